Source: an optimization exercise on an open RTL-to-GDS flow (aim: small area and a short achievable clock period). Production flows keep margins and buffers that such runs may drop.
At most, simulation tests tie the RTL to the original design; equivalence was not proved.
Order is by start time. A run may have started before the one above it ended, and the first run may already hold edits.
Some runs may be left out. An edit can pass the tests and still lose a function that they never use.
Only the layout flow was run in runs 8, 9, 12 and 28; the RTL was not checked for function there.
No activity file was given, so power comes from the tool's default toggle rates.

==> design.v <==
module rat_round #(parameter WIDTH=32) (
        input clk,
        input rst,
        input [WIDTH-1:0] in_num,
        input [WIDTH-1:0] in_den,
        output reg [WIDTH-1:0] out_num,
        output wire [WIDTH-1:0] out_den,
        output wire rdy
    );
    reg [WIDTH-1:0] tmp_num;
    reg [WIDTH-1:0] tmp_den;
    reg [WIDTH-1:0] quo;
    reg [WIDTH-1:0] rem;
    reg [WIDTH-1:0] den_b;
    reg reg_rdy_a;
    reg reg_rdy_b;
    reg reg_rdy_c;
    wire den_is_neg;
    wire [WIDTH-1:0] round_up;
    assign den_is_neg = in_den[WIDTH-1];
    assign round_up = rem >= (den_b >> 1);
    assign rdy = reg_rdy_c;
    assign out_den = 1;
    always @(posedge clk) begin
        if (rst) begin
            out_num <= 0;
            tmp_num <= 0;
            tmp_den <= 0;
            quo <= 0;
            rem <= 0;
            den_b <= 0;
            reg_rdy_a <= 0;
            reg_rdy_b <= 0;
            reg_rdy_c <= 0;
        end else begin
            tmp_num <= (den_is_neg) ? -in_num : in_num;
            tmp_den <= (den_is_neg) ? -in_den : in_den;
            reg_rdy_a <= 1;
            quo <= tmp_num / tmp_den;
            rem <= tmp_num % tmp_den;
            den_b <= tmp_den;
            reg_rdy_b <= reg_rdy_a;
            out_num <= quo + round_up;
            reg_rdy_c <= reg_rdy_b;
        end
    end
endmodule
==> run.sh <==
#!/bin/bash
# synth_recipe.tcl (not shown) runs the flow's synth.tcl, then flattens the netlist and writes it again
# the make line also repeats each setting of config.mk as NAME=value (left out here)
make -C /OpenROAD-flow-scripts/flow DESIGN_CONFIG=/design/flow/config.mk WORK_HOME=/design/flow/orfs CLKGATE_MAP_FILE= SYNTH_SCRIPT=/design/flow/synth_recipe.tcl finish
==> config.mk <==
export PLATFORM = sky130hd
export DESIGN_NAME = rat_round
export DESIGN_NICKNAME = rat_round
export VERILOG_FILES = /design/flow/design.v
export SDC_FILE = /design/flow/constraint.sdc
export NUM_CORES = 4
export LEC_CHECK = 0
export CAP_MARGIN = 20
export CORE_MARGIN = 2
export CORE_UTILIZATION = 40
export SLEW_MARGIN = 20
==> constraint.sdc <==
create_clock -name core_clock -period 72.0 [get_ports {clk}]
set_input_delay 14.4000 -clock core_clock [delete_from_list [all_inputs] [get_ports {clk}]]
set_output_delay 14.4000 -clock core_clock [all_outputs]
set_load 0.01 [all_outputs]
==> impl_results.md, run 1 <==
* HPWL Detailed at 140 mm
* Clk slew on worst S/H paths at 80 ps
* Max Cap Violations at 0
* Peak fanout along the critical path at 30
* CP Class: reg -> reg
* Register area at 3880 µm²
* Tcrit/Tclk final at 95.1%
* CTS HTree Levels at 4
* Kind of end point of the critical path: flop
* Yosys cell types at 106
* Die H at ~320 µm
* Root buffer cell: clkbuf_16
* Buf+Inv Stages, Crit Path at 36
* GRT Residual Overflow at 0
* Fmax at 14.6 MHz
* CP arrival at roughly 69000 ps
* Area grow syn2layout at 25.6%
* Post-synth top area share at 18.0%
* HP Class: reg -> reg
* Finished Layout Cells at 7681
* Total CTS buffers at 17
* Final min period at slightly below 70000 ps
* Final hold vios at 0
* Initial antenna violation count at 4
* Most frequent CP cell: ha_1
* Die Wd at 317 µm
* #FFs+latches synth at 194
* Fin nets at 7020
* Total Routed Length at 173 mm
* CTS tree: built
* Worst Path Required at between 70000 and 80000 ps
* WHS at 432 ps
* 1st-iter DRT viols at 4602
* Vias in the first global route at 42.8k
* Fillers at between 9k and 10k
* DR vias at 46.5k
* Inst Count DP at 7613
* Slowest CP cell: o311ai_1
* Synthesized area at 39200 µm²
* First-pass DRT Iterations at 6
* Syn_area_per_cell at roughly 7 µm²
* Yosys warnings at 1
* Worst-Skew Late Latency at 500 ps
* Setup crit start kind: flop
* Post-synth EDFFs at 0
* Die area at 100000 µm²
* Final setup fails at 0
* Syn Inst Count at 5536
* Dominant synthesized flop cell: dfxtp_1
* First-pass GRT wire length at between 200 and 300 mm
* Peak per-stage delay on the critical path at ~600 ps
* Status: complete, no violations
* Area of the multi-input gates at 34300 µm²
* Post-synth ARST share at 0%
* Share of cells above drive strength 1 at between 15 and 20%
* Critical path's top delay family: compound AO/OA/AOI/OAI gates
* Rows at 114
* Drt drc at 0
* Initial core utilization at 40.5%
* Post-DR wirelength/cell at roughly 23 µm
* I/O pin cnt at about 130
* Slew @ Worst Pin at ~1200 ps
* Antenna Nets Post-Route at 0
* Largest area contributor in the netlist: ha_1
* Setup Skew at 22.7 ps
* Routability cong. at 1.06
* PortBufs at 98
* # clock sinks at about 190
* Total Routing Usage GR at about 33%
* Largest net degree at the start of global routing at roughly 70
* Top post-synthesis cells by area: ha_1 18%, dfxtp_1 9.9%, nor2_1 6.3%, a21oi_1 5.5%, xor2_1 5.1%
* Clock Tree Buf Depth at 2
* Vias/cell at 6.05
* Seq/Total Area, Yosys at 9.91%
* Fin. max-slew vios at 0
* Total core area at slightly below 100000 µm²
* Slew margin rel. at 23.2%
[worst paths after layout]
kind / startpoint / to / slack, ps / cells past startpoint
setup / recovery: tmp_den[14] / rem[15] / 3530 / 287
hold / removal: reg_rdy_b / reg_rdy_c / 430 / 1
setup reg to reg: tmp_den[14] / rem[15] / 3530 / 287
hold reg to reg: reg_rdy_b / reg_rdy_c / 430 / 1
[cell type report]
| class | count | area share, % |
|---|---|---|
| diodes | 4 | 0.0203 |
| clock buffers | 18 | 0.892 |
| clock inverters | 14 | 0.328 |
| inverters | 228 | 1.74 |
| multi-input cells | 4929 | 69.6 |
| flip-flops and latches | 194 | 7.89 |
| well taps | 1276 | 3.24 |
| repair buffers | 1018 | 16.3 |
[cell families after synthesis]
| kind of cell | count (synthesis) | synth area share, % |
|---|---|---|
| simple gates | 2016 | 24.3 |
| compound gates | 1781 | 30.6 |
| fa+ha+maj | 566 | 18.1 |
| xor+xnor | 445 | 9.95 |
| buf+inv | 444 | 4.71 |
| flops | 194 | 9.91 |
| mux | 88 | 2.45 |
| other cells | 2 | 0.0192 |
[metrics by stage]
step,setup TNS (ps),utilization [%],cell area [µm²],setup slack (ps)
after global routing,-2240,50.8,49200,-181
after detailed placement,-72490,49.3,47700,-2300
after CTS,0,50.0,48500,20.3
after floorplan,0,-,39300,3610
final,0,50.8,49200,3530
after global placement,-61240,49.3,47700,-1970
[state kept, by name, summed over array words and instances, names as in the netlist]
| register | flops |
|---|---|
| quo | 32 |
| rem | 32 |
| tmp_num | 32 |
| reg_rdy_c | 1 |
| reg_rdy_a | 1 |
| tmp_den | 32 |
| den_b | 31 |
| reg_rdy_b | 1 |
| out_num | 32 |
[cells in the final DEF (no fill, tap or decap), types with 52 or more instances in the layout]
cell and n:
o211ai_1 71, dfxtp_1 194, o21ai_0 295, nor3_1 164, a21oi_1 413, nand2b_1 67, o21a_1 133, nand2_1 525
nor2_1 644, ha_1 565, nand3_1 158, a31oi_1 73, nand4_1 55, xnor2_1 219, clkdlybuf4s50_1 96, or3_1 71
buf_4 909, a21o_1 188, a211oi_1 52, o31ai_1 54, and3_1 52, xor2_1 226, inv_1 223
[cells in the mapped netlist (80+ instances only)]
cell type and instances:
a31oi_1 80, xor2_1 226, o21ai_0 308, inv_1 225
nand2_1 527, xnor2_1 219, clkbuf_1 123, a21oi_1 428
dfxtp_1 194, o21a_1 135, ha_1 565, nor2_1 654
nand3_1 160, nor3_1 166, a21o_1 189
[timing repair]
action | CTS | global route
gates resized for setup | 18 | 121
pin swaps | 3 | 14
hold buffers | 0 | 0
gates cloned | 0 | 1
buffers inserted | 7 | 24
setup endpoints to repair | 33 | 34
[layer usage]
metal | part of all wire (%) | vias up | track usage (%)
met5 | 0 | - | 0
met4 | 5.5 | 0 | 15.0
met3 | 8.2 | 481 | 5.44
met2 | 44 | 2131 | 53.9
met1 | 42 | 21800 | 43.3
li1 | - | 22100 | -
Power of run 1 is not shown: default switching activity piles up to over one toggle a cycle in this logic, so the estimate is an artifact.
## Run 2: large edit since run 1, in outline
design.v: 47 -> 3918 lines; modules unchanged: 0
  rat_round: edited, 47 -> 3918 lines, shown in part
==> module rat_round, changes in run 2, first 59 of 3950 lines <==
@@ -3,45 +3,3916 @@
         input rst,
         input [WIDTH-1:0] in_num,
         input [WIDTH-1:0] in_den,
-        output reg [WIDTH-1:0] out_num,
+        output wire [WIDTH-1:0] out_num,
         output wire [WIDTH-1:0] out_den,
         output wire rdy
     );
-    reg [WIDTH-1:0] tmp_num;
-    reg [WIDTH-1:0] tmp_den;
-    reg [WIDTH-1:0] quo;
-    reg [WIDTH-1:0] rem;
-    reg [WIDTH-1:0] den_b;
-    reg reg_rdy_a;
-    reg reg_rdy_b;
-    reg reg_rdy_c;
-    wire den_is_neg;
-    wire [WIDTH-1:0] round_up;
-    assign den_is_neg = in_den[WIDTH-1];
-    assign round_up = rem >= (den_b >> 1);
-    assign rdy = reg_rdy_c;
-    assign out_den = 1;
+    reg rdy_a, rdy_b, rdy_c;
     always @(posedge clk) begin
         if (rst) begin
-            out_num <= 0;
-            tmp_num <= 0;
-            tmp_den <= 0;
-            quo <= 0;
-            rem <= 0;
-            den_b <= 0;
-            reg_rdy_a <= 0;
-            reg_rdy_b <= 0;
-            reg_rdy_c <= 0;
+            rdy_a <= 1'b0;
+            rdy_b <= 1'b0;
+            rdy_c <= 1'b0;
         end else begin
-            tmp_num <= (den_is_neg) ? -in_num : in_num;
-            tmp_den <= (den_is_neg) ? -in_den : in_den;
-            reg_rdy_a <= 1;
-            quo <= tmp_num / tmp_den;
-            rem <= tmp_num % tmp_den;
-            den_b <= tmp_den;
-            reg_rdy_b <= reg_rdy_a;
-            out_num <= quo + round_up;
-            reg_rdy_c <= reg_rdy_b;
+            rdy_a <= 1'b1;
+            rdy_b <= rdy_a;
+            rdy_c <= rdy_b;
         end
     end
+    assign rdy = rdy_c;
+    assign out_den = 1;
+    wire        neg = in_den[31];
+    wire [31:0] n0 = neg ? -in_num : in_num;
+    wire [31:0] d0 = neg ? -in_den : in_den;
+    wire [0:0] x31 = n0[31];
--- a/config.mk
+++ b/config.mk
@@ -5,6 +5,7 @@
 export SDC_FILE = /design/flow/constraint.sdc
 export NUM_CORES = 4
 export LEC_CHECK = 0
+export ABC_AREA = 1
 export CAP_MARGIN = 20
 export CORE_MARGIN = 2
 export CORE_UTILIZATION = 40
==> impl_results.md, run 2 <==
* Finished Layout Cells at 6645
* Syn Inst Count at around 5.4k
* Sw power at 601 µW
* Worst Path Required at 72500 ps
* Gate power share at 69.8%
* Pwr dens at between 30 and 40 nW/µm²
* Syn_area_per_cell at 6.76 µm²
* Initial antenna violation count at 1
* Internal power at 598 µW
* First-pass GRT wire length at 173 mm
* Routability cong. at 0.913
* CP Class: reg -> reg
* Worst-Skew Late Latency at about 580 ps
* #FFs+latches synth at 250
* Most common cell after layout, fill and taps aside: nand2_1
* Initial core utilization at 40.3%
* Post-synth EDFFs at 0
* CTS tree: built
* Fin nets at 6165
* Fin. max-slew vios at 0
* I/O pin cnt at 131
* RSZ-0062 raised after global routing: false
* Largest area contributor in the netlist: ha_1
* Final design utilization at ~44%
* Largest net degree at the start of global routing at 58
* Post-DR wirelength/cell at 16.1 µm
* Die Wd at 305 µm
* Vias in the first global route at 32.5k
* Max Cap Violations at 0
* PnR worst setup slack at 41340 ps
* Register area at between 5000 and 6000 µm²
* Clk pwr share at 15.4%
* Biggest regs: a_d: 32 flops, b_d: 32 flops, c_d: 32 flops
* HP Class: reg -> reg
* Design Power at approximately 1200 µW
* Setup Skew at roughly 32 ps
* Total Routed Length at around 110 mm
* Area grow syn2layout at 9.01%
* Final min period at 30660 ps
* Total Neg Setup Slack at 0 ps
* Slew @ Worst Pin at 1050 ps
* Seq/Total Area, Yosys at between 10% and 20%
* Setup crit start kind: flop
* Yosys warnings at 1
* Area of the multi-input gates at 27800 µm²
* Post-synth top cells: 1295 x nand2_1, 720 x inv_1, 528 x ha_1
* PortBufs at 98
* Fmax at approximately 33 MHz
* Total Routing Usage GR at 23.0%
* Pleak at 0.0207 µW
* Drt drc at 0
* Final setup fails at 0
* Setup WS pre-CTS at 41530 ps
* Inst Count DP at ~6.6k
* Setup repair bufs after CTS at 0
* Total core area at about 90000 µm²
* HPWL Detailed at 89.6 mm
* Most frequent cells in the layout: 1295 x nand2_1, 720 x inv_1, 528 x ha_1, 525 x nand3_1, 301 x nor2_1
* CTS HTree Levels at 2
* Post-CTS sizing at 0
* 1st-iter DRT viols at 1713
* Peak fanout along the critical path at 24
* CP arrival at approximately 31000 ps
* Slew margin rel. at 29.7%
* Kind of end point of the critical path: flop
* Peak per-stage delay on the critical path at 960 ps
* Slowest CP cell: dfxtp_1
* Rows at 110
* DR vias at about 34k
* Antenna Nets Post-Route at 0
* Post-synth top area share at 18.2%
* GRT Residual Overflow at 0
* Status: complete, no violations
* Die H at 305 µm
* Dominant synthesized flop cell: dfxtp_1
* Tcrit/Tclk final at 42.6%
* Fillers at between 9k and 10k
* First-pass DRT Iterations at 5
* Net Sw Frac at 50.1%
* Post-synth ARST share at 0%
* # clock sinks at 250
* Top post-synthesis cells by area: ha_1 18%, dfxtp_1 14%, nand2_1 13%, inv_1 7.4%, nand3_1 7.2%
* N_diodes at 0
* Die area at about 93000 µm²
* Vias/cell at between 5 and 6
* Share of cells above drive strength 1 at under 10%
* Final hold vios at 0
* Yosys cell types at 77
* Synthesized area at 36300 µm²
* Clock Tree Buf Depth at 3
* Root buffer cell: clkbuf_16
* Clk slew on worst S/H paths at 60 ps
* Hold_buf cts at 0
* Total CTS buffers at 35
* Maximum VDD drop at 0.0320 mV
* Sequential share of power at 14.9%
* Most frequent CP cell: nand2_1
* Most common cell in the synthesized netlist: nand2_1
-- run 2: kinds of logic (layout without fill, tap and decap cells) --
group / after synthesis / in the layout / synth area share [%]
buf+inv: 872 / 945 / 9.90
mux: 5 / 5 / 0.138
other cells: 2 / 32 / 0.0207
fa+ha+maj: 656 / 656 / 25.3
compound gates: 700 / 700 / 11.1
simple gates: 2546 / 2546 / 31.7
flops: 250 / 250 / 13.8
xor+xnor: 335 / 335 / 8.08
-- run 2: worst paths after layout --
check	depth (start not counted)	start	slack [ps]	to
hold / removal	0	a_n[5]	320	b_n[5]
setup reg to reg	184	a_d[0]	41340	b_p[15]
setup / recovery	184	a_d[0]	41340	b_p[15]
hold reg to reg	0	a_n[5]	320	b_n[5]
-- run 2: layer usage --
layer	vias up	share of wire, %	GRT usage, %	wire (µm)
met2	577	45	39.1	48600
li1	17600	-	-	-
met4	0	3.0	6.71	3190
met3	130	3.7	2.23	3980
met5	-	0	0	0
met1	15600	48	30.9	51200
-- run 2: cell type report --
type                    count  area share, %
clock inverters            23          0.759
clock buffers              40           2.34
well taps                1176           3.72
flip-flops and latches    250           12.7
multi-input cells        4274           70.3
repair buffers            133           3.13
inverters                 749           7.11
-- run 2: power groups by stage --
stage | Sequential, µW | Clock, µW | Combinational, µW
final | 178 | 184 | 837
after global routing | 181 | 194 | 968
after CTS | 179 | 189 | 841
after detailed placement | 181 | 0 | 835
after global placement | 182 | 0 | 824
after floorplan | 175 | 0 | 646
-- run 2: metrics by stage --
| stage | cell area, µm² | hold WS, ps |
|---|---|---|
| CTS | 39600 | 312 |
| global placement | 38300 | 310 |
| global route | 39600 | 323 |
| detailed placement | 38300 | 312 |
| floorplan | 36400 | 310 |
| finish | 39600 | 316 |
-- run 2: critical path, delay by kind of cell, from the launching register on --
| kind | cells | cell delay (ps) |
|---|---|---|
| flops | 1 | 960 |
| buf+inv | 23 | 4590 |
| compound gates | 26 | 4880 |
| fa+ha+maj | 16 | 5660 |
| simple gates | 119 | 14360 |
==> inputs of run 3 (changes only) <==
--- a/config.mk
+++ b/config.mk
@@ -9,4 +9,4 @@
 export CAP_MARGIN = 20
 export CORE_MARGIN = 2
 export CORE_UTILIZATION = 40
-export SLEW_MARGIN = 20
+export SLEW_MARGIN = 80
==> impl_results.md, run 3 <==
* Tcrit/Tclk final at 38.0%
* Gate power share at a little under three quarters
* Setup Skew at 43.4 ps
* Yosys cell types at 77
* Fillers at just over 9k
* Area grow syn2layout at 14.7%
* Final hold vios at 0
* Max Cap Violations at 0
* Die Wd at 305 µm
* Setup crit start kind: flop
* Largest net degree at the start of global routing at 40
* PortBufs at 98
* Die H at 305 µm
* Post-synth EDFFs at 0
* CP Class: reg -> reg
* Most frequent cells in the layout: 1286 x nand2_1, 708 x inv_1, 527 x ha_1, 517 x nand3_1, 287 x nor2_1
* Yosys warnings at 1
* Clk slew on worst S/H paths at 60 ps
* Critical path's top delay family: simple AND/OR/NAND/NOR gates
* Net Sw Frac at 50.2%
* Buf+Inv Stages, Crit Path at 34
* Biggest regs: a_d: 32 flops, b_d: 32 flops, c_d: 32 flops
* Post-synth ARST share at 0%
* DR vias at 34.4k
* Sequential share of power at 14.3%
* Post-CTS sizing at 0
* Final instance area at 41600 µm²
* Pleak at 0.0214 µW
* Fin nets at 6244
* CTS HTree Levels at 2
* Fmax at ~37 MHz
* Status: complete, no violations
* Register area at 5110 µm²
* First-pass GRT wire length at ~180 mm
* Vias in the first global route at around 33k
* Drt drc at 0
* Worst-Skew Late Latency at 590 ps
* WHS at 314 ps
* Met3 Use GR at ~2.2%
* DP Area at 39900 µm²
* Top post-synthesis cells by area: ha_1 18%, dfxtp_1 14%, nand2_1 13%, inv_1 7.4%, nand3_1 7.2%
* Die area at 93200 µm²
* Initial antenna violation count at 1
* CTS tree: built
* Maximum VDD drop at 0.0326 mV
* GRT Residual Overflow at 0
* Met1 Use GR at 31.5%
* N_diodes at 0
* Vias/cell at between 5 and 6
* RSZ-0062 raised after global routing: false
* Slowest CP cell: fa_1
* Initial core utilization at 40.3%
* Hold_buf cts at 0
* Hold path start: a_n[5]
* Post-synth top area share at 18.2%
* Total Routing Usage GR at a little under a quarter
* Fin. max-slew vios at 0
* Area of the multi-input gates at ~29000 µm²
* Total Neg Setup Slack at 0 ps
* Internal power at 623 µW
* Setup repair bufs after CTS at 0
* Most Used Layer, Global Route: met2
* I/O pin cnt at 131
* Kind of end point of the critical path: flop
* Pwr dens at 30.0 nW/µm²
* Most common cell after layout, fill and taps aside: nand2_1
* First-pass DRT Iterations at 5
* Post-synth top cells: 1295 x nand2_1, 720 x inv_1, 528 x ha_1
* Rows at 110
* Total CTS buffers at 35
* Largest area contributor in the netlist: ha_1
* 1st-iter DRT viols at 1912
* Routability cong. at between 0.9 and 1
* Total Routed Length at ~110 mm
* HPWL Detailed at 90.7 mm
* # clock sinks at 250
* Design Power at around 1300 µW
* Syn Inst Count at 5366
* Share of cells above drive strength 1 at 11.0%
* HP Class: reg -> reg
* Most frequent CP cell: nand2_1
* Seq/Total Area, Yosys at 13.8%
* Worst Path Required at 72490 ps
* Peak per-stage delay on the critical path at 490 ps
* Final setup fails at 0
* Total core area at roughly 90000 µm²
* Most common cell in the synthesized netlist: nand2_1
* Peak fanout along the critical path at 39
* Synthesized area at 36300 µm²
* Dominant synthesized flop cell: dfxtp_1
* GR met2 Demand/Resource at 39.2%
* CP arrival at 27840 ps
* RR Startpoint: b_d[1]
* #FFs+latches synth at 250
* Sw power at about 630 µW
* Syn_area_per_cell at 6.76 µm²
* Worst setup path start: b_d[1]
* Final min period at 27350 ps
* Antenna Nets Post-Route at 0
* Clock Tree Buf Depth at 3
* Clk pwr share at 14.2%
* Post-DR wirelength/cell at 16.1 µm
* Root buffer cell: clkbuf_16
-- run 3: cell counts after synthesis --
No cell type changed its count.
-- run 3: layer usage --
metal	wire, µm	up-vias	share of wire [%]
met5	13	-	0.012
met4	3270	2	3.0
met3	4200	162	3.9
met2	49300	647	46
met1	51200	15800	47
li1	-	17800	-
-- run 3: layout make-up --
| type | count | area share, % |
|---|---|---|
| Clock inverter | 19 | 0.499 |
| Inverter | 749 | 6.87 |
| Clock buffer | 45 | 2.32 |
| Timing Repair Buffer | 212 | 4.62 |
| Tap cell | 1176 | 3.54 |
| Multi-Input combinational cell | 4274 | 69.9 |
| Sequential cell | 250 | 12.3 |
-- run 3: logic make-up (layout without fill, tap and decap cells) --
family | count (synthesis) | in the layout | share of synthesized area (%)
other | 2 | 32 | 0.0207
AND/OR/NAND/NOR | 2546 | 2546 | 31.7
buffers and inverters | 872 | 1025 | 9.90
adder cells (fa/ha/maj) | 656 | 656 | 25.3
AO/OA/AOI/OAI | 700 | 700 | 11.1
multiplexers | 5 | 5 | 0.138
XOR/XNOR | 335 | 335 | 8.08
flip-flops | 250 | 250 | 13.8
-- run 3: worst register-to-register path, delay by kind of cell (launching register included) --
kind	cells	cell delay (ps)
AO/OA/AOI/OAI	34	5750
adder cells (fa/ha/maj)	12	4540
buffers and inverters	34	6050
flip-flops	1	430
AND/OR/NAND/NOR	101	10490
-- run 3: final timing paths --
| kind | depth (start not counted) | slack, ps | end |
|---|---|---|---|
| worst max-delay path | 181 | 44650 | c_p[22] |
| worst min-delay path | 0 | 310 | b_n[5] |
| worst max register to register | 181 | 44650 | c_p[22] |
| worst min register to register | 0 | 310 | b_n[5] |
-- run 3: stage by stage --
step | setup WS, ps | utilization, % | std cells
2_1_floorplan | 48640 | - | 5396
6_report | 44650 | 46.2 | 6725
3_5_place_dp | 44790 | 44.3 | 6647
5_1_grt | 41690 | 46.2 | 6725
4_1_cts | 44680 | 45.6 | 6711
3_3_place_gp | 41600 | 42.6 | 6582
-- run 3: power by group through the flow --
stage	combinational, µW	sequential [µW]	clock (µW)
3_3_place_gp	824	182	0
5_1_grt	1030	181	187
4_1_cts	876	179	182
3_5_place_dp	871	181	0
6_report	895	178	177
2_1_floorplan	646	175	0
==> inputs of run 4 (changes only) <==
--- a/design.v
+++ b/design.v
@@ -149,32 +149,21 @@
     assign p26[4] = q26 ? (r26_e4 ~^ r26g_33) : x26[4];
     assign p26[5] = q26 ? (r26_e5 ~^ r26g_35) : x26[5];
     wire [31:26] qq26 = {qq27, q26};
-    reg [5:0] a_p;
-    reg [31:26] a_q;
-    reg [25:0] a_n;
-    reg [31:0] a_d;
-    always @(posedge clk) begin
-        a_p <= p26;
-        a_q <= qq26;
-        a_n <= n0[25:0];
-        a_d <= d0;
-    end
-    wire [31:0] a_nx = {6'b0, a_n};
-    wire [6:0] x25 = {a_p, a_nx[25]};
-    wire r25_g0 = ~x25[0] & a_d[0];
-    wire r25_e0 = ~(x25[0] ^ a_d[0]);
-    wire r25_g1 = ~x25[1] & a_d[1];
-    wire r25_e1 = ~(x25[1] ^ a_d[1]);
-    wire r25_g2 = ~x25[2] & a_d[2];
-    wire r25_e2 = ~(x25[2] ^ a_d[2]);
-    wire r25_g3 = ~x25[3] & a_d[3];
-    wire r25_e3 = ~(x25[3] ^ a_d[3]);
-    wire r25_g4 = ~x25[4] & a_d[4];
-    wire r25_e4 = ~(x25[4] ^ a_d[4]);
-    wire r25_g5 = ~x25[5] & a_d[5];
-    wire r25_e5 = ~(x25[5] ^ a_d[5]);
-    wire r25_g6 = ~x25[6] & a_d[6];
-    wire r25_e6 = ~(x25[6] ^ a_d[6]);
+    wire [6:0] x25 = {p26, n0[25]};
+    wire r25_g0 = ~x25[0] & d0[0];
+    wire r25_e0 = ~(x25[0] ^ d0[0]);
+    wire r25_g1 = ~x25[1] & d0[1];
+    wire r25_e1 = ~(x25[1] ^ d0[1]);
+    wire r25_g2 = ~x25[2] & d0[2];
+    wire r25_e2 = ~(x25[2] ^ d0[2]);
+    wire r25_g3 = ~x25[3] & d0[3];
+    wire r25_e3 = ~(x25[3] ^ d0[3]);
+    wire r25_g4 = ~x25[4] & d0[4];
+    wire r25_e4 = ~(x25[4] ^ d0[4]);
+    wire r25_g5 = ~x25[5] & d0[5];
+    wire r25_e5 = ~(x25[5] ^ d0[5]);
+    wire r25_g6 = ~x25[6] & d0[6];
+    wire r25_e6 = ~(x25[6] ^ d0[6]);
     wire r25g_39 = r25_g1 | (r25_e1 & r25_g0);
     wire r25p_40 = r25_e1 & r25_e0;
     wire r25g_41 = r25_g3 | (r25_e3 & r25_g2);
@@ -193,7 +182,7 @@
     wire r25p_54 = r25p_44 & r25p_48;
     wire r25g_55 = r25g_49 | (r25p_50 & r25g_47);
     wire r25p_56 = r25p_50 & r25p_48;
-    wire q25 = ~r25g_55 & ~|a_d[31:7];
+    wire q25 = ~r25g_55 & ~|d0[31:7];
     wire [6:0] p25;
     assign p25[0] = q25 ? (r25_e0 ~^ 1'b0) : x25[0];
     assign p25[1] = q25 ? (r25_e1 ~^ r25_g0) : x25[1];
@@ -202,8 +191,19 @@
     assign p25[4] = q25 ? (r25_e4 ~^ r25g_47) : x25[4];
     assign p25[5] = q25 ? (r25_e5 ~^ r25g_51) : x25[5];
     assign p25[6] = q25 ? (r25_e6 ~^ r25g_53) : x25[6];
-    wire [31:25] qq25 = {a_q, q25};
-    wire [7:0] x24 = {p25, a_nx[24]};
+    wire [31:25] qq25 = {qq26, q25};
+    reg [6:0] a_p;
+    reg [31:25] a_q;
+    reg [24:0] a_n;
+    reg [31:0] a_d;
+    always @(posedge clk) begin
+        a_p <= p25;
+        a_q <= qq25;
+        a_n <= n0[24:0];
+        a_d <= d0;
+    end
+    wire [31:0] a_nx = {7'b0, a_n};
+    wire [7:0] x24 = {a_p, a_nx[24]};
     wire r24_g0 = ~x24[0] & a_d[0];
     wire r24_e0 = ~(x24[0] ^ a_d[0]);
     wire r24_g1 = ~x24[1] & a_d[1];
@@ -254,7 +254,7 @@
     assign p24[5] = q24 ? (r24_e5 ~^ r24g_73) : x24[5];
     assign p24[6] = q24 ? (r24_e6 ~^ r24g_75) : x24[6];
     assign p24[7] = q24 ? (r24_e7 ~^ r24g_77) : x24[7];
-    wire [31:24] qq24 = {qq25, q24};
+    wire [31:24] qq24 = {a_q, q24};
     wire [8:0] x23 = {p24, a_nx[23]};
     wire r23_g0 = ~x23[0] & a_d[0];
     wire r23_e0 = ~(x23[0] ^ a_d[0]);
--- a/config.mk
+++ b/config.mk
@@ -8,5 +8,6 @@
 export ABC_AREA = 1
 export CAP_MARGIN = 20
 export CORE_MARGIN = 2
-export CORE_UTILIZATION = 40
+export CORE_UTILIZATION = 55
+export PLACE_DENSITY = 0.8
 export SLEW_MARGIN = 80
==> impl_results.md, run 4 <==
* Status: complete, no violations
* Kind of end point of the critical path: flop
* Fmax at 36.6 MHz
* Post-synth top cells: 1477 x nand2_1, 763 x inv_1, 590 x nand3_1
* Most common cell after layout, fill and taps aside: nand2_1
* 1st-iter DRT viols at roughly 2.5k
* First-pass DRT Iterations at 6
* Pleak at 0.0217 µW
* Antenna Nets Post-Route at 0
* Clk slew on worst S/H paths at ~60 ps
* Setup WS pre-CTS at 45100 ps
* Die Wd at 262 µm
* #FFs+latches synth at 251
* GRT Residual Overflow at 0
* Fin nets at 6404
* R2r worst-path depth at 163
* Peak per-stage delay on the critical path at between 500 and 600 ps
* Max Cap Violations at 0
* Tcrit/Tclk final at 38.0%
* DR vias at approximately 36k
* PnR worst setup slack at 44640 ps
* Fillers at 5818
* CTS HTree Levels at 1
* HP Class: reg -> reg
* Root buffer cell: clkbuf_16
* Inst Count DP at 6501
* Vias/cell at 5.52
* Total core area at 65700 µm²
* Rows at 94
* Dominant synthesized flop cell: dfxtp_1
* Clock Tree Buf Depth at 3
* HPWL Detailed at 84.9 mm
* Slowest CP cell: clkdlybuf4s50_1
* Setup Skew at 32.4 ps
* Maximum VDD drop at 0.0309 mV
* Hold_buf cts at 0
* Post-synth EDFFs at 0
* Total Neg Setup Slack at 0 ps
* Worst-Skew Late Latency at 620 ps
* Die area at 68600 µm²
* Total Routing Usage GR at between 20 and 30%
* Initial core utilization at a little under three fifths
* Critical path's top delay family: simple AND/OR/NAND/NOR gates
* Worst Path Required at around 72000 ps
* CP Class: reg -> reg
* Initial antenna violation count at 2
* Largest net degree at the start of global routing at 55
* Final design utilization at 62.8%
* I/O pin cnt at 131
* Drt drc at 0
* Finished Layout Cells at 6570
* Syn_area_per_cell at 6.58 µm²
* CP arrival at approximately 28000 ps
* Seq/Total Area, Yosys at 13.7%
* Largest area contributor in the netlist: ha_1
* Vias in the first global route at 34.8k
* Routability cong. at 0.948
* Setup repair bufs after CTS at 0
* Most common cell in the synthesized netlist: nand2_1
* Most frequent cells in the layout: 1465 x nand2_1, 750 x inv_1, 580 x nand3_1, 527 x ha_1, 310 x nor2_1
* Syn Inst Count at 5555
* Most frequent CP cell: nand2_1
* Final hold vios at 0
* Peak fanout along the critical path at 24
* CTS tree: built
* Buf+Inv Stages, Crit Path at 28
* Post-synth top area share at approximately 18%
* Biggest regs: a_d: 32 flops, b_d: 32 flops, c_d: 32 flops
* Setup crit start kind: flop
* First-pass GRT wire length at 168 mm
* Top post-synthesis cells by area: ha_1 18%, nand2_1 15%, dfxtp_1 14%, nand3_1 8.1%, inv_1 7.8%
* Yosys cell types at 66
* Final min period at 27360 ps
* Stages on worst setup path at 163
* Post-CTS sizing at 0
* Total CTS buffers at 30
* Final setup fails at 0
* Synthesized area at between 30000 and 40000 µm²
* Fin. max-slew vios at 0
* Yosys warnings at 1
* Post-DR wirelength/cell at 15.8 µm
* Hold path cells at 0
* Pwr dens at 30.4 nW/µm²
* N_diodes at 0
* Share of cells above drive strength 1 at 8.75%
* Die H at 262 µm
* # clock sinks at 251
* Post-synth ARST share at 0%
* RSZ-0062 raised after global routing: false
* Area grow syn2layout at 13.0%
* PortBufs at 98
* Total Routed Length at 104 mm
-- run 4: cell count changes after synthesis, sizes merged, moves of 26 or more --
cell | before | now
a21oi | 303 | 273
inv | 744 | 771
nand2 | 1334 | 1495
nand3 | 542 | 596
nor2 | 313 | 339
o21ai | 245 | 205
-- run 4: worst reg2reg max path, delay by kind of cell, from the launching register on --
family	cells	cell delay, ps
DFF	1	430
buffers and inverters	28	6850
and+or+nand+nor	89	9860
adders and majority gates	15	5130
AOI/OAI and AO/OA	31	4930
-- run 4: path summary, 6_finish.rpt --
kind	startpoint	to	slack (ps)
setup / recovery	a_d[0]	b_p[7]	44640
hold / removal	b_q[26]	c_q[26]	330
setup reg to reg	a_d[0]	b_p[7]	44640
hold reg to reg	b_q[26]	c_q[26]	330
-- run 4: layer usage --
metal  global-route usage [%]  vias up  wire length [µm]
li1                         -    18200                 -
met1                     36.9    16700             43700
met2                     52.5     1080             48500
met3                     3.14      285              6340
met4                     13.7        2              5050
met5                        0        -                13
-- run 4: cells by family (layout without fill, tap and decap cells) --
logic type	count (synthesis)	count (layout)	synth area share [%]
and+or+nand+nor	2766	2766	33.2
muxes	6	6	0.164
adders and majority gates	656	656	25.1
AOI/OAI and AO/OA	642	642	10.0
DFF	251	251	13.7
buffers and inverters	901	1022	9.83
other	2	32	0.0205
xor gates and xnor gates	331	331	7.93
-- run 4: cell type report --
| class | count | area (µm²) | area share [%] |
|---|---|---|---|
| clock buffers | 36 | 825 | 2.00 |
| clock inverters | 20 | 280 | 0.678 |
| inverters | 776 | 2960 | 7.16 |
| multi-input cells | 4433 | 29200 | 70.7 |
| flip-flops and latches | 251 | 5140 | 12.5 |
| well taps | 864 | 1080 | 2.62 |
| repair buffers | 190 | 1810 | 4.37 |
-- run 4: through the flow --
step           total power (µW)  hold slack (ps)  instance area (µm²)
6_report                   1260              326                41300
3_5_place_dp               1060              312                39700
2_1_floorplan               832              310                36700
4_1_cts                    1230              326                40800
3_3_place_gp               1000              311                38300
5_1_grt                    1400              331                41300
-- run 4: power breakdown --
group	switching, µW	internal, µW	total, µW
clock	68.5	101	169
combinational	537	368	906
sequential	23.2	158	182
==> inputs of run 5 (changes only) <==
--- a/config.mk
+++ b/config.mk
@@ -8,6 +8,8 @@
 export ABC_AREA = 1
 export CAP_MARGIN = 20
 export CORE_MARGIN = 2
-export CORE_UTILIZATION = 55
-export PLACE_DENSITY = 0.8
+export CORE_UTILIZATION = 60
+export CTS_BUF_LIST = sky130_fd_sc_hd__clkbuf_4 sky130_fd_sc_hd__clkbuf_8
+export GPL_ROUTABILITY_DRIVEN = 0
+export PLACE_DENSITY = 0.85
 export SLEW_MARGIN = 80
==> impl_results.md, run 5 <==
* Fin nets at approximately 6.4k
* R2r worst-path depth at 171
* Final setup fails at 0
* Biggest regs: a_d: 32 flops, b_d: 32 flops, c_d: 32 flops
* Yosys warnings at 1
* PortBufs at 98
* Setup Skew at slightly below 50 ps
* Gate power share at between 70% and 80%
* Post-DR wirelength/cell at 16.2 µm
* Fillers at 4955
* Vias in the first global route at 35.9k
* Sequential share of power at 14.4%
* Largest net degree at the start of global routing at 55
* Antenna Nets Post-Route at 0
* Total Routing Usage GR at between 30% and 40%
* Post-synth ARST share at 0%
* Root buffer cell: clkbuf_8
* I/O pin cnt at around 130
* Worst Path Required at 57600 ps
* #FFs+latches synth at 251
* DP Area at slightly below 40000 µm²
* CP arrival at 12370 ps
* Synthesized area at 36600 µm²
* Die area at around 63000 µm²
* First-pass DRT Iterations at 6
* 1st-iter DRT viols at 2765
* Die H at 251 µm
* Slowest CP cell: clkdlybuf4s50_1
* CTS HTree Levels at 2
* Initial antenna violation count at 2
* Total core area at 60400 µm²
* Area grow syn2layout at 12.8%
* Total CTS buffers at 46
* Status: complete, no violations
* Top post-synthesis cells by area: ha_1 18%, nand2_1 15%, dfxtp_1 14%, nand3_1 8.1%, inv_1 7.8%
* Tcrit/Tclk final at 37.2%
* Total Routed Length at about 110 mm
* Peak per-stage delay on the critical path at 600 ps
* CP Class: reg -> out
* Total Neg Setup Slack at 0 ps
* Dominant synthesized flop cell: dfxtp_1
* Max Cap Violations at 0
* Final hold vios at 0
* Worst-Skew Late Latency at 660 ps
* Pleak at 0.0217 µW
* Post-CTS sizing at 0
* GRT Residual Overflow at 0
* Clk pwr share at 12.9%
* Post-synth EDFFs at 0
* Setup repair bufs after CTS at 0
* Vias/cell at 5.69
* Post-synth top area share at 18.1%
* Most common cell in the synthesized netlist: nand2_1
* Share of cells above drive strength 1 at 9.51%
* Net Sw Frac at 50.6%
* Initial core utilization at around three fifths
* Pwr dens at approximately 30 nW/µm²
* Clk slew on worst S/H paths at roughly 60 ps
* Internal power at 619 µW
* First-pass GRT wire length at 172 mm
* Rows at 90
* Largest area contributor in the netlist: ha_1
* Maximum VDD drop at 0.0239 mV
* Die Wd at about 250 µm
* Most frequent CP cell: nand2_1
* Fmax at between 30 and 40 MHz
* Final instance area at about 41000 µm²
* Seq/Total Area, Yosys at between 10 and 15%
* # clock sinks at 251
* Most frequent cells in the layout: 1465 x nand2_1, 746 x inv_1, 579 x nand3_1, 527 x ha_1, 309 x nor2_1
* Post-synth top cells: 1477 x nand2_1, 763 x inv_1, 590 x nand3_1
* HPWL Detailed at 85.1 mm
* Yosys cell types at 66
* Syn_area_per_cell at between 6 and 7 µm²
* Drt drc at 0
* Final min period at 26770 ps
* Hold path cells at 0
* Sw power at around 630 µW
* DR vias at between 30k and 40k
* RSZ-0062 raised after global routing: false
* Fin. max-slew vios at 0
* HP Class: reg -> reg
* Peak fanout along the critical path at 54
* Clock Tree Buf Depth at 3
* Most common cell after layout, fill and taps aside: nand2_1
* N_diodes at 0
* Setup crit start kind: flop
* Hold_buf cts at 0
* CTS tree: built
* Kind of end point of the critical path: primary output
* Syn Inst Count at ~5.6k
run 5: final timing paths:
check | slack, ps | endpoint | from
worst max-delay path | 45230 | out_num[30] | c_n[1]
worst min-delay path | 320 | b_n[3] | a_n[3]
worst max register to register | 45290 | b_p[2] | a_d[0]
worst min register to register | 320 | b_n[3] | a_n[3]
run 5: final cells by class:
class	instances	area, µm²	area share (%)
repair buffers	190	1740	4.22
well taps	782	978	2.37
inverters	776	2970	7.19
multi-input cells	4433	29400	71.2
clock inverters	22	299	0.725
clock buffers	61	777	1.88
flip-flops and latches	251	5140	12.5
run 5: power groups by stage:
| stage | clock [µW] | sequential [µW] | combinational, µW |
|---|---|---|---|
| 6_report | 162 | 181 | 911 |
| 2_1_floorplan | 0 | 174 | 658 |
| 3_5_place_dp | 0 | 183 | 874 |
| 3_3_place_gp | 0 | 182 | 813 |
| 5_1_grt | 169 | 183 | 1040 |
| 4_1_cts | 164 | 180 | 881 |
run 5: critical path: cells and delay by family, from the launching register on:
kind,cells,cell delay (ps)
AOI/OAI and AO/OA,16,2240
xor gates and xnor gates,1,170
adders and majority gates,6,1800
buffers and inverters,9,2360
DFF,1,330
and+or+nand+nor,39,4760
run 5: stage by stage:
stage	std cells	setup slack, ps	hold slack [ps]	utilization, %	power (µW)
6_report	6515	45230	323	68.3	1250
5_1_grt	6515	42730	331	68.3	1390
4_1_cts	6506	45240	327	67.4	1220
3_5_place_dp	6423	45030	312	65.7	1060
3_3_place_gp	6368	43290	310	63.2	995
2_1_floorplan	5585	47710	310	-	832
run 5: cell families after synthesis:
| logic type | count (synthesis) | synth area share, % |
|---|---|---|
| AO/OA/AOI/OAI | 642 | 10.0 |
| buffers and inverters | 901 | 9.83 |
| adder cells (fa/ha/maj) | 656 | 25.1 |
| flip-flops | 251 | 13.7 |
| multiplexers | 6 | 0.164 |
| AND/OR/NAND/NOR | 2766 | 33.2 |
| other | 2 | 0.0205 |
| XOR/XNOR | 331 | 7.93 |
run 5: routing by layer:
| metal | wire length (µm) | GRT usage [%] | vias to the layer above | part of all wire [%] |
|---|---|---|---|---|
| met5 | 23 | 0 | - | 0.022 |
| met4 | 6420 | 17.3 | 4 | 6.1 |
| met3 | 7690 | 4.89 | 412 | 7.3 |
| met2 | 48800 | 57.3 | 1350 | 46 |
| met1 | 42500 | 39.7 | 17000 | 40 |
| li1 | - | - | 18300 | - |
==> inputs of run 6 (changes only) <==
==> flow/run.sh (new file) <==
#!/bin/bash
# Own layout flow: the standard synthesis and layout (standard.sh), except
# that the input and output ports are buffered with buf_2 cells rather than the
# clkdlybuf4s50 delay buffer that buffer_ports picks by itself, and that global
# placement reweights a larger share of the most timing-critical nets.
set -euo pipefail
cd "$(dirname "$(readlink -f "$0")")/.."
bash standard.sh synth > flow_synth.log 2>&1
bash standard.sh "BUFFER_PORTS_ARGS=-buffer_cell sky130_fd_sc_hd__buf_2" \
  "GLOBAL_PLACEMENT_ARGS=-timing_driven_nets_percentage 30 -timing_driven_net_weight_max 5" \
  finish > flow_layout.log 2>&1
==> standard.sh (new file) <==
#!/bin/bash
# synth_recipe.tcl (not shown) runs the flow's synth.tcl, then flattens the netlist and writes it again
# the make line also repeats each setting of config.mk as NAME=value (left out here)
make -C /OpenROAD-flow-scripts/flow DESIGN_CONFIG=/design/flow/config.mk WORK_HOME=/design/flow/orfs CLKGATE_MAP_FILE= SYNTH_SCRIPT=/design/flow/synth_recipe.tcl "${@:-finish}"
removed: run.sh
==> impl_results.md, run 6 <==
* Status: complete, no violations
* Initial core utilization at 60.6%
* Peak per-stage delay on the critical path at 580 ps
* PnR worst setup slack at ~45000 ps
* Total Routed Length at 108 mm
* R2r worst-path depth at 172
* CTS HTree Levels at 2
* Hold path cells at 0
* Worst Path Required at 72600 ps
* Final min period at 27390 ps
* Seq/Total Area, Yosys at between 10 and 15%
* Die Wd at roughly 250 µm
* DR vias at 37.4k
* Sequential share of power at 14.6%
* Yosys warnings at 1
* Setup repair bufs after CTS at 0
* 1st-iter DRT viols at between 3k and 4k
* Area grow syn2layout at 11.6%
* Syn_area_per_cell at about 6.6 µm²
* RR Startpoint: a_d[0]
* Vias/cell at 5.73
* HPWL Detailed at 86.8 mm
* Syn Inst Count at 5555
* Fin. max-slew vios at 0
* Post-synth EDFFs at 0
* Root buffer cell: clkbuf_8
* Gate power share at 72.4%
* Met1 wire length at ~43 mm
* Setup crit start kind: flop
* Total CTS buffers at between 40 and 50
* Vias in the first global route at approximately 36k
* Top layer in use: met5
* Maximum VDD drop at 0.0312 mV
* Setup Skew at 39.7 ps
* Most frequent cells in the layout: 1468 x nand2_1, 747 x inv_1, 579 x nand3_1, 528 x ha_1, 307 x nor2_1
* Initial antenna violation count at 2
* Final hold vios at 0
* Clk pwr share at 12.9%
* Largest net degree at the start of global routing at 55
* Hold path start: a_n[10]
* Yosys cell types at 66
* Antenna Nets Post-Route at 0
* Kind of end point of the critical path: flop
* GRT Residual Overflow at 0
* RSZ-0062 raised after global routing: false
* First-pass DRT Iterations at 8
* Fin nets at 6424
* Rows at 90
* Pwr dens at ~30 nW/µm²
* Drt drc at 0
* Routed met3 length at between 8 and 9 mm
* Biggest regs: a_d: 32 flops, b_d: 32 flops, c_d: 32 flops
* Die area at 62900 µm²
* Hold_buf cts at 0
* Most frequent CP cell: nand2_1
* Peak fanout along the critical path at 24
* Clk slew on worst S/H paths at 70 ps
* HP Class: reg -> reg
* Slowest CP cell: clkdlybuf4s50_1
* Post-CTS sizing at 0
* Die H at 251 µm
* Worst setup path start: a_d[0]
* Fillers at 4919
* #FFs+latches synth at 251
* CP arrival at 27990 ps
* Share of cells above drive strength 1 at 11.0%
* First-pass GRT wire length at 175 mm
* Synthesized area at 36600 µm²
* Total core area at 60400 µm²
* Fmax at 36.5 MHz
* Post-synth top cells: 1477 x nand2_1, 763 x inv_1, 590 x nand3_1
* # clock sinks at 251
* Setup WS pre-CTS at 44980 ps
* Pleak at 0.0218 µW
* Internal power at between 600 and 700 µW
* Largest area contributor in the netlist: ha_1
* Post-synth top area share at approximately 18%
* Clock Tree Buf Depth at 3
* Max Cap Violations at 0
* CP Class: reg -> reg
* Tcrit/Tclk final at 38.0%
* Worst-Skew Late Latency at 670 ps
* Most common cell in the synthesized netlist: nand2_1
* Net Sw Frac at roughly half
* I/O pin cnt at ~130
* PortBufs at 98
* Final setup fails at 0
* Post-synth ARST share at 0%
* Sw power at 635 µW
* CTS tree: built
* Total Neg Setup Slack at 0 ps
* Most common cell after layout, fill and taps aside: nand2_1
* Met2 WL post-DR at 49.9 mm
* Dominant synthesized flop cell: dfxtp_1
* Top post-synthesis cells by area: ha_1 18%, nand2_1 15%, dfxtp_1 14%, nand3_1 8.1%, inv_1 7.8%
* Final design utilization at ~68%
* Total Routing Usage GR at 33.6%
* Post-DR wirelength/cell at between 15 and 20 µm
-- run 6: power by group through the flow --
stage / clock network (µW) / registers [µW] / logic (µW)
detailed placement: 0 / 183 / 862
floorplan: 0 / 174 / 658
CTS: 161 / 180 / 871
global placement: 0 / 183 / 801
finish: 160 / 181 / 896
global route: 167 / 182 / 1020
-- run 6: area by class of cell --
class                           instances  area (µm²)  area share, %
Clock buffer                           64         812           1.99
Multi-Input combinational cell       4433       29400           72.0
Timing Repair Buffer                  194        1320           3.23
Sequential cell                       251        5120           12.5
Inverter                              776        2970           7.26
Clock inverter                         21         246          0.604
Antenna cell                            2        5.00         0.0123
Tap cell                              782         978           2.40
-- run 6: stage by stage --
step / hold slack (ps) / instance area, µm² / total power [µW] / cells
floorplan: 310 / 36700 / 832 / 5585
global placement: 310 / 37700 / 984 / 6371
detailed placement: 312 / 39300 / 1040 / 6430
CTS: 322 / 40300 / 1210 / 6515
global route: 329 / 40800 / 1370 / 6521
finish: 318 / 40800 / 1240 / 6523
-- run 6: worst max-delay path: cells and delay by family, from the launching register on --
kind / cells / cell delay (ps)
compound gates: 31 / 4940
fa+ha+maj: 15 / 5120
buf+inv: 25 / 5250
flops: 1 / 430
simple gates: 101 / 11490
-- run 6: logic make-up (layout without fill, tap and decap cells) --
kind of cell	Yosys count	in the layout	share of synthesized area, %
simple gates	2766	2766	33.2
buf+inv	901	1055	9.83
fa+ha+maj	656	656	25.1
compound gates	642	642	10.0
xor+xnor	331	331	7.93
flops	251	251	13.7
mux	6	6	0.164
other cells	2	34	0.0205
-- run 6: final timing paths --
check	end	slack, ps
worst min-delay path	b_n[10]	320
worst max register to register	b_p[18]	44610
worst max-delay path	b_p[18]	44610
worst min register to register	b_n[10]	320
-- run 6: routing by layer --
metal | GRT usage [%] | vias up
met5 | 0 | -
met1 | 40.0 | 17100
met4 | 19.6 | 2
li1 | - | 18300
met2 | 57.2 | 1524
met3 | 5.81 | 440
==> inputs of run 7 (changes only) <==
==> flow/run.sh (replaced) <==
#!/bin/bash
# Own layout flow: the standard synthesis and layout (standard.sh), except
# that the input and output ports are buffered with buf_2 cells rather than the
# clkdlybuf4s50 delay buffer that buffer_ports picks by itself, and that the
# layout steps after synthesis may not use the delay cells (clkdlybuf, dlygate,
# dlymetal) as ordinary buffers either.  The platform's own don't-use list is
# repeated because a make variable on the command line replaces it.
set -euo pipefail
cd "$(dirname "$(readlink -f "$0")")/.."
bash standard.sh synth > flow_synth.log 2>&1
DU="sky130_fd_sc_hd__probe_p_8 sky130_fd_sc_hd__probec_p_8 sky130_fd_sc_hd__lpflow_bleeder_1 sky130_fd_sc_hd__lpflow_clkbufkapwr_1 sky130_fd_sc_hd__lpflow_clkbufkapwr_16 sky130_fd_sc_hd__lpflow_clkbufkapwr_2 sky130_fd_sc_hd__lpflow_clkbufkapwr_4 sky130_fd_sc_hd__lpflow_clkbufkapwr_8 sky130_fd_sc_hd__lpflow_clkinvkapwr_1 sky130_fd_sc_hd__lpflow_clkinvkapwr_16 sky130_fd_sc_hd__lpflow_clkinvkapwr_2 sky130_fd_sc_hd__lpflow_clkinvkapwr_4 sky130_fd_sc_hd__lpflow_clkinvkapwr_8 sky130_fd_sc_hd__lpflow_decapkapwr_12 sky130_fd_sc_hd__lpflow_decapkapwr_3 sky130_fd_sc_hd__lpflow_decapkapwr_4 sky130_fd_sc_hd__lpflow_decapkapwr_6 sky130_fd_sc_hd__lpflow_decapkapwr_8 sky130_fd_sc_hd__lpflow_inputiso0n_1 sky130_fd_sc_hd__lpflow_inputiso0p_1 sky130_fd_sc_hd__lpflow_inputiso1n_1 sky130_fd_sc_hd__lpflow_inputiso1p_1 sky130_fd_sc_hd__lpflow_inputisolatch_1 sky130_fd_sc_hd__lpflow_isobufsrc_1 sky130_fd_sc_hd__lpflow_isobufsrc_16 sky130_fd_sc_hd__lpflow_isobufsrc_2 sky130_fd_sc_hd__lpflow_isobufsrc_4 sky130_fd_sc_hd__lpflow_isobufsrc_8 sky130_fd_sc_hd__lpflow_isobufsrckapwr_16 sky130_fd_sc_hd__lpflow_lsbuf_lh_hl_isowell_tap_1 sky130_fd_sc_hd__lpflow_lsbuf_lh_hl_isowell_tap_2 sky130_fd_sc_hd__lpflow_lsbuf_lh_hl_isowell_tap_4 sky130_fd_sc_hd__lpflow_lsbuf_lh_isowell_4 sky130_fd_sc_hd__lpflow_lsbuf_lh_isowell_tap_1 sky130_fd_sc_hd__lpflow_lsbuf_lh_isowell_tap_2 sky130_fd_sc_hd__lpflow_lsbuf_lh_isowell_tap_4"
DLY="sky130_fd_sc_hd__clkdlybuf4s15_1 sky130_fd_sc_hd__clkdlybuf4s15_2 sky130_fd_sc_hd__clkdlybuf4s18_1 sky130_fd_sc_hd__clkdlybuf4s18_2 sky130_fd_sc_hd__clkdlybuf4s25_1 sky130_fd_sc_hd__clkdlybuf4s25_2 sky130_fd_sc_hd__clkdlybuf4s50_1 sky130_fd_sc_hd__clkdlybuf4s50_2 sky130_fd_sc_hd__dlygate4sd1_1 sky130_fd_sc_hd__dlygate4sd2_1 sky130_fd_sc_hd__dlygate4sd3_1 sky130_fd_sc_hd__dlymetal6s2s_1 sky130_fd_sc_hd__dlymetal6s4s_1 sky130_fd_sc_hd__dlymetal6s6s_1"
bash standard.sh "BUFFER_PORTS_ARGS=-buffer_cell sky130_fd_sc_hd__buf_2" \
  "DONT_USE_CELLS=$DU $DLY" \
  finish > flow_layout.log 2>&1
==> impl_results.md, run 7 <==
* Status: complete, no violations
* Pleak at 0.0218 µW
* Max Cap Violations at 0
* Final setup fails at 0
* GRT Residual Overflow at 0
* Yosys cell types at 66
* Syn Inst Count at ~5.6k
* Initial core utilization at 60.6%
* Biggest regs: a_d: 32 flops, b_d: 32 flops, c_d: 32 flops
* Total Routed Length at 108 mm
* Clk slew on worst S/H paths at 70 ps
* DP Area at 39100 µm²
* Fillers at between 4k and 5k
* Dominant synthesized flop cell: dfxtp_1
* Post-synth ARST share at 0%
* Most frequent cells in the layout: 1466 x nand2_1, 744 x inv_1, 574 x nand3_1, 528 x ha_1, 313 x nor2_1
* Final design utilization at around two thirds
* Inst Count DP at 6462
* Die area at 62900 µm²
* Most common cell in the synthesized netlist: nand2_1
* HPWL Detailed at roughly 90 mm
* Routed met3 length at around 9.1 mm
* Synthesized area at 36600 µm²
* Setup crit start kind: flop
* Post-DR wirelength/cell at 16.5 µm
* Clock Tree Buf Depth at 3
* Seq/Total Area, Yosys at a little over an eighth
* Setup repair bufs after CTS at 0
* #FFs+latches synth at 251
* Pwr dens at 30.4 nW/µm²
* Post-synth top cells: 1477 x nand2_1, 763 x inv_1, 590 x nand3_1
* Most common cell after layout, fill and taps aside: nand2_1
* Yosys warnings at 1
* Setup Skew at roughly 22 ps
* Antenna Nets Post-Route at 0
* Vias in the first global route at approximately 36k
* Total core area at between 60000 and 70000 µm²
* Worst-Skew Late Latency at 650 ps
* CTS HTree Levels at 2
* Fmax at ~38 MHz
* PortBufs at 98
* # clock sinks at 251
* Post-synth EDFFs at 0
* CTS tree: built
* Share of cells above drive strength 1 at a little under an eighth
* Largest area contributor in the netlist: ha_1
* Met1 wire length at 42.8 mm
* Top layer in use: met5
* Post-CTS sizing at 0
* Initial antenna violation count at 3
* Final instance area at 40700 µm²
* Worst Path Required at roughly 73000 ps
* DR vias at between 30k and 40k
* HP Class: reg -> reg
* Post-synth top area share at 18.1%
* Peak fanout along the critical path at 34
* CP arrival at 27020 ps
* Area grow syn2layout at 11.3%
* Kind of end point of the critical path: flop
* Area of the multi-input gates at 29200 µm²
* Total Neg Setup Slack at 0 ps
* Top post-synthesis cells by area: ha_1 18%, nand2_1 15%, dfxtp_1 14%, nand3_1 8.1%, inv_1 7.8%
* RSZ-0062 raised after global routing: false
* Slowest CP cell: dfxtp_2
* Total CTS buffers at 47
* Fin nets at 6458
* Finished Layout Cells at 6557
* Root buffer cell: clkbuf_8
* Vias/cell at 5.74
* Most frequent CP cell: nand2_1
* Peak per-stage delay on the critical path at about 500 ps
* First-pass DRT Iterations at 7
* Die H at 251 µm
* Tcrit/Tclk final at 36.7%
* Rows at 90
* 1st-iter DRT viols at roughly 3.4k
* Met2 WL post-DR at 49.7 mm
* Total Routing Usage GR at between 30% and 40%
* Fin. max-slew vios at 0
* Largest net degree at the start of global routing at 55
* Die Wd at between 200 and 300 µm
* I/O pin cnt at ~130
* Maximum VDD drop at 0.0272 mV
* Drt drc at 0
* First-pass GRT wire length at approximately 170 mm
* Final hold vios at 0
* Hold_buf cts at 0
* Register area at 5130 µm²
* CP Class: reg -> reg
* Syn_area_per_cell at 6.58 µm²
* Final min period at 26440 ps
-- run 7: critical path: cells and delay by family, from the launching register on --
| family | cells | cell delay, ps |
|---|---|---|
| adder cells (fa/ha/maj) | 12 | 3770 |
| flip-flops | 1 | 500 |
| AND/OR/NAND/NOR | 94 | 12310 |
| AO/OA/AOI/OAI | 25 | 4280 |
| buffers and inverters | 32 | 5390 |
-- run 7: path summary, 6_finish.rpt --
path | from | end | slack, ps | depth (start not counted)
worst max-delay path | b_d[0] | c_p[4] | 45560 | 163
worst min-delay path | b_n[0] | c_n[0] | 330 | 0
worst max register to register | b_d[0] | c_p[4] | 45560 | 163
worst min register to register | b_n[0] | c_n[0] | 330 | 0
-- run 7: cell type report --
type / count / area share, %
clock buffer: 63 / 2.05
tap: 782 / 2.40
inverter: 776 / 7.29
multi-input combinational: 4433 / 71.8
antenna: 2 / 0.0123
clock inverter: 23 / 0.630
sequential: 251 / 12.6
timing repair buffer: 227 / 3.22
-- run 7: through the flow --
stage / setup slack [ps] / total power, µW / hold WS (ps)
2_1_floorplan: 47710 / 832 / 310
3_3_place_gp: 41110 / 982 / 310
3_5_place_dp: 45680 / 1040 / 312
4_1_cts: 45680 / 1210 / 326
5_1_grt: 43340 / 1370 / 330
6_report: 45560 / 1240 / 325
-- run 7: where the power goes --
| part | internal [µW] | leakage [µW] | switching [µW] | total (µW) |
|---|---|---|---|---|
| Clock | 91.8 | 0.000573 | 71.3 | 163 |
| Combinational | 353 | 0.0192 | 539 | 892 |
| Sequential | 158 | 0.00210 | 23.2 | 182 |
| Total | 604 | 0.0218 | 633 | 1240 |
-- run 7: per-layer routing --
layer | up-vias | track usage [%]
met4 | 2 | 18.1
met1 | 17200 | 40.0
li1 | 18400 | -
met3 | 452 | 5.62
met5 | - | 0
met2 | 1579 | 56.7
-- run 7: kinds of logic after synthesis --
| family | Yosys count | synth area share (%) |
|---|---|---|
| AOI/OAI and AO/OA | 642 | 10.0 |
| xor gates and xnor gates | 331 | 7.93 |
| adders and majority gates | 656 | 25.1 |
| buffers and inverters | 901 | 9.83 |
| DFF | 251 | 13.7 |
| muxes | 6 | 0.164 |
| other | 2 | 0.0205 |
| and+or+nand+nor | 2766 | 33.2 |
## Run 8: large edit since run 7, in outline
design.v: 3918 -> 3359 lines; modules unchanged: 0
  rat_round: edited, 3918 -> 3359 lines, shown in part
==> module rat_round, changes in run 8, first 43 of 4997 lines <==
@@ -52,9 +52,9 @@
     wire r29_e2 = ~(x29[2] ^ d0[2]);
     wire r29g_3 = r29_g1 | (r29_e1 & r29_g0);
     wire r29p_4 = r29_e1 & r29_e0;
-    wire r29g_5 = r29_g2 | (r29_e2 & r29g_3);
-    wire r29p_6 = r29_e2 & r29p_4;
-    wire q29 = ~r29g_5 & ~|d0[31:3];
+    wire r29bg_5 = r29_g2 | (r29_e2 & r29g_3);
+    wire r29bp_6 = r29_e2 & r29p_4;
+    wire q29 = ~r29bg_5 & ~|d0[31:3];
     wire [2:0] p29;
     assign p29[0] = q29 ? (r29_e0 ~^ 1'b0) : x29[0];
     assign p29[1] = q29 ? (r29_e1 ~^ r29_g0) : x29[1];
@@ -73,16 +73,15 @@
     wire r28p_8 = r28_e1 & r28_e0;
     wire r28g_9 = r28_g3 | (r28_e3 & r28_g2);
     wire r28p_10 = r28_e3 & r28_e2;
-    wire r28g_11 = r28_g2 | (r28_e2 & r28g_7);
-    wire r28p_12 = r28_e2 & r28p_8;
-    wire r28g_13 = r28g_9 | (r28p_10 & r28g_7);
-    wire r28p_14 = r28p_10 & r28p_8;
-    wire q28 = ~r28g_13 & ~|d0[31:4];
+    wire r28bg_11 = r28g_9 | (r28p_10 & r28g_7);
+    wire r28bp_12 = r28p_10 & r28p_8;
+    wire r28c_13 = r28_g2 | (r28_e2 & r28g_7);
+    wire q28 = ~r28bg_11 & ~|d0[31:4];
     wire [3:0] p28;
     assign p28[0] = q28 ? (r28_e0 ~^ 1'b0) : x28[0];
     assign p28[1] = q28 ? (r28_e1 ~^ r28_g0) : x28[1];
     assign p28[2] = q28 ? (r28_e2 ~^ r28g_7) : x28[2];
-    assign p28[3] = q28 ? (r28_e3 ~^ r28g_11) : x28[3];
+    assign p28[3] = q28 ? (r28_e3 ~^ r28c_13) : x28[3];
     wire [31:28] qq28 = {qq29, q28};
     wire [4:0] x27 = {p28, n0[27]};
     wire r27_g0 = ~x27[0] & d0[0];
@@ -95,23 +94,22 @@
     wire r27_e3 = ~(x27[3] ^ d0[3]);
     wire r27_g4 = ~x27[4] & d0[4];
     wire r27_e4 = ~(x27[4] ^ d0[4]);
-    wire r27g_15 = r27_g1 | (r27_e1 & r27_g0);
-    wire r27p_16 = r27_e1 & r27_e0;
-    wire r27g_17 = r27_g3 | (r27_e3 & r27_g2);
-    wire r27p_18 = r27_e3 & r27_e2;
==> flow/run.sh (replaced) <==
#!/bin/bash
# Own layout flow: the standard synthesis and layout (standard.sh), except
# that the input and output ports are buffered with buf_2 cells rather than the
# clkdlybuf4s50 delay buffer that buffer_ports picks by itself.
set -euo pipefail
cd "$(dirname "$(readlink -f "$0")")/.."
bash standard.sh synth > flow_synth.log 2>&1
bash standard.sh "BUFFER_PORTS_ARGS=-buffer_cell sky130_fd_sc_hd__buf_2" finish > flow_layout.log 2>&1
==> impl_results.md, run 8 <==
* Final min period at roughly 28000 ps
* Die H at 247 µm
* Antenna Nets Post-Route at 0
* Post-CTS sizing at 0
* Most frequent cells in the layout: 1172 x nand2_1, 583 x inv_1, 528 x ha_1, 257 x fa_1, 239 x nand3_1
* Post-synth EDFFs at 0
* Area grow syn2layout at 12.0%
* Post-synth ARST share at 0%
* Vias/cell at 5.87
* Post-synth top area share at 18.6%
* Post-DR wirelength/cell at 17.7 µm
* # clock sinks at 251
* Clock Tree Buf Depth at 3
* Syn Inst Count at around 4.7k
* Peak per-stage delay on the critical path at 570 ps
* RSZ-0062 raised after global routing: false
* Peak fanout along the critical path at 56
* Final design utilization at 67.7%
* Tcrit/Tclk final at 38.6%
* Most common cell after layout, fill and taps aside: nand2_1
* Fin. max-slew vios at 0
* Most frequent CP cell: nand2_1
* Worst-Skew Late Latency at roughly 640 ps
* Most Used Layer, Global Route: met2
* Finished Layout Cells at 5657
* First-pass DRT Iterations at 6
* 1st-iter DRT viols at around 2.5k
* #FFs+latches synth at 251
* GRT Residual Overflow at 0
* Critical path's top delay family: simple AND/OR/NAND/NOR gates
* Initial core utilization at 60.4%
* Yosys cell types at 71
* Root buffer cell: clkbuf_8
* Total core area at 58700 µm²
* Clk slew on worst S/H paths at 60 ps
* Final setup fails at 0
* GR met2 Demand/Resource at 54.9%
* Met3 Use GR at under 10%
* Setup repair bufs after CTS at 0
* Met1 Use GR at 38.8%
* Die Wd at 247 µm
* Rows at 89
* Stages on worst setup path at 74
* CTS HTree Levels at 2
* HPWL Detailed at 77.7 mm
* Drt drc at 0
* First-pass GRT wire length at 158 mm
* CP Class: reg -> out
* Hold path cells at 0
* Setup crit start kind: flop
* Kind of end point of the critical path: primary output
* Largest area contributor in the netlist: ha_1
* Most common cell in the synthesized netlist: nand2_1
* Worst Path Required at 57600 ps
* Share of cells above drive strength 1 at 14.6%
* Pwr dens at 30.9 nW/µm²
* Yosys warnings at 1
* Largest net degree at the start of global routing at 57
* I/O pin cnt at 131
* Post-synth top cells: 1177 x nand2_1, 601 x inv_1, 528 x ha_1
* Total Routing Usage GR at 31.9%
* Total Routed Length at about 100 mm
* Syn_area_per_cell at 7.52 µm²
* Synthesized area at 35500 µm²
* Slowest CP cell: clkdlybuf4s50_1
* PortBufs at 98
* CTS tree: built
* Status: complete, no violations
* Hold_buf cts at 0
* CP arrival at approximately 13000 ps
* Vias in the first global route at 32.6k
* Biggest regs: a_d: 32 flops, b_d: 32 flops, c_d: 32 flops
* DR vias at 33.2k
* Total Neg Setup Slack at 0 ps
* Initial antenna violation count at 3
* Total CTS buffers at 43
* Fillers at about 4.3k
* Final hold vios at 0
* Pleak at between 0.02 and 0.025 µW
* Max Cap Violations at 0
* Top post-synthesis cells by area: ha_1 19%, fa_1 15%, dfxtp_1 14%, nand2_1 12%, inv_1 6.4%
* R2r worst-path depth at 160
* Dominant synthesized flop cell: dfxtp_1
* Die area at 61100 µm²
* Seq/Total Area, Yosys at 14.2%
* HP Class: reg -> reg
* Setup Skew at 44.6 ps
* Buf+Inv Stages, Crit Path at 10
* Fin nets at 5698
* Maximum VDD drop at 0.0548 mV
* Fmax at 36.0 MHz
* Inst Count DP at between 5k and 6k
[run 8: where the power goes]
part / leakage (µW) / internal, µW / switching, µW
Clock: 0.000529 / 89.9 / 66.2
Sequential: 0.00210 / 159 / 22.2
Combinational: 0.0176 / 363 / 529
[run 8: final timing paths]
check / startpoint / end / slack [ps]
setup reg to reg: a_d[10] / b_p[5] / 44890
setup / recovery: c_n[1] / out_num[30] / 44230
hold / removal: a_q[27] / b_q[27] / 330
hold reg to reg: a_q[27] / b_q[27] / 330
[run 8: per-layer routing]
| layer | routed length, µm | up-vias |
|---|---|---|
| met1 | 39000 | 15600 |
| met4 | 5660 | 2 |
| li1 | - | 15700 |
| met5 | 13 | - |
| met3 | 8470 | 456 |
| met2 | 47100 | 1440 |
[run 8: cells by family (layout without fill, tap and decap cells)]
kind of cell,count (synthesis),after routing,synth area share [%]
compound gates,724,724,12.7
fa+ha+maj,785,785,33.1
simple gates,1877,1877,23.0
flops,251,251,14.2
mux,15,15,0.423
other cells,2,35,0.0212
xor+xnor,311,311,7.70
buf+inv,750,886,8.83
[run 8: cell type report]
cell class	instances	area (µm²)	area share, %
Multi-Input combinational cell	3744	28800	72.6
Sequential cell	251	5120	12.9
Inverter	620	2380	5.99
Timing Repair Buffer	187	1400	3.52
Tap cell	773	967	2.43
Clock buffer	59	743	1.87
Clock inverter	20	284	0.715
Antenna cell	3	7.51	0.0189
[run 8: through the flow]
stage	power, µW	cell area, µm²	worst slack (ps)	hold slack (ps)
final	1230	39700	44230	328
after global placement	967	36500	43100	310
after CTS	1200	39000	44160	328
after detailed placement	1040	37900	44910	314
after global routing	1370	39700	43030	324
after floorplan	832	35600	47410	310
## Run 9: large edit since run 8, in outline
design.v: 3359 -> 3454 lines; modules unchanged: 0
  rat_round: edited, 3359 -> 3454 lines, shown in part
==> module rat_round, changes in run 9, first 43 of 4533 lines <==
@@ -52,9 +52,9 @@
     wire r29_e2 = ~(x29[2] ^ d0[2]);
     wire r29g_3 = r29_g1 | (r29_e1 & r29_g0);
     wire r29p_4 = r29_e1 & r29_e0;
-    wire r29bg_5 = r29_g2 | (r29_e2 & r29g_3);
-    wire r29bp_6 = r29_e2 & r29p_4;
-    wire q29 = ~r29bg_5 & ~|d0[31:3];
+    wire r29g_5 = r29_g2 | (r29_e2 & r29g_3);
+    wire r29p_6 = r29_e2 & r29p_4;
+    wire q29 = ~r29g_5 & ~|d0[31:3];
     wire [2:0] p29;
     assign p29[0] = q29 ? (r29_e0 ~^ 1'b0) : x29[0];
     assign p29[1] = q29 ? (r29_e1 ~^ r29_g0) : x29[1];
@@ -73,15 +73,16 @@
     wire r28p_8 = r28_e1 & r28_e0;
     wire r28g_9 = r28_g3 | (r28_e3 & r28_g2);
     wire r28p_10 = r28_e3 & r28_e2;
-    wire r28bg_11 = r28g_9 | (r28p_10 & r28g_7);
-    wire r28bp_12 = r28p_10 & r28p_8;
-    wire r28c_13 = r28_g2 | (r28_e2 & r28g_7);
-    wire q28 = ~r28bg_11 & ~|d0[31:4];
+    wire r28g_11 = r28g_9 | (r28p_10 & r28g_7);
+    wire r28p_12 = r28p_10 & r28p_8;
+    wire r28g_13 = r28_g2 | (r28_e2 & r28g_7);
+    wire r28p_14 = r28_e2 & r28p_8;
+    wire q28 = ~r28g_11 & ~|d0[31:4];
     wire [3:0] p28;
     assign p28[0] = q28 ? (r28_e0 ~^ 1'b0) : x28[0];
     assign p28[1] = q28 ? (r28_e1 ~^ r28_g0) : x28[1];
     assign p28[2] = q28 ? (r28_e2 ~^ r28g_7) : x28[2];
-    assign p28[3] = q28 ? (r28_e3 ~^ r28c_13) : x28[3];
+    assign p28[3] = q28 ? (r28_e3 ~^ r28g_13) : x28[3];
     wire [31:28] qq28 = {qq29, q28};
     wire [4:0] x27 = {p28, n0[27]};
     wire r27_g0 = ~x27[0] & d0[0];
@@ -94,22 +95,23 @@
     wire r27_e3 = ~(x27[3] ^ d0[3]);
     wire r27_g4 = ~x27[4] & d0[4];
     wire r27_e4 = ~(x27[4] ^ d0[4]);
-    wire r27g_14 = r27_g1 | (r27_e1 & r27_g0);
-    wire r27p_15 = r27_e1 & r27_e0;
-    wire r27g_16 = r27_g3 | (r27_e3 & r27_g2);
-    wire r27p_17 = r27_e3 & r27_e2;
==> impl_results.md, run 9 <==
* Post-synth top area share at 18.1%
* Post-synth ARST share at 0%
* Dominant synthesized flop cell: dfxtp_1
* Seq/Total Area, Yosys at roughly 14%
* Clk slew on worst S/H paths at 60 ps
* Gate power share at 71.6%
* Setup Skew at approximately 40 ps
* Total Routing Usage GR at 33.1%
* RSZ-0062 raised after global routing: false
* Post-CTS sizing at 0
* Setup repair bufs after CTS at 0
* Most frequent CP cell: nand2_1
* DR vias at 33.5k
* Total CTS buffers at 44
* Post-synth top cells: 1161 x nand2_1, 651 x inv_1, 516 x ha_1
* Max Cap Violations at 0
* Register area at 5090 µm²
* Final setup fails at 0
* Sw power at slightly below 600 µW
* Vias in the first global route at 33.4k
* Fin. max-slew vios at 0
* # clock sinks at 251
* Final design utilization at about two thirds
* Clk pwr share at 13.1%
* Status: complete, no violations
* Area grow syn2layout at 10.3%
* First-pass GRT wire length at 164 mm
* CP Class: reg -> reg
* Kind of end point of the critical path: flop
* Buf+Inv Stages, Crit Path at 33
* Clock Tree Buf Depth at 3
* Setup crit start kind: flop
* HPWL Detailed at 80.4 mm
* Yosys cell types at 62
* Met2 WL post-DR at ~47 mm
* Total Routed Length at roughly 100 mm
* Initial core utilization at 60.6%
* Peak per-stage delay on the critical path at 570 ps
* Maximum VDD drop at roughly 0.032 mV
* Final min period at 31310 ps
* Most common cell after layout, fill and taps aside: nand2_1
* Die H at between 200 and 250 µm
* Fillers at 4551
* Initial antenna violation count at 3
* Area of the multi-input gates at 28500 µm²
* Syn Inst Count at 4855
* Post-synth EDFFs at 0
* Met1 wire length at ~40 mm
* GRT Residual Overflow at 0
* First-pass DRT Iterations at 8
* CTS HTree Levels at 2
* Design Power at 1160 µW
* Vias/cell at 5.80
* Peak fanout along the critical path at 40
* #FFs+latches synth at 251
* Tcrit/Tclk final at between 40% and 50%
* Most common cell in the synthesized netlist: nand2_1
* Largest area contributor in the netlist: ha_1
* Pleak at 0.0208 µW
* Final hold vios at 0
* 1st-iter DRT viols at 2887
* HP Class: reg -> reg
* WHS at 323 ps
* Die Wd at around 250 µm
* CTS tree: built
* Top post-synthesis cells by area: ha_1 18%, fa_1 15%, dfxtp_1 14%, nand2_1 12%, nand3_1 6.9%
* Top layer in use: met4
* Critical path's top delay family: simple AND/OR/NAND/NOR gates
* Internal power at 577 µW
* Post-DR wirelength/cell at 17.5 µm
* Yosys warnings at 1
* PortBufs at 98
* Pwr dens at just under 30 nW/µm²
* CP arrival at around 32000 ps
* Biggest regs: a_d: 32 flops, b_d: 32 flops, c_d: 32 flops
* I/O pin cnt at around 130
* Root buffer cell: clkbuf_8
* Most frequent cells in the layout: 1147 x nand2_1, 630 x inv_1, 516 x ha_1, 486 x nand3_1, 270 x fa_1
* Hold_buf cts at 0
* Net Sw Frac at between 50% and 60%
* Total Neg Setup Slack at 0 ps
* Rows at 89
* Fmax at 31.9 MHz
* Synthesized area at 35700 µm²
* Worst Path Required at 72500 ps
* Worst-Skew Late Latency at 660 ps
* Fin nets at 5824
* Largest net degree at the start of global routing at 41
* Antenna Nets Post-Route at 0
* Drt drc at 0
* Total core area at 58900 µm²
* Share of cells above drive strength 1 at 12.1%
* Slowest CP cell: clkdlybuf4s50_1
* Syn_area_per_cell at 7.35 µm²
* Die area at 61500 µm²
* Routed met3 length at 8.32 mm
* Sequential share of power at 15.3%
run 9: cell types whose count changed after synthesis, sizes merged, moves of 24 or more:
| cell | delta |
|---|---|
| buf | -24 |
| nand3 | +233 |
| or2 | +77 |
| xor2 | +45 |
| clkbuf | +26 |
| and2 | +56 |
| nand2 | -28 |
| xnor2 | -56 |
| inv | +45 |
| o21ai | -152 |
| nor3 | -34 |
run 9: per-stage QoR:
stage / instances / area (µm²) / setup slack [ps]
2_1_floorplan: 4885 / 35800 / 46060
3_3_place_gp: 5670 / 36900 / 37760
3_5_place_dp: 5692 / 38000 / 41130
4_1_cts: 5770 / 39000 / 40990
5_1_grt: 5779 / 39400 / 38460
6_report: 5779 / 39400 / 40690
run 9: cell type report:
| cell class | count | share of cell area, % |
|---|---|---|
| antenna | 2 | 0.0127 |
| clock buffer | 61 | 1.94 |
| clock inverter | 17 | 0.585 |
| inverter | 666 | 6.47 |
| multi-input combinational | 3836 | 72.4 |
| sequential | 251 | 12.9 |
| tap | 773 | 2.46 |
| timing repair buffer | 173 | 3.21 |
run 9: cells by family after synthesis:
group | after synthesis | share of synthesized area (%)
muxes | 10 | 0.280
other | 2 | 0.0210
xor gates and xnor gates | 300 | 7.38
AOI/OAI and AO/OA | 536 | 8.92
buffers and inverters | 798 | 8.97
and+or+nand+nor | 2172 | 27.1
adders and majority gates | 786 | 33.2
DFF | 251 | 14.1
run 9: metal layers:
| layer | track usage, % | vias up |
|---|---|---|
| li1 | - | 16000 |
| met1 | 39.6 | 15600 |
| met2 | 55.4 | 1493 |
| met3 | 6.17 | 427 |
| met4 | 19.6 | 0 |
| met5 | 0 | - |
run 9: worst paths after layout:
| check | from | endpoint | slack (ps) | depth (start not counted) |
|---|---|---|---|---|
| max | b_d[0] | c_p[6] | 40690 | 191 |
| min | b_q[27] | c_q[27] | 320 | 0 |
| max reg2reg | b_d[0] | c_p[6] | 40690 | 191 |
| min reg2reg | b_q[27] | c_q[27] | 320 | 0 |
run 9: worst reg2reg max path, delay by kind of cell (launching register included):
family	cells	cell delay, ps
AOI/OAI and AO/OA	41	8020
DFF	1	470
adders and majority gates	17	5270
buffers and inverters	33	5830
and+or+nand+nor	100	11560
run 9: power by group through the flow:
stage	sequential [µW]	combinational, µW	clock, µW
after floorplan	178	604	0
after global placement	179	748	0
after detailed placement	180	805	0
after CTS	177	813	154
after global routing	179	952	158
final	178	831	152
==> inputs of run 10 (changes only) <==
==> design.v: back to that of run 4 <==
==> impl_results.md, run 10 <==
* First-pass GRT wire length at 169 mm
* Most frequent CP cell: nand2_1
* Rows at 90
* Largest net degree at the start of global routing at 55
* Final min period at 26540 ps
* Kind of end point of the critical path: primary output
* First-pass DRT Iterations at 6
* Final setup fails at 0
* Final hold vios at 0
* Root buffer cell: clkbuf_8
* Area grow syn2layout at 11.1%
* Maximum VDD drop at 0.0273 mV
* CP arrival at 12140 ps
* Vias in the first global route at 35.2k
* CTS tree: built
* Inst Count DP at 6422
* Total Routing Usage GR at between 30% and 40%
* Peak per-stage delay on the critical path at 550 ps
* Synthesized area at around 37000 µm²
* Design Power at 1240 µW
* Initial core utilization at 60.6%
* Post-CTS sizing at 0
* Share of cells above drive strength 1 at 10.4%
* GRT Residual Overflow at 0
* Clk slew on worst S/H paths at approximately 70 ps
* Drt drc at 0
* R2r worst-path depth at 169
* Tcrit/Tclk final at 36.9%
* Fin nets at ~6.4k
* I/O pin cnt at 131
* Most common cell in the synthesized netlist: nand2_1
* Fin. max-slew vios at 0
* Clock Tree Buf Depth at 3
* Die Wd at ~250 µm
* CTS HTree Levels at 2
* Post-synth ARST share at 0%
* 1st-iter DRT viols at around 2.7k
* Post-synth top area share at 18.1%
* Biggest regs: a_d: 32 flops, b_d: 32 flops, c_d: 32 flops
* # clock sinks at roughly 250
* Dominant synthesized flop cell: dfxtp_1
* Setup Skew at 40.9 ps
* Hold_buf cts at 0
* Yosys cell types at 66
* Yosys warnings at 1
* Initial antenna violation count at 2
* Post-synth top cells: 1477 x nand2_1, 763 x inv_1, 590 x nand3_1
* HP Class: reg -> reg
* Largest area contributor in the netlist: ha_1
* Pwr dens at ~30 nW/µm²
* Status: complete, no violations
* Most frequent cells in the layout: 1467 x nand2_1, 746 x inv_1, 581 x nand3_1, 528 x ha_1, 313 x nor2_1
* Fmax at 37.7 MHz
* RSZ-0062 raised after global routing: false
* #FFs+latches synth at 251
* Post-synth EDFFs at 0
* N_diodes at 0
* CP Class: reg -> out
* Total core area at slightly above 60000 µm²
* Syn_area_per_cell at 6.58 µm²
* Vias/cell at 5.68
* Worst Path Required at 57600 ps
* Total Neg Setup Slack at 0 ps
* Most common cell after layout, fill and taps aside: nand2_1
* Die H at 251 µm
* Max Cap Violations at 0
* Finished Layout Cells at roughly 6.5k
* Die area at 62900 µm²
* HPWL Detailed at 84.2 mm
* Post-DR wirelength/cell at about 16 µm
* Slowest CP cell: clkdlybuf4s50_1
* PortBufs at about 100
* Setup crit start kind: flop
* Antenna Nets Post-Route at 0
* Total Routed Length at 105 mm
* DR vias at between 30k and 40k
* Pleak at 0.0218 µW
* Total CTS buffers at 45
* Peak fanout along the critical path at 54
* Hold path cells at 0
* Seq/Total Area, Yosys at 13.7%
* Syn Inst Count at 5555
* Top post-synthesis cells by area: ha_1 18%, nand2_1 15%, dfxtp_1 14%, nand3_1 8.1%, inv_1 7.8%
* Setup repair bufs after CTS at 0
* Worst-Skew Late Latency at around 660 ps
==> run 10: cells by family (layout without fill, tap and decap cells) <==
family	after synthesis	in the layout	share of synthesized area [%]
AND/OR/NAND/NOR	2766	2766	33.2
buffers and inverters	901	1050	9.83
adder cells (fa/ha/maj)	656	656	25.1
AO/OA/AOI/OAI	642	642	10.0
XOR/XNOR	331	331	7.93
flip-flops	251	251	13.7
multiplexers	6	6	0.164
other	2	32	0.0205
==> run 10: worst max-delay path, delay by kind of cell, from the launching register on <==
kind / cells / cell delay, ps
buffers and inverters: 10 / 2060
adders and majority gates: 6 / 1850
and+or+nand+nor: 39 / 4790
xor gates and xnor gates: 1 / 140
AOI/OAI and AO/OA: 16 / 2250
DFF: 1 / 350
==> run 10: worst paths after layout <==
| kind | start | endpoint | slack (ps) |
|---|---|---|---|
| hold reg to reg | a_q[26] | b_q[26] | 330 |
| setup / recovery | c_n[1] | out_num[30] | 45460 |
| setup reg to reg | a_d[0] | b_p[3] | 45700 |
| hold / removal | a_q[26] | b_q[26] | 330 |
==> run 10: area by class of cell <==
class	count	area, µm²
clock buffers	59	749
clock inverters	25	365
fillers	5022	19700
inverters	776	2970
multi-input cells	4433	29100
flip-flops and latches	251	5130
well taps	782	978
repair buffers	190	1280
==> run 10: power by group <==
part / switching [µW] / total, µW / internal [µW]
Combinational: 538 / 892 / 354
Sequential: 21.5 / 180 / 158
Clock: 70.2 / 169 / 98.7
==> run 10: per-layer routing <==
| metal | share of wire [%] | wire length (µm) | track usage [%] |
|---|---|---|---|
| met2 | 47 | 49100 | 56.7 |
| met1 | 40 | 42200 | 38.7 |
| met5 | 0.0066 | 7 | 0 |
| met4 | 5.7 | 5990 | 16.4 |
| met3 | 7.5 | 7950 | 5.39 |
==> run 10: metrics by stage <==
step	area (µm²)	hold slack (ps)	worst slack, ps	utilization [%]
after floorplan	36700	310	47710	-
after global placement	37700	311	43780	62.5
after detailed placement	39000	312	45230	64.5
after CTS	40100	320	45740	66.4
after global routing	40600	329	43280	67.3
final	40600	326	45460	67.3
==> inputs of run 11 (changes only) <==
--- a/design.v
+++ b/design.v
@@ -149,21 +149,32 @@
     assign p26[4] = q26 ? (r26_e4 ~^ r26g_33) : x26[4];
     assign p26[5] = q26 ? (r26_e5 ~^ r26g_35) : x26[5];
     wire [31:26] qq26 = {qq27, q26};
-    wire [6:0] x25 = {p26, n0[25]};
-    wire r25_g0 = ~x25[0] & d0[0];
-    wire r25_e0 = ~(x25[0] ^ d0[0]);
-    wire r25_g1 = ~x25[1] & d0[1];
-    wire r25_e1 = ~(x25[1] ^ d0[1]);
-    wire r25_g2 = ~x25[2] & d0[2];
-    wire r25_e2 = ~(x25[2] ^ d0[2]);
-    wire r25_g3 = ~x25[3] & d0[3];
-    wire r25_e3 = ~(x25[3] ^ d0[3]);
-    wire r25_g4 = ~x25[4] & d0[4];
-    wire r25_e4 = ~(x25[4] ^ d0[4]);
-    wire r25_g5 = ~x25[5] & d0[5];
-    wire r25_e5 = ~(x25[5] ^ d0[5]);
-    wire r25_g6 = ~x25[6] & d0[6];
-    wire r25_e6 = ~(x25[6] ^ d0[6]);
+    reg [5:0] a_p;
+    reg [31:26] a_q;
+    reg [25:0] a_n;
+    reg [31:0] a_d;
+    always @(posedge clk) begin
+        a_p <= p26;
+        a_q <= qq26;
+        a_n <= n0[25:0];
+        a_d <= d0;
+    end
+    wire [31:0] a_nx = {6'b0, a_n};
+    wire [6:0] x25 = {a_p, a_nx[25]};
+    wire r25_g0 = ~x25[0] & a_d[0];
+    wire r25_e0 = ~(x25[0] ^ a_d[0]);
+    wire r25_g1 = ~x25[1] & a_d[1];
+    wire r25_e1 = ~(x25[1] ^ a_d[1]);
+    wire r25_g2 = ~x25[2] & a_d[2];
+    wire r25_e2 = ~(x25[2] ^ a_d[2]);
+    wire r25_g3 = ~x25[3] & a_d[3];
+    wire r25_e3 = ~(x25[3] ^ a_d[3]);
+    wire r25_g4 = ~x25[4] & a_d[4];
+    wire r25_e4 = ~(x25[4] ^ a_d[4]);
+    wire r25_g5 = ~x25[5] & a_d[5];
+    wire r25_e5 = ~(x25[5] ^ a_d[5]);
+    wire r25_g6 = ~x25[6] & a_d[6];
+    wire r25_e6 = ~(x25[6] ^ a_d[6]);
     wire r25g_39 = r25_g1 | (r25_e1 & r25_g0);
     wire r25p_40 = r25_e1 & r25_e0;
     wire r25g_41 = r25_g3 | (r25_e3 & r25_g2);
@@ -182,7 +193,7 @@
     wire r25p_54 = r25p_44 & r25p_48;
     wire r25g_55 = r25g_49 | (r25p_50 & r25g_47);
     wire r25p_56 = r25p_50 & r25p_48;
-    wire q25 = ~r25g_55 & ~|d0[31:7];
+    wire q25 = ~r25g_55 & ~|a_d[31:7];
     wire [6:0] p25;
     assign p25[0] = q25 ? (r25_e0 ~^ 1'b0) : x25[0];
     assign p25[1] = q25 ? (r25_e1 ~^ r25_g0) : x25[1];
@@ -191,19 +202,8 @@
     assign p25[4] = q25 ? (r25_e4 ~^ r25g_47) : x25[4];
     assign p25[5] = q25 ? (r25_e5 ~^ r25g_51) : x25[5];
     assign p25[6] = q25 ? (r25_e6 ~^ r25g_53) : x25[6];
-    wire [31:25] qq25 = {qq26, q25};
-    reg [6:0] a_p;
-    reg [31:25] a_q;
-    reg [24:0] a_n;
-    reg [31:0] a_d;
-    always @(posedge clk) begin
-        a_p <= p25;
-        a_q <= qq25;
-        a_n <= n0[24:0];
-        a_d <= d0;
-    end
-    wire [31:0] a_nx = {7'b0, a_n};
-    wire [7:0] x24 = {a_p, a_nx[24]};
+    wire [31:25] qq25 = {a_q, q25};
+    wire [7:0] x24 = {p25, a_nx[24]};
     wire r24_g0 = ~x24[0] & a_d[0];
     wire r24_e0 = ~(x24[0] ^ a_d[0]);
     wire r24_g1 = ~x24[1] & a_d[1];
@@ -254,7 +254,7 @@
     assign p24[5] = q24 ? (r24_e5 ~^ r24g_73) : x24[5];
     assign p24[6] = q24 ? (r24_e6 ~^ r24g_75) : x24[6];
     assign p24[7] = q24 ? (r24_e7 ~^ r24g_77) : x24[7];
-    wire [31:24] qq24 = {a_q, q24};
+    wire [31:24] qq24 = {qq25, q24};
     wire [8:0] x23 = {p24, a_nx[23]};
     wire r23_g0 = ~x23[0] & a_d[0];
     wire r23_e0 = ~(x23[0] ^ a_d[0]);
@@ -1180,45 +1180,56 @@
     assign p14[16] = q14 ? (r14_e16 ~^ r14g_555) : x14[16];
     assign p14[17] = q14 ? (r14_e17 ~^ r14g_557) : x14[17];
     wire [31:14] qq14 = {qq15, q14};
-    wire [18:0] x13 = {p14, a_nx[13]};
-    wire r13_g0 = ~x13[0] & a_d[0];
-    wire r13_e0 = ~(x13[0] ^ a_d[0]);
-    wire r13_g1 = ~x13[1] & a_d[1];
-    wire r13_e1 = ~(x13[1] ^ a_d[1]);
-    wire r13_g2 = ~x13[2] & a_d[2];
-    wire r13_e2 = ~(x13[2] ^ a_d[2]);
-    wire r13_g3 = ~x13[3] & a_d[3];
-    wire r13_e3 = ~(x13[3] ^ a_d[3]);
-    wire r13_g4 = ~x13[4] & a_d[4];
-    wire r13_e4 = ~(x13[4] ^ a_d[4]);
-    wire r13_g5 = ~x13[5] & a_d[5];
-    wire r13_e5 = ~(x13[5] ^ a_d[5]);
-    wire r13_g6 = ~x13[6] & a_d[6];
-    wire r13_e6 = ~(x13[6] ^ a_d[6]);
-    wire r13_g7 = ~x13[7] & a_d[7];
-    wire r13_e7 = ~(x13[7] ^ a_d[7]);
-    wire r13_g8 = ~x13[8] & a_d[8];
-    wire r13_e8 = ~(x13[8] ^ a_d[8]);
-    wire r13_g9 = ~x13[9] & a_d[9];
-    wire r13_e9 = ~(x13[9] ^ a_d[9]);
-    wire r13_g10 = ~x13[10] & a_d[10];
-    wire r13_e10 = ~(x13[10] ^ a_d[10]);
-    wire r13_g11 = ~x13[11] & a_d[11];
-    wire r13_e11 = ~(x13[11] ^ a_d[11]);
-    wire r13_g12 = ~x13[12] & a_d[12];
-    wire r13_e12 = ~(x13[12] ^ a_d[12]);
-    wire r13_g13 = ~x13[13] & a_d[13];
-    wire r13_e13 = ~(x13[13] ^ a_d[13]);
-    wire r13_g14 = ~x13[14] & a_d[14];
-    wire r13_e14 = ~(x13[14] ^ a_d[14]);
-    wire r13_g15 = ~x13[15] & a_d[15];
-    wire r13_e15 = ~(x13[15] ^ a_d[15]);
-    wire r13_g16 = ~x13[16] & a_d[16];
-    wire r13_e16 = ~(x13[16] ^ a_d[16]);
-    wire r13_g17 = ~x13[17] & a_d[17];
-    wire r13_e17 = ~(x13[17] ^ a_d[17]);
-    wire r13_g18 = ~x13[18] & a_d[18];
-    wire r13_e18 = ~(x13[18] ^ a_d[18]);
+    reg [17:0] b_p;
+    reg [31:14] b_q;
+    reg [13:0] b_n;
+    reg [31:0] b_d;
+    always @(posedge clk) begin
+        b_p <= p14;
+        b_q <= qq14;
+        b_n <= a_nx[13:0];
+        b_d <= a_d;
+    end
+    wire [31:0] b_nx = {18'b0, b_n};
+    wire [18:0] x13 = {b_p, b_nx[13]};
+    wire r13_g0 = ~x13[0] & b_d[0];
+    wire r13_e0 = ~(x13[0] ^ b_d[0]);
+    wire r13_g1 = ~x13[1] & b_d[1];
+    wire r13_e1 = ~(x13[1] ^ b_d[1]);
+    wire r13_g2 = ~x13[2] & b_d[2];
+    wire r13_e2 = ~(x13[2] ^ b_d[2]);
+    wire r13_g3 = ~x13[3] & b_d[3];
+    wire r13_e3 = ~(x13[3] ^ b_d[3]);
+    wire r13_g4 = ~x13[4] & b_d[4];
+    wire r13_e4 = ~(x13[4] ^ b_d[4]);
+    wire r13_g5 = ~x13[5] & b_d[5];
+    wire r13_e5 = ~(x13[5] ^ b_d[5]);
+    wire r13_g6 = ~x13[6] & b_d[6];
+    wire r13_e6 = ~(x13[6] ^ b_d[6]);
+    wire r13_g7 = ~x13[7] & b_d[7];
+    wire r13_e7 = ~(x13[7] ^ b_d[7]);
+    wire r13_g8 = ~x13[8] & b_d[8];
+    wire r13_e8 = ~(x13[8] ^ b_d[8]);
+    wire r13_g9 = ~x13[9] & b_d[9];
+    wire r13_e9 = ~(x13[9] ^ b_d[9]);
+    wire r13_g10 = ~x13[10] & b_d[10];
+    wire r13_e10 = ~(x13[10] ^ b_d[10]);
+    wire r13_g11 = ~x13[11] & b_d[11];
+    wire r13_e11 = ~(x13[11] ^ b_d[11]);
+    wire r13_g12 = ~x13[12] & b_d[12];
+    wire r13_e12 = ~(x13[12] ^ b_d[12]);
+    wire r13_g13 = ~x13[13] & b_d[13];
+    wire r13_e13 = ~(x13[13] ^ b_d[13]);
+    wire r13_g14 = ~x13[14] & b_d[14];
+    wire r13_e14 = ~(x13[14] ^ b_d[14]);
+    wire r13_g15 = ~x13[15] & b_d[15];
+    wire r13_e15 = ~(x13[15] ^ b_d[15]);
+    wire r13_g16 = ~x13[16] & b_d[16];
+    wire r13_e16 = ~(x13[16] ^ b_d[16]);
+    wire r13_g17 = ~x13[17] & b_d[17];
+    wire r13_e17 = ~(x13[17] ^ b_d[17]);
+    wire r13_g18 = ~x13[18] & b_d[18];
+    wire r13_e18 = ~(x13[18] ^ b_d[18]);
     wire r13g_561 = r13_g1 | (r13_e1 & r13_g0);
     wire r13p_562 = r13_e1 & r13_e0;
     wire r13g_563 = r13_g3 | (r13_e3 & r13_g2);
@@ -1293,7 +1304,7 @@
     wire r13p_632 = r13p_578 & r13p_628;
     wire r13g_633 = r13g_595 | (r13p_596 & r13g_627);
     wire r13p_634 = r13p_596 & r13p_628;
-    wire q13 = ~r13g_633 & ~|a_d[31:19];
+    wire q13 = ~r13g_633 & ~|b_d[31:19];
     wire [18:0] p13;
     assign p13[0] = q13 ? (r13_e0 ~^ 1'b0) : x13[0];
     assign p13[1] = q13 ? (r13_e1 ~^ r13_g0) : x13[1];
@@ -1314,19 +1325,8 @@
     assign p13[16] = q13 ? (r13_e16 ~^ r13g_627) : x13[16];
     assign p13[17] = q13 ? (r13_e17 ~^ r13g_629) : x13[17];
     assign p13[18] = q13 ? (r13_e18 ~^ r13g_631) : x13[18];
-    wire [31:13] qq13 = {qq14, q13};
-    reg [18:0] b_p;
-    reg [31:13] b_q;
-    reg [12:0] b_n;
-    reg [31:0] b_d;
-    always @(posedge clk) begin
-        b_p <= p13;
-        b_q <= qq13;
-        b_n <= a_nx[12:0];
-        b_d <= a_d;
-    end
-    wire [31:0] b_nx = {19'b0, b_n};
-    wire [19:0] x12 = {b_p, b_nx[12]};
+    wire [31:13] qq13 = {b_q, q13};
+    wire [19:0] x12 = {p13, b_nx[12]};
     wire r12_g0 = ~x12[0] & b_d[0];
     wire r12_e0 = ~(x12[0] ^ b_d[0]);
     wire r12_g1 = ~x12[1] & b_d[1];
@@ -1469,7 +1469,7 @@
     assign p12[17] = q12 ? (r12_e17 ~^ r12g_707) : x12[17];
     assign p12[18] = q12 ? (r12_e18 ~^ r12g_709) : x12[18];
     assign p12[19] = q12 ? (r12_e19 ~^ r12g_711) : x12[19];
-    wire [31:12] qq12 = {b_q, q12};
+    wire [31:12] qq12 = {qq13, q12};
     wire [20:0] x11 = {p12, b_nx[11]};
     wire r11_g0 = ~x11[0] & b_d[0];
     wire r11_e0 = ~(x11[0] ^ b_d[0]);
@@ -3159,67 +3159,78 @@
     assign p3[27] = q3 ? (r3_e27 ~^ r3g_1687) : x3[27];
     assign p3[28] = q3 ? (r3_e28 ~^ r3g_1689) : x3[28];
     wire [31:3] qq3 = {qq4, q3};
-    wire [29:0] x2 = {p3, b_nx[2]};
-    wire r2_g0 = ~x2[0] & b_d[0];
-    wire r2_e0 = ~(x2[0] ^ b_d[0]);
-    wire r2_g1 = ~x2[1] & b_d[1];
-    wire r2_e1 = ~(x2[1] ^ b_d[1]);
-    wire r2_g2 = ~x2[2] & b_d[2];
-    wire r2_e2 = ~(x2[2] ^ b_d[2]);
-    wire r2_g3 = ~x2[3] & b_d[3];
-    wire r2_e3 = ~(x2[3] ^ b_d[3]);
-    wire r2_g4 = ~x2[4] & b_d[4];
-    wire r2_e4 = ~(x2[4] ^ b_d[4]);
-    wire r2_g5 = ~x2[5] & b_d[5];
-    wire r2_e5 = ~(x2[5] ^ b_d[5]);
-    wire r2_g6 = ~x2[6] & b_d[6];
-    wire r2_e6 = ~(x2[6] ^ b_d[6]);
-    wire r2_g7 = ~x2[7] & b_d[7];
-    wire r2_e7 = ~(x2[7] ^ b_d[7]);
-    wire r2_g8 = ~x2[8] & b_d[8];
-    wire r2_e8 = ~(x2[8] ^ b_d[8]);
-    wire r2_g9 = ~x2[9] & b_d[9];
-    wire r2_e9 = ~(x2[9] ^ b_d[9]);
-    wire r2_g10 = ~x2[10] & b_d[10];
-    wire r2_e10 = ~(x2[10] ^ b_d[10]);
-    wire r2_g11 = ~x2[11] & b_d[11];
-    wire r2_e11 = ~(x2[11] ^ b_d[11]);
-    wire r2_g12 = ~x2[12] & b_d[12];
-    wire r2_e12 = ~(x2[12] ^ b_d[12]);
-    wire r2_g13 = ~x2[13] & b_d[13];
-    wire r2_e13 = ~(x2[13] ^ b_d[13]);
-    wire r2_g14 = ~x2[14] & b_d[14];
-    wire r2_e14 = ~(x2[14] ^ b_d[14]);
-    wire r2_g15 = ~x2[15] & b_d[15];
-    wire r2_e15 = ~(x2[15] ^ b_d[15]);
-    wire r2_g16 = ~x2[16] & b_d[16];
-    wire r2_e16 = ~(x2[16] ^ b_d[16]);
-    wire r2_g17 = ~x2[17] & b_d[17];
-    wire r2_e17 = ~(x2[17] ^ b_d[17]);
-    wire r2_g18 = ~x2[18] & b_d[18];
-    wire r2_e18 = ~(x2[18] ^ b_d[18]);
-    wire r2_g19 = ~x2[19] & b_d[19];
-    wire r2_e19 = ~(x2[19] ^ b_d[19]);
-    wire r2_g20 = ~x2[20] & b_d[20];
-    wire r2_e20 = ~(x2[20] ^ b_d[20]);
-    wire r2_g21 = ~x2[21] & b_d[21];
-    wire r2_e21 = ~(x2[21] ^ b_d[21]);
-    wire r2_g22 = ~x2[22] & b_d[22];
-    wire r2_e22 = ~(x2[22] ^ b_d[22]);
-    wire r2_g23 = ~x2[23] & b_d[23];
-    wire r2_e23 = ~(x2[23] ^ b_d[23]);
-    wire r2_g24 = ~x2[24] & b_d[24];
-    wire r2_e24 = ~(x2[24] ^ b_d[24]);
-    wire r2_g25 = ~x2[25] & b_d[25];
-    wire r2_e25 = ~(x2[25] ^ b_d[25]);
-    wire r2_g26 = ~x2[26] & b_d[26];
-    wire r2_e26 = ~(x2[26] ^ b_d[26]);
-    wire r2_g27 = ~x2[27] & b_d[27];
-    wire r2_e27 = ~(x2[27] ^ b_d[27]);
-    wire r2_g28 = ~x2[28] & b_d[28];
-    wire r2_e28 = ~(x2[28] ^ b_d[28]);
-    wire r2_g29 = ~x2[29] & b_d[29];
-    wire r2_e29 = ~(x2[29] ^ b_d[29]);
+    reg [28:0] c_p;
+    reg [31:3] c_q;
+    reg [2:0] c_n;
+    reg [31:0] c_d;
+    always @(posedge clk) begin
+        c_p <= p3;
+        c_q <= qq3;
+        c_n <= b_nx[2:0];
+        c_d <= b_d;
+    end
+    wire [31:0] c_nx = {29'b0, c_n};
+    wire [29:0] x2 = {c_p, c_nx[2]};
+    wire r2_g0 = ~x2[0] & c_d[0];
+    wire r2_e0 = ~(x2[0] ^ c_d[0]);
+    wire r2_g1 = ~x2[1] & c_d[1];
+    wire r2_e1 = ~(x2[1] ^ c_d[1]);
+    wire r2_g2 = ~x2[2] & c_d[2];
+    wire r2_e2 = ~(x2[2] ^ c_d[2]);
+    wire r2_g3 = ~x2[3] & c_d[3];
+    wire r2_e3 = ~(x2[3] ^ c_d[3]);
+    wire r2_g4 = ~x2[4] & c_d[4];
+    wire r2_e4 = ~(x2[4] ^ c_d[4]);
+    wire r2_g5 = ~x2[5] & c_d[5];
+    wire r2_e5 = ~(x2[5] ^ c_d[5]);
+    wire r2_g6 = ~x2[6] & c_d[6];
+    wire r2_e6 = ~(x2[6] ^ c_d[6]);
+    wire r2_g7 = ~x2[7] & c_d[7];
+    wire r2_e7 = ~(x2[7] ^ c_d[7]);
+    wire r2_g8 = ~x2[8] & c_d[8];
+    wire r2_e8 = ~(x2[8] ^ c_d[8]);
+    wire r2_g9 = ~x2[9] & c_d[9];
+    wire r2_e9 = ~(x2[9] ^ c_d[9]);
+    wire r2_g10 = ~x2[10] & c_d[10];
+    wire r2_e10 = ~(x2[10] ^ c_d[10]);
+    wire r2_g11 = ~x2[11] & c_d[11];
+    wire r2_e11 = ~(x2[11] ^ c_d[11]);
+    wire r2_g12 = ~x2[12] & c_d[12];
+    wire r2_e12 = ~(x2[12] ^ c_d[12]);
+    wire r2_g13 = ~x2[13] & c_d[13];
+    wire r2_e13 = ~(x2[13] ^ c_d[13]);
+    wire r2_g14 = ~x2[14] & c_d[14];
+    wire r2_e14 = ~(x2[14] ^ c_d[14]);
+    wire r2_g15 = ~x2[15] & c_d[15];
+    wire r2_e15 = ~(x2[15] ^ c_d[15]);
+    wire r2_g16 = ~x2[16] & c_d[16];
+    wire r2_e16 = ~(x2[16] ^ c_d[16]);
+    wire r2_g17 = ~x2[17] & c_d[17];
+    wire r2_e17 = ~(x2[17] ^ c_d[17]);
+    wire r2_g18 = ~x2[18] & c_d[18];
+    wire r2_e18 = ~(x2[18] ^ c_d[18]);
+    wire r2_g19 = ~x2[19] & c_d[19];
+    wire r2_e19 = ~(x2[19] ^ c_d[19]);
+    wire r2_g20 = ~x2[20] & c_d[20];
+    wire r2_e20 = ~(x2[20] ^ c_d[20]);
+    wire r2_g21 = ~x2[21] & c_d[21];
+    wire r2_e21 = ~(x2[21] ^ c_d[21]);
+    wire r2_g22 = ~x2[22] & c_d[22];
+    wire r2_e22 = ~(x2[22] ^ c_d[22]);
+    wire r2_g23 = ~x2[23] & c_d[23];
+    wire r2_e23 = ~(x2[23] ^ c_d[23]);
+    wire r2_g24 = ~x2[24] & c_d[24];
+    wire r2_e24 = ~(x2[24] ^ c_d[24]);
+    wire r2_g25 = ~x2[25] & c_d[25];
+    wire r2_e25 = ~(x2[25] ^ c_d[25]);
+    wire r2_g26 = ~x2[26] & c_d[26];
+    wire r2_e26 = ~(x2[26] ^ c_d[26]);
+    wire r2_g27 = ~x2[27] & c_d[27];
+    wire r2_e27 = ~(x2[27] ^ c_d[27]);
+    wire r2_g28 = ~x2[28] & c_d[28];
+    wire r2_e28 = ~(x2[28] ^ c_d[28]);
+    wire r2_g29 = ~x2[29] & c_d[29];
+    wire r2_e29 = ~(x2[29] ^ c_d[29]);
     wire r2g_1693 = r2_g1 | (r2_e1 & r2_g0);
     wire r2p_1694 = r2_e1 & r2_e0;
     wire r2g_1695 = r2_g3 | (r2_e3 & r2_g2);
@@ -3362,7 +3373,7 @@
     wire r2p_1832 = r2p_1804 & r2p_1794;
     wire r2g_1833 = r2g_1805 | (r2p_1806 & r2g_1793);
     wire r2p_1834 = r2p_1806 & r2p_1794;
-    wire q2 = ~r2g_1833 & ~|b_d[31:30];
+    wire q2 = ~r2g_1833 & ~|c_d[31:30];
     wire [29:0] p2;
     assign p2[0] = q2 ? (r2_e0 ~^ 1'b0) : x2[0];
     assign p2[1] = q2 ? (r2_e1 ~^ r2_g0) : x2[1];
@@ -3394,19 +3405,8 @@
     assign p2[27] = q2 ? (r2_e27 ~^ r2g_1827) : x2[27];
     assign p2[28] = q2 ? (r2_e28 ~^ r2g_1829) : x2[28];
     assign p2[29] = q2 ? (r2_e29 ~^ r2g_1831) : x2[29];
-    wire [31:2] qq2 = {qq3, q2};
-    reg [29:0] c_p;
-    reg [31:2] c_q;
-    reg [1:0] c_n;
-    reg [31:0] c_d;
-    always @(posedge clk) begin
-        c_p <= p2;
-        c_q <= qq2;
-        c_n <= b_nx[1:0];
-        c_d <= b_d;
-    end
-    wire [31:0] c_nx = {30'b0, c_n};
-    wire [30:0] x1 = {c_p, c_nx[1]};
+    wire [31:2] qq2 = {c_q, q2};
+    wire [30:0] x1 = {p2, c_nx[1]};
     wire r1_g0 = ~x1[0] & c_d[0];
     wire r1_e0 = ~(x1[0] ^ c_d[0]);
     wire r1_g1 = ~x1[1] & c_d[1];
@@ -3652,7 +3652,7 @@
     assign p1[28] = q1 ? (r1_e28 ~^ r1g_1977) : x1[28];
     assign p1[29] = q1 ? (r1_e29 ~^ r1g_1979) : x1[29];
     assign p1[30] = q1 ? (r1_e30 ~^ r1g_1981) : x1[30];
-    wire [31:1] qq1 = {c_q, q1};
+    wire [31:1] qq1 = {qq2, q1};
     wire [31:0] x0 = {p1, c_nx[0]};
     wire r0_g0 = ~x0[0] & c_d[0];
     wire r0_e0 = ~(x0[0] ^ c_d[0]);
@@ -3914,5 +3914,12 @@
     assign p0[31] = q0 ? (r0_e31 ~^ r0g_2141) : x0[31];
     wire [31:0] qq0 = {qq1, q0};
     wire rnd = {p0, 1'b1} >= {1'b0, c_d};
-    assign out_num = qq0 + rnd;
+    wire [31:0] qa = qq0;
+    wire [32:0] ones;
+    assign ones[0] = 1'b1;
+    genvar gi;
+    generate for (gi = 0; gi < 32; gi = gi + 1) begin : inc
+        assign ones[gi+1] = ones[gi] & qa[gi];
+        assign out_num[gi] = qa[gi] ^ (rnd & ones[gi]);
+    end endgenerate
 endmodule
==> impl_results.md, run 11 <==
* Initial core utilization at 60.6%
* Rows at 90
* Tcrit/Tclk final at 36.9%
* Fillers at between 4k and 5k
* CTS tree: built
* Die H at about 250 µm
* Setup Skew at 38.7 ps
* Reg-to-reg endpoint: b_p[15]
* Kind of end point of the critical path: primary output
* Syn Inst Count at 5568
* HP Class: reg -> reg
* Most frequent CP cell: nand2_1
* Total core area at 60400 µm²
* Biggest regs: a_d: 32 flops, b_d: 32 flops, c_d: 32 flops
* Fin nets at 6429
* Worst-Skew Late Latency at 650 ps
* I/O pin cnt at 131
* Max Cap Violations at 0
* Most frequent cells in the layout: 1464 x nand2_1, 769 x inv_1, 592 x nand3_1, 527 x ha_1, 284 x a21oi_1
* Post-synth top area share at a little under a fifth
* Setup WS pre-CTS at 46750 ps
* Inst Count DP at around 6.4k
* R2r worst-path depth at 158
* Setup slack, reg-to-reg at 47290 ps
* Total Routed Length at 105 mm
* Drt drc at 0
* Clock Tree Buf Depth at 3
* #FFs+latches synth at 248
* Area grow syn2layout at 10.8%
* Finished Layout Cells at between 6k and 7k
* HPWL Detailed at 84.7 mm
* Largest area contributor in the netlist: ha_1
* Largest net degree at the start of global routing at 46
* First-pass DRT Iterations at 8
* Top post-synthesis cells by area: ha_1 18%, nand2_1 15%, dfxtp_1 14%, nand3_1 8.2%, inv_1 8.1%
* Maximum VDD drop at 0.0309 mV
* PortBufs at between 90 and 100
* Setup crit start kind: flop
* Dominant synthesized flop cell: dfxtp_1
* Internal power at ~660 µW
* Final design utilization at 67.2%
* CP arrival at 12170 ps
* Final setup fails at 0
* Seq/Total Area, Yosys at 13.6%
* Pwr dens at 33.9 nW/µm²
* Gate power share at between 70% and 80%
* RR Startpoint: a_d[0]
* Post-synth EDFFs at 0
* PnR worst setup slack at 45430 ps
* Worst Path Required at between 50000 and 60000 ps
* Status: complete, no violations
* GRT Residual Overflow at 0
* Total Routing Usage GR at 32.5%
* CTS HTree Levels at 2
* Initial antenna violation count at 3
* 1st-iter DRT viols at approximately 2.9k
* Setup repair bufs after CTS at 0
* Net Sw Frac at between 50% and 60%
* Synthesized area at 36600 µm²
* Peak per-stage delay on the critical path at 550 ps
* # clock sinks at 248
* Most common cell in the synthesized netlist: nand2_1
* Die Wd at 251 µm
* Post-synth top cells: 1476 x nand2_1, 789 x inv_1, 603 x nand3_1
* Fin. max-slew vios at 0
* Yosys warnings at 1
* Yosys cell types at 68
* Design Power at between 1000 and 1500 µW
* Vias in the first global route at around 36k
* Total CTS buffers at 45
* Root buffer cell: clkbuf_8
* DR vias at 37.2k
* Post-synth ARST share at 0%
* Worst setup path start: c_d[29]
* Area of the multi-input gates at 29100 µm²
* Fmax at 37.6 MHz
* Clk pwr share at a little over a tenth
* CP Class: reg -> out
* Vias/cell at 5.70
* RSZ-0062 raised after global routing: false
* Sw power at about 720 µW
* Total Neg Setup Slack at 0 ps
* Antenna Nets Post-Route at 0
* Most common cell after layout, fill and taps aside: nand2_1
* Die area at 63000 µm²
* Slowest CP cell: clkdlybuf4s50_1
* Sequential share of power at 12.7%
* Post-DR wirelength/cell at 16.1 µm
* Share of cells above drive strength 1 at 11.3%
* Register area at 5050 µm²
* Pleak at 0.0216 µW
* Post-CTS sizing at 0
* First-pass GRT wire length at 170 mm
* CP endpoint: out_num[24]
* Final hold vios at 0
* Final min period at 26570 ps
* Clk slew on worst S/H paths at 60 ps
* Hold_buf cts at 0
* Syn_area_per_cell at 6.57 µm²
* Peak fanout along the critical path at 36
run 11: cell types whose count changed in the layout (fill, tap and decap cells not counted), moves of 12 or more:
cell,delta
a21o_1,-12
or2_2,+13
nor2_1,-56
and2_1,-19
a21oi_1,+28
inv_1,+23
run 11: area by class of cell:
type	instances	area share [%]
Antenna cell	2	0.0123
Clock buffer	65	2.05
Clock inverter	14	0.386
Inverter	814	7.69
Multi-Input combinational cell	4414	71.8
Sequential cell	248	12.5
Tap cell	782	2.41
Timing Repair Buffer	185	3.20
run 11: metal layers:
metal / share of wire [%] / vias to the layer above / wire, µm / global-route usage, %
li1: - / 18300 / - / -
met1: 40 / 17000 / 42000 / 39.5
met2: 46 / 1467 / 48100 / 55.6
met3: 9.1 / 373 / 9480 / 6.34
met4: 4.9 / 0 / 5130 / 14.5
met5: 0 / - / 0 / 0
run 11: cell families (layout without fill, tap and decap cells):
logic type               after synthesis  count (layout)  share of synthesized area, %
multiplexers                           4               4                         0.109
AND/OR/NAND/NOR                     2741            2741                          33.3
flip-flops                           248             248                          13.6
adder cells (fa/ha/maj)              655             655                          25.0
AO/OA/AOI/OAI                        662             662                          10.1
XOR/XNOR                             320             320                          7.66
buffers and inverters                936            1078                          10.2
other                                  2              34                        0.0205
run 11: worst min-delay path by stage:
stage	from	endpoint	slack [ps]	depth (start not counted)
after detailed placement	a_n[12]	b_n[12]	310	0
after global placement	b_q[19]	c_q[19]	310	0
after global routing	a_n[2]	b_n[2]	320	0
after CTS	a_n[2]	b_n[2]	320	0
final	b_q[20]	c_q[20]	320	0
after floorplan	a_n[0]	b_n[0]	310	0
run 11: power groups by stage:
stage          clock, µW  combinational [µW]  sequential (µW)
2_1_floorplan          0                 770              170
3_3_place_gp           0                 928              175
3_5_place_dp           0                1020              176
4_1_cts              151                1020              173
5_1_grt              157                1200              175
6_report             150                1050              174
run 11: critical path: cells and delay by family (launching register included):
kind	cells	cell delay, ps
fa+ha+maj	4	1560
compound gates	12	1950
simple gates	35	3590
buf+inv	12	3750
xor+xnor	1	160
flops	1	430
run 11: stage by stage:
stage                     instance area (µm²)  hold WS [ps]
after floorplan                         36700           310
after global placement                  37700           310
after detailed placement                39100           312
after CTS                               40100           318
after global routing                    40500           321
final                                   40500           324
## Run 12: large edit since run 11, in outline
design.v: 3925 -> 4149 lines; modules unchanged: 0
  rat_round: edited, 3925 -> 4149 lines, shown in part
==> module rat_round, changes in run 12, first 43 of 5873 lines <==
@@ -22,8 +22,232 @@
     assign rdy = rdy_c;
     assign out_den = 1;
     wire        neg = in_den[31];
-    wire [31:0] n0 = neg ? -in_num : in_num;
-    wire [31:0] d0 = neg ? -in_den : in_den;
+    wire n0_or_1 = in_num[1] | in_num[0];
+    wire n0_or_2 = in_num[3] | in_num[2];
+    wire n0_or_3 = in_num[5] | in_num[4];
+    wire n0_or_4 = in_num[7] | in_num[6];
+    wire n0_or_5 = in_num[9] | in_num[8];
+    wire n0_or_6 = in_num[11] | in_num[10];
+    wire n0_or_7 = in_num[13] | in_num[12];
+    wire n0_or_8 = in_num[15] | in_num[14];
+    wire n0_or_9 = in_num[17] | in_num[16];
+    wire n0_or_10 = in_num[19] | in_num[18];
+    wire n0_or_11 = in_num[21] | in_num[20];
+    wire n0_or_12 = in_num[23] | in_num[22];
+    wire n0_or_13 = in_num[25] | in_num[24];
+    wire n0_or_14 = in_num[27] | in_num[26];
+    wire n0_or_15 = in_num[29] | in_num[28];
+    wire n0_or_16 = in_num[31] | in_num[30];
+    wire n0_or_17 = in_num[2] | n0_or_1;
+    wire n0_or_18 = n0_or_2 | n0_or_1;
+    wire n0_or_19 = in_num[6] | n0_or_3;
+    wire n0_or_20 = n0_or_4 | n0_or_3;
+    wire n0_or_21 = in_num[10] | n0_or_5;
+    wire n0_or_22 = n0_or_6 | n0_or_5;
+    wire n0_or_23 = in_num[14] | n0_or_7;
+    wire n0_or_24 = n0_or_8 | n0_or_7;
+    wire n0_or_25 = in_num[18] | n0_or_9;
+    wire n0_or_26 = n0_or_10 | n0_or_9;
+    wire n0_or_27 = in_num[22] | n0_or_11;
+    wire n0_or_28 = n0_or_12 | n0_or_11;
+    wire n0_or_29 = in_num[26] | n0_or_13;
+    wire n0_or_30 = n0_or_14 | n0_or_13;
+    wire n0_or_31 = in_num[30] | n0_or_15;
+    wire n0_or_32 = n0_or_16 | n0_or_15;
+    wire n0_or_33 = in_num[4] | n0_or_18;
+    wire n0_or_34 = n0_or_3 | n0_or_18;
+    wire n0_or_35 = n0_or_19 | n0_or_18;
+    wire n0_or_36 = n0_or_20 | n0_or_18;
+    wire n0_or_37 = in_num[12] | n0_or_22;
==> impl_results.md, run 12 <==
* CTS tree: built
* I/O pin cnt at 131
* First-pass DRT Iterations at 9
* Biggest regs: a_d: 32 flops, b_d: 32 flops, c_d: 32 flops
* Largest area contributor in the netlist: ha_1
* Max Cap Violations at 0
* Post-synth ARST share at 0%
* Worst Path Required at between 70000 and 80000 ps
* HPWL Detailed at ~85 mm
* Status: complete, no violations
* GRT Residual Overflow at 0
* Setup slack, reg-to-reg at 47000 ps
* #FFs+latches synth at ~250
* Setup Skew at ~55 ps
* Post-synth EDFFs at 0
* Tcrit/Tclk final at between 30% and 40%
* Finished Layout Cells at 6468
* Final design utilization at 67.1%
* Initial core utilization at ~60%
* WHS at 309 ps
* Final min period at 25740 ps
* Post-synth top cells: 1501 x nand2_1, 768 x inv_1, 601 x nand3_1
* Yosys warnings at 1
* Pleak at 0.0216 µW
* Antenna Nets Post-Route at 0
* Final hold vios at 0
* Most common cell in the synthesized netlist: nand2_1
* Share of cells above drive strength 1 at 10.7%
* Top post-synthesis cells by area: ha_1 18%, nand2_1 16%, dfxtp_1 14%, nand3_1 8.3%, inv_1 8.0%
* Vias/cell at 5.75
* Fin. max-slew vios at 0
* Clk slew on worst S/H paths at around 70 ps
* Final instance area at 40300 µm²
* DR vias at 37.2k
* Hold_buf cts at 0
* Pwr dens at 33.7 nW/µm²
* Maximum VDD drop at around 0.039 mV
* Most frequent CP cell: nand2_1
* Total Routing Usage GR at 33.8%
* Largest net degree at the start of global routing at 49
* Seq/Total Area, Yosys at between 10% and 20%
* Total Routed Length at ~110 mm
* Post-synth top area share at a little under a fifth
* Clock Tree Buf Depth at 3
* Slowest CP cell: fa_1
* Total Neg Setup Slack at 0 ps
* Final setup fails at 0
* Synthesized area at 36200 µm²
* Fin nets at 6366
* HP Class: reg -> reg
* Vias in the first global route at 35.8k
* First-pass GRT wire length at 173 mm
* Syn Inst Count at 5505
* Rows at 90
* Dominant synthesized flop cell: dfxtp_1
* Fmax at 38.8 MHz
* Post-DR wirelength/cell at 16.7 µm
* Initial antenna violation count at 3
* Total CTS buffers at 47
* RSZ-0062 raised after global routing: false
* Most common cell after layout, fill and taps aside: nand2_1
* Buf+Inv Stages, Crit Path at 11
* # clock sinks at 249
* Post-CTS sizing at 0
* Inst Count DP at ~6.4k
* Peak per-stage delay on the critical path at about 450 ps
* CP Class: in -> reg
* Peak fanout along the critical path at 11
* Setup repair bufs after CTS at 0
* Die Wd at between 200 and 250 µm
* Area grow syn2layout at 11.1%
* Kind of end point of the critical path: flop
* Total core area at 60000 µm²
* Root buffer cell: clkbuf_8
* Setup crit start kind: input port
* Drt drc at 0
* Syn_area_per_cell at around 6.6 µm²
* Most frequent cells in the layout: 1490 x nand2_1, 749 x inv_1, 592 x nand3_1, 525 x ha_1, 272 x a21oi_1
* Die H at 250 µm
* CP arrival at 26360 ps
* DP Area at between 30000 and 40000 µm²
* Yosys cell types at 63
* PortBufs at 98
* Die area at 62400 µm²
* 1st-iter DRT viols at 2784
* Worst-Skew Late Latency at 690 ps
* CTS HTree Levels at 2
* Fillers at approximately 5k
* Critical path's top delay family: simple AND/OR/NAND/NOR gates
[run 12: cell count changes in the layout (fill, tap and decap cells not counted), sizes merged, moves of 7 or more]
cell / before / now
a21oi: 306 / 288
nor2: 284 / 251
or2: 109 / 97
inv: 810 / 782
nand2: 1500 / 1518
nor3: 54 / 47
buf: 164 / 172
[run 12: cells by family after synthesis]
logic type	synth area share (%)
compound gates	10.2
xor+xnor	7.70
fa+ha+maj	25.2
buf+inv	9.96
flops	13.8
mux	0.138
other cells	0.0207
simple gates	33.0
[run 12: worst paths after layout]
check	startpoint	to	depth (start not counted)
hold reg to reg	a_q[28]	b_q[28]	0
setup / recovery	in_num[1]	a_p[2]	72
hold / removal	a_q[28]	b_q[28]	0
setup reg to reg	b_d[1]	c_p[1]	164
[run 12: final cells by class]
class                   count  area (µm²)  area share [%]
diodes                      3        7.51          0.0186
clock buffers              66         833            2.07
clock inverters            19         320           0.795
inverters                 789        3020            7.49
multi-input cells        4372       28700            71.3
flip-flops and latches    249        5050            12.5
well taps                 782         978            2.43
repair buffers            188        1340            3.33
[run 12: routing by layer]
layer  track usage (%)  wire length, µm  vias to the layer above
met1              39.4            41800                    17000
met4              21.4             7320                        0
li1                  -                -                    18100
met2              57.0            49500                     1556
met3              6.53             9130                      494
met5                 0                0                        -
[run 12: metrics by stage]
stage	setup WS, ps	power, µW
after CTS	46310	1330
after detailed placement	45740	1140
final	46260	1360
after floorplan	47930	891
after global routing	44780	1500
after global placement	45080	1070
[run 12: worst reg2reg max path: cells and delay by family, from the launching register on]
kind | cells | cell delay [ps]
buffers and inverters | 26 | 4880
adders and majority gates | 11 | 3570
DFF | 1 | 460
AOI/OAI and AO/OA | 17 | 3120
and+or+nand+nor | 110 | 12930
[run 12: where the power goes]
group	total, µW	switching, µW	internal [µW]
clock network	176	71.7	104
logic	1010	621	388
registers	173	18.5	154
## Run 13: large edit since run 12, in outline
design.v: 4149 -> 3925 lines; modules unchanged: 0
  rat_round: edited, 4149 -> 3925 lines, shown in part
==> module rat_round as of run 13, first 54 of 3925 lines <==
module rat_round #(parameter WIDTH=32) (
        input clk,
        input rst,
        input [WIDTH-1:0] in_num,
        input [WIDTH-1:0] in_den,
        output wire [WIDTH-1:0] out_num,
        output wire [WIDTH-1:0] out_den,
        output wire rdy
    );
    reg rdy_a, rdy_b, rdy_c;
    always @(posedge clk) begin
        if (rst) begin
            rdy_a <= 1'b0;
            rdy_b <= 1'b0;
            rdy_c <= 1'b0;
        end else begin
            rdy_a <= 1'b1;
            rdy_b <= rdy_a;
            rdy_c <= rdy_b;
        end
    end
    assign rdy = rdy_c;
    assign out_den = 1;
    wire        neg = in_den[31];
    wire [31:0] n0 = neg ? -in_num : in_num;
    wire [31:0] d0 = neg ? -in_den : in_den;
    wire [0:0] x31 = n0[31];
    wire r31_g0 = ~x31[0] & d0[0];
    wire r31_e0 = ~(x31[0] ^ d0[0]);
    wire q31 = ~r31_g0 & ~|d0[31:1];
    wire [0:0] p31;
    assign p31[0] = q31 ? (r31_e0 ~^ 1'b0) : x31[0];
    wire [31:31] qq31 = q31;
    wire [1:0] x30 = {p31, n0[30]};
    wire r30_g0 = ~x30[0] & d0[0];
    wire r30_e0 = ~(x30[0] ^ d0[0]);
    wire r30_g1 = ~x30[1] & d0[1];
    wire r30_e1 = ~(x30[1] ^ d0[1]);
    wire r30g_1 = r30_g1 | (r30_e1 & r30_g0);
    wire r30p_2 = r30_e1 & r30_e0;
    wire q30 = ~r30g_1 & ~|d0[31:2];
    wire [1:0] p30;
    assign p30[0] = q30 ? (r30_e0 ~^ 1'b0) : x30[0];
    assign p30[1] = q30 ? (r30_e1 ~^ r30_g0) : x30[1];
    wire [31:30] qq30 = {qq31, q30};
    wire [2:0] x29 = {p30, n0[29]};
    wire r29_g0 = ~x29[0] & d0[0];
    wire r29_e0 = ~(x29[0] ^ d0[0]);
    wire r29_g1 = ~x29[1] & d0[1];
    wire r29_e1 = ~(x29[1] ^ d0[1]);
    wire r29_g2 = ~x29[2] & d0[2];
    wire r29_e2 = ~(x29[2] ^ d0[2]);
    wire r29g_3 = r29_g1 | (r29_e1 & r29_g0);
    wire r29p_4 = r29_e1 & r29_e0;
==> impl_results.md, run 13 <==
* Most frequent cells in the layout: 1467 x nand2_1, 772 x inv_1, 598 x nand3_1, 527 x ha_1, 287 x a21oi_1
* Initial antenna violation count at 8
* Post-synth top cells: 1476 x nand2_1, 787 x inv_1, 603 x nand3_1
* Reg-to-reg endpoint: c_p[8]
* Post-DR wirelength/cell at 15.4 µm
* Peak per-stage delay on the critical path at 460 ps
* Antenna Nets Post-Route at 0
* Drt drc at 0
* Synth Area in XOR/XNOR at 7.39%
* R2r worst-path depth at between 150 and 200
* Syn_area_per_cell at 6.56 µm²
* Hold_buf cts at 0
* PortBufs at between 90 and 100
* Fmax at 38.9 MHz
* Area grow syn2layout at 10.2%
* Post-synth EDFFs at 0
* Synthesized area at 36600 µm²
* Final hold vios at 0
* WHS at ~320 ps
* Tcrit/Tclk final at 35.7%
* Most common cell in the synthesized netlist: nand2_1
* GRT Residual Overflow at 0
* Setup repair bufs after CTS at 0
* CP Class: in -> reg
* DR vias at around 37k
* Final min period at 25690 ps
* Vias in the first global route at 36.3k
* Pleak at between 0.02 and 0.025 µW
* Status: complete, no violations
* Biggest regs: a_d: 32 flops, b_d: 32 flops, c_d: 32 flops
* Hold EP: c_q[26]
* Syn Inst Count at 5583
* Final instance area at 40400 µm²
* Post-synth top area share at 18.0%
* CTS tree: built
* Design Power at approximately 1400 µW
* Dominant synthesized flop cell: dfxtp_1
* Root buffer cell: clkbuf_8
* Most frequent CP cell: nand2_1
* Total Neg Setup Slack at 0 ps
* Most common cell after layout, fill and taps aside: nand2_1
* Critical path's top delay family: simple AND/OR/NAND/NOR gates
* Clk slew on worst S/H paths at around 60 ps
* Largest area contributor in the netlist: ha_1
* Die Wd at 251 µm
* Setup crit start kind: input port
* Setup WS pre-CTS at around 46000 ps
* HP Class: reg -> reg
* Worst-Skew Late Latency at 640 ps
* Seq/Total Area, Yosys at 13.6%
* Total CTS buffers at 43
* DP Area at 39000 µm²
* Fraction of the mapped netlist area in adder cells at 25.0%
* PnR worst setup slack at 46310 ps
* First-pass GRT wire length at between 150 and 200 mm
* Yosys cell types at 67
* 1st-iter DRT viols at around 2.4k
* Hold path start: b_q[26]
* Yosys warnings at 1
* Die H at 251 µm
* Largest family of logic cells by synthesized area: simple AND/OR/NAND/NOR gates
* Rows at 90
* Peak fanout along the critical path at 9
* RR Startpoint: b_d[0]
* Fin. max-slew vios at 0
* First-pass DRT Iterations at 7
* Total core area at 60400 µm²
* Post-Synth Simple-Gate Area at 33.3%
* Total Routing Usage GR at between 30% and 40%
* Kind of end point of the critical path: flop
* Max Cap Violations at 0
* Final setup fails at 0
* Setup slack, reg-to-reg at 47510 ps
* Slowest CP cell: fa_1
* Die area at 63100 µm²
* # clock sinks at 249
* CTS HTree Levels at 2
* Top post-synthesis cells by area: ha_1 18%, nand2_1 15%, dfxtp_1 14%, nand3_1 8.2%, inv_1 8.1%
* Largest net degree at the start of global routing at 51
* RSZ-0062 raised after global routing: false
* Vias/cell at 5.65
* Post-synth ARST share at 0%
* Share of cells above drive strength 1 at 10.9%
* Mux cell area share after synthesis at 0.109%
* I/O pin cnt at roughly 130
* Maximum VDD drop at 0.0266 mV
* Buf+Inv Stages, Crit Path at 9
* Setup Skew at 59.2 ps
* #FFs+latches synth at 249
* Clock Tree Buf Depth at 3
* Synth Area in Compound Gates at between 10% and 20%
* Initial core utilization at 60.7%
* Fin nets at around 6.4k
* Pwr dens at roughly 34 nW/µm²
* Hold path cells at 0
* CP arrival at 26250 ps
* Post-CTS sizing at 0
* HPWL Detailed at 83.7 mm
* Total Routed Length at 101 mm
* Worst Path Required at between 70000 and 80000 ps
-- run 13: final cells by class --
class	count	area, µm²
clock inverter	16	225
timing repair buffer	170	1110
inverter	812	3120
multi-input combinational	4429	29100
fill	5092	20000
tap	782	978
clock buffer	61	771
sequential	249	5090
antenna	5	12.5
-- run 13: worst reg2reg max path: cells and delay by family, from the launching register on --
| family | cells | cell delay [ps] |
|---|---|---|
| DFF | 1 | 480 |
| buffers and inverters | 26 | 4700 |
| and+or+nand+nor | 106 | 12400 |
| xor gates and xnor gates | 1 | 70 |
| adders and majority gates | 12 | 3600 |
| AOI/OAI and AO/OA | 17 | 3140 |
-- run 13: per-layer routing --
layer  share of wire, %  up-vias  GRT usage [%]
li1                   -    18400              -
met1                 39    16800           35.1
met2                 49     1246           57.5
met3                6.9      391           4.83
met4                5.2        0           16.9
met5                  0        -              0
-- run 13: per-stage QoR --
step / utilization [%] / cells
floorplan: - / 5613
global placement: 62.5 / 6395
detailed placement: 64.6 / 6437
CTS: 66.3 / 6514
global route: 66.9 / 6524
finish: 66.9 / 6524
-- run 13: how the worst max path moves through the flow --
stage	to	slack, ps	cells past startpoint	startpoint
4_1_cts	a_p[5]	46300	71	in_num[0]
2_1_floorplan	a_p[3]	47510	70	in_num[2]
5_1_grt	c_p[25]	45110	163	b_d[0]
3_5_place_dp	a_p[3]	45800	70	in_num[0]
6_report	a_p[5]	46310	71	in_num[0]
3_3_place_gp	b_p[5]	44570	159	a_d[0]
-- run 13: cell families after synthesis --
| kind of cell | after synthesis |
|---|---|
| AOI/OAI and AO/OA | 678 |
| xor gates and xnor gates | 309 |
| adders and majority gates | 655 |
| buffers and inverters | 935 |
| DFF | 249 |
| muxes | 4 |
| other | 2 |
| and+or+nand+nor | 2751 |
-- run 13: report_power, final --
| group | internal, µW | total, µW | switching (µW) | leakage (µW) |
|---|---|---|---|---|
| clock network | 87.6 | 151 | 63.4 | 0.000525 |
| registers | 156 | 174 | 18.9 | 0.00209 |
| logic | 413 | 1050 | 638 | 0.0191 |
| total | 656 | 1380 | 720 | 0.0217 |
==> inputs of run 14 (changes only) <==
--- a/config.mk
+++ b/config.mk
@@ -9,7 +9,9 @@
 export CAP_MARGIN = 20
 export CORE_MARGIN = 2
 export CORE_UTILIZATION = 60
-export CTS_BUF_LIST = sky130_fd_sc_hd__clkbuf_4 sky130_fd_sc_hd__clkbuf_8
+export CTS_BUF_LIST = sky130_fd_sc_hd__clkbuf_16
+export CTS_CLUSTER_DIAMETER = 80
+export CTS_CLUSTER_SIZE = 16
 export GPL_ROUTABILITY_DRIVEN = 0
 export PLACE_DENSITY = 0.85
 export SLEW_MARGIN = 80
==> impl_results.md, run 14 <==
* Critical path's top delay family: simple AND/OR/NAND/NOR gates
* CP Class: in -> reg
* Post-CTS sizing at 0
* Setup crit start kind: input port
* Maximum VDD drop at 0.0267 mV
* Initial core utilization at 60.7%
* Register area at about 5000 µm²
* HP Class: reg -> reg
* Pleak at 0.0215 µW
* Area grow syn2layout at 9.19%
* Post-synth top cells: 1476 x nand2_1, 787 x inv_1, 603 x nand3_1
* Clock Tree Buf Depth at 3
* CP arrival at about 26000 ps
* Kind of end point of the critical path: flop
* Peak fanout along the critical path at 9
* Fin. max-slew vios at 0
* Yosys cell types at between 60 and 70
* Die H at 251 µm
* Post-Synth Simple-Gate Area at 33.3%
* Biggest regs: a_d: 32 flops, b_d: 32 flops, c_d: 32 flops
* Slowest CP cell: fa_1
* Root buffer cell: clkbuf_16
* Synth Area in Compound Gates at approximately 10%
* First-pass DRT Iterations at 6
* Seq/Total Area, Yosys at a little over an eighth
* Largest family of logic cells by synthesized area: simple AND/OR/NAND/NOR gates
* Post-synth EDFFs at 0
* Post-synth top area share at 18.0%
* Area of the multi-input gates at between 20000 and 30000 µm²
* # clock sinks at about 250
* 1st-iter DRT viols at 2500
* Total Routed Length at approximately 99 mm
* Die area at roughly 63000 µm²
* Drt drc at 0
* First-pass GRT wire length at ~160 mm
* Mux cell area share after synthesis at less than 1%
* Dominant synthesized flop cell: dfxtp_1
* Final design utilization at 66.3%
* CTS HTree Levels at 1
* Synthesized area at 36600 µm²
* Synth Area in XOR/XNOR at 7.39%
* Fraction of the mapped netlist area in adder cells at about a quarter
* Post-synth ARST share at 0%
* Max Cap Violations at 0
* Post-DR wirelength/cell at 15.3 µm
* Rows at 90
* HPWL Detailed at 83.7 mm
* Share of cells above drive strength 1 at 10.1%
* Setup Skew at between 10 and 15 ps
* Most common cell in the synthesized netlist: nand2_1
* Inst Count DP at 6437
* Initial antenna violation count at 7
* Yosys warnings at 1
* Largest area contributor in the netlist: ha_1
* Die Wd at 251 µm
* Syn Inst Count at 5583
* Pwr dens at 33.2 nW/µm²
* Vias in the first global route at 35.9k
* Vias/cell at approximately 5.6
* Tcrit/Tclk final at 35.8%
* Most frequent CP cell: nand2_1
* Clk slew on worst S/H paths at ~70 ps
* Antenna Nets Post-Route at 0
* DR vias at 36.5k
* RSZ-0062 raised after global routing: false
* #FFs+latches synth at 249
* Finished Layout Cells at 6481
* Fin nets at approximately 6.4k
* Final min period at 25780 ps
* PortBufs at 98
* Most frequent cells in the layout: 1467 x nand2_1, 781 x inv_1, 598 x nand3_1, 527 x ha_1, 286 x a21oi_1
* I/O pin cnt at 131
* Worst-Skew Late Latency at 530 ps
* Status: complete, no violations
* Total core area at 60400 µm²
* Top post-synthesis cells by area: ha_1 18%, nand2_1 15%, dfxtp_1 14%, nand3_1 8.2%, inv_1 8.1%
* Worst Path Required at between 70000 and 80000 ps
* Total Neg Setup Slack at 0 ps
* Total CTS buffers at 20
* Buf+Inv Stages, Crit Path at 9
* Syn_area_per_cell at 6.56 µm²
* Fmax at 38.8 MHz
* Largest net degree at the start of global routing at slightly above 50
* Total Routing Usage GR at 31.1%
* Fillers at between 5k and 6k
* Design Power at between 1000 and 1500 µW
* GRT Residual Overflow at 0
* Final setup fails at 0
* Hold_buf cts at 0
* Most common cell after layout, fill and taps aside: nand2_1
* Peak per-stage delay on the critical path at 460 ps
* Final hold vios at 0
* CTS tree: built
* Setup repair bufs after CTS at 0
## run 14: cell type report
type,instances,area share (%)
antenna,5,0.0313
clock buffer,21,1.31
clock inverter,13,0.147
inverter,812,7.79
multi-input combinational,4429,72.8
sequential,249,12.7
tap,782,2.45
timing repair buffer,170,2.78
## run 14: metrics by stage
stage | area [µm²] | hold WS (ps) | setup slack, ps
3_3_place_gp | 37700 | 310 | 44570
5_1_grt | 40000 | 328 | 45220
2_1_floorplan | 36700 | 310 | 47510
4_1_cts | 39600 | 321 | 46280
6_report | 40000 | 320 | 46220
3_5_place_dp | 39000 | 312 | 45800
## run 14: report_power, final
| group | internal (µW) | leakage [µW] | total [µW] | switching [µW] |
|---|---|---|---|---|
| clock | 52.7 | 0.000317 | 104 | 51.4 |
| sequential | 155 | 0.00209 | 174 | 18.9 |
| combinational | 413 | 0.0191 | 1050 | 637 |
## run 14: worst paths after layout
path	from	to	slack (ps)	cells past startpoint
max	in_num[0]	a_p[3]	46220	70
max reg2reg	b_d[0]	c_p[8]	47610	162
min	a_n[11]	b_n[11]	320	0
min reg2reg	a_n[11]	b_n[11]	320	0
## run 14: worst reg2reg max path, delay by kind of cell (launching register included)
kind / cells / cell delay (ps)
and+or+nand+nor: 106 / 12320
buffers and inverters: 26 / 4720
adders and majority gates: 12 / 3590
AOI/OAI and AO/OA: 17 / 3140
DFF: 1 / 480
xor gates and xnor gates: 1 / 70
## run 14: logic make-up after synthesis
kind of cell	count (synthesis)
AO/OA/AOI/OAI	678
XOR/XNOR	309
adder cells (fa/ha/maj)	655
buffers and inverters	935
flip-flops	249
multiplexers	4
other	2
AND/OR/NAND/NOR	2751
## run 14: layer usage
layer	share of wire (%)	up-vias	global-route usage, %
met3	6.4	367	4.13
met4	5.1	0	15.2
met1	40	16700	35.1
met2	49	1207	57.4
li1	-	18300	-
met5	0	-	0
==> inputs of run 15 (changes only) <==
--- a/config.mk
+++ b/config.mk
@@ -9,9 +9,9 @@
 export CAP_MARGIN = 20
 export CORE_MARGIN = 2
 export CORE_UTILIZATION = 60
-export CTS_BUF_LIST = sky130_fd_sc_hd__clkbuf_16
-export CTS_CLUSTER_DIAMETER = 80
-export CTS_CLUSTER_SIZE = 16
+export CTS_BUF_LIST = sky130_fd_sc_hd__clkbuf_8 sky130_fd_sc_hd__clkbuf_16
+export CTS_CLUSTER_DIAMETER = 60
+export CTS_CLUSTER_SIZE = 12
 export GPL_ROUTABILITY_DRIVEN = 0
 export PLACE_DENSITY = 0.85
 export SLEW_MARGIN = 80
==> impl_results.md, run 15 <==
* Kind of end point of the critical path: flop
* Post-synth top area share at 18.0%
* Antenna Nets Post-Route at 0
* #FFs+latches synth at 249
* Peak per-stage delay on the critical path at 470 ps
* Buf+Inv Stages, Crit Path at 9
* Post-CTS sizing at 0
* Max Cap Violations at 0
* Largest net degree at the start of global routing at 51
* Setup crit start kind: input port
* Largest area contributor in the netlist: ha_1
* Vias/cell at 5.64
* Die H at about 250 µm
* Clk slew on worst S/H paths at ~60 ps
* Total Neg Setup Slack at 0 ps
* PortBufs at 98
* Setup repair bufs after CTS at 0
* Total Routed Length at 100 mm
* Final hold vios at 0
* Most common cell in the synthesized netlist: nand2_1
* Fin. max-slew vios at 0
* Top post-synthesis cells by area: ha_1 18%, nand2_1 15%, dfxtp_1 14%, nand3_1 8.2%, inv_1 8.1%
* HPWL Detailed at 83.7 mm
* Most frequent cells in the layout: 1466 x nand2_1, 781 x inv_1, 598 x nand3_1, 527 x ha_1, 286 x a21oi_1
* HP Class: reg -> reg
* Final instance area at 40400 µm²
* Rows at 90
* Drt drc at 0
* Synthesized area at 36600 µm²
* # clock sinks at about 250
* Initial core utilization at 60.7%
* Tcrit/Tclk final at approximately 36%
* 1st-iter DRT viols at 2505
* Setup Skew at 22.7 ps
* Maximum VDD drop at about 0.027 mV
* Yosys warnings at 1
* Initial antenna violation count at 8
* Slowest CP cell: fa_1
* Worst-Skew Late Latency at 590 ps
* Post-synth EDFFs at 0
* Final min period at 25780 ps
* CP Class: in -> reg
* Area grow syn2layout at 10.2%
* Final setup fails at 0
* Share of cells above drive strength 1 at 10.5%
* Most common cell after layout, fill and taps aside: nand2_1
* Status: complete, no violations
* Peak fanout along the critical path at 9
* Vias in the first global route at 36.1k
* Worst Path Required at 72520 ps
* Die area at about 63000 µm²
* GRT Residual Overflow at 0
* Clock Tree Buf Depth at 3
* CTS HTree Levels at 1
* Seq/Total Area, Yosys at between 10% and 20%
* First-pass GRT wire length at 165 mm
* Fin nets at 6414
* Fmax at 38.8 MHz
* Total CTS buffers at 31
* Biggest regs: a_d: 32 flops, b_d: 32 flops, c_d: 32 flops
* Total Routing Usage GR at 31.2%
* Post-synth top cells: 1476 x nand2_1, 787 x inv_1, 603 x nand3_1
* Critical path's top delay family: simple AND/OR/NAND/NOR gates
* Pwr dens at 34.0 nW/µm²
* Dominant synthesized flop cell: dfxtp_1
* Syn Inst Count at 5583
* Yosys cell types at 67
* Pleak at 0.0217 µW
* Hold_buf cts at 0
* Total core area at a little over 60000 µm²
* CTS tree: built
* Syn_area_per_cell at between 6 and 7 µm²
* Die Wd at 251 µm
* CP arrival at 26310 ps
* DR vias at approximately 37k
* RSZ-0062 raised after global routing: false
* DP Area at between 30000 and 40000 µm²
* I/O pin cnt at 131
* Post-synth ARST share at 0%
* Root buffer cell: clkbuf_16
* First-pass DRT Iterations at 6
* Most frequent CP cell: nand2_1
* Post-DR wirelength/cell at 15.4 µm
run 15: layer usage:
metal / global-route usage [%] / wire, µm / vias to the layer above
li1: - / - / 18300
met5: 0 / 0 / -
met2: 57.6 / 49100 / 1190
met3: 4.22 / 6390 / 364
met1: 35.2 / 39700 / 16800
met4: 15.5 / 4960 / 0
run 15: final timing paths:
kind | start | endpoint | slack, ps | cells after the start
worst max-delay path | in_num[0] | a_p[4] | 46220 | 71
worst max register to register | b_d[0] | c_p[8] | 47640 | 167
worst min register to register | b_q[22] | c_q[22] | 330 | 0
worst min-delay path | b_q[22] | c_q[22] | 330 | 0
run 15: area by class of cell:
| class | count | area, µm² |
|---|---|---|
| multi-input cells | 4429 | 29100 |
| fillers | 5066 | 20000 |
| flip-flops and latches | 249 | 5090 |
| inverters | 812 | 3120 |
| repair buffers | 170 | 1100 |
| well taps | 782 | 978 |
| clock buffers | 33 | 815 |
| clock inverters | 20 | 131 |
| diodes | 5 | 12.5 |
run 15: power breakdown:
| part | switching, µW | total (µW) | internal (µW) |
|---|---|---|---|
| sequential | 19.0 | 175 | 155 |
| clock | 63.4 | 145 | 82.0 |
| combinational | 638 | 1050 | 413 |
| total | 721 | 1370 | 651 |
run 15: cells by family after synthesis:
group                      Yosys count  share of synthesized area [%]
AOI/OAI and AO/OA                  678                           10.4
xor gates and xnor gates           309                           7.39
muxes                                4                          0.109
buffers and inverters              935                           10.2
and+or+nand+nor                   2751                           33.3
other                                2                         0.0205
adders and majority gates          655                           25.0
DFF                                249                           13.6
run 15: worst reg2reg max path: cells and delay by family, from the launching register on:
family	cells	cell delay (ps)
adder cells (fa/ha/maj)	12	3670
AO/OA/AOI/OAI	13	2330
XOR/XNOR	1	70
AND/OR/NAND/NOR	114	13090
buffers and inverters	27	4640
flip-flops	1	470
run 15: stage by stage:
stage,setup WS (ps),power (µW),instances,util (%),hold slack [ps]
after floorplan,47510,963,5613,-,310
after global placement,44570,1140,6395,62.5,310
after detailed placement,45800,1200,6437,64.6,312
after CTS,46310,1350,6490,66.2,326
after global routing,45240,1530,6500,66.9,327
final,46220,1370,6500,66.9,325
==> inputs of run 16 (changes only) <==
==> config.mk (replaced) <==
export PLATFORM = sky130hd
export DESIGN_NAME = rat_round
export DESIGN_NICKNAME = rat_round
export VERILOG_FILES = /design/flow/design.v
export SDC_FILE = /design/flow/constraint.sdc
export NUM_CORES = 4
export LEC_CHECK = 0
export ABC_AREA = 1
export CAP_MARGIN = 20
export CORE_MARGIN = 2
export CORE_UTILIZATION = 70
export CTS_BUF_LIST = sky130_fd_sc_hd__clkbuf_16
export CTS_CLUSTER_DIAMETER = 80
export CTS_CLUSTER_SIZE = 16
export GPL_ROUTABILITY_DRIVEN = 0
export PLACE_DENSITY = 0.9
export SLEW_MARGIN = 80
==> impl_results.md, run 16 <==
* Seq/Total Area, Yosys at 13.6%
* Area grow syn2layout at 9.23%
* WHS at about 330 ps
* Hold_buf cts at 0
* # clock sinks at 249
* Pwr dens at 34.3 nW/µm²
* DR vias at 38.1k
* Internal power at between 600 and 700 µW
* CP Class: in -> reg
* Drt drc at 0
* Final hold vios at 0
* Post-synth EDFFs at 0
* Hold path cells at 0
* Final design utilization at 77.7%
* Clk slew on worst S/H paths at 70 ps
* Post-synth top cells: 1476 x nand2_1, 787 x inv_1, 603 x nand3_1
* #FFs+latches synth at about 250
* Yosys warnings at 1
* HPWL Detailed at 86.8 mm
* Share of cells above drive strength 1 at 10.3%
* Most frequent CP cell: nand2_1
* Synthesized area at between 30000 and 40000 µm²
* Syn Inst Count at 5583
* Final setup fails at 0
* Sequential share of power at between 10% and 20%
* CTS HTree Levels at 1
* First-pass GRT wire length at approximately 170 mm
* Most common cell in the synthesized netlist: nand2_1
* I/O pin cnt at around 130
* First-pass DRT Iterations at 6
* Post-CTS sizing at 0
* Total Routing Usage GR at 38.6%
* Root buffer cell: clkbuf_16
* Peak fanout along the critical path at 9
* 1st-iter DRT viols at about 2.5k
* Setup repair bufs after CTS at 0
* Buf+Inv Stages, Crit Path at 8
* Total core area at 51500 µm²
* Critical path's top delay family: simple AND/OR/NAND/NOR gates
* Fmax at 38.1 MHz
* CP arrival at ~27000 ps
* Largest area contributor in the netlist: ha_1
* Fin nets at 6412
* Die Wd at 233 µm
* Tcrit/Tclk final at a little over a third
* Setup Skew at 37.4 ps
* CTS tree: built
* Status: complete, no violations
* R2r worst-path depth at 174
* Gate power share at 78.0%
* Initial antenna violation count at 6
* Antenna Nets Post-Route at 0
* Vias/cell at approximately 6.0
* HP Class: reg -> reg
* Dominant synthesized flop cell: dfxtp_1
* Rows at 83
* Setup crit start kind: input port
* Die H at 233 µm
* Pleak at about 0.022 µW
* Biggest regs: a_d: 32 flops, b_d: 32 flops, c_d: 32 flops
* PortBufs at 98
* Stages on worst setup path at 71
* Worst-Skew Late Latency at 580 ps
* Clock Tree Buf Depth at 3
* Setup slack, reg-to-reg at 47230 ps
* Die area at 54200 µm²
* Slowest CP cell: fa_1
* Kind of end point of the critical path: flop
* RSZ-0062 raised after global routing: false
* Net Sw Frac at roughly 54%
* Initial core utilization at a little under three quarters
* Most common cell after layout, fill and taps aside: nand2_1
* Post-synth top area share at 18.0%
* Sw power at approximately 740 µW
* Clk pwr share at under 10%
* Peak per-stage delay on the critical path at 440 ps
* Worst Path Required at 72440 ps
* Total Neg Setup Slack at 0 ps
* Most frequent cells in the layout: 1464 x nand2_1, 776 x inv_1, 596 x nand3_1, 527 x ha_1, 288 x a21oi_1
* GRT Residual Overflow at 0
* Total Routed Length at 107 mm
* Top post-synthesis cells by area: ha_1 18%, nand2_1 15%, dfxtp_1 14%, nand3_1 8.2%, inv_1 8.1%
* Fin. max-slew vios at 0
* Post-DR wirelength/cell at 16.7 µm
* Final min period at 26270 ps
* Max Cap Violations at 0
* Maximum VDD drop at 0.0446 mV
* Syn_area_per_cell at 6.56 µm²
* Yosys cell types at 67
* Vias in the first global route at 37.5k
* Largest net degree at the start of global routing at 45
* Total CTS buffers at 23
* Post-synth ARST share at 0%
-- run 16: per-stage QoR --
step	instances	worst slack (ps)	power, µW	instance area [µm²]
CTS	6380	46160	1340	39600
global placement	6289	44090	1140	37600
floorplan	5613	47510	963	36700
finish	6393	45730	1370	40000
detailed placement	6339	45660	1210	38800
global route	6393	44820	1520	40000
-- run 16: power groups by stage --
stage	logic [µW]	registers (µW)	clock network, µW
2_1_floorplan	792	171	0
3_3_place_gp	966	178	0
3_5_place_dp	1030	180	0
4_1_cts	1040	177	124
5_1_grt	1220	180	129
6_report	1070	178	124
-- run 16: area by class of cell --
cell class / instances / area [µm²]
multi-input cells: 4429 / 29100
fillers: 3763 / 11500
flip-flops and latches: 249 / 5120
inverters: 812 / 3120
repair buffers: 176 / 1130
well taps: 680 / 851
clock buffers: 23 / 576
clock inverters: 18 / 150
diodes: 6 / 15.0
-- run 16: path summary, 6_finish.rpt --
path | from | end
min | b_q[25] | c_q[25]
min reg2reg | b_q[25] | c_q[25]
max reg2reg | a_d[31] | b_p[15]
max | in_num[0] | a_p[2]
-- run 16: worst register-to-register path, delay by kind of cell, from the launching register on --
family	cells	cell delay (ps)
buffers and inverters	26	4210
AO/OA/AOI/OAI	27	4430
flip-flops	1	370
adder cells (fa/ha/maj)	12	4150
AND/OR/NAND/NOR	108	11380
XOR/XNOR	1	170
-- run 16: cells by family (layout without fill, tap and decap cells) --
kind of cell             count (synthesis)  in the layout  synth area share (%)
XOR/XNOR                               309            309                  7.39
flip-flops                             249            249                  13.6
buffers and inverters                  935           1029                  10.2
multiplexers                             4              4                 0.109
AO/OA/AOI/OAI                          678            678                  10.4
AND/OR/NAND/NOR                       2751           2751                  33.3
adder cells (fa/ha/maj)                655            655                  25.0
other                                    2             38                0.0205
-- run 16: per-layer routing --
metal / up-vias / GRT usage, % / share of wire, %
met5: - / 0 / 0
met4: 0 / 29.9 / 8.6
met3: 622 / 6.94 / 7.5
met2: 1667 / 69.3 / 48
met1: 17400 / 39.8 / 36
li1: 18300 / - / -
==> inputs of run 17 (changes only) <==
--- a/config.mk
+++ b/config.mk
@@ -8,10 +8,10 @@
 export ABC_AREA = 1
 export CAP_MARGIN = 20
 export CORE_MARGIN = 2
-export CORE_UTILIZATION = 70
+export CORE_UTILIZATION = 60
 export CTS_BUF_LIST = sky130_fd_sc_hd__clkbuf_16
-export CTS_CLUSTER_DIAMETER = 80
-export CTS_CLUSTER_SIZE = 16
+export CTS_CLUSTER_DIAMETER = 100
+export CTS_CLUSTER_SIZE = 22
 export GPL_ROUTABILITY_DRIVEN = 0
-export PLACE_DENSITY = 0.9
+export PLACE_DENSITY = 0.85
 export SLEW_MARGIN = 80
==> impl_results.md, run 17 <==
* Final hold vios at 0
* Final min period at ~26000 ps
* Post-synth ARST share at 0%
* CP arrival at 26150 ps
* Pleak at approximately 0.021 µW
* Status: complete, no violations
* Syn Inst Count at 5583
* Dominant synthesized flop cell: dfxtp_1
* Most common cell in the synthesized netlist: nand2_1
* PortBufs at 98
* Total Routing Usage GR at 31.1%
* Design Power at around 1300 µW
* Most frequent CP cell: nand2_1
* Vias/cell at 5.65
* Largest area contributor in the netlist: ha_1
* Fin nets at 6399
* Register area at 5090 µm²
* #FFs+latches synth at approximately 250
* Most common cell after layout, fill and taps aside: nand2_1
* First-pass DRT Iterations at 6
* Peak per-stage delay on the critical path at around 460 ps
* Clk slew on worst S/H paths at ~90 ps
* Reg-to-reg endpoint: c_p[8]
* Root buffer cell: clkbuf_16
* CTS tree: built
* Maximum VDD drop at about 0.027 mV
* Hold_buf cts at 0
* Slowest CP cell: fa_1
* Synthesized area at between 30000 and 40000 µm²
* HPWL Detailed at around 84 mm
* CP Class: in -> reg
* Post-CTS sizing at 0
* Worst-Skew Late Latency at 530 ps
* I/O pin cnt at 131
* Largest net degree at the start of global routing at 51
* Worst Path Required at 72420 ps
* Area of the multi-input gates at 29100 µm²
* Tcrit/Tclk final at 35.7%
* Seq/Total Area, Yosys at 13.6%
* Share of cells above drive strength 1 at 10.0%
* Clock Tree Buf Depth at 3
* Die area at 63100 µm²
* Yosys cell types at 67
* RR Startpoint: b_d[0]
* Vias in the first global route at 35.8k
* PnR worst setup slack at ~46000 ps
* RSZ-0062 raised after global routing: false
* Max Cap Violations at 0
* Setup repair bufs after CTS at 0
* Rows at 90
* Worst setup path start: in_num[0]
* Post-synth top cells: 1476 x nand2_1, 787 x inv_1, 603 x nand3_1
* GRT Residual Overflow at 0
* Setup Skew at between 20 and 25 ps
* Total CTS buffers at 16
* Initial antenna violation count at 9
* Fin. max-slew vios at 0
* Initial core utilization at 60.7%
* Post-DR wirelength/cell at between 15 and 20 µm
* Syn_area_per_cell at 6.56 µm²
* 1st-iter DRT viols at 2403
* Die Wd at 251 µm
* WHS at 333 ps
* First-pass GRT wire length at 164 mm
* # clock sinks at 249
* R2r worst-path depth at about 160
* Total Neg Setup Slack at 0 ps
* DR vias at 36.5k
* Total core area at 60400 µm²
* Peak fanout along the critical path at 9
* Setup crit start kind: input port
* Pwr dens at 33.1 nW/µm²
* Total Routed Length at approximately 99 mm
* Fmax at 38.9 MHz
* Biggest regs: a_d: 32 flops, b_d: 32 flops, c_d: 32 flops
* Fillers at between 5k and 6k
* CTS HTree Levels at 1
* DP Area at just under 40000 µm²
* Most frequent cells in the layout: 1467 x nand2_1, 777 x inv_1, 598 x nand3_1, 527 x ha_1, 287 x a21oi_1
* Final instance area at about 40000 µm²
* Yosys warnings at 1
* Setup slack, reg-to-reg at 47520 ps
* Final setup fails at 0
* Die H at between 200 and 300 µm
* Post-synth top area share at about 18%
* Setup WS pre-CTS at 45800 ps
* Drt drc at 0
* Antenna Nets Post-Route at 0
* Area grow syn2layout at 8.89%
* CP endpoint: a_p[3]
* Kind of end point of the critical path: flop
* Post-synth EDFFs at 0
* Top post-synthesis cells by area: ha_1 18%, nand2_1 15%, dfxtp_1 14%, nand3_1 8.2%, inv_1 8.1%
* HP Class: reg -> reg
==> run 17: worst min path at each step <==
stage	start	endpoint	slack [ps]	cells after the start
floorplan	a_n[0]	b_n[0]	310	0
global placement	a_n[8]	b_n[8]	310	0
detailed placement	a_n[10]	b_n[10]	310	0
CTS	a_n[13]	b_n[13]	330	0
global route	a_n[11]	b_n[11]	340	0
finish	a_n[2]	b_n[2]	330	0
==> run 17: report_power, final <==
part	internal, µW	leakage [µW]	total, µW	switching (µW)
clock	44.1	0.000258	95.2	51.1
sequential	155	0.00209	174	18.8
combinational	413	0.0191	1050	637
total	612	0.0214	1320	707
==> run 17: critical path: cells and delay by family <==
| family | cells | cell delay (ps) |
|---|---|---|
| simple gates | 42 | 5450 |
| xor+xnor | 1 | 160 |
| fa+ha+maj | 9 | 3100 |
| compound gates | 9 | 1790 |
| buf+inv | 9 | 1270 |
==> run 17: stage by stage <==
step	instances	utilization, %
2_1_floorplan	5613	-
3_3_place_gp	6395	62.5
6_report	6473	66.1
5_1_grt	6473	66.1
4_1_cts	6463	65.4
3_5_place_dp	6437	64.6
==> run 17: cell type report <==
class	instances	share of cell area, %
Antenna cell	5	0.0314
Clock buffer	17	1.07
Clock inverter	9	0.157
Inverter	812	7.81
Multi-Input combinational cell	4429	72.9
Sequential cell	249	12.8
Tap cell	782	2.45
Timing Repair Buffer	170	2.79
==> run 17: per-layer routing <==
metal / wire length, µm / share of wire, % / up-vias / global-route usage, %
met2: 48400 / 49 / 1163 / 57.4
met4: 4880 / 4.9 / 0 / 14.9
met1: 39300 / 40 / 16700 / 35.3
met5: 0 / 0 / - / 0
met3: 6300 / 6.4 / 354 / 3.78
li1: - / - / 18300 / -
==> run 17: kinds of logic (layout without fill, tap and decap cells) <==
logic type                 count (synthesis)  count (layout)  share of synthesized area, %
muxes                                      4               4                         0.109
other                                      2              37                        0.0205
xor gates and xnor gates                 309             309                          7.39
and+or+nand+nor                         2751            2751                          33.3
DFF                                      249             249                          13.6
buffers and inverters                    935            1008                          10.2
adders and majority gates                655             655                          25.0
AOI/OAI and AO/OA                        678             678                          10.4
==> inputs of run 18 (changes only) <==
==> design.v: back to that of run 11 <==
==> impl_results.md, run 18 <==
* Status: complete, no violations
* Most common cell in the synthesized netlist: nand2_1
* GRT Residual Overflow at 0
* Post-synth top cells: 1476 x nand2_1, 789 x inv_1, 603 x nand3_1
* HP Class: reg -> reg
* Total Neg Setup Slack at 0 ps
* Inst Count DP at 6436
* Drt drc at 0
* Pwr dens at 33.1 nW/µm²
* Max Cap Violations at 0
* First-pass GRT wire length at 167 mm
* HPWL Detailed at around 85 mm
* Maximum VDD drop at 0.0310 mV
* CTS tree: built
* Peak fanout along the critical path at 36
* Fraction of the mapped netlist area in adder cells at between 20 and 30%
* Clk slew on worst S/H paths at 90 ps
* Post-DR wirelength/cell at 15.8 µm
* Final hold vios at 0
* Seq/Total Area, Yosys at 13.6%
* I/O pin cnt at between 100 and 150
* Tcrit/Tclk final at 36.8%
* RSZ-0062 raised after global routing: false
* Clock Tree Buf Depth at 3
* Antenna Nets Post-Route at 0
* 1st-iter DRT viols at 2652
* Biggest regs: a_d: 32 flops, b_d: 32 flops, c_d: 32 flops
* # clock sinks at 248
* CTS HTree Levels at 1
* Synth Area in Compound Gates at 10.1%
* Largest family of logic cells by synthesized area: simple AND/OR/NAND/NOR gates
* DR vias at 36.9k
* Largest area contributor in the netlist: ha_1
* Hold_buf cts at 0
* Pleak at 0.0214 µW
* Clk pwr share at 7.6%
* Synthesized area at 36600 µm²
* Vias in the first global route at 35.3k
* #FFs+latches synth at 248
* Setup crit start kind: flop
* Slowest CP cell: clkdlybuf4s50_1
* Worst-Skew Late Latency at around 540 ps
* Post-synth ARST share at 0%
* Syn Inst Count at 5568
* Die area at 63000 µm²
* Kind of end point of the critical path: primary output
* Net Sw Frac at a little over half
* Setup repair bufs after CTS at 0
* Post-synth EDFFs at 0
* Post-Synth Simple-Gate Area at 33.3%
* Most frequent CP cell: nand2_1
* CP arrival at between 10000 and 15000 ps
* Total Routing Usage GR at around a third
* Finished Layout Cells at ~6.5k
* Total core area at approximately 60000 µm²
* Post-synth top area share at 18.0%
* Buf+Inv Stages, Crit Path at 11
* Fin nets at 6402
* Critical path's top delay family: buffers and inverters
* Initial core utilization at 60.6%
* Largest net degree at the start of global routing at 46
* Sw power at 705 µW
* Die H at roughly 250 µm
* PnR worst setup slack at 45510 ps
* Mux cell area share after synthesis at 0.109%
* Worst Path Required at between 50000 and 60000 ps
* Vias/cell at 5.69
* Final min period at 26490 ps
* Fin. max-slew vios at 0
* Setup Skew at 28.0 ps
* Yosys cell types at 68
* Synth Area in XOR/XNOR at 7.66%
* Gate power share at 79.2%
* Root buffer cell: clkbuf_16
* Internal power at 621 µW
* Fillers at between 5k and 6k
* Area grow syn2layout at 9.59%
* Yosys warnings at 1
* Top post-synthesis cells by area: ha_1 18%, nand2_1 15%, dfxtp_1 14%, nand3_1 8.2%, inv_1 8.1%
* Total Routed Length at ~100 mm
* Most frequent cells in the layout: 1463 x nand2_1, 774 x inv_1, 592 x nand3_1, 527 x ha_1, 284 x a21oi_1
* Total CTS buffers at 17
* CP Class: reg -> out
* Post-CTS sizing at 0
* Setup WS pre-CTS at 46750 ps
* Share of cells above drive strength 1 at 10.5%
* Initial antenna violation count at 5
* First-pass DRT Iterations at 6
* Dominant synthesized flop cell: dfxtp_1
* Rows at 90
* Syn_area_per_cell at ~6.6 µm²
* Fmax at 37.7 MHz
* Most common cell after layout, fill and taps aside: nand2_1
* Final setup fails at 0
* Die Wd at about 250 µm
* Peak per-stage delay on the critical path at 550 ps
* PortBufs at 98
* Sequential share of power at 13.1%
==> run 18: worst reg2reg max path, delay by kind of cell, from the launching register on <==
kind            cells  cell delay (ps)
simple gates       94            10100
fa+ha+maj          17             5760
compound gates     28             4770
buf+inv            22             3210
flops               1              430
xor+xnor            1              160
==> run 18: layout make-up <==
class	count	area (µm²)	area share, %
well taps	782	978	2.44
clock buffers	17	425	1.06
clock inverters	13	96.3	0.240
diodes	4	10.0	0.0250
flip-flops and latches	248	5050	12.6
repair buffers	186	1310	3.26
multi-input cells	4414	29100	72.6
inverters	814	3120	7.77
==> run 18: kinds of logic after synthesis <==
group	after synthesis
multiplexers	4
other	2
buffers and inverters	936
XOR/XNOR	320
flip-flops	248
adder cells (fa/ha/maj)	655
AND/OR/NAND/NOR	2741
AO/OA/AOI/OAI	662
==> run 18: path summary, 6_finish.rpt <==
check        startpoint     endpoint  slack [ps]  cells past startpoint
max reg2reg      a_d[0]      b_p[15]       47510                    162
min             b_q[26]      c_q[26]         320                      0
max             c_d[29]  out_num[12]       45510                     61
min reg2reg     b_q[26]      c_q[26]         320                      0
==> run 18: per-stage QoR <==
stage               area (µm²)  power [µW]  utilization (%)  hold slack (ps)
floorplan                36700         940                -              310
global placement         37700        1100             62.4              310
detailed placement       39100        1190             64.8              312
CTS                      39600        1300             65.7              323
global route             40100        1480             66.4              339
finish                   40100        1330             66.4              321
==> run 18: per-layer routing <==
layer | up-vias | GRT usage [%] | routed length [µm]
li1 | 18300 | - | -
met1 | 16800 | 39.5 | 41700
met2 | 1453 | 55.0 | 47200
met3 | 329 | 5.23 | 8870
met4 | 0 | 13.0 | 4640
met5 | - | 0 | 0
==> run 18: power by group through the flow <==
stage | registers (µW) | clock network (µW) | logic (µW)
2_1_floorplan | 170 | 0 | 770
3_3_place_gp | 175 | 0 | 928
3_5_place_dp | 176 | 0 | 1020
4_1_cts | 173 | 102 | 1020
5_1_grt | 175 | 107 | 1200
6_report | 174 | 101 | 1050
==> inputs of run 19 (changes only) <==
==> design.v: back to that of run 13 <==
--- a/config.mk
+++ b/config.mk
@@ -14,4 +14,4 @@
 export CTS_CLUSTER_SIZE = 22
 export GPL_ROUTABILITY_DRIVEN = 0
 export PLACE_DENSITY = 0.85
-export SLEW_MARGIN = 80
+export SLEW_MARGIN = 70
==> impl_results.md, run 19 <==
* Critical path's top delay family: simple AND/OR/NAND/NOR gates
* Biggest regs: a_d: 32 flops, b_d: 32 flops, c_d: 32 flops
* Total Routed Length at 97.5 mm
* Finished Layout Cells at 6432
* Worst Path Required at around 72000 ps
* Inst Count DP at 6401
* Fillers at 5386
* Antenna Nets Post-Route at 0
* Buf+Inv Stages, Crit Path at 9
* Post-synth EDFFs at 0
* Kind of end point of the critical path: flop
* Most frequent CP cell: nand2_1
* HP Class: reg -> reg
* CTS HTree Levels at 1
* First-pass GRT wire length at 161 mm
* Syn_area_per_cell at approximately 6.6 µm²
* 1st-iter DRT viols at ~2.4k
* Largest area contributor in the netlist: ha_1
* Most common cell in the synthesized netlist: nand2_1
* Post-CTS sizing at 0
* Tcrit/Tclk final at 36.1%
* RSZ-0062 raised after global routing: false
* Yosys cell types at 67
* Internal power at 596 µW
* Maximum VDD drop at 0.0429 mV
* Clk pwr share at 7.4%
* Final min period at 26020 ps
* Post-synth ARST share at 0%
* Hold path start: a_n[10]
* Fin nets at 6360
* Area grow syn2layout at 5.49%
* First-pass DRT Iterations at 6
* Slew margin rel. at 65.3%
* Most frequent cells in the layout: 1472 x nand2_1, 779 x inv_1, 598 x nand3_1, 527 x ha_1, 304 x a21oi_1
* Reg-to-reg endpoint: c_p[26]
* Pwr dens at about 33 nW/µm²
* Status: complete, no violations
* Sequential share of power at 13.6%
* Peak fanout along the critical path at 9
* Rows at 90
* Setup repair bufs after CTS at 0
* #FFs+latches synth at 249
* Yosys warnings at 1
* Sw power at 688 µW
* Final setup fails at 0
* Vias in the first global route at between 30k and 40k
* Final instance area at between 30000 and 40000 µm²
* Slew @ Worst Pin at 518 ps
* Die Wd at 251 µm
* Synthesized area at 36600 µm²
* Initial core utilization at between 60% and 70%
* Hold EP: b_n[10]
* Share of cells above drive strength 1 at 7.28%
* DP Area at 38000 µm²
* # clock sinks at around 250
* Clk slew on worst S/H paths at 90 ps
* Dominant synthesized flop cell: dfxtp_1
* I/O pin cnt at approximately 130
* Net Sw Frac at 53.6%
* HPWL Detailed at 82.3 mm
* Post-synth top area share at 18.0%
* Max Cap Violations at 0
* Worst-Skew Late Latency at around 530 ps
* Gate power share at 79.0%
* Largest net degree at the start of global routing at 54
* R2r worst-path depth at 167
* Drt drc at 0
* Total core area at a little over 60000 µm²
* Clock Tree Buf Depth at 3
* Hold path cells at 0
* Total Neg Setup Slack at 0 ps
* Die H at about 250 µm
* Peak per-stage delay on the critical path at 460 ps
* Die area at 63100 µm²
* DR vias at 36.1k
* Hold_buf cts at 0
* CP Class: in -> reg
* Design Power at 1280 µW
* Final hold vios at 0
* Post-DR wirelength/cell at 15.2 µm
* PortBufs at 98
* CTS tree: built
* Initial antenna violation count at 11
* Slowest CP cell: fa_1
* RR Startpoint: b_d[1]
* Syn Inst Count at 5583
* Total CTS buffers at 16
* Vias/cell at 5.61
* Post-synth top cells: 1476 x nand2_1, 787 x inv_1, 603 x nand3_1
* Total Routing Usage GR at 30.5%
* CP arrival at about 26000 ps
* Fmax at ~38 MHz
* Fin. max-slew vios at 0
* Top post-synthesis cells by area: ha_1 18%, nand2_1 15%, dfxtp_1 14%, nand3_1 8.2%, inv_1 8.1%
* Setup crit start kind: input port
* Setup Skew at 21.2 ps
* Seq/Total Area, Yosys at 13.6%
* GRT Residual Overflow at 0
* Final design utilization at 64.0%
* Most common cell after layout, fill and taps aside: nand2_1
* Setup slack, reg-to-reg at 46060 ps
* Root buffer cell: clkbuf_16
* Pleak at between 0.02 and 0.025 µW
==> run 19: changes by cell type after synthesis, sizes merged, moves of 4 or more <==
| cell | change |
|---|---|
| o211ai | +11 |
| inv | -4 |
| a31oi | -9 |
| o31ai | +5 |
| o21a | +6 |
| nor3 | +8 |
| o21ai | +9 |
| o21bai | -9 |
| and2 | +10 |
| a21o | +5 |
| xor2 | -8 |
| nand2 | -4 |
==> run 19: worst max-delay path by stage <==
| stage | cells after the start | to | startpoint | slack [ps] |
|---|---|---|---|---|
| 2_1_floorplan | 70 | a_p[3] | in_num[2] | 47510 |
| 5_1_grt | 165 | c_p[26] | b_d[1] | 43270 |
| 6_report | 70 | a_p[3] | in_num[0] | 45980 |
| 3_5_place_dp | 70 | a_p[3] | in_num[0] | 45560 |
| 4_1_cts | 70 | a_p[3] | in_num[0] | 46030 |
| 3_3_place_gp | 159 | b_p[5] | a_d[0] | 44570 |
==> run 19: cells by family (layout without fill, tap and decap cells) <==
family / count (synthesis) / after routing / synth area share, %
fa+ha+maj: 655 / 655 / 25.0
buf+inv: 935 / 967 / 10.2
other cells: 2 / 37 / 0.0205
xor+xnor: 309 / 309 / 7.39
mux: 4 / 4 / 0.109
compound gates: 678 / 678 / 10.4
simple gates: 2751 / 2751 / 33.3
flops: 249 / 249 / 13.6
==> run 19: power by group through the flow <==
stage / Combinational, µW / Clock, µW / Sequential [µW]
5_1_grt: 1170 / 100 / 177
3_3_place_gp: 961 / 0 / 177
6_report: 1020 / 94.4 / 175
3_5_place_dp: 1000 / 0 / 177
2_1_floorplan: 792 / 0 / 171
4_1_cts: 1010 / 96.2 / 174
==> run 19: worst reg2reg max path: cells and delay by family, from the launching register on <==
family                   cells  cell delay [ps]
buffers and inverters       28             5950
adder cells (fa/ha/maj)     11             3620
AND/OR/NAND/NOR            109            12410
AO/OA/AOI/OAI               19             3580
flip-flops                   1              350
==> run 19: cell type report <==
class	count	area (µm²)	share of cell area (%)
sequential	249	5030	13.0
tap	782	978	2.53
clock inverter	7	57.6	0.149
timing repair buffer	131	758	1.96
multi-input combinational	4429	28300	73.3
clock buffer	17	425	1.10
antenna	5	12.5	0.0324
inverter	812	3060	7.92
==> run 19: stage by stage <==
stage	setup slack, ps	hold WS (ps)
6_report	45980	325
5_1_grt	43270	329
4_1_cts	46030	331
3_5_place_dp	45560	312
3_3_place_gp	44570	310
2_1_floorplan	47510	310
==> run 19: metal layers <==
metal	share of wire [%]	GRT usage (%)	vias to the layer above
met1	40	35.6	16500
met5	0	0	-
met3	6.8	3.62	280
li1	-	-	18200
met2	49	56.3	1129
met4	4.3	13.0	0
==> inputs of run 20 (changes only) <==
==> design.v: back to that of run 11 <==
--- a/config.mk
+++ b/config.mk
@@ -14,4 +14,4 @@
 export CTS_CLUSTER_SIZE = 22
 export GPL_ROUTABILITY_DRIVEN = 0
 export PLACE_DENSITY = 0.85
-export SLEW_MARGIN = 70
+export SLEW_MARGIN = 60
==> impl_results.md, run 20 <==
* Dominant synthesized flop cell: dfxtp_1
* CP arrival at between 20000 and 30000 ps
* Share of cells above drive strength 1 at roughly 7%
* 1st-iter DRT viols at 2457
* Worst Path Required at 72470 ps
* Die area at 63000 µm²
* Largest net degree at the start of global routing at 50
* Top post-synthesis cells by area: ha_1 18%, nand2_1 15%, dfxtp_1 14%, nand3_1 8.2%, inv_1 8.1%
* Post-CTS sizing at 0
* Design Power at 1260 µW
* Post-synth EDFFs at 0
* Final min period at 27120 ps
* Die H at around 250 µm
* Seq/Total Area, Yosys at 13.6%
* Biggest regs: a_d: 32 flops, b_d: 32 flops, c_d: 32 flops
* Rows at 90
* Peak fanout along the critical path at 26
* Yosys cell types at 68
* RSZ-0062 raised after global routing: false
* Initial antenna violation count at 4
* Setup crit start kind: flop
* Initial core utilization at approximately three fifths
* Fmax at 36.9 MHz
* Vias in the first global route at 34.2k
* DR vias at 36.0k
* Die Wd at 251 µm
* Worst-Skew Late Latency at roughly 530 ps
* Total Routing Usage GR at 31.2%
* Syn_area_per_cell at about 6.6 µm²
* I/O pin cnt at around 130
* Total Routed Length at 99.5 mm
* WHS at 321 ps
* Fillers at 5360
* Max Cap Violations at 0
* Largest area contributor in the netlist: ha_1
* Total CTS buffers at 17
* Kind of end point of the critical path: flop
* Pleak at 0.0209 µW
* GRT Residual Overflow at 0
* Antenna Nets Post-Route at 0
* Total Neg Setup Slack at 0 ps
* Tcrit/Tclk final at 37.7%
* Final design utilization at 63.6%
* Most common cell in the synthesized netlist: nand2_1
* Vias/cell at 5.62
* CP Class: reg -> reg
* Most frequent cells in the layout: 1475 x nand2_1, 777 x inv_1, 597 x nand3_1, 527 x ha_1, 303 x a21oi_1
* Post-DR wirelength/cell at roughly 16 µm
* CTS tree: built
* HP Class: reg -> reg
* First-pass DRT Iterations at 6
* Post-synth top cells: 1476 x nand2_1, 789 x inv_1, 603 x nand3_1
* Setup repair bufs after CTS at 0
* Drt drc at 0
* HPWL Detailed at 82.8 mm
* Hold_buf cts at 0
* Most frequent CP cell: nand2_1
* PortBufs at just under 100
* Maximum VDD drop at about 0.045 mV
* Post-synth ARST share at 0%
* Peak per-stage delay on the critical path at 500 ps
* Status: complete, no violations
* Final setup fails at 0
* Clk slew on worst S/H paths at 90 ps
* Slowest CP cell: inv_1
* Critical path's top delay family: simple AND/OR/NAND/NOR gates
* Pwr dens at 32.9 nW/µm²
* Fin nets at 6341
* Clock Tree Buf Depth at 3
* #FFs+latches synth at roughly 250
* Setup Skew at 25.1 ps
* Buf+Inv Stages, Crit Path at 17
* Slew margin rel. at about three fifths
* Root buffer cell: clkbuf_16
* Post-synth top area share at 18.0%
* CTS HTree Levels at 1
* Final hold vios at 0
* Fin. max-slew vios at 0
* Yosys warnings at 1
* First-pass GRT wire length at approximately 160 mm
* Area grow syn2layout at 4.92%
* Most common cell after layout, fill and taps aside: nand2_1
* Syn Inst Count at 5568
* Total core area at 60400 µm²
* Slew @ Worst Pin at around 600 ps
* Synthesized area at 36600 µm²
* # clock sinks at 248
-- run 20: path summary, 6_finish.rpt --
kind / to / start / depth (start not counted) / slack [ps]
max: b_p[12] / a_d[0] / 165 / 44880
max reg2reg: b_p[12] / a_d[0] / 165 / 44880
min: c_q[24] / b_q[24] / 0 / 320
min reg2reg: c_q[24] / b_q[24] / 0 / 320
-- run 20: kinds of logic (layout without fill, tap and decap cells) --
logic type | Yosys count | after routing | share of synthesized area, %
other cells | 2 | 34 | 0.0205
mux | 4 | 4 | 0.109
buf+inv | 936 | 964 | 10.2
flops | 248 | 248 | 13.6
simple gates | 2741 | 2741 | 33.3
xor+xnor | 320 | 320 | 7.66
fa+ha+maj | 655 | 655 | 25.0
compound gates | 662 | 662 | 10.1
-- run 20: through the flow --
stage	instance area, µm²	cells	setup WS (ps)
after floorplan	36700	5598	49390
after global placement	37700	6380	43090
after detailed placement	37800	6383	44970
after CTS	38300	6408	44860
after global routing	38400	6409	42200
final	38400	6410	44880
-- run 20: layer usage --
metal,vias up,part of all wire [%],GRT usage (%),wire (µm)
li1,18100,-,-,-
met5,-,0.013,0,13
met2,1278,46,53.7,45400
met4,2,4.3,12.6,4330
met3,304,8.3,5.33,8290
met1,16300,42,38.6,41500
-- run 20: report_power, final --
part	internal [µW]	switching (µW)	leakage (µW)	total, µW
Combinational	385	601	0.0185	986
Sequential	154	19.1	0.00207	173
Clock	48.7	55.1	0.000263	104
Total	588	676	0.0209	1260
-- run 20: area by class of cell --
type	instances	area [µm²]	share of cell area (%)
well taps	782	978	2.55
repair buffers	125	691	1.80
diodes	2	5.00	0.0130
clock inverters	8	104	0.271
inverters	814	3060	7.97
clock buffers	17	425	1.11
flip-flops and latches	248	4980	13.0
multi-input cells	4414	28100	73.3
==> inputs of run 21 (changes only) <==
--- a/config.mk
+++ b/config.mk
@@ -14,4 +14,4 @@
 export CTS_CLUSTER_SIZE = 22
 export GPL_ROUTABILITY_DRIVEN = 0
 export PLACE_DENSITY = 0.85
-export SLEW_MARGIN = 60
+export SLEW_MARGIN = 70
==> impl_results.md, run 21 <==
* Status: complete, no violations
* Vias in the first global route at 34.2k
* Die area at between 60000 and 70000 µm²
* # clock sinks at between 200 and 250
* Post-synth top cells: 1476 x nand2_1, 789 x inv_1, 603 x nand3_1
* Syn Inst Count at 5568
* Worst Path Required at 72440 ps
* Seq/Total Area, Yosys at 13.6%
* CTS tree: built
* 1st-iter DRT viols at 2547
* Maximum VDD drop at approximately 0.035 mV
* RSZ-0062 raised after global routing: false
* First-pass DRT Iterations at 6
* Total CTS buffers at 17
* Kind of end point of the critical path: flop
* Slowest CP cell: dfxtp_2
* Pleak at 0.0209 µW
* Vias/cell at 5.62
* CP arrival at 26130 ps
* Fin nets at 6350
* HPWL Detailed at a little over 80 mm
* PortBufs at 98
* Share of cells above drive strength 1 at roughly 7.6%
* Post-synth EDFFs at 0
* Die Wd at 251 µm
* Tcrit/Tclk final at 35.7%
* Worst-Skew Late Latency at 550 ps
* Max Cap Violations at 0
* Final setup fails at 0
* Yosys cell types at slightly below 70
* Clk slew on worst S/H paths at 100 ps
* Hold_buf cts at 0
* RR Startpoint: a_d[0]
* Setup crit start kind: flop
* Pwr dens at approximately 33 nW/µm²
* Clock Tree Buf Depth at 3
* Fillers at 5322
* Top post-synthesis cells by area: ha_1 18%, nand2_1 15%, dfxtp_1 14%, nand3_1 8.2%, inv_1 8.1%
* Syn_area_per_cell at 6.57 µm²
* I/O pin cnt at ~130
* Largest net degree at the start of global routing at 50
* Initial antenna violation count at 5
* Antenna Nets Post-Route at 0
* CTS HTree Levels at 1
* R2r worst-path depth at 170
* Worst setup path start: a_d[0]
* Hold path cells at 0
* Total Neg Setup Slack at 0 ps
* Total core area at 60400 µm²
* Yosys warnings at 1
* Root buffer cell: clkbuf_16
* Fin. max-slew vios at 0
* Post-synth ARST share at 0%
* Die H at 251 µm
* Post-synth top area share at a little under a fifth
* Post-DR wirelength/cell at 15.6 µm
* Final min period at around 26000 ps
* Peak fanout along the critical path at 26
* Initial core utilization at around three fifths
* Most frequent cells in the layout: 1472 x nand2_1, 776 x inv_1, 597 x nand3_1, 527 x ha_1, 303 x a21oi_1
* Total Routing Usage GR at around 31%
* Total Routed Length at 100 mm
* Most frequent CP cell: nand2_1
* Area grow syn2layout at 5.67%
* Reg-to-reg endpoint: b_p[15]
* CP Class: reg -> reg
* First-pass GRT wire length at 163 mm
* Post-CTS sizing at 0
* Final design utilization at between 60 and 70%
* CP endpoint: b_p[15]
* HP Class: reg -> reg
* Setup Skew at 41.5 ps
* GRT Residual Overflow at 0
* Most common cell in the synthesized netlist: nand2_1
* #FFs+latches synth at 248
* Fmax at 38.9 MHz
* Setup slack, reg-to-reg at 46310 ps
* Peak per-stage delay on the critical path at 440 ps
* Setup repair bufs after CTS at 0
* Largest area contributor in the netlist: ha_1
* Synthesized area at 36600 µm²
* Drt drc at 0
* Most common cell after layout, fill and taps aside: nand2_1
* DR vias at 36.1k
* Final hold vios at 0
* Biggest regs: a_d: 32 flops, b_d: 32 flops, c_d: 32 flops
* Rows at 90
* Dominant synthesized flop cell: dfxtp_1
-- run 21: cell counts after synthesis --
Identical to the previous run, type by type.
-- run 21: layer usage --
metal | part of all wire, % | vias to the layer above | routed length, µm | GRT usage [%]
li1 | - | 18100 | - | -
met1 | 41 | 16400 | 41300 | 38.6
met2 | 46 | 1320 | 45800 | 53.9
met3 | 8.7 | 296 | 8660 | 5.48
met4 | 4.1 | 0 | 4120 | 12.4
met5 | 0 | - | 0 | 0
-- run 21: cell families after synthesis --
logic type	after synthesis	share of synthesized area [%]
and+or+nand+nor	2741	33.3
buffers and inverters	936	10.2
AOI/OAI and AO/OA	662	10.1
adders and majority gates	655	25.0
xor gates and xnor gates	320	7.66
DFF	248	13.6
muxes	4	0.109
other	2	0.0205
-- run 21: worst min-delay path by stage --
stage / start / slack (ps) / end
finish: a_q[26] / 320 / b_q[26]
global route: b_q[24] / 330 / c_q[24]
CTS: b_q[24] / 320 / c_q[24]
detailed placement: b_q[20] / 310 / c_q[20]
global placement: b_q[19] / 310 / c_q[19]
floorplan: a_n[0] / 310 / b_n[0]
-- run 21: critical path, delay by kind of cell, from the launching register on --
kind	cells	cell delay [ps]
AND/OR/NAND/NOR	110	12370
AO/OA/AOI/OAI	28	4930
adder cells (fa/ha/maj)	15	4850
buffers and inverters	16	2730
flip-flops	1	440
XOR/XNOR	1	160
-- run 21: area by class of cell --
type / instances / area, µm² / share of cell area [%]
Multi-Input combinational cell: 4414 / 28300 / 73.2
Timing Repair Buffer: 134 / 763 / 1.97
Clock buffer: 17 / 425 / 1.10
Tap cell: 782 / 978 / 2.53
Clock inverter: 10 / 87.6 / 0.227
Antenna cell: 5 / 12.5 / 0.0324
Inverter: 814 / 3070 / 7.93
Sequential cell: 248 / 5010 / 13.0
-- run 21: power by group --
group	internal (µW)	total [µW]	leakage, µW	switching, µW
Clock	45.2	101	0.000261	55.6
Combinational	394	1000	0.0186	607
Sequential	154	174	0.00207	19.2
Total	593	1280	0.0209	682
-- run 21: stage by stage --
step | setup WS (ps) | instance area, µm² | power [µW] | std cells | hold slack, ps
after floorplan | 49390 | 36700 | 940 | 5598 | 310
after global placement | 43090 | 37700 | 1100 | 6380 | 310
after detailed placement | 46360 | 38000 | 1150 | 6388 | 312
after CTS | 46210 | 38500 | 1260 | 6415 | 321
after global routing | 43830 | 38700 | 1430 | 6421 | 330
final | 46310 | 38700 | 1280 | 6424 | 316
==> inputs of run 22 (changes only) <==
--- a/config.mk
+++ b/config.mk
@@ -6,7 +6,7 @@
 export NUM_CORES = 4
 export LEC_CHECK = 0
 export ABC_AREA = 1
-export CAP_MARGIN = 20
+export CAP_MARGIN = 0
 export CORE_MARGIN = 2
 export CORE_UTILIZATION = 60
 export CTS_BUF_LIST = sky130_fd_sc_hd__clkbuf_16
==> impl_results.md, run 22 <==
* Status: complete, no violations
* Final hold vios at 0
* Met2 WL post-DR at 45.8 mm
* Most frequent CP cell: nand2_1
* 1st-iter DRT viols at roughly 2.5k
* Root buffer cell: clkbuf_16
* Synth Area in XOR/XNOR at 7.66%
* Worst setup path start: a_d[0]
* Sequential share of power at around 14%
* Post-synth top cells: 1476 x nand2_1, 789 x inv_1, 603 x nand3_1
* Initial core utilization at 60.6%
* Setup repair bufs after CTS at 0
* Post-synth top area share at 18.0%
* Setup slack, reg-to-reg at 46310 ps
* RR Startpoint: a_d[0]
* Setup Skew at 41.5 ps
* CTS HTree Levels at 1
* Fmax at 38.9 MHz
* Max Cap Violations at 0
* Share of cells above drive strength 1 at 7.61%
* Hold_buf cts at 0
* GRT Residual Overflow at 0
* Register area at 5010 µm²
* Final setup fails at 0
* Die Wd at between 200 and 300 µm
* Total Routed Length at about 100 mm
* Vias in the first global route at 34.2k
* Most frequent cells in the layout: 1472 x nand2_1, 776 x inv_1, 597 x nand3_1, 527 x ha_1, 303 x a21oi_1
* Synthesized area at ~37000 µm²
* Fraction of the mapped netlist area in adder cells at 25.0%
* CP endpoint: b_p[15]
* Net Sw Frac at 53.5%
* Top layer in use: met4
* Mux cell area share after synthesis at less than 1%
* Peak fanout along the critical path at 26
* Post-synth ARST share at 0%
* Seq/Total Area, Yosys at 13.6%
* # clock sinks at 248
* Area grow syn2layout at 5.67%
* Final min period at 25690 ps
* Sw power at just under 700 µW
* Top post-synthesis cells by area: ha_1 18%, nand2_1 15%, dfxtp_1 14%, nand3_1 8.2%, inv_1 8.1%
* Post-synth EDFFs at 0
* CTS tree: built
* Fin. max-slew vios at 0
* Largest area contributor in the netlist: ha_1
* Gate power share at 78.5%
* Die area at around 63000 µm²
* Clk slew on worst S/H paths at ~100 ps
* #FFs+latches synth at between 200 and 250
* RSZ-0062 raised after global routing: false
* Total Neg Setup Slack at 0 ps
* Rows at 90
* Most common cell after layout, fill and taps aside: nand2_1
* Total CTS buffers at 17
* Post-Synth Simple-Gate Area at between 30% and 40%
* CP Class: reg -> reg
* Yosys cell types at 68
* Met1 wire length at 41.3 mm
* Routed met3 length at 8.66 mm
* Fillers at 5322
* Largest family of logic cells by synthesized area: simple AND/OR/NAND/NOR gates
* Drt drc at 0
* Syn_area_per_cell at 6.57 µm²
* Internal power at between 500 and 600 µW
* Die H at between 200 and 300 µm
* Peak per-stage delay on the critical path at 440 ps
* Total Routing Usage GR at 31.2%
* Largest net degree at the start of global routing at 50
* Antenna Nets Post-Route at 0
* Total core area at 60400 µm²
* Dominant synthesized flop cell: dfxtp_1
* I/O pin cnt at around 130
* First-pass DRT Iterations at 6
* Clock Tree Buf Depth at 3
* First-pass GRT wire length at 163 mm
* Worst-Skew Late Latency at 550 ps
* R2r worst-path depth at 170
* Maximum VDD drop at 0.0352 mV
* Slowest CP cell: dfxtp_2
* Yosys warnings at 1
* PortBufs at 98
* Pwr dens at 33.0 nW/µm²
* Final design utilization at 64.1%
* Reg-to-reg endpoint: b_p[15]
* DR vias at 36.1k
* Fin nets at 6350
* Vias/cell at 5.62
* Worst Path Required at a little over 70000 ps
* Area of the multi-input gates at 28300 µm²
* Biggest regs: a_d: 32 flops, b_d: 32 flops, c_d: 32 flops
* Setup crit start kind: flop
* Kind of end point of the critical path: flop
* Pleak at about 0.021 µW
* Clk pwr share at under 10%
* HPWL Detailed at slightly above 80 mm
* Synth Area in Compound Gates at between 10% and 20%
* Post-DR wirelength/cell at around 16 µm
* Most common cell in the synthesized netlist: nand2_1
* Post-CTS sizing at 0
* Tcrit/Tclk final at between 30% and 40%
* CP arrival at roughly 26000 ps
* Syn Inst Count at 5568
* Hold path start: a_q[26]
* Initial antenna violation count at 5
* HP Class: reg -> reg
## run 22: cell counts after synthesis
No cell type changed its count.
## run 22: area by class of cell
cell class | instances | area share [%]
clock inverter | 10 | 0.227
sequential | 248 | 13.0
multi-input combinational | 4414 | 73.2
antenna | 5 | 0.0324
clock buffer | 17 | 1.10
inverter | 814 | 7.93
tap | 782 | 2.53
timing repair buffer | 134 | 1.97
## run 22: power by group through the flow
stage          registers [µW]  clock network [µW]  logic (µW)
3_3_place_gp              175                   0         928
4_1_cts                   173                 101         981
2_1_floorplan             170                   0         770
3_5_place_dp              176                   0         976
6_report                  174                 101        1000
5_1_grt                   175                 106        1150
## run 22: kinds of logic (layout without fill, tap and decap cells)
| kind of cell | Yosys count | in the layout |
|---|---|---|
| AND/OR/NAND/NOR | 2741 | 2741 |
| buffers and inverters | 936 | 975 |
| AO/OA/AOI/OAI | 662 | 662 |
| adder cells (fa/ha/maj) | 655 | 655 |
| XOR/XNOR | 320 | 320 |
| flip-flops | 248 | 248 |
| multiplexers | 4 | 4 |
| other | 2 | 37 |
## run 22: per-layer routing
metal	vias up	GRT usage, %
li1	18100	-
met1	16400	38.6
met2	1320	53.9
met3	296	5.48
met4	0	12.4
met5	-	0
## run 22: how the worst min path moves through the flow
stage,end,cells after the start
finish,b_q[26],0
global route,c_q[24],0
global placement,c_q[19],0
detailed placement,c_q[20],0
floorplan,b_n[0],0
CTS,c_q[24],0
## run 22: worst max-delay path: cells and delay by family, from the launching register on
kind,cells,cell delay [ps]
AOI/OAI and AO/OA,28,4930
xor gates and xnor gates,1,160
adders and majority gates,15,4850
buffers and inverters,16,2730
DFF,1,440
and+or+nand+nor,110,12370
## run 22: through the flow
step           hold WS [ps]  power, µW  area (µm²)  setup WS [ps]  std cells
3_3_place_gp            310       1100       37700          43090       6380
5_1_grt                 330       1430       38700          43830       6421
2_1_floorplan           310        940       36700          49390       5598
4_1_cts                 321       1260       38500          46210       6415
6_report                316       1280       38700          46310       6424
3_5_place_dp            312       1150       38000          46360       6388
==> inputs of run 23 (changes only) <==
--- a/config.mk
+++ b/config.mk
@@ -6,7 +6,7 @@
 export NUM_CORES = 4
 export LEC_CHECK = 0
 export ABC_AREA = 1
-export CAP_MARGIN = 0
+export CAP_MARGIN = 20
 export CORE_MARGIN = 2
 export CORE_UTILIZATION = 60
 export CTS_BUF_LIST = sky130_fd_sc_hd__clkbuf_16
@@ -14,4 +14,4 @@
 export CTS_CLUSTER_SIZE = 22
 export GPL_ROUTABILITY_DRIVEN = 0
 export PLACE_DENSITY = 0.85
-export SLEW_MARGIN = 70
+export SLEW_MARGIN = 75
==> impl_results.md, run 23 <==
* Register area at 5040 µm²
* Final min period at 25610 ps
* Total Routed Length at 101 mm
* Root buffer cell: clkbuf_16
* CTS tree: built
* PortBufs at 98
* Post-synth top area share at 18.0%
* Total CTS buffers at 17
* GRT Residual Overflow at 0
* Clk slew on worst S/H paths at 100 ps
* Syn Inst Count at approximately 5.6k
* Die area at about 63000 µm²
* Most frequent cells in the layout: 1470 x nand2_1, 776 x inv_1, 597 x nand3_1, 527 x ha_1, 300 x a21oi_1
* RR Startpoint: a_d[0]
* Final hold vios at 0
* Rows at 90
* CP Class: reg -> reg
* R2r worst-path depth at 165
* RSZ-0062 raised after global routing: false
* Biggest regs: a_d: 32 flops, b_d: 32 flops, c_d: 32 flops
* Routed met3 length at 8.86 mm
* Seq/Total Area, Yosys at between 10% and 20%
* Synthesized area at 36600 µm²
* Share of cells above drive strength 1 at 8.15%
* Total Neg Setup Slack at 0 ps
* Tcrit/Tclk final at between 30% and 40%
* Most frequent CP cell: nand2_1
* Initial core utilization at 60.6%
* CP arrival at 26040 ps
* CTS HTree Levels at 1
* Worst Path Required at roughly 72000 ps
* Setup repair bufs after CTS at 0
* Post-CTS sizing at 0
* Clock Tree Buf Depth at 3
* Yosys warnings at 1
* Maximum VDD drop at 0.0320 mV
* Total Routing Usage GR at 31.7%
* Fmax at ~39 MHz
* Peak fanout along the critical path at 26
* Fin nets at 6364
* 1st-iter DRT viols at 2869
* Kind of end point of the critical path: flop
* Area of the multi-input gates at 28500 µm²
* Met1 wire length at 41.5 mm
* Post-synth ARST share at 0%
* Top post-synthesis cells by area: ha_1 18%, nand2_1 15%, dfxtp_1 14%, nand3_1 8.2%, inv_1 8.1%
* Top layer in use: met4
* Hold_buf cts at 0
* Most common cell after layout, fill and taps aside: nand2_1
* Worst-Skew Late Latency at 540 ps
* Area grow syn2layout at 6.72%
* CP endpoint: b_p[15]
* Syn_area_per_cell at between 6 and 7 µm²
* HPWL Detailed at 83.5 mm
* Final instance area at 39000 µm²
* First-pass GRT wire length at 166 mm
* #FFs+latches synth at roughly 250
* Initial antenna violation count at 3
* Yosys cell types at 68
* Fillers at 5262
* Peak per-stage delay on the critical path at ~600 ps
* Vias/cell at approximately 5.7
* Pwr dens at 33.0 nW/µm²
* Setup crit start kind: flop
* DP Area at 38300 µm²
* Drt drc at 0
* # clock sinks at between 200 and 250
* Slowest CP cell: clkdlybuf4s50_1
* Post-synth top cells: 1476 x nand2_1, 789 x inv_1, 603 x nand3_1
* Largest area contributor in the netlist: ha_1
* Dominant synthesized flop cell: dfxtp_1
* I/O pin cnt at ~130
* Die H at roughly 250 µm
* Fin. max-slew vios at 0
* Final setup fails at 0
* Max Cap Violations at 0
* Vias in the first global route at 34.9k
* First-pass DRT Iterations at 7
* HP Class: reg -> reg
* DR vias at 36.6k
* Die Wd at 251 µm
* Setup slack, reg-to-reg at 46390 ps
* Most common cell in the synthesized netlist: nand2_1
* Post-DR wirelength/cell at 15.8 µm
* Antenna Nets Post-Route at 0
* Total core area at 60400 µm²
* Reg-to-reg endpoint: b_p[15]
* Setup Skew at 26.2 ps
* Status: complete, no violations
* Pleak at 0.0211 µW
* Met2 WL post-DR at 46.7 mm
* Worst setup path start: a_d[0]
* Largest net degree at the start of global routing at 50
* Post-synth EDFFs at 0
[run 23: cell counts after synthesis]
Identical to the previous run, type by type.
[run 23: metrics by stage]
step	power [µW]	utilization [%]	instances	hold slack (ps)	setup WS, ps
2_1_floorplan	940	-	5598	310	49390
6_report	1290	64.7	6437	319	46390
4_1_cts	1280	64.4	6433	321	46420
5_1_grt	1440	64.7	6436	331	44030
3_5_place_dp	1170	63.5	6404	312	46760
3_3_place_gp	1100	62.4	6380	310	43090
[run 23: worst min path at each step]
stage / startpoint / end / slack (ps) / depth (start not counted)
after floorplan: a_n[0] / b_n[0] / 310 / 0
after global placement: b_q[19] / c_q[19] / 310 / 0
after detailed placement: b_q[20] / c_q[20] / 310 / 0
after CTS: b_n[1] / c_n[1] / 320 / 0
after global routing: b_n[1] / c_n[1] / 330 / 0
final: b_n[1] / c_n[1] / 320 / 0
[run 23: logic make-up after synthesis]
logic type      after synthesis  share of synthesized area (%)
compound gates              662                           10.1
xor+xnor                    320                           7.66
fa+ha+maj                   655                           25.0
buf+inv                     936                           10.2
flops                       248                           13.6
mux                           4                          0.109
other cells                   2                         0.0205
simple gates               2741                           33.3
[run 23: layout make-up]
cell class	count	share of cell area, %
clock buffer	17	1.09
timing repair buffer	148	2.30
inverter	814	7.90
multi-input combinational	4414	73.0
tap	782	2.51
antenna	2	0.0128
clock inverter	12	0.314
sequential	248	12.9
[run 23: critical path: cells and delay by family, from the launching register on]
family | cells | cell delay (ps)
flip-flops | 1 | 420
adder cells (fa/ha/maj) | 16 | 5180
buffers and inverters | 16 | 3650
XOR/XNOR | 1 | 160
AO/OA/AOI/OAI | 27 | 4740
AND/OR/NAND/NOR | 105 | 11330
[run 23: metal layers]
metal	vias to the layer above	GRT usage, %
li1	18200	-
met1	16700	39.6
met2	1453	54.6
met3	312	4.73
met4	0	13.0
met5	-	0
[run 23: power by group]
| group | internal [µW] | total (µW) | switching, µW |
|---|---|---|---|
| combinational | 400 | 1010 | 612 |
| sequential | 154 | 174 | 19.3 |
| clock | 48.8 | 105 | 55.9 |
| total | 603 | 1290 | 687 |
==> inputs of run 24 (changes only) <==
--- a/config.mk
+++ b/config.mk
@@ -13,5 +13,5 @@
 export CTS_CLUSTER_DIAMETER = 100
 export CTS_CLUSTER_SIZE = 22
 export GPL_ROUTABILITY_DRIVEN = 0
-export PLACE_DENSITY = 0.85
-export SLEW_MARGIN = 75
+export PLACE_DENSITY = 0.75
+export SLEW_MARGIN = 70
==> impl_results.md, run 24 <==
* Reg-to-reg endpoint: b_p[3]
* Fin nets at 6351
* HP Class: reg -> reg
* Largest net degree at the start of global routing at 50
* Die area at about 63000 µm²
* Yosys warnings at 1
* Setup repair bufs after CTS at 0
* Maximum VDD drop at 0.0412 mV
* I/O pin cnt at 131
* Post-CTS sizing at 0
* Vias in the first global route at 33.9k
* Total Neg Setup Slack at 0 ps
* 1st-iter DRT viols at 2013
* Die H at around 250 µm
* First-pass GRT wire length at between 150 and 200 mm
* Register area at around 5000 µm²
* Inst Count DP at roughly 6.4k
* Hold EP: c_q[30]
* Initial antenna violation count at 7
* Syn Inst Count at 5568
* Pwr dens at 32.5 nW/µm²
* Finished Layout Cells at 6419
* Final hold vios at 0
* Yosys cell types at 68
* First-pass DRT Iterations at 6
* Post-synth EDFFs at 0
* Status: complete, no violations
* RSZ-0062 raised after global routing: false
* Die Wd at 251 µm
* Dominant synthesized flop cell: dfxtp_1
* Total Routing Usage GR at 31.2%
* HPWL Detailed at 84.0 mm
* Share of cells above drive strength 1 at 7.60%
* Most frequent cells in the layout: 1471 x nand2_1, 777 x inv_1, 597 x nand3_1, 527 x ha_1, 303 x a21oi_1
* CP Class: reg -> out
* Initial core utilization at 60.6%
* DR vias at 35.3k
* Setup crit start kind: flop
* CTS tree: built
* Slowest CP cell: dfxtp_1
* Post-synth top cells: 1476 x nand2_1, 789 x inv_1, 603 x nand3_1
* Drt drc at 0
* Hold path cells at 0
* Synthesized area at between 30000 and 40000 µm²
* # clock sinks at 248
* Peak fanout along the critical path at 44
* GRT Residual Overflow at 0
* Most frequent CP cell: nand2_1
* Hold path start: b_q[30]
* Hold_buf cts at 0
* CTS HTree Levels at 1
* Clk slew on worst S/H paths at 80 ps
* Setup slack, reg-to-reg at 46520 ps
* Post-synth ARST share at 0%
* Total CTS buffers at 16
* Largest area contributor in the netlist: ha_1
* Kind of end point of the critical path: primary output
* CP arrival at 11700 ps
* Fmax at 38.3 MHz
* Biggest regs: a_d: 32 flops, b_d: 32 flops, c_d: 32 flops
* Total Routed Length at roughly 100 mm
* Root buffer cell: clkbuf_16
* Rows at 90
* Final setup fails at 0
* Clock Tree Buf Depth at 3
* Area grow syn2layout at 5.66%
* Most common cell after layout, fill and taps aside: nand2_1
* #FFs+latches synth at 248
* Worst-Skew Late Latency at 530 ps
* Pleak at ~0.021 µW
* PortBufs at a little under 100
* RR Startpoint: a_n[25]
* R2r worst-path depth at 166
* Vias/cell at 5.51
* Area of the multi-input gates at about 28000 µm²
* Post-DR wirelength/cell at about 15 µm
* Final min period at 26100 ps
* Peak per-stage delay on the critical path at 470 ps
* Worst Path Required at about 58000 ps
* Syn_area_per_cell at ~6.6 µm²
* Top post-synthesis cells by area: ha_1 18%, nand2_1 15%, dfxtp_1 14%, nand3_1 8.2%, inv_1 8.1%
* Setup Skew at 20.5 ps
* Most common cell in the synthesized netlist: nand2_1
* Seq/Total Area, Yosys at a little over an eighth
* Post-synth top area share at 18.0%
* Total core area at just over 60000 µm²
* Fillers at 5686
* Tcrit/Tclk final at approximately 36%
* Max Cap Violations at 0
* Antenna Nets Post-Route at 0
* Fin. max-slew vios at 0
==> run 24: layer usage <==
metal  track usage, %  up-vias  routed length, µm
li1                 -    18100                  -
met1             37.4    16100              40800
met2             56.6      893              47300
met3             4.30      230               6540
met4             11.3        4               3700
met5                0        -                 27
==> run 24: how the worst max path moves through the flow <==
stage,from,to,slack (ps),depth (start not counted)
floorplan,c_n[2],out_num[1],49390,61
global placement,a_d[1],b_p[3],43240,161
detailed placement,c_d[0],out_num[27],46110,67
CTS,c_d[0],out_num[27],45510,67
global route,b_d[1],c_p[16],43950,156
finish,c_d[0],out_num[27],45900,69
==> run 24: critical path: cells and delay by family, from the launching register on <==
kind	cells	cell delay [ps]
AOI/OAI and AO/OA	6	810
buffers and inverters	9	2240
xor gates and xnor gates	1	290
adders and majority gates	5	1540
and+or+nand+nor	48	5760
DFF	1	470
==> run 24: kinds of logic after synthesis <==
kind of cell             share of synthesized area [%]
buffers and inverters                             10.2
flip-flops                                        13.6
multiplexers                                     0.109
other                                           0.0205
AND/OR/NAND/NOR                                   33.3
adder cells (fa/ha/maj)                           25.0
AO/OA/AOI/OAI                                     10.1
XOR/XNOR                                          7.66
==> run 24: report_power, final <==
group	internal [µW]	switching, µW
registers	154	18.7
clock network	43.8	51.0
logic	391	597
total	589	667
==> run 24: through the flow <==
step	total power (µW)	area [µm²]	hold slack, ps	util (%)	worst slack [ps]
floorplan	940	36700	310	-	49390
global placement	1110	37700	310	62.5	43240
detailed placement	1150	38000	312	63.0	46110
CTS	1250	38500	331	63.8	45510
global route	1410	38700	338	64.0	43950
finish	1260	38700	332	64.0	45900
==> run 24: final cells by class <==
class / instances / area share (%)
diodes: 2 / 0.0129
clock buffers: 17 / 1.10
clock inverters: 6 / 0.139
inverters: 814 / 7.92
multi-input cells: 4414 / 73.2
flip-flops and latches: 248 / 13.0
well taps: 782 / 2.53
repair buffers: 136 / 2.12
==> inputs of run 25 (changes only) <==
--- a/config.mk
+++ b/config.mk
@@ -13,5 +13,5 @@
 export CTS_CLUSTER_DIAMETER = 100
 export CTS_CLUSTER_SIZE = 22
 export GPL_ROUTABILITY_DRIVEN = 0
-export PLACE_DENSITY = 0.75
+export PLACE_DENSITY = 0.65
 export SLEW_MARGIN = 70
==> impl_results.md, run 25 <==
* Status: complete, no violations
* Antenna Nets Post-Route at 0
* Vias in the first global route at 34.1k
* DP Area at 38000 µm²
* Most common cell after layout, fill and taps aside: nand2_1
* Post-synth top area share at 18.0%
* HPWL Detailed at 86.8 mm
* Setup repair bufs after CTS at 0
* Slowest CP cell: dfxtp_1
* Area grow syn2layout at 5.62%
* Seq/Total Area, Yosys at between 10 and 15%
* Vias/cell at 5.45
* 1st-iter DRT viols at 1791
* CP arrival at 11800 ps
* Pleak at approximately 0.021 µW
* Clk slew on worst S/H paths at 80 ps
* Die area at between 60000 and 70000 µm²
* I/O pin cnt at 131
* Post-synth EDFFs at 0
* Root buffer cell: clkbuf_16
* Setup Skew at 24.0 ps
* First-pass GRT wire length at 167 mm
* Most common cell in the synthesized netlist: nand2_1
* Largest area contributor in the netlist: ha_1
* HP Class: reg -> reg
* Final hold vios at 0
* Fin. max-slew vios at 0
* Biggest regs: a_d: 32 flops, b_d: 32 flops, c_d: 32 flops
* Register area at 5020 µm²
* Share of cells above drive strength 1 at 7.43%
* Final setup fails at 0
* Total Routed Length at around 100 mm
* PortBufs at 98
* Die H at 251 µm
* Setup crit start kind: flop
* Post-synth top cells: 1476 x nand2_1, 789 x inv_1, 603 x nand3_1
* Hold_buf cts at 0
* Worst Path Required at between 50000 and 60000 ps
* Fillers at around 5.8k
* Kind of end point of the critical path: primary output
* CTS HTree Levels at 1
* #FFs+latches synth at 248
* DR vias at 35.1k
* Yosys cell types at 68
* CP Class: reg -> out
* R2r worst-path depth at 156
* Max Cap Violations at 0
* Maximum VDD drop at 0.0366 mV
* Total CTS buffers at 17
* Total Routing Usage GR at 32.5%
* Yosys warnings at 1
* Worst-Skew Late Latency at between 500 and 600 ps
* Fin nets at 6355
* Peak per-stage delay on the critical path at 510 ps
* Fmax at 38.2 MHz
* Rows at 90
* # clock sinks at 248
* Initial core utilization at between 60% and 70%
* Initial antenna violation count at 15
* RSZ-0062 raised after global routing: false
* Peak fanout along the critical path at 49
* Most frequent cells in the layout: 1471 x nand2_1, 784 x inv_1, 598 x nand3_1, 527 x ha_1, 302 x a21oi_1
* Total core area at 60400 µm²
* Area of the multi-input gates at 28200 µm²
* Setup WS pre-CTS at 45550 ps
* Syn Inst Count at 5568
* First-pass DRT Iterations at 6
* Tcrit/Tclk final at between 30% and 40%
* Hold path cells at 0
* Drt drc at 0
* Die Wd at ~250 µm
* Synthesized area at 36600 µm²
* Largest net degree at the start of global routing at 50
* Pwr dens at 32.5 nW/µm²
* CTS tree: built
* Final min period at around 26000 ps
* Post-DR wirelength/cell at around 16 µm
* Dominant synthesized flop cell: dfxtp_1
* GRT Residual Overflow at 0
* Post-synth ARST share at 0%
* Most frequent CP cell: nand2_1
* Clock Tree Buf Depth at 3
* Post-CTS sizing at 0
* Final instance area at just under 40000 µm²
* Top post-synthesis cells by area: ha_1 18%, nand2_1 15%, dfxtp_1 14%, nand3_1 8.2%, inv_1 8.1%
* Total Neg Setup Slack at 0 ps
* PnR worst setup slack at 45800 ps
* Syn_area_per_cell at 6.57 µm²
[run 25: cell families after synthesis]
family	count (synthesis)	share of synthesized area, %
DFF	248	13.6
adders and majority gates	655	25.0
AOI/OAI and AO/OA	662	10.1
other	2	0.0205
muxes	4	0.109
buffers and inverters	936	10.2
xor gates and xnor gates	320	7.66
and+or+nand+nor	2741	33.3
[run 25: layout make-up]
class / instances / share of cell area [%]
Timing Repair Buffer: 139 / 2.13
Antenna cell: 12 / 0.0777
Clock buffer: 17 / 1.10
Inverter: 814 / 7.93
Multi-Input combinational cell: 4414 / 73.0
Tap cell: 782 / 2.53
Sequential cell: 248 / 13.0
Clock inverter: 9 / 0.217
[run 25: per-layer routing]
layer | part of all wire, % | track usage, %
met1 | 40 | 36.4
met2 | 49 | 59.7
met3 | 4.1 | 3.29
met4 | 6.3 | 19.1
met5 | 0.021 | 0
[run 25: final timing paths]
check               start     endpoint  slack [ps]
setup / recovery   c_n[2]  out_num[22]       45800
hold / removal    a_n[10]      b_n[10]         330
setup reg to reg   a_d[0]       b_p[5]       45890
hold reg to reg   a_n[10]      b_n[10]         330
[run 25: metrics by stage]
| stage | cells | power, µW | util (%) | hold WS [ps] |
|---|---|---|---|---|
| after floorplan | 5598 | 940 | - | 310 |
| after global placement | 6386 | 1130 | 62.5 | 310 |
| after detailed placement | 6391 | 1150 | 62.9 | 312 |
| after CTS | 6417 | 1260 | 63.8 | 332 |
| after global routing | 6434 | 1420 | 64.0 | 337 |
| final | 6435 | 1250 | 64.0 | 328 |
[run 25: power by group]
part           total (µW)  switching, µW  internal, µW
Combinational         979            594           385
Sequential            175           20.5           154
Clock                 100           55.3          45.0
Total                1250            670           585
[run 25: worst max-delay path, delay by kind of cell, from the launching register on]
family	cells	cell delay, ps
AND/OR/NAND/NOR	47	5600
adder cells (fa/ha/maj)	5	1790
buffers and inverters	9	1990
flip-flops	1	510
AO/OA/AOI/OAI	7	1220
==> inputs of run 26 (changes only) <==
--- a/config.mk
+++ b/config.mk
@@ -13,5 +13,5 @@
 export CTS_CLUSTER_DIAMETER = 100
 export CTS_CLUSTER_SIZE = 22
 export GPL_ROUTABILITY_DRIVEN = 0
-export PLACE_DENSITY = 0.65
+export PLACE_DENSITY = 0.8
 export SLEW_MARGIN = 70
==> impl_results.md, run 26 <==
* Most common cell after layout, fill and taps aside: nand2_1
* Setup crit start kind: flop
* Yosys cell types at 68
* Fin. max-slew vios at 0
* #FFs+latches synth at 248
* HP Class: reg -> reg
* PortBufs at 98
* Worst Path Required at 72460 ps
* Pleak at about 0.021 µW
* Pwr dens at 33.0 nW/µm²
* Total Routing Usage GR at 31.5%
* Initial core utilization at around three fifths
* PnR worst setup slack at around 46000 ps
* DP Area at 38000 µm²
* Design Power at 1280 µW
* GRT Residual Overflow at 0
* Biggest regs: a_d: 32 flops, b_d: 32 flops, c_d: 32 flops
* Post-synth EDFFs at 0
* Synth Area in XOR/XNOR at 7.66%
* Rows at 90
* Clk slew on worst S/H paths at 90 ps
* Area grow syn2layout at 6.03%
* Tcrit/Tclk final at 36.0%
* Most common cell in the synthesized netlist: nand2_1
* Fin nets at 6354
* I/O pin cnt at 131
* Final setup fails at 0
* Setup repair bufs after CTS at 0
* Final min period at 25910 ps
* Largest area contributor in the netlist: ha_1
* Fmax at 38.6 MHz
* Post-DR wirelength/cell at 15.7 µm
* Setup WS pre-CTS at 46470 ps
* Status: complete, no violations
* Clock Tree Buf Depth at 3
* Synthesized area at 36600 µm²
* Die Wd at 251 µm
* Yosys warnings at 1
* Syn_area_per_cell at 6.57 µm²
* Vias in the first global route at between 30k and 40k
* Kind of end point of the critical path: flop
* 1st-iter DRT viols at 2570
* CTS tree: built
* First-pass GRT wire length at 165 mm
* Hold path cells at 0
* Total CTS buffers at 18
* Peak fanout along the critical path at 26
* Post-Synth Simple-Gate Area at about 33%
* Total core area at around 60000 µm²
* Largest family of logic cells by synthesized area: simple AND/OR/NAND/NOR gates
* Post-synth ARST share at 0%
* Worst-Skew Late Latency at 560 ps
* Most frequent cells in the layout: 1473 x nand2_1, 776 x inv_1, 597 x nand3_1, 527 x ha_1, 302 x a21oi_1
* Initial antenna violation count at 6
* Hold_buf cts at 0
* Fillers at ~5.5k
* Syn Inst Count at 5568
* Total Routed Length at slightly above 100 mm
* Largest net degree at the start of global routing at 50
* Root buffer cell: clkbuf_16
* Most frequent CP cell: nand2_1
* Fraction of the mapped netlist area in adder cells at 25.0%
* Antenna Nets Post-Route at 0
* # clock sinks at 248
* Die H at 251 µm
* Post-synth top cells: 1476 x nand2_1, 789 x inv_1, 603 x nand3_1
* Maximum VDD drop at 0.0333 mV
* Vias/cell at approximately 5.6
* Total Neg Setup Slack at 0 ps
* Share of cells above drive strength 1 at 7.50%
* CP Class: reg -> reg
* RSZ-0062 raised after global routing: false
* DR vias at 35.9k
* Slowest CP cell: dfxtp_2
* Mux cell area share after synthesis at 0.109%
* Post-synth top area share at a little under a fifth
* Max Cap Violations at 0
* Top post-synthesis cells by area: ha_1 18%, nand2_1 15%, dfxtp_1 14%, nand3_1 8.2%, inv_1 8.1%
* Peak per-stage delay on the critical path at 450 ps
* CTS HTree Levels at 1
* CP arrival at 26370 ps
* Die area at 63000 µm²
* Setup Skew at ~45 ps
* R2r worst-path depth at about 170
* First-pass DRT Iterations at 6
* Drt drc at 0
* Final instance area at 38800 µm²
* HPWL Detailed at 83.9 mm
* Seq/Total Area, Yosys at 13.6%
* Synth Area in Compound Gates at slightly above 10%
* Post-CTS sizing at 0
* Dominant synthesized flop cell: dfxtp_1
* Final hold vios at 0
## run 26: cell counts after synthesis
No cell type changed its count.
## run 26: final timing paths
path	start	end	slack (ps)
max	a_d[0]	b_p[16]	46090
min	a_q[28]	b_q[28]	320
max reg2reg	a_d[0]	b_p[16]	46090
min reg2reg	a_q[28]	b_q[28]	320
## run 26: metal layers
layer / track usage, % / part of all wire (%) / wire [µm]
met1: 40.6 / 43 / 43100
met2: 54.0 / 46 / 46000
met3: 4.07 / 7.7 / 7740
met4: 11.5 / 3.8 / 3820
met5: 0 / 0.012 / 12
## run 26: kinds of logic after synthesis
family / after synthesis
and+or+nand+nor: 2741
buffers and inverters: 936
AOI/OAI and AO/OA: 662
adders and majority gates: 655
xor gates and xnor gates: 320
DFF: 248
muxes: 4
other: 2
## run 26: critical path: cells and delay by family, from the launching register on
kind	cells	cell delay, ps
and+or+nand+nor	106	12080
AOI/OAI and AO/OA	27	4980
adders and majority gates	15	4840
buffers and inverters	17	3330
DFF	1	450
## run 26: report_power, final
part	internal (µW)	total (µW)	switching [µW]
Combinational	393	998	605
Sequential	154	173	18.8
Clock	52.1	111	58.4
Total	599	1280	682
## run 26: per-stage QoR
stage | utilization [%] | cells | hold WS [ps]
after floorplan | - | 5598 | 310
after CTS | 64.0 | 6418 | 325
after global routing | 64.3 | 6426 | 324
after detailed placement | 63.0 | 6389 | 312
final | 64.3 | 6427 | 322
after global placement | 62.5 | 6384 | 310
## run 26: area by class of cell
type | count | area (µm²) | share of cell area [%]
multi-input cells | 4414 | 28300 | 73.0
flip-flops and latches | 248 | 5010 | 12.9
inverters | 814 | 3070 | 7.91
well taps | 782 | 978 | 2.52
repair buffers | 137 | 830 | 2.14
clock buffers | 18 | 450 | 1.16
clock inverters | 11 | 141 | 0.364
diodes | 3 | 7.51 | 0.0194
==> inputs of run 27 (changes only) <==
--- a/config.mk
+++ b/config.mk
@@ -13,5 +13,5 @@
 export CTS_CLUSTER_DIAMETER = 100
 export CTS_CLUSTER_SIZE = 22
 export GPL_ROUTABILITY_DRIVEN = 0
-export PLACE_DENSITY = 0.8
-export SLEW_MARGIN = 70
+export PLACE_DENSITY = 0.75
+export SLEW_MARGIN = 65
==> impl_results.md, run 27 <==
* Status: complete, no violations
* HPWL Detailed at 84.0 mm
* Gate power share at 78.4%
* Most common cell in the synthesized netlist: nand2_1
* Worst Path Required at around 58000 ps
* Fin. max-slew vios at 0
* Total Neg Setup Slack at 0 ps
* Tcrit/Tclk final at 36.8%
* Hold_buf cts at 0
* Post-DR wirelength/cell at 15.3 µm
* Vias in the first global route at ~34k
* Slew margin rel. at 61.9%
* Post-synth ARST share at 0%
* Largest area contributor in the netlist: ha_1
* Buf+Inv Stages, Crit Path at 8
* Total Routed Length at roughly 100 mm
* Die H at 251 µm
* Syn_area_per_cell at 6.57 µm²
* 1st-iter DRT viols at ~2k
* Die area at between 60000 and 70000 µm²
* Total Routing Usage GR at 31.0%
* I/O pin cnt at 131
* Drt drc at 0
* Share of cells above drive strength 1 at 7.12%
* Worst-Skew Late Latency at 530 ps
* Fmax at 37.7 MHz
* PnR worst setup slack at 45480 ps
* Maximum VDD drop at 0.0331 mV
* Initial antenna violation count at 4
* RSZ-0062 raised after global routing: false
* Sw power at 662 µW
* Final design utilization at 63.7%
* Setup repair bufs after CTS at 0
* Antenna Nets Post-Route at 0
* Max Cap Violations at 0
* Pleak at roughly 0.021 µW
* Pwr dens at 32.4 nW/µm²
* Area of the multi-input gates at 28200 µm²
* Vias/cell at approximately 5.5
* Synthesized area at 36600 µm²
* CP Class: reg -> out
* Rows at 90
* Fin nets at 6344
* PortBufs at 98
* Critical path's top delay family: simple AND/OR/NAND/NOR gates
* First-pass DRT Iterations at 6
* GRT Residual Overflow at 0
* Yosys cell types at 68
* Total core area at 60400 µm²
* Post-synth top cells: 1476 x nand2_1, 789 x inv_1, 603 x nand3_1
* Seq/Total Area, Yosys at 13.6%
* Internal power at 582 µW
* Most frequent CP cell: nand2_1
* Dominant synthesized flop cell: dfxtp_1
* Post-CTS sizing at 0
* Kind of end point of the critical path: primary output
* #FFs+latches synth at 248
* Slowest CP cell: fa_1
* Most common cell after layout, fill and taps aside: nand2_1
* Area grow syn2layout at 5.05%
* Sequential share of power at roughly 14%
* Peak fanout along the critical path at 44
* Yosys warnings at 1
* Root buffer cell: clkbuf_16
* Clk slew on worst S/H paths at 100 ps
* HP Class: reg -> reg
* Top post-synthesis cells by area: ha_1 18%, nand2_1 15%, dfxtp_1 14%, nand3_1 8.2%, inv_1 8.1%
* Largest net degree at the start of global routing at 50
* Final hold vios at 0
* First-pass GRT wire length at about 160 mm
* Initial core utilization at 60.6%
* Post-synth top area share at 18.0%
* CTS HTree Levels at 1
* Setup WS pre-CTS at 45790 ps
* Net Sw Frac at 53.2%
* Clk pwr share at 7.6%
* Setup Skew at 26.2 ps
* Final min period at 26520 ps
* Setup crit start kind: flop
* Die Wd at roughly 250 µm
* Peak per-stage delay on the critical path at 460 ps
* Syn Inst Count at 5568
* Slew @ Worst Pin at 570 ps
* Clock Tree Buf Depth at 3
* DR vias at 35.4k
* Total CTS buffers at 16
* CTS tree: built
* # clock sinks at around 250
* CP arrival at 12120 ps
* Register area at 4990 µm²
* Fillers at between 5k and 6k
* Biggest regs: a_d: 32 flops, b_d: 32 flops, c_d: 32 flops
* Final setup fails at 0
* Post-synth EDFFs at 0
* Most frequent cells in the layout: 1473 x nand2_1, 781 x inv_1, 597 x nand3_1, 527 x ha_1, 303 x a21oi_1
[run 27: final cells by class]
type	count	area share (%)
Clock buffer	17	1.11
Multi-Input combinational cell	4414	73.4
Inverter	814	7.96
Sequential cell	248	13.0
Timing Repair Buffer	129	1.88
Antenna cell	2	0.0130
Clock inverter	7	0.147
Tap cell	782	2.55
[run 27: metrics by stage]
stage                     cells  power (µW)  area [µm²]  hold WS, ps
after global placement     6384        1110       37700          310
after CTS                  6411        1240       38400          323
after floorplan            5598         940       36700          310
after global routing       6412        1400       38400          337
after detailed placement   6387        1140       37900          312
final                      6413        1240       38400          318
[run 27: final timing paths]
check	startpoint	endpoint	slack, ps	cells past startpoint
max reg2reg	a_d[15]	b_p[3]	45730	159
min	b_q[22]	c_q[22]	320	0
min reg2reg	b_q[22]	c_q[22]	320	0
max	c_d[0]	out_num[27]	45480	67
[run 27: metal layers]
metal / GRT usage (%) / wire [µm] / share of wire [%] / vias to the layer above
met4: 11.2 / 3650 / 3.7 / 0
met5: 0 / 0 / 0 / -
met3: 3.03 / 5930 / 6.0 / 208
met1: 38.1 / 41500 / 42 / 16100
li1: - / - / - / 18100
met2: 56.0 / 47000 / 48 / 899
[run 27: cells by family (layout without fill, tap and decap cells)]
group / count (synthesis) / count (layout) / synth area share [%]
AOI/OAI and AO/OA: 662 / 662 / 10.1
buffers and inverters: 936 / 967 / 10.2
DFF: 248 / 248 / 13.6
and+or+nand+nor: 2741 / 2741 / 33.3
other: 2 / 34 / 0.0205
muxes: 4 / 4 / 0.109
xor gates and xnor gates: 320 / 320 / 7.66
adders and majority gates: 655 / 655 / 25.0
[run 27: power groups by stage]
| stage | Sequential, µW | Clock [µW] | Combinational [µW] |
|---|---|---|---|
| 2_1_floorplan | 170 | 0 | 770 |
| 6_report | 173 | 95.1 | 976 |
| 3_3_place_gp | 176 | 0 | 939 |
| 5_1_grt | 175 | 101 | 1120 |
| 3_5_place_dp | 176 | 0 | 969 |
| 4_1_cts | 173 | 96.7 | 974 |
--- run 28: outline of the changes from run 27 ---
design.v: 3925 -> 3366 lines; modules unchanged: 0
  rat_round: edited, 3925 -> 3366 lines, shown in part
==> module rat_round, changes in run 28, first 43 of 4997 lines <==
@@ -52,9 +52,9 @@
     wire r29_e2 = ~(x29[2] ^ d0[2]);
     wire r29g_3 = r29_g1 | (r29_e1 & r29_g0);
     wire r29p_4 = r29_e1 & r29_e0;
-    wire r29g_5 = r29_g2 | (r29_e2 & r29g_3);
-    wire r29p_6 = r29_e2 & r29p_4;
-    wire q29 = ~r29g_5 & ~|d0[31:3];
+    wire r29bg_5 = r29_g2 | (r29_e2 & r29g_3);
+    wire r29bp_6 = r29_e2 & r29p_4;
+    wire q29 = ~r29bg_5 & ~|d0[31:3];
     wire [2:0] p29;
     assign p29[0] = q29 ? (r29_e0 ~^ 1'b0) : x29[0];
     assign p29[1] = q29 ? (r29_e1 ~^ r29_g0) : x29[1];
@@ -73,16 +73,15 @@
     wire r28p_8 = r28_e1 & r28_e0;
     wire r28g_9 = r28_g3 | (r28_e3 & r28_g2);
     wire r28p_10 = r28_e3 & r28_e2;
-    wire r28g_11 = r28_g2 | (r28_e2 & r28g_7);
-    wire r28p_12 = r28_e2 & r28p_8;
-    wire r28g_13 = r28g_9 | (r28p_10 & r28g_7);
-    wire r28p_14 = r28p_10 & r28p_8;
-    wire q28 = ~r28g_13 & ~|d0[31:4];
+    wire r28bg_11 = r28g_9 | (r28p_10 & r28g_7);
+    wire r28bp_12 = r28p_10 & r28p_8;
+    wire r28c_13 = r28_g2 | (r28_e2 & r28g_7);
+    wire q28 = ~r28bg_11 & ~|d0[31:4];
     wire [3:0] p28;
     assign p28[0] = q28 ? (r28_e0 ~^ 1'b0) : x28[0];
     assign p28[1] = q28 ? (r28_e1 ~^ r28_g0) : x28[1];
     assign p28[2] = q28 ? (r28_e2 ~^ r28g_7) : x28[2];
-    assign p28[3] = q28 ? (r28_e3 ~^ r28g_11) : x28[3];
+    assign p28[3] = q28 ? (r28_e3 ~^ r28c_13) : x28[3];
     wire [31:28] qq28 = {qq29, q28};
     wire [4:0] x27 = {p28, n0[27]};
     wire r27_g0 = ~x27[0] & d0[0];
@@ -95,23 +94,22 @@
     wire r27_e3 = ~(x27[3] ^ d0[3]);
     wire r27_g4 = ~x27[4] & d0[4];
     wire r27_e4 = ~(x27[4] ^ d0[4]);
-    wire r27g_15 = r27_g1 | (r27_e1 & r27_g0);
-    wire r27p_16 = r27_e1 & r27_e0;
-    wire r27g_17 = r27_g3 | (r27_e3 & r27_g2);
-    wire r27p_18 = r27_e3 & r27_e2;
--- a/config.mk
+++ b/config.mk
@@ -14,4 +14,4 @@
 export CTS_CLUSTER_SIZE = 22
 export GPL_ROUTABILITY_DRIVEN = 0
 export PLACE_DENSITY = 0.75
-export SLEW_MARGIN = 65
+export SLEW_MARGIN = 70
==> impl_results.md, run 28 <==
* RR Startpoint: a_d[0]
* Fillers at approximately 5.3k
* Area grow syn2layout at 5.63%
* Total Neg Setup Slack at 0 ps
* Clock Tree Buf Depth at 3
* Register area at 4990 µm²
* Most common cell after layout, fill and taps aside: nand2_1
* Area of the multi-input gates at between 20000 and 30000 µm²
* Die Wd at 249 µm
* Most frequent cells in the layout: 1123 x nand2_1, 612 x inv_1, 527 x ha_1, 257 x fa_1, 234 x dfxtp_1
* Peak fanout along the critical path at 61
* Kind of end point of the critical path: primary output
* Final hold vios at 0
* First-pass DRT Iterations at 20
* Fin nets at roughly 5.6k
* Final setup fails at 0
* Post-synth ARST share at 0%
* Rows at 89
* Setup Skew at 21.8 ps
* Total CTS buffers at 17
* Root buffer cell: clkbuf_16
* 1st-iter DRT viols at 1879
* Die H at 249 µm
* Vias/cell at roughly 5.5
* PortBufs at 98
* I/O pin cnt at between 100 and 150
* Final min period at 26760 ps
* Worst Path Required at 57600 ps
* Top post-synthesis cells by area: ha_1 18%, fa_1 14%, dfxtp_1 14%, nand2_1 12%, inv_1 6.5%
* Syn_area_per_cell at 7.61 µm²
* Setup WS pre-CTS at roughly 45000 ps
* Antenna Nets Post-Route at 0
* Vias in the first global route at 30.1k
* Post-synth top area share at about 18%
* RSZ-0062 raised after global routing: false
* Post-synth EDFFs at 0
* Share of cells above drive strength 1 at 12.1%
* CP arrival at around 12000 ps
* Yosys cell types at 74
* #FFs+latches synth at roughly 250
* Status: complete, no violations
* GRT Residual Overflow at 0
* Mux cell area share after synthesis at 0.474%
* Most common cell in the synthesized netlist: nand2_1
* Slowest CP cell: fa_1
* Setup crit start kind: flop
* Post-DR wirelength/cell at 16.6 µm
* Hold path start: b_q[30]
* Biggest regs: a_d: 32 flops, b_d: 32 flops, c_d: 32 flops
* Setup repair bufs after CTS at 0
* Seq/Total Area, Yosys at between 10% and 20%
* Post-synth top cells: 1129 x nand2_1, 619 x inv_1, 527 x ha_1
* Tcrit/Tclk final at between 30 and 40%
* CTS tree: built
* Initial antenna violation count at 6
* # clock sinks at 248
* Total Routed Length at 92.4 mm
* CTS HTree Levels at 1
* Largest area contributor in the netlist: ha_1
* Synth Area in XOR/XNOR at 7.39%
* PnR worst setup slack at 45240 ps
* Syn Inst Count at around 4.7k
* Peak per-stage delay on the critical path at 420 ps
* Total core area at 59100 µm²
* Dominant synthesized flop cell: dfxtp_1
* Yosys warnings at 1
* Worst-Skew Late Latency at ~540 ps
* Die area at 61800 µm²
* Largest net degree at the start of global routing at 62
* Initial core utilization at 60.7%
* Pwr dens at roughly 33 nW/µm²
* HPWL Detailed at 76.5 mm
* Fraction of the mapped netlist area in adder cells at between 30% and 40%
* Total Routing Usage GR at 29.9%
* First-pass GRT wire length at 151 mm
* Hold_buf cts at 0
* Fmax at approximately 37 MHz
* Maximum VDD drop at 0.0269 mV
* HP Class: reg -> reg
* Clk slew on worst S/H paths at 80 ps
* Post-Synth Simple-Gate Area at 22.9%
* Synthesized area at roughly 36000 µm²
* Fin. max-slew vios at 0
* CP Class: reg -> out
* Worst setup path start: c_n[2]
* Largest family of logic cells by synthesized area: adder cells
* Post-CTS sizing at 0
* Drt drc at 0
* Pleak at between 0.015 and 0.02 µW
* WHS at approximately 330 ps
* Synth Area in Compound Gates at 13.1%
* Max Cap Violations at 0
* DR vias at 30.9k
## run 28: changes by cell type after synthesis, sizes merged, moves of 101 or more
cell | previous run | this run
nor2 | 284 | 183
o21ai | 216 | 351
nand2 | 1500 | 1204
nand3 | 617 | 249
inv | 809 | 639
fa | 128 | 257
## run 28: metrics by stage
| step | power [µW] | util [%] | instances | instance area (µm²) |
|---|---|---|---|---|
| finish | 1250 | 64.2 | 5581 | 37900 |
| global route | 1420 | 64.2 | 5579 | 37900 |
| CTS | 1250 | 63.8 | 5574 | 37700 |
| detailed placement | 1150 | 62.9 | 5547 | 37200 |
| global placement | 1110 | 62.3 | 5538 | 36800 |
| floorplan | 924 | - | 4752 | 36000 |
## run 28: power breakdown
part	switching [µW]	internal, µW
Sequential	16.1	154
Combinational	592	390
Clock	53.8	47.4
## run 28: routing by layer
layer	global-route usage [%]	share of wire, %
met1	37.5	43
met2	52.2	47
met3	4.20	5.8
met4	11.0	4.2
met5	0	0.038
## run 28: worst paths after layout
check	to	slack, ps	depth (start not counted)
worst min register to register	c_q[30]	330	0
worst max-delay path	out_num[5]	45240	71
worst min-delay path	c_q[30]	330	0
worst max register to register	b_p[16]	45560	149
## run 28: cell families after synthesis
group | after synthesis
DFF | 248
and+or+nand+nor | 1837
xor gates and xnor gates | 303
muxes | 17
AOI/OAI and AO/OA | 757
adders and majority gates | 784
other | 2
buffers and inverters | 774
## run 28: cell type report
type,count,share of cell area (%)
clock buffers,18,1.19
flip-flops and latches,248,13.2
well taps,773,2.55
repair buffers,157,2.74
clock inverters,9,0.221
multi-input cells,3730,73.7
inverters,643,6.41
diodes,3,0.0198
## run 28: critical path, delay by kind of cell, from the launching register on
kind | cells | cell delay (ps)
AO/OA/AOI/OAI | 16 | 3220
adder cells (fa/ha/maj) | 5 | 1530
buffers and inverters | 16 | 2620
flip-flops | 1 | 330
AND/OR/NAND/NOR | 34 | 4020
==> inputs of run 29 (changes only) <==
==> design.v: back to that of run 13 <==
==> impl_results.md, run 29 <==
* Hold_buf cts at 0
* Peak per-stage delay on the critical path at 420 ps
* Syn Inst Count at 5583
* #FFs+latches synth at 249
* CTS HTree Levels at 1
* First-pass GRT wire length at 168 mm
* CP arrival at about 12000 ps
* PortBufs at 98
* Setup WS pre-CTS at 45770 ps
* Fin nets at 6380
* Slowest CP cell: dfxtp_1
* RSZ-0062 raised after global routing: false
* Setup crit start kind: flop
* Setup slack, reg-to-reg at 46790 ps
* Hold path cells at 0
* Synthesized area at 36600 µm²
* Clock Tree Buf Depth at 3
* Total Neg Setup Slack at 0 ps
* Fmax at 38.3 MHz
* Max Cap Violations at 0
* Post-synth top area share at between 10% and 20%
* Rows at 90
* Die H at around 250 µm
* RR Startpoint: b_d[0]
* Setup Skew at between 20 and 30 ps
* Most frequent cells in the layout: 1472 x nand2_1, 776 x inv_1, 598 x nand3_1, 527 x ha_1, 303 x a21oi_1
* # clock sinks at 249
* CTS tree: built
* Worst-Skew Late Latency at 570 ps
* First-pass DRT Iterations at 8
* Yosys cell types at 67
* I/O pin cnt at 131
* Pwr dens at 34.7 nW/µm²
* Hold path start: b_q[27]
* Post-synth EDFFs at 0
* Vias/cell at roughly 5.6
* Total Routing Usage GR at 32.8%
* Final min period at 26080 ps
* Post-DR wirelength/cell at 16.2 µm
* Tcrit/Tclk final at 36.2%
* Antenna Nets Post-Route at 0
* Final instance area at 38900 µm²
* Post-synth top cells: 1476 x nand2_1, 787 x inv_1, 603 x nand3_1
* Share of cells above drive strength 1 at 7.45%
* Total CTS buffers at 19
* HPWL Detailed at 86.8 mm
* Die Wd at 251 µm
* Root buffer cell: clkbuf_16
* Drt drc at 0
* Pleak at 0.0212 µW
* Initial core utilization at roughly three fifths
* 1st-iter DRT viols at approximately 2.6k
* Reg-to-reg endpoint: c_p[16]
* Area grow syn2layout at 6.12%
* DP Area at 38100 µm²
* Syn_area_per_cell at 6.56 µm²
* WHS at 331 ps
* R2r worst-path depth at roughly 150
* Vias in the first global route at 33.5k
* GRT Residual Overflow at 0
* Post-synth ARST share at 0%
* Die area at 63100 µm²
* Worst Path Required at 57600 ps
* Setup repair bufs after CTS at 0
* Most common cell after layout, fill and taps aside: nand2_1
* Seq/Total Area, Yosys at 13.6%
* Total core area at just over 60000 µm²
* Dominant synthesized flop cell: dfxtp_1
* Final setup fails at 0
* Post-CTS sizing at 0
* Largest area contributor in the netlist: ha_1
* Status: complete, no violations
* DR vias at 36.0k
* Fin. max-slew vios at 0
* Most common cell in the synthesized netlist: nand2_1
* Clk slew on worst S/H paths at roughly 90 ps
* Final design utilization at 64.4%
* HP Class: reg -> reg
* Maximum VDD drop at ~0.040 mV
* Kind of end point of the critical path: primary output
* CP Class: reg -> out
* Hold EP: c_q[27]
* Peak fanout along the critical path at 51
* Initial antenna violation count at 5
* Final hold vios at 0
* Biggest regs: a_d: 32 flops, b_d: 32 flops, c_d: 32 flops
* PnR worst setup slack at 45920 ps
* Total Routed Length at 104 mm
* Yosys warnings at 1
* Top post-synthesis cells by area: ha_1 18%, nand2_1 15%, dfxtp_1 14%, nand3_1 8.2%, inv_1 8.1%
* Largest net degree at the start of global routing at between 50 and 60
* Most frequent CP cell: nand2_1
-- run 29: worst max-delay path by stage --
stage	startpoint	to	slack, ps
floorplan	in_num[2]	a_p[3]	47510
global placement	a_d[0]	b_p[5]	43910
detailed placement	in_num[0]	a_p[3]	45770
CTS	c_d[0]	out_num[30]	45970
global route	b_d[0]	c_p[16]	43970
finish	c_d[0]	out_num[30]	45920
-- run 29: logic make-up (layout without fill, tap and decap cells) --
logic type	Yosys count	after routing	share of synthesized area [%]
flops	249	249	13.6
compound gates	678	678	10.4
buf+inv	935	990	10.2
mux	4	4	0.109
fa+ha+maj	655	655	25.0
simple gates	2751	2751	33.3
xor+xnor	309	309	7.39
other cells	2	33	0.0205
-- run 29: area by class of cell --
class,count,area (µm²)
antenna,1,2.50
clock buffer,19,475
clock inverter,11,166
fill,5688,21500
inverter,812,3060
multi-input combinational,4429,28300
sequential,249,5010
tap,782,978
timing repair buffer,148,916
-- run 29: per-layer routing --
layer / vias up / wire length (µm) / track usage (%)
met5: - / 18 / 0
met4: 2 / 6050 / 16.8
met3: 317 / 7170 / 4.32
met2: 1063 / 46700 / 54.3
met1: 16400 / 44400 / 42.0
li1: 18200 / - / -
-- run 29: critical path: cells and delay by family, from the launching register on --
kind                     cells  cell delay [ps]
AO/OA/AOI/OAI                8             1790
XOR/XNOR                     1              190
adder cells (fa/ha/maj)      5             1350
buffers and inverters        8             1660
flip-flops                   1              420
AND/OR/NAND/NOR             46             5580
-- run 29: power breakdown --
part	switching, µW	internal [µW]	leakage [µW]
Combinational	654	405	0.0188
Clock	61.2	55.0	0.000309
Sequential	18.1	155	0.00208
-- run 29: per-stage QoR --
| stage | total power (µW) | cells |
|---|---|---|
| floorplan | 963 | 5613 |
| global placement | 1180 | 6408 |
| detailed placement | 1220 | 6416 |
| CTS | 1340 | 6446 |
| global route | 1510 | 6450 |
| finish | 1350 | 6451 |

what the ideal ports hide:
How much do the figures lean on ideal ports? The routed layouts below were timed once more, with nothing changed but the port constraints.
Step 1, drivers: a clkbuf_16 drives clk and a buf_2 each remaining input, both assumed.
Step 2, shift: input delay + t, output delay - t, t = (earliest + latest rising clock arrival at the registers) / 2. This alone moves slack from input paths to output paths.
Slacks: ideal ports / drivers / drivers and shift; pairs: ideal ports / drivers.
run | shift t [ns] | slack for setup (ns) | slew at the worst register clock pin (ns)
run 1 | 0.553 | 3.532 / 3.532 / 3.532 | 0.09 / 0.09
run 2 | 0.637 | 41.336 / 41.336 / 41.336 | 0.07 / 0.07
run 3 | 0.641 | 44.651 / 44.651 / 44.651 | 0.07 / 0.07
run 4 | 0.665 | 44.640 / 44.640 / 44.640 | 0.07 / 0.07
run 5 | 0.698 | 45.226 / 45.168 / 44.901 | 0.09 / 0.09
run 6 | 0.704 | 44.606 / 44.606 / 44.606 | 0.07 / 0.07
run 7 | 0.702 | 45.562 / 45.562 / 45.248 | 0.07 / 0.07
run 8 | 0.667 | 44.228 / 44.178 / 44.724 | 0.08 / 0.08
run 9 | 0.700 | 40.687 / 40.687 / 40.687 | 0.08 / 0.08
run 10 | 0.695 | 45.462 / 45.405 / 44.927 | 0.08 / 0.08
run 11 | 0.685 | 45.429 / 45.378 / 46.064 | 0.07 / 0.07
run 12 | 0.726 | 46.259 / 46.299 / 45.573 | 0.08 / 0.08
run 13 | 0.665 | 46.307 / 46.338 / 45.672 | 0.09 / 0.09
run 14 | 0.583 | 46.225 / 46.262 / 45.679 | 0.08 / 0.08
run 15 | 0.633 | 46.215 / 46.252 / 45.619 | 0.06 / 0.06
run 16 | 0.625 | 45.729 / 45.745 / 45.120 | 0.08 / 0.08
run 17 | 0.577 | 46.267 / 46.309 / 45.732 | 0.09 / 0.09
run 18 | 0.588 | 45.508 / 45.449 / 46.037 | 0.10 / 0.10
run 19 | 0.575 | 45.983 / 46.022 / 45.447 | 0.09 / 0.09
run 20 | 0.578 | 44.883 / 44.883 / 44.883 | 0.10 / 0.10
run 21 | 0.585 | 46.308 / 46.308 / 46.308 | 0.10 / 0.10
run 22 | 0.585 | 46.308 / 46.308 / 46.308 | 0.10 / 0.10
run 23 | 0.585 | 46.390 / 46.390 / 46.390 | 0.10 / 0.10
run 24 | 0.580 | 45.903 / 45.840 / 46.420 | 0.09 / 0.09
run 25 | 0.603 | 45.801 / 45.737 / 45.885 | 0.10 / 0.10
run 26 | 0.595 | 46.091 / 46.091 / 46.091 | 0.10 / 0.10
run 27 | 0.581 | 45.482 / 45.420 / 45.729 | 0.10 / 0.10
run 28 | 0.583 | 45.239 / 45.184 / 45.562 | 0.10 / 0.10
run 29 | 0.622 | 45.919 / 45.852 / 45.819 | 0.10 / 0.10
After both steps every run listed still meets setup and hold. For run 12, which loses most, drivers alone change the setup slack by +0.040 ns; drivers and shift together by -0.686 ns.
